From an optimization exercise on the open Yosys and OpenROAD flow, aimed at small area; shortcuts taken in it are not production practice.
Only simulation tests tie the RTL to the original design; equivalence was not proved.
The runs stand in the order in which they began. Some may have run side by side, so a run need not build on the results above it, and the first need not be the original design.
Not every run is shown, and edits may drop behaviour that the tests do not exercise.
No activity file was given, so power comes from the tool's default toggle rates.

`design/flow/config.mk`:
```
export PLATFORM = sky130hd
export DESIGN_NAME = dp_dtm
export DESIGN_NICKNAME = dp_dtm
export VERILOG_FILES = /design/flow/design.v
export SDC_FILE = /design/flow/constraint.sdc
export NUM_CORES = 4
export LEC_CHECK = 0
export CAP_MARGIN = 20
export CORE_MARGIN = 2
export CORE_UTILIZATION = 40
export SLEW_MARGIN = 20
```
`design/flow/constraint.sdc`:
```
create_clock -name core_clock -period 10.0 [get_ports {tck}]
set_input_delay 2.0000 -clock core_clock [delete_from_list [all_inputs] [get_ports {tck}]]
set_output_delay 2.0000 -clock core_clock [all_outputs]
set_load 0.01 [all_outputs]
```
`design/flow/design.v`:
```
typedef enum logic [3 : 0]
{
    SEL_IDCODE  =   4'h0,
    SEL_DTMCS   =   4'h1,
    SEL_DMI     =   4'h2,
    SEL_BYPASS  =   4'h3,
    SEL_ANY     =   4'b????
} sel_dr_types;
typedef enum logic [4 : 0]
{
    BYPASS_0        =   5'h00,
    IDCODE          =   5'h01,
    DTMCS           =   5'h10,
    DMI             =   5'h11,
    RSV_BYPASS_0    =   5'h12,
    RSV_BYPASS_1    =   5'h13,
    RSV_BYPASS_2    =   5'h14,
    RSV_BYPASS_3    =   5'h15,
    RSV_BYPASS_4    =   5'h16,
    RSV_BYPASS_5    =   5'h17,
    BYPASS_1        =   5'h1f,
    ANY             =   5'b?????
} ir_types;
module dp_tap_controller
(
    input   logic   [0 : 0]     tms,         
    input   logic   [0 : 0]     tck,         
    input   logic   [0 : 0]     trst,        
    output  logic   [0 : 0]     iclk,        
    output  logic   [0 : 0]     iresetn,     
    output  logic   [0 : 0]     sel_tdo,     
    output  logic   [0 : 0]     mode,        
    output  logic   [0 : 0]     shift_dr,    
    output  logic   [0 : 0]     clk_dr,      
    output  logic   [0 : 0]     update_dr,   
    output  logic   [0 : 0]     shift_ir,    
    output  logic   [0 : 0]     clk_ir,      
    output  logic   [0 : 0]     update_ir    
);
    enum
    logic   [3 : 0]     { 
                            TEST_LOGIC_RESET_S, 
                            RUN_TEST_IDLE_S,
                            SELECT_DR_SCAN_S, 
                            CAPTURE_DR_S,
                            SHIFT_DR_S,
                            EXIT1_DR_S,
                            PAUSE_DR_S,
                            EXIT2_DR_S,
                            UPDATE_DR_S,
                            SELECT_IR_SCAN_S,
                            CAPTURE_IR_S,
                            SHIFT_IR_S,
                            EXIT1_IR_S,
                            PAUSE_IR_S,
                            EXIT2_IR_S,
                            UPDATE_IR_S
                        } state, next_state;
    assign iclk      = tck;
    assign iresetn   = trst;
    always_ff @(posedge tck, negedge trst) 
        if( !trst )
            state <= TEST_LOGIC_RESET_S;
        else
            state <= next_state;
    always_comb
    begin
        next_state = state;
        case( state )
            TEST_LOGIC_RESET_S  :   next_state = tms ? state              : RUN_TEST_IDLE_S;
            RUN_TEST_IDLE_S     :   next_state = tms ? SELECT_DR_SCAN_S   : state;
            SELECT_DR_SCAN_S    :   next_state = tms ? SELECT_IR_SCAN_S   : CAPTURE_DR_S;
            CAPTURE_DR_S        :   next_state = tms ? EXIT1_DR_S         : SHIFT_DR_S;
            SHIFT_DR_S          :   next_state = tms ? EXIT1_DR_S         : state;
            EXIT1_DR_S          :   next_state = tms ? UPDATE_DR_S        : PAUSE_DR_S;
            PAUSE_DR_S          :   next_state = tms ? EXIT2_DR_S         : state;
            EXIT2_DR_S          :   next_state = tms ? UPDATE_DR_S        : SHIFT_DR_S;
            UPDATE_DR_S         :   next_state = tms ? SELECT_DR_SCAN_S   : RUN_TEST_IDLE_S;
            SELECT_IR_SCAN_S    :   next_state = tms ? TEST_LOGIC_RESET_S : CAPTURE_IR_S;
            CAPTURE_IR_S        :   next_state = tms ? EXIT1_IR_S         : SHIFT_IR_S;
            SHIFT_IR_S          :   next_state = tms ? EXIT1_IR_S         : state;
            EXIT1_IR_S          :   next_state = tms ? UPDATE_IR_S        : PAUSE_IR_S;
            PAUSE_IR_S          :   next_state = tms ? EXIT2_IR_S         : state;
            EXIT2_IR_S          :   next_state = tms ? UPDATE_IR_S        : SHIFT_IR_S;
            UPDATE_IR_S         :   next_state = tms ? SELECT_DR_SCAN_S   : RUN_TEST_IDLE_S;
            default             : ;
        endcase         
    end
    always_ff @(posedge tck, negedge trst)
        if( !trst )
            mode <= '0;
        else if( state == TEST_LOGIC_RESET_S )
            mode <= tms ? '0 : '1;
    always_ff @(posedge tck, negedge trst)
        if( !trst )
            update_dr <= '0;
        else
        begin
            case( state )
                EXIT1_DR_S  :   update_dr <= tms ? '1 : update_dr;
                EXIT2_DR_S  :   update_dr <= tms ? '1 : update_dr;
                UPDATE_DR_S :   update_dr <= '0;
                default     : ;
            endcase
        end
    always_ff @(posedge tck, negedge trst)
        if( !trst )
            shift_dr <= '0;
        else
        begin
            case( state )
                CAPTURE_DR_S    :   shift_dr <= tms ? shift_dr : '1;
                SHIFT_DR_S      :   shift_dr <= tms ? '0 : '1;
                default         : ;
            endcase
        end
    always_ff @(posedge tck, negedge trst)
        if( !trst )
            clk_dr <= '0;
        else
        begin
            case( state )
                SELECT_DR_SCAN_S    :   clk_dr <= tms ? clk_dr : '1;
                CAPTURE_DR_S        :   clk_dr <= tms ? '0 : '1;
                SHIFT_DR_S          :   clk_dr <= tms ? '0 : '1;
                default             : ;
            endcase
        end
    always_ff @(posedge tck, negedge trst)
        if( !trst )
            update_ir   <= '0;
        else
        begin
            case( state )
                EXIT1_IR_S  :   update_ir <= tms ? '1 : update_ir;
                EXIT2_IR_S  :   update_ir <= tms ? '1 : update_ir;
                UPDATE_IR_S :   update_ir <= '0;
                default     : ;
            endcase
        end
    always_ff @(posedge tck, negedge trst)
        if( !trst )
            shift_ir <= '0;
        else
        begin
            case( state )
                CAPTURE_IR_S    :   shift_ir <= tms ? shift_ir : '1;
                SHIFT_IR_S      :   shift_ir <= tms ? '0 : '1;
                default         : ;
            endcase
        end
    always_ff @(posedge tck, negedge trst)
        if( !trst )
            clk_ir <= '0;
        else
        begin
            case( state )
                SELECT_IR_SCAN_S    :   clk_ir <= tms ? clk_ir : '0;
                CAPTURE_IR_S        :   clk_ir <= tms ? '0 : '1;
                SHIFT_IR_S          :   clk_ir <= tms ? '0 : '1;
                default             : ;
            endcase
        end
    always_ff @(posedge tck, negedge trst)
        if( !trst )
            sel_tdo <= '0;
        else
        begin
            case( state )
                SELECT_DR_SCAN_S    :   sel_tdo <= tms ? sel_tdo : '0;
                SELECT_IR_SCAN_S    :   sel_tdo <= tms ? sel_tdo : '1;
                default             : ;
            endcase
        end
endmodule
module dp_ir_dec
( 
    input   logic   [4 : 0]     pdi,   
    output  logic   [3 : 0]     bsr_sel      
);
    always_comb
    begin
        bsr_sel = SEL_IDCODE;
        casex( pdi )
            IDCODE          :   bsr_sel = SEL_IDCODE;
            DTMCS           :   bsr_sel = SEL_DTMCS;
            DMI             :   bsr_sel = SEL_DMI;
            BYPASS_0        :   bsr_sel = SEL_BYPASS;
            BYPASS_1        :   bsr_sel = SEL_BYPASS;
            RSV_BYPASS_0    :   bsr_sel = SEL_BYPASS;
            RSV_BYPASS_1    :   bsr_sel = SEL_BYPASS;
            RSV_BYPASS_2    :   bsr_sel = SEL_BYPASS;
            RSV_BYPASS_3    :   bsr_sel = SEL_BYPASS;
            RSV_BYPASS_4    :   bsr_sel = SEL_BYPASS;
            RSV_BYPASS_5    :   bsr_sel = SEL_BYPASS;
            ANY             :   bsr_sel = SEL_IDCODE;
        endcase
    end
endmodule
module dp_mux_dr
( 
    input   logic   [3 : 0][0 : 0]  sdi,             
    input   logic   [0 : 0]         shift_dr,        
    input   logic   [0 : 0]         clk_dr,          
    input   logic   [0 : 0]         update_dr,       
    output  logic   [0 : 0]         sdo,             
    output  logic   [3 : 0][0 : 0]  shift_dr_out,    
    output  logic   [3 : 0][0 : 0]  clk_dr_out,      
    output  logic   [3 : 0][0 : 0]  update_dr_out,   
    input   logic   [3 : 0]         bsr_sel          
);
    always_comb
    begin
        sdo             = 1'b0;
        clk_dr_out      = 4'h0;
        shift_dr_out    = 4'h0;
        update_dr_out   = 4'h0;
        casex( bsr_sel )
            SEL_IDCODE:
                begin 
                    sdo                             = sdi[SEL_IDCODE];
                    update_dr_out   [SEL_IDCODE]    = update_dr; 
                    clk_dr_out      [SEL_IDCODE]    = clk_dr; 
                    shift_dr_out    [SEL_IDCODE]    = shift_dr;
                end
            SEL_DTMCS:
                begin 
                    sdo                             = sdi[SEL_DTMCS];
                    update_dr_out   [SEL_DTMCS]     = update_dr; 
                    clk_dr_out      [SEL_DTMCS]     = clk_dr; 
                    shift_dr_out    [SEL_DTMCS]     = shift_dr;
                end
            SEL_DMI:
                begin 
                    sdo                             = sdi[SEL_DMI];
                    update_dr_out   [SEL_DMI]       = update_dr; 
                    clk_dr_out      [SEL_DMI]       = clk_dr; 
                    shift_dr_out    [SEL_DMI]       = shift_dr;
                end
            SEL_BYPASS:
                begin 
                    sdo                             = sdi[SEL_BYPASS];
                    update_dr_out   [SEL_BYPASS]    = update_dr; 
                    clk_dr_out      [SEL_BYPASS]    = clk_dr; 
                    shift_dr_out    [SEL_BYPASS]    = shift_dr;
                end
            SEL_ANY:
                begin 
                    sdo                             = sdi[SEL_IDCODE];
                    update_dr_out   [SEL_IDCODE]    = update_dr; 
                    clk_dr_out      [SEL_IDCODE]    = clk_dr; 
                    shift_dr_out    [SEL_IDCODE]    = shift_dr;
                end
            default:;
        endcase
    end
endmodule
module dp_one_bsc
#(
    parameter                   UPD_r = '0,
                                CAP_r = '0
)(
    input   logic   [0 : 0]     iclk,        
    input   logic   [0 : 0]     iresetn,     
    input   logic   [0 : 0]     pdi,         
    output  logic   [0 : 0]     pdo,         
    input   logic   [0 : 0]     sdi,         
    output  logic   [0 : 0]     sdo,         
    input   logic   [0 : 0]     mode,        
    input   logic   [0 : 0]     shift_dr,    
    input   logic   [0 : 0]     clk_dr,      
    input   logic   [0 : 0]     update_dr    
);
    logic   [0 : 0]     shift_dr_mux;    
    logic   [0 : 0]     CAP;             
    logic   [0 : 0]     UPD;             
    assign shift_dr_mux = shift_dr ? sdi : pdi;
    assign sdo   = CAP;
    assign pdo   = mode ? UPD : pdi;
    always_ff @(posedge iclk, negedge iresetn)
        if( !iresetn )
            CAP <= CAP_r;
        else
            CAP <= clk_dr ? shift_dr_mux : CAP;
    always_ff @(posedge iclk, negedge iresetn)
        if( !iresetn )
            UPD <= UPD_r;
        else
            UPD <= update_dr ? CAP : UPD;
endmodule
module dp_bsr 
#(
    parameter                       width = 8,
                                    UPD_r = 8'h55,
                                    CAP_r = 8'haa
)(
    input   logic   [0       : 0]   iclk,        
    input   logic   [0       : 0]   iresetn,     
    input   logic   [width-1 : 0]   pdi,         
    output  logic   [width-1 : 0]   pdo,         
    input   logic   [0       : 0]   sdi,         
    output  logic   [0       : 0]   sdo,         
    input   logic   [0       : 0]   mode,        
    input   logic   [0       : 0]   shift_dr,    
    input   logic   [0       : 0]   clk_dr,      
    input   logic   [0       : 0]   update_dr    
);
    logic   [width : 0]     i_con;   
    assign sdo      = i_con[width];
    assign i_con[0] = sdi;
    genvar bsc_n;    
    generate
        for( bsc_n = 0 ; bsc_n < width ; bsc_n = bsc_n + 1 )
        begin: generate_bsr
            dp_one_bsc
            #(
                .UPD_r      ( UPD_r [bsc_n]         ),
                .CAP_r      ( CAP_r [bsc_n]         )
            )
            dp_one_bsc_ 
            (
                .iclk       ( iclk                  ),   
                .iresetn    ( iresetn               ),   
                .pdi        ( pdi   [bsc_n        ] ),   
                .pdo        ( pdo   [bsc_n        ] ),   
                .sdi        ( i_con [width-bsc_n-1] ),   
                .sdo        ( i_con [width-bsc_n-0] ),   
                .mode       ( mode                  ),   
                .shift_dr   ( shift_dr              ),   
                .clk_dr     ( clk_dr                ),   
                .update_dr  ( update_dr             )    
            );
        end
    endgenerate
endmodule
module dp_br
( 
    input   logic   [0 : 0]     iclk,        
    input   logic   [0 : 0]     iresetn,     
    input   logic   [0 : 0]     sdi,         
    output  logic   [0 : 0]     sdo,         
    input   logic   [0 : 0]     clock_dr     
);
    always_ff @(posedge iclk, negedge iresetn)
        if( !iresetn )
            sdo <= '0;
        else
            sdo <= clock_dr ? sdi : sdo;
endmodule
module dp_one_irc
#(
    parameter                   UPD_r = '0,
                                CAP_r = '0
)(
    input   logic   [0 : 0]     iclk,        
    input   logic   [0 : 0]     iresetn,     
    input   logic   [0 : 0]     pdi,         
    output  logic   [0 : 0]     pdo,         
    input   logic   [0 : 0]     sdi,         
    output  logic   [0 : 0]     sdo,         
    input   logic   [0 : 0]     shift_ir,    
    input   logic   [0 : 0]     clk_ir,      
    input   logic   [0 : 0]     update_ir    
);
    logic   [0 : 0]     shift_ir_mux;    
    logic   [0 : 0]     CAP;             
    logic   [0 : 0]     UPD;             
    assign shift_ir_mux = shift_ir ? sdi : pdi;
    assign sdo   = CAP;
    assign pdo   = UPD;
    always_ff @(posedge iclk, negedge iresetn)
        if( !iresetn )
            CAP <= CAP_r;
        else
            CAP <= clk_ir ? shift_ir_mux : CAP;
    always_ff @(posedge iclk, negedge iresetn)
        if( !iresetn )
            UPD <= UPD_r;
        else
            UPD <= update_ir ? CAP : UPD;
endmodule
module dp_ir 
#(
    parameter                       width = 8,
                                    UPD_r = 8'h55,
                                    CAP_r = 8'haa
)(
    input   logic   [0       : 0]   iclk,        
    input   logic   [0       : 0]   iresetn,     
    input   logic   [width-1 : 0]   pdi,         
    output  logic   [width-1 : 0]   pdo,         
    input   logic   [0       : 0]   sdi,         
    output  logic   [0       : 0]   sdo,         
    input   logic   [0       : 0]   shift_ir,    
    input   logic   [0       : 0]   clk_ir,      
    input   logic   [0       : 0]   update_ir    
);
    logic   [width : 0]     i_con;       
    assign sdo      = i_con[width];
    assign i_con[0] = sdi;
    genvar irc_n;    
    generate
        for( irc_n = 0 ; irc_n < width ; irc_n = irc_n + 1 )
        begin : generate_irc
            dp_one_irc
            #(
                .UPD_r      ( UPD_r [irc_n]         ),
                .CAP_r      ( CAP_r [irc_n]         )
            )
            dp_one_irc_ 
            (
                .iclk       ( iclk                  ),   
                .iresetn    ( iresetn               ),   
                .pdi        ( pdi   [irc_n        ] ),   
                .pdo        ( pdo   [irc_n        ] ),   
                .sdi        ( i_con [width-irc_n-1] ),   
                .sdo        ( i_con [width-irc_n-0] ),   
                .shift_ir   ( shift_ir              ),   
                .clk_ir     ( clk_ir                ),   
                .update_ir  ( update_ir             )    
            );
        end
    endgenerate
endmodule
module dp_dtm 
( 
    input   logic   [0  : 0]    tdi,             
    input   logic   [0  : 0]    tms,             
    input   logic   [0  : 0]    tck,             
    input   logic   [0  : 0]    trst,            
    output  logic   [0  : 0]    tdo,             
    output  logic   [6  : 0]    dmi_address,     
    output  logic   [31 : 0]    dmi_wdata,       
    input   logic   [31 : 0]    dmi_rdata,       
    output  logic   [1  : 0]    dmi_op           
);
    localparam          IDCODE_V =  
                                    {
                                        4'b0001,                     
                                        16'b0000_0000_0000_0111,     
                                        11'b000_0000_0111,           
                                        1'b1                         
                                    };
    localparam          DTMCS_V = 
                                    {
                                        14'b00_0000_0000_0000,       
                                        1'b0,                        
                                        1'b0,                        
                                        1'b0,                        
                                        3'b001,                      
                                        2'b00,                       
                                        6'b00_0110,                  
                                        4'b0001                      
                                    };
    localparam          DMI_V   = 
                                    {
                                        7'b000_0000,                 
                                        32'h00_00_00_00,             
                                        2'b00                        
                                    };
    logic   [0  : 0]        iclk;            
    logic   [0  : 0]        iresetn;         
    logic   [0  : 0]        mode_tap;        
    logic   [0  : 0]        shift_tap;       
    logic   [0  : 0]        clk_tap;         
    logic   [0  : 0]        update_tap;      
    logic   [0  : 0]        sel_tdo;         
    logic   [3  : 0]        bsr_sel;         
    logic   [0  : 0]        sdo_ir;          
    logic   [4  : 0]        pdo_ir;          
    logic   [0  : 0]        sdo_dr;          
    logic   [3  : 0][0 : 0] sdo_bsr;         
    logic   [0  : 0]        mode_bsr;        
    logic   [3  : 0][0 : 0] shift_bsr;       
    logic   [3  : 0][0 : 0] clk_bsr;         
    logic   [3  : 0][0 : 0] update_bsr;      
    logic   [0  : 0]        shift_ir;        
    logic   [0  : 0]        clk_ir;          
    logic   [0  : 0]        update_ir;       
    logic   [40 : 0]        pdo_dmi;         
    logic   [40 : 0]        pdi_dmi;
    assign mode_bsr = mode_tap;
    assign tdo  = sel_tdo ? sdo_ir : sdo_dr;
    assign  dmi_address = pdo_dmi[40 : 34],
            dmi_wdata   = pdo_dmi[33 :  2],
            dmi_op      = pdo_dmi[1  :  0];
    assign  pdi_dmi     = { 7'b000_0000 , dmi_rdata , 2'b00 };
    dp_tap_controller
    dp_tap_controller_0
    (
        .tms            ( tms                           ),   
        .tck            ( tck                           ),   
        .trst           ( trst                          ),   
        .iclk           ( iclk                          ),   
        .iresetn        ( iresetn                       ),   
        .sel_tdo        ( sel_tdo                       ),   
        .mode           ( mode_tap                      ),   
        .shift_dr       ( shift_tap                     ),   
        .clk_dr         ( clk_tap                       ),   
        .update_dr      ( update_tap                    ),   
        .shift_ir       ( shift_ir                      ),   
        .clk_ir         ( clk_ir                        ),   
        .update_ir      ( update_ir                     )    
    );
    dp_mux_dr  
    dp_mux_dr_0
    ( 
        .sdi            ( sdo_bsr                       ),
        .shift_dr       ( shift_tap                     ),
        .clk_dr         ( clk_tap                       ),
        .update_dr      ( update_tap                    ),
        .sdo            ( sdo_dr                        ),
        .shift_dr_out   ( shift_bsr                     ),
        .clk_dr_out     ( clk_bsr                       ),
        .update_dr_out  ( update_bsr                    ),
        .bsr_sel        ( bsr_sel                       )
    );
    dp_ir_dec 
    dp_ir_dec_0 
    ( 
        .pdi            ( pdo_ir                        ),   
        .bsr_sel        ( bsr_sel                       )    
    );
    dp_bsr 
    #(
        .width          ( 32                            ),
        .UPD_r          ( DTMCS_V                       ),
        .CAP_r          ( DTMCS_V                       )
    ) 
    dp_bsr_dtmcs
    (
        .iclk           ( iclk                          ),   
        .iresetn        ( iresetn                       ),   
        .pdi            ( DTMCS_V                       ),   
        .pdo            (                               ),   
        .sdi            ( tdi                           ),   
        .sdo            ( sdo_bsr       [SEL_DTMCS]     ),   
        .mode           ( mode_bsr                      ),   
        .shift_dr       ( shift_bsr     [SEL_DTMCS]     ),   
        .clk_dr         ( clk_bsr       [SEL_DTMCS]     ),   
        .update_dr      ( update_bsr    [SEL_DTMCS]     )    
    );
    dp_bsr 
    #(
        .width          ( 41                            ),
        .UPD_r          ( DMI_V                         ),
        .CAP_r          ( DMI_V                         )
    ) 
    dp_bsr_dmi
    (
        .iclk           ( iclk                          ),   
        .iresetn        ( iresetn                       ),   
        .pdi            ( pdi_dmi                       ),   
        .pdo            ( pdo_dmi                       ),   
        .sdi            ( tdi                           ),   
        .sdo            ( sdo_bsr       [SEL_DMI]       ),   
        .mode           ( mode_bsr                      ),   
        .shift_dr       ( shift_bsr     [SEL_DMI]       ),   
        .clk_dr         ( clk_bsr       [SEL_DMI]       ),   
        .update_dr      ( update_bsr    [SEL_DMI]       )    
    );
    dp_bsr 
    #(
        .width          ( 32                            ),
        .UPD_r          ( IDCODE_V                      ),
        .CAP_r          ( IDCODE_V                      )
    ) 
    dp_bsr_idcode
    (
        .iclk           ( iclk                          ),   
        .iresetn        ( iresetn                       ),   
        .pdi            ( IDCODE_V                      ),   
        .pdo            (                               ),   
        .sdi            ( tdi                           ),   
        .sdo            ( sdo_bsr       [SEL_IDCODE]    ),   
        .mode           ( mode_bsr                      ),   
        .shift_dr       ( shift_bsr     [SEL_IDCODE]    ),   
        .clk_dr         ( clk_bsr       [SEL_IDCODE]    ),   
        .update_dr      ( update_bsr    [SEL_IDCODE]    )    
    );
    dp_br
    dp_br_0 
    ( 
        .iclk           ( iclk                          ),   
        .iresetn        ( iresetn                       ),   
        .sdi            ( tdi                           ),   
        .sdo            ( sdo_bsr       [SEL_BYPASS]    ),   
        .clock_dr       ( clk_bsr       [SEL_BYPASS]    )    
    );
    dp_ir 
    #(
        .width          ( 5                ),
        .UPD_r          ( 5'h01              ),
        .CAP_r          ( 5'h01              )
    ) 
    dp_ir_reg 
    (
        .iclk           ( iclk                          ),   
        .iresetn        ( iresetn                       ),   
        .pdi            ( '0                            ),   
        .pdo            ( pdo_ir                        ),   
        .sdi            ( tdi                           ),   
        .sdo            ( sdo_ir                        ),   
        .shift_ir       ( shift_ir                      ),   
        .clk_ir         ( clk_ir                        ),   
        .update_ir      ( update_ir                     )    
    );
endmodule
```
`design/flow/run.sh`:
```
#!/bin/bash
# synth_recipe.tcl (not shown) runs the flow's synth.tcl, then flattens the netlist and writes it again
# the make line also repeats each setting of config.mk as NAME=value (left out here)
make -C /OpenROAD-flow-scripts/flow DESIGN_CONFIG=/design/flow/config.mk WORK_HOME=/design/flow/orfs CLKGATE_MAP_FILE= SYNTH_SCRIPT=/design/flow/synth_recipe.tcl finish
```
==> reports/summary.txt, run 1 <==
Post-synthesis cell type count: 42
# hold bufs at CTS: 0
Antenna violations before repair: 0
Top post-synthesis cells by area: dfrtp_1 (49%), mux2_2 (11%), nand2_1 (8.3%)
Synth Flop Type: dfrtp_1
Final net count: 812
RSZ-0062 raised after global routing: false
Clock Latency Late Sink: 0.42 ns
Synth Instances: 771
Largest net degree at the start of global routing: 99
Total Routing Usage GR: 15.1%
Post-synth top area share: 49.2%
Post-place setup slack: 4.77 ns
Placed cells: 1021
Synth Register Bits: 169
Reg clk slew, reported paths: 0.06 ns
Placement Rows: 51
TNS Setup: 0 ns
Outcome: no timing/DRC/antenna violations
Pwr Density: 303 nW/um^2
Worst Min Path Start: dp_bsr_idcode.generate_bsr[12].dp_one_bsc_.CAP
Grt ovf: 0
Setup crit start: dmi_rdata[21]
Initial Util: 40.6%
Die Span X: 144 um
Period utilisation layout: 52.2%
Worst-path fanout max: 2
Mapped Nets: 807
WP data arrival: 3.22 ns
Syn. warnings: 10
Final worst slack: 4.78 ns
Max Cap Viol: 0
First-pass DRT Iterations: 6
Iteration-0 DRC Markers: 399
Critical path launch point type: input port
Commonest non-fill, non-tap cells in the layout: nand2_1 (175), dfrtp_1 (154), o21ai_0 (106)
Detailed Route WL: 14700 um
Post-synthesis sequential area ratio: 53.9%
R2R setup slack: 7.94 ns
Relative slew slack: 40.8%
Die Ht: 144 um
Non-filler cells, final: 1054
Via count: 5183
Critical Path Most Common Cell: clkdlybuf4s50_1
CTS H-tree lvls: 4
Setup violators final: 0
Max Slew Vio Count: 0
Reg2reg path depth: 4
Hold EP: dp_bsr_idcode.generate_bsr[12].dp_one_bsc_.CAP
Ant diodes: 0
Critical path cell sequence: clkdlybuf4s50_1, mux2_2, clkdlybuf4s50_1
Reg-to-reg critical path endpoint: dp_bsr_dmi.generate_bsr[27].dp_one_bsc_.UPD
Largest stage delay on the critical path: 0.48 ns
Filler cell count in the final layout: 1814
Worst EP required: 8.00 ns
Post-CTS Resized: 0
Fmax: 192 MHz
Layout cells sized above 1: 16.7%
Clock buffer depth: 2
First-pass GRT wire length: 25100 um
Min Tclk post-route: 5.22 ns
Slew @ Worst Pin: 0.888 ns
Class of the worst hold path: register to register
CTS buffer count: 17
Synth async-reset ratio: 100%
WHS: 0.471 ns
WL per Instance: 13.9 um
EDFF count, synth: 0
Root Buffer: clkbuf_16
Final GP Congestion: 0.739
Core area: 19400 sq um
CP max stage cell: clkdlybuf4s50_1
Mean Syn Cell Area: 10.2 sq um
CTS tree: built
Die area: 20800 sq um
Setup crit end kind: output port
Vias in the first global route: 5221
Synth-to-Final Area Change: 16.2%
Most common cell after layout, fill and taps aside: nand2_1
Drt drc: 0
Mapped cell area: 7880 sq um
Hold path depth: 2
Clock sink count: 169
Clk_skew: 0.00572 ns
Worst r2r src: dp_ir_reg.generate_irc[1].dp_one_irc_.UPD
Post CTS Setup Buffer Count: 0
DP HPWL: 9170 um
Pleak: 3.97 nW
Critical path type: input port to output port
Vias per inst: 4.92
Dominant cell type by area after synthesis: dfrtp_1
Port bufs: 77
Post-route ant nets: 0
I/O Pins: 78
Final hold vios: 0
Worst vdd ir: 0.000182 V
through the flow:
step	total power (W)	area [sq um]	util, %
detailed placement	0.00206	8470	43.7
finish	0.00277	9150	47.2
CTS	0.00281	9130	47.1
global placement	0.00203	8470	43.7
floorplan	0.00184	7880	-
global route	0.00297	9150	47.2
cell families after synthesis:
family / count (synthesis) / synth area share, %
simple gates: 236 / 13.1
flops: 169 / 53.9
compound gates: 145 / 9.98
mux: 111 / 15.4
buf+inv: 110 / 7.61
per-layer routing:
layer | global-route usage [%] | vias to the layer above | part of all wire, %
met5 | 0 | - | 0
li1 | - | 2567 | -
met3 | 3.91 | 14 | 2.8
met4 | 4.45 | 0 | 1.1
met1 | 20.0 | 2543 | 48
met2 | 24.4 | 59 | 48
flip-flops by register name (all words and copies together) (netlist names):
register / count
dp_bsr_dmi.generate_bsr.dp_one_bsc_.UPD: 41
dp_tap_controller_0.clk_dr: 1
dp_tap_controller_0.update_dr: 1
dp_ir_reg.generate_irc.dp_one_irc_.UPD: 5
dp_ir_reg.generate_irc.dp_one_irc_.CAP: 5
dp_tap_controller_0.state: 4
dp_tap_controller_0.mode: 1
dp_tap_controller_0.shift_dr: 1
dp_tap_controller_0.update_ir: 1
dp_bsr_idcode.generate_bsr.dp_one_bsc_.CAP: 32
dp_bsr_dmi.generate_bsr.dp_one_bsc_.CAP: 41
dp_tap_controller_0.clk_ir: 1
dp_br_0.sdo: 1
dp_bsr_dtmcs.generate_bsr.dp_one_bsc_.CAP: 32
dp_tap_controller_0.shift_ir: 1
dp_tap_controller_0.sel_tdo: 1
worst max-delay path, delay by kind of cell:
| kind | cells | cell delay [ns] |
|---|---|---|
| muxes | 1 | 0.29 |
| buffers and inverters | 2 | 0.92 |
Yosys cell counts (2+ instances only):
library cell and count:
a21oi_1 8, a31oi_1 6, and2_1 9, and4_1 2, buf_2 8, buf_4 45, clkbuf_1 43, clkinv_1 2
dfrtp_1 155, dfstp_2 14, inv_1 11, mux2_1 2, mux2_2 75, mux2i_1 33, nand2_1 175, nand2b_1 2
nand3_1 18, nand4_1 3, nor2_1 5, nor2b_1 14, nor4_1 2, o21ai_0 106, o21ai_1 7, o221ai_1 2
o22ai_1 4, o31ai_1 4
worst max-delay path by stage:
stage | to | cells past startpoint
after floorplan | dmi_wdata[6] | 2
after global placement | dmi_wdata[21] | 3
after detailed placement | dmi_wdata[21] | 3
after CTS | dmi_wdata[21] | 3
after global routing | dmi_wdata[10] | 3
final | dmi_wdata[21] | 3
layout make-up:
type | count | area, sq um | area share [%]
inverter | 13 | 48.8 | 0.533
multi-input combinational | 492 | 3030 | 33.1
clock inverter | 12 | 221 | 2.42
tap | 265 | 332 | 3.62
clock buffer | 20 | 437 | 4.77
sequential | 169 | 4250 | 46.5
timing repair buffer | 83 | 830 | 9.07
report_power, final:
part	total, W	internal (W)	switching [W]	leakage (nW)
logic	0.000895	0.000468	0.000427	1.58
registers	0.00115	0.000931	0.000214	2.06
clock network	0.000733	0.000469	0.000264	0.322
total	0.00277	0.00187	0.000905	3.97
==> run 2, diff against run 1 <==
==> design/flow/design.v (replaced) <==
module dp_dtm
(
    input   logic   [0  : 0]    tdi,
    input   logic   [0  : 0]    tms,
    input   logic   [0  : 0]    tck,
    input   logic   [0  : 0]    trst,
    output  logic   [0  : 0]    tdo,
    output  logic   [6  : 0]    dmi_address,
    output  logic   [31 : 0]    dmi_wdata,
    input   logic   [31 : 0]    dmi_rdata,
    output  logic   [1  : 0]    dmi_op
);
    localparam logic [3:0] TLR  = 4'hF, RTI  = 4'hC, SDS  = 4'h7, CDR  = 4'h6,
                           SHDR = 4'h2, E1DR = 4'h1, PDR  = 4'h3, E2DR = 4'h0,
                           UDR  = 4'h5, SIS  = 4'h4, CIR  = 4'hE, SHIR = 4'hA,
                           E1IR = 4'h9, PIR  = 4'hB, E2IR = 4'h8, UIR  = 4'hD;
    logic [3:0]  state, next_state;
    logic        mode;
    logic        shf;           
    logic [4:0]  ir;            
    logic [40:0] sr;            
    logic [40:0] upd;           
    always_comb
        case (state)
            TLR:     next_state = tms ? TLR  : RTI;
            RTI:     next_state = tms ? SDS  : RTI;
            SDS:     next_state = tms ? SIS  : CDR;
            CDR:     next_state = tms ? E1DR : SHDR;
            SHDR:    next_state = tms ? E1DR : SHDR;
            E1DR:    next_state = tms ? UDR  : PDR;
            PDR:     next_state = tms ? E2DR : PDR;
            E2DR:    next_state = tms ? UDR  : SHDR;
            UDR:     next_state = tms ? SDS  : RTI;
            SIS:     next_state = tms ? TLR  : CIR;
            CIR:     next_state = tms ? E1IR : SHIR;
            SHIR:    next_state = tms ? E1IR : SHIR;
            E1IR:    next_state = tms ? UIR  : PIR;
            PIR:     next_state = tms ? E2IR : PIR;
            E2IR:    next_state = tms ? UIR  : SHIR;
            default: next_state = tms ? SDS  : RTI;    
        endcase
    always_ff @(posedge tck, negedge trst)
        if (!trst) state <= TLR;
        else       state <= next_state;
    always_ff @(posedge tck, negedge trst)
        if (!trst)              mode <= 1'b0;
        else if (state == TLR)  mode <= !tms;
    wire capture = state[2] & state[1] & !state[0];
    wire is_ir   = state[3];
    wire update  = state[2] & !state[1] & state[0];
    always_ff @(posedge tck)
        shf <= !tms & state[1] & !state[0];
    wire sel_dtmcs = (ir == 5'h10);
    wire sel_dmi   = (ir == 5'h11);
    wire sel_byp   = (ir == 5'h00) | (ir[4:3] == 2'b10 & ir[2:1] != 2'b00) | (ir == 5'h1f);
    wire sel_id    = !sel_dtmcs & !sel_dmi & !sel_byp;
    logic [40:0] cap;
    always_comb begin
        cap         = '0;
        cap[40]     = is_ir ? ir[4] : (sel_byp & tdi);
        cap[39]     = is_ir & ir[3];
        cap[38]     = is_ir & ir[2];
        cap[37]     = is_ir ? ir[1] : sel_id;
        cap[36]     = is_ir & ir[0];
        cap[33:2]   = dmi_rdata & {32{sel_dmi}};
        cap[23]     = sel_dmi ? dmi_rdata[21] : sel_id;
        cap[22]     = sel_dmi ? dmi_rdata[20] : sel_id;
        cap[21]     = sel_dmi ? dmi_rdata[19] : 1'b1;
        cap[15]     = sel_dmi ? dmi_rdata[13] : sel_dtmcs;
        cap[14]     = sel_dmi ? dmi_rdata[12] : sel_dtmcs;
        cap[12]     = sel_dmi ? dmi_rdata[10] : sel_id;
        cap[11]     = sel_dmi ? dmi_rdata[9]  : sel_id;
        cap[10]     = sel_dmi ? dmi_rdata[8]  : sel_id;
        cap[9]      = sel_dmi ? dmi_rdata[7]  : 1'b1;
        cap[8:2]    = dmi_rdata[6:0];
    end
    always_ff @(posedge tck)
        if (capture)  sr <= cap;
        else if (shf) sr <= {tdi, sr[40:1]};
    always_ff @(posedge tck, negedge trst)
        if (!trst)                  ir <= 5'h01;
        else if (update & is_ir)    ir <= sr[40:36];
    always_ff @(posedge tck, negedge trst)
        if (!trst)                           upd <= '0;
        else if (update & !is_ir & sel_dmi)  upd <= sr;
    assign tdo = is_ir   ? sr[36] :
                 sel_dmi ? sr[0]  :
                 sel_byp ? sr[40] : sr[9];
    assign dmi_address = mode ? upd[40:34] : 7'd0;
    assign dmi_wdata   = mode ? upd[33:2]  : dmi_rdata;
    assign dmi_op      = mode ? upd[1:0]   : 2'd0;
endmodule
==> run 2 against run 1 <==
Routed wire length is 34% lower. Largest cell class unchanged. Highest routed layer unchanged. Critical endpoint unchanged. Via count decreased by 45%. Maximum frequency is 0.14% lower.
==> reports/summary.txt, run 2 <==
Outcome: no timing/DRC/antenna violations
Synth Instances: 326 (-58%)
Iteration-0 DRC Markers: 158 (-60%)
Ant diodes: 0 (unchanged)
Max Cap Viol: 0 (unchanged)
Fmax: 191 MHz (-0.14%)
Mapped cell area: 4440 sq um (-44%)
Layout cells sized above 1: 24.6% (+7.9 points)
Biggest regs: sr x41, upd x41, ir x5
Vias in the first global route: 2819 (-46%)
Pleak: 2.34 nW (-41%)
Setup violators final: 0 (unchanged)
Class of the worst hold path: register to register
Setup crit end kind: output port
Die Span X: 109 um (-24%)
Via count: 2826 (-45%)
Die area: 12000 sq um (-43%)
Top post-synthesis cells by area: dfrtp_1 (26%), edfxtp_1 (25%), mux2_4 (10%)
Drt drc: 0 (unchanged)
Port bufs: 77 (unchanged)
Critical path launch point type: input port
Pwr Density: 258 nW/um^2 (-15%)
First-pass GRT wire length: 15200 um (-39%)
Period utilisation layout: 52.2% (+0.073 points)
Final hold vios: 0 (unchanged)
Synth Flop Type: dfrtp_1
Root Buffer: clkbuf_8
Clock Latency Late Sink: 0.37 ns (-0.05 ns)
Mean Syn Cell Area: 13.6 sq um (+33%)
Post-synthesis cell type count: 40 (-4.8%)
Reg clk slew, reported paths: 0.10 ns (+0.04 ns)
Mapped Nets: 362 (-55%)
Commonest non-fill, non-tap cells in the layout: clkdlybuf4s50_1 (76), dfrtp_1 (46), mux2_2 (38)
CTS tree: built
Initial Util: 41.0% (+0.38 points)
Relative slew slack: 30.7% (-10 points)
Grt ovf: 0 (unchanged)
Worst-path fanout max: 2 (unchanged)
R2R setup slack: 7.49 ns (-0.45 ns)
CTS H-tree lvls: 3 (-1)
Final net count: 429 (-47%)
Min Tclk post-route: 5.22 ns (+0.00732 ns)
Worst EP required: 8.00 ns (about the same)
Total Power: 0.00142 W (-49%)
Detailed Route WL: 9730 um (-34%)
Vias per inst: 5.25 (+6.8%)
Post-synth top area share: 25.9% (-23 points)
Total Routing Usage GR: 16.8% (+1.8 points)
Final GP Congestion: 0.763 (+3.2%)
Final core occ: 50.6% (+3.4 points)
Post-route ant nets: 0 (unchanged)
Syn. warnings: 1 (-9)
RSZ-0062 raised after global routing: false
DP HPWL: 6160 um (-33%)
Post-synth top cells: dfrtp_1 (46), mux2_2 (38), edfxtp_1 (37)
I/O Pins: 78 (unchanged)
CTS buffer count: 9 (-8)
Synth Register Bits: 93 (-45%)
Placement Rows: 38 (-25%)
Post-synthesis sequential area ratio: 56.1% (+2.2 points)
WP data arrival: 3.22 ns (about the same)
Slew @ Worst Pin: 1.04 ns (+0.152 ns)
Post CTS Setup Buffer Count: 0 (unchanged)
Most common cell in the netlist: dfrtp_1
Post-CTS Resized: 0 (unchanged)
Synth async-reset ratio: 54.8% (-45 points)
Clock buffer depth: 2 (unchanged)
Max Slew Vio Count: 0 (unchanged)
WL per Instance: 18.1 um (+30%)
Largest net degree at the start of global routing: 52 (-47%)
Die Ht: 109 um (-24%)
Most common cell after layout, fill and taps aside: clkdlybuf4s50_1
Clock sink count: 93 (-45%)
EDFF count, synth: 37 (+37)
# hold bufs at CTS: 0 (unchanged)
Antenna violations before repair: 0 (unchanged)
Critical path type: input port to output port
Synth-to-Final Area Change: 23.4%
Worst vdd ir: 0.000118 V (-35%)
Dominant cell type by area after synthesis: dfrtp_1
Clk_skew: 0.0128 ns (+0.00711 ns)
TNS Setup: 0 ns (unchanged)
First-pass DRT Iterations: 4 (-2)
Core area: 10800 sq um (-44%)
## run 2: per-layer routing
layer | track usage, % | share of wire, % | vias up
met3 | 3.44 | 4.5 | 11
li1 | - | - | 1342
met4 | 4.07 | 0.97 | 0
met5 | 0 | 0 | -
met1 | 22.8 | 48 | 1406
met2 | 27.8 | 46 | 67
## run 2: where the power goes
group	total, W	leakage, nW	internal (W)	switching, W
Clock	0.000237	0.0886	0.0000943	0.000142
Sequential	0.000686	1.08	0.000562	0.000124
Combinational	0.000494	1.17	0.000274	0.000220
Total	0.00142	2.34	0.000931	0.000485
## run 2: stage by stage
| stage | cells | hold WS [ns] | instance area (sq um) | worst slack, ns |
|---|---|---|---|---|
| after floorplan | 326 | 0.459 | 4440 | 5.73 |
| after global placement | 521 | 0.466 | 5280 | 4.76 |
| after detailed placement | 522 | 0.477 | 5300 | 4.78 |
| after CTS | 538 | 0.494 | 5480 | 4.78 |
| after global routing | 538 | 0.516 | 5480 | 4.75 |
| final | 538 | 0.492 | 5480 | 4.78 |
## run 2: cell type report
cell class / count / area [sq um]
Sequential cell: 93 / 2490
Timing Repair Buffer: 82 / 816
Multi-Input combinational cell: 203 / 1800
Clock inverter: 7 / 57.6
Tap cell: 140 / 175
Clock buffer: 9 / 124
Fill cell: 981 / 5360
Inverter: 4 / 15.0
## run 2: worst max-delay path, cell delays in order
cell,delay (ns)
clkdlybuf4s50_1,0.45
mux2_2,0.30
clkdlybuf4s50_1,0.48
## run 2: final timing paths
kind | start | end | depth (start not counted)
max in group asynchronous | trst[0] | upd[10] | 2
min in group asynchronous | trst[0] | upd[29] | 2
min | sr[17] | upd[17] | 1
max | dmi_rdata[21] | dmi_wdata[21] | 3
max reg2reg | ir[3] | upd[19] | 5
min reg2reg | sr[17] | upd[17] | 1
## run 2: cell families (layout without fill, tap and decap cells)
| logic type | Yosys count | after routing | share of synthesized area (%) |
|---|---|---|---|
| DFF | 93 | 93 | 56.1 |
| AOI/OAI and AO/OA | 62 | 62 | 10.1 |
| buffers and inverters | 30 | 102 | 3.41 |
| and+or+nand+nor | 59 | 59 | 7.15 |
| muxes | 82 | 82 | 23.2 |
==> run 3, diff against run 2 <==
--- a/design/flow/design.v
+++ b/design/flow/design.v
@@ -80,13 +80,18 @@
     always_ff @(posedge tck, negedge trst)
         if (!trst)                  ir <= 5'h01;
         else if (update & is_ir)    ir <= sr[40:36];
+    logic valid;
+    wire  upd_en = update & !is_ir & sel_dmi;
     always_ff @(posedge tck, negedge trst)
-        if (!trst)                           upd <= '0;
-        else if (update & !is_ir & sel_dmi)  upd <= sr;
+        if (!trst)        valid <= 1'b0;
+        else if (upd_en)  valid <= 1'b1;
+    always_ff @(posedge tck)
+        if (upd_en) upd <= sr;
     assign tdo = is_ir   ? sr[36] :
                  sel_dmi ? sr[0]  :
                  sel_byp ? sr[40] : sr[9];
-    assign dmi_address = mode ? upd[40:34] : 7'd0;
-    assign dmi_wdata   = mode ? upd[33:2]  : dmi_rdata;
-    assign dmi_op      = mode ? upd[1:0]   : 2'd0;
+    wire show = mode & valid;
+    assign dmi_address = upd[40:34] & {7{show}};
+    assign dmi_wdata   = (upd[33:2] & {32{show}}) | (dmi_rdata & {32{!mode}});
+    assign dmi_op      = upd[1:0] & {2{show}};
 endmodule
==> run 3 against run 2 <==
Still clean on timing, DRC and antenna. Clock power increased by 5%. First-iteration DRC count is 20% lower. Design area is 5.4% lower. Worst hold slack got worse by 0.037 ns. Largest power group unchanged. Highest routed layer unchanged.
==> reports/summary.txt, run 3 <==
Final GP Congestion: 0.770 (+0.98%)
Filler cell count in the final layout: 930 (-5.2%)
Largest net degree at the start of global routing: 43 (-17%)
Clock Latency Late Sink: 0.36 ns (about the same)
Critical path cell sequence: clkdlybuf4s50_1, inv_1, o21ai_0, clkdlybuf4s50_1
Die Span X: 106 um (-3.4%)
Ant diodes: 0 (unchanged)
Mean Syn Cell Area: 11.7 sq um (-14%)
Most common cell after layout, fill and taps aside: edfxtp_1
CTS H-tree lvls: 3 (unchanged)
Commonest non-fill, non-tap cells in the layout: edfxtp_1 (78), clkdlybuf4s50_1 (77), nand2_1 (54)
First-pass GRT wire length: 14500 um (-4.7%)
Compound-Gate Fraction of Synth Area: 14.1% (+4.0 points)
Multiplexer share of the synthesized area: 2.33% (-21 points)
Pleak: 1.91 nW (-18%)
Post-Synth Simple-Gate Area: 11.5% (+4.3 points)
RSZ-0062 raised after global routing: false
CTS tree: built
Synth Area in XOR/XNOR: 0% (unchanged)
Total Routing Usage GR: 16.8% (-0.050 points)
Post-synthesis cell type count: 39 (-2.5%)
Min Tclk post-route: 5.35 ns (+0.128 ns)
Non-filler cells, final: 563 (+4.6%)
Period utilisation layout: 53.5% (+1.3 points)
Fmax: 187 MHz (-2.4%)
Iteration-0 DRC Markers: 127 (-20%)
Synth-to-Final Area Change: 25.3%
Vias in the first global route: 2722 (-3.4%)
Clk_skew: 0.0138 ns (+0.00102 ns)
EDFF count, synth: 78 (+110%)
Final hold vios: 0 (unchanged)
Largest family of logic cells by synthesized area: compound AO/OA/AOI/OAI gates
Core area: 10200 sq um (-6.0%)
Critical path launch point type: input port
Dominant cell type by area after synthesis: edfxtp_1
Die area: 11200 sq um (-6.6%)
Max Cap Viol: 0 (unchanged)
Clock sink count: 94 (+1.1%)
Root Buffer: clkbuf_8
CTS buffer count: 9 (unchanged)
Relative slew slack: 33.8% (+3.1 points)
Post-CTS Resized: 0 (unchanged)
Slew @ Worst Pin: 0.993 ns (-0.0470 ns)
Antenna violations before repair: 0 (unchanged)
Post-route ant nets: 0 (unchanged)
Setup violators final: 0 (unchanged)
WP data arrival: 3.35 ns (+0.13 ns)
Detailed Route WL: 8910 um (-8.4%)
Via count: 2873 (+1.7%)
Syn. warnings: 1 (unchanged)
Grt ovf: 0 (unchanged)
Reg clk slew, reported paths: 0.09 ns (about the same)
Area of the multi-input gates: 1170 sq um (-35%)
Placed cells: 547 (+4.8%)
# hold bufs at CTS: 0 (unchanged)
CP max stage cell: clkdlybuf4s50_1
Vias per inst: 5.10 (-2.9%)
Critical Path Most Common Cell: clkdlybuf4s50_1
Reg2reg path depth: 5 (unchanged)
Critical path type: input port to output port
Worst EP required: 8.00 ns (about the same)
Synth async-reset ratio: 11.7% (-43 points)
Final net count: 458 (+6.8%)
Post CTS Setup Buffer Count: 0 (unchanged)
Layout cells sized above 1: 8.67% (-16 points)
Initial Util: 40.6% (-0.35 points)
Top post-synthesis cells by area: edfxtp_1 (57%), o21ai_0 (5.4%), nand2_1 (4.9%)
Hold path depth: 0 (-1)
Outcome: no timing/DRC/antenna violations
Class of the worst hold path: register to register
Port bufs: 77 (unchanged)
Worst-path fanout max: 2 (unchanged)
I/O Pins: 78 (unchanged)
Adder-cell area share of the yosys netlist: 0% (unchanged)
Post-synthesis sequential area ratio: 65.8% (+9.7 points)
Clock buffer depth: 2 (unchanged)
First-pass DRT Iterations: 4 (unchanged)
Storage cell area: 2720 sq um (+9.2%)
Max Slew Vio Count: 0 (unchanged)
Mapped cell area: 4140 sq um (-6.8%)
Pwr Density: 248 nW/um^2 (-4.1%)
Post-synth top cells: edfxtp_1 (78), nand2_1 (54), o21ai_0 (45)
Post-synth top area share: 56.6% (+31 points)
TNS Setup: 0 ns (unchanged)
Synth Instances: 355 (+8.9%)
Synth Register Bits: 94 (+1.1%)
Most common cell in the netlist: edfxtp_1
Largest stage delay on the critical path: 0.58 ns (+0.10 ns)
Synth Flop Type: edfxtp_1
Drt drc: 0 (unchanged)
Mapped Nets: 391 (+8.0%)
WL per Instance: 15.8 um (-12%)
Biggest regs: sr x41, upd x41, ir x5
Die Ht: 106 um (-3.4%)
Placement Rows: 37 (-2.6%)
Worst vdd ir: 0.000185 V (+57%)
Setup crit end kind: output port
DP HPWL: 5750 um (-6.7%)
run 3: cell count changes in the layout (fill, tap and decap cells not counted), sizes merged, moves of 8 or more:
cell,change
and2,-8
and3,+9
dfrtp,-40
edfxtp,+41
inv,+29
mux2,-73
nand2,+39
o21ai,+39
run 3: cells by family (layout without fill, tap and decap cells):
group                  count (synthesis)  count (layout)
AO/OA/AOI/OAI                         94              94
buffers and inverters                 61             133
flip-flops                            94              94
multiplexers                           9               9
AND/OR/NAND/NOR                       97              97
run 3: power by group:
part / total, W / internal [W] / switching, W
Sequential: 0.000656 / 0.000565 / 0.0000900
Clock: 0.000248 / 0.000116 / 0.000132
Combinational: 0.000382 / 0.000175 / 0.000206
run 3: final timing paths:
kind	from	end	slack [ns]
min in group asynchronous	trst[0]	ir[3]	1.97
max in group asynchronous	trst[0]	state[3]	7.67
hold reg to reg	sr[30]	upd[30]	0.45
setup / recovery	dmi_rdata[0]	dmi_wdata[0]	4.65
setup reg to reg	state[0]	sr[2]	7.96
hold / removal	sr[30]	upd[30]	0.45
run 3: per-layer routing:
| layer | vias up | part of all wire (%) | GRT usage (%) |
|---|---|---|---|
| met5 | - | 0 | 0 |
| met4 | 0 | 1.3 | 5.55 |
| met3 | 10 | 6.1 | 3.59 |
| met2 | 89 | 46 | 25.6 |
| met1 | 1379 | 46 | 23.9 |
| li1 | 1395 | - | - |
run 3: area by class of cell:
| cell class | instances | area share (%) |
|---|---|---|
| sequential | 94 | 52.5 |
| timing repair buffer | 81 | 15.4 |
| tap | 136 | 3.28 |
| clock buffer | 10 | 2.46 |
| inverter | 36 | 2.61 |
| clock inverter | 6 | 1.21 |
| multi-input combinational | 200 | 22.5 |
run 3: stage by stage:
stage / utilization [%] / setup WS [ns] / total power [W] / area (sq um) / hold WS, ns
after floorplan: - / 4.62 / 0.000871 / 4140 / 0.426
after global placement: 49.1 / 4.60 / 0.00104 / 5000 / 0.431
after detailed placement: 49.1 / 4.60 / 0.00105 / 5000 / 0.435
after CTS: 50.9 / 4.60 / 0.00130 / 5190 / 0.451
after global routing: 50.9 / 4.56 / 0.00137 / 5190 / 0.460
final: 50.9 / 4.65 / 0.00129 / 5190 / 0.455
run 3: critical path: cells and delay by family:
family	cells	cell delay, ns
AO/OA/AOI/OAI	1	0.25
buffers and inverters	3	1.09
==> run 4, diff against run 3 <==
==> design/flow/design.v (replaced) <==
module dp_dtm
(
    input   logic   [0  : 0]    tdi,
    input   logic   [0  : 0]    tms,
    input   logic   [0  : 0]    tck,
    input   logic   [0  : 0]    trst,
    output  logic   [0  : 0]    tdo,
    output  logic   [6  : 0]    dmi_address,
    output  logic   [31 : 0]    dmi_wdata,
    input   logic   [31 : 0]    dmi_rdata,
    output  logic   [1  : 0]    dmi_op
);
    localparam logic [3:0] TLR  = 4'h0, RTI  = 4'h3, SDS  = 4'h8, CDR  = 4'h9,
                           SHDR = 4'hD, E1DR = 4'hE, PDR  = 4'hC, E2DR = 4'hF,
                           UDR  = 4'hA, SIS  = 4'hB, CIR  = 4'h1, SHIR = 4'h5,
                           E1IR = 4'h6, PIR  = 4'h4, E2IR = 4'h7, UIR  = 4'h2;
    logic [3:0]  state, next_state;
    logic        mode;
    logic        shf;           
    logic [4:0]  ir;            
    logic [40:0] sr;            
    logic [40:0] sr_d;
    logic [40:0] upd;           
    logic        valid;         
    always_comb
        case (state)
            TLR:     next_state = tms ? TLR  : RTI;
            RTI:     next_state = tms ? SDS  : RTI;
            SDS:     next_state = tms ? SIS  : CDR;
            CDR:     next_state = tms ? E1DR : SHDR;
            SHDR:    next_state = tms ? E1DR : SHDR;
            E1DR:    next_state = tms ? UDR  : PDR;
            PDR:     next_state = tms ? E2DR : PDR;
            E2DR:    next_state = tms ? UDR  : SHDR;
            UDR:     next_state = tms ? SDS  : RTI;
            SIS:     next_state = tms ? TLR  : CIR;
            CIR:     next_state = tms ? E1IR : SHIR;
            SHIR:    next_state = tms ? E1IR : SHIR;
            E1IR:    next_state = tms ? UIR  : PIR;
            PIR:     next_state = tms ? E2IR : PIR;
            E2IR:    next_state = tms ? UIR  : SHIR;
            default: next_state = tms ? SDS  : RTI;    
        endcase
    always_ff @(posedge tck, negedge trst)
        if (!trst) state <= TLR;
        else       state <= next_state;
    always_ff @(posedge tck, negedge trst)
        if (!trst)              mode <= 1'b0;
        else if (state == TLR)  mode <= !tms;
    wire capture = !state[2] & !state[1] & state[0];
    wire ncap    = !capture;
    wire is_ir   = !state[3];
    wire update  = !state[2] & state[1] & !state[0];
    always_ff @(posedge tck)
        shf <= !tms & !state[1] & state[0];
    wire sel_dtmcs = (ir == 5'h10);
    wire sel_dmi   = (ir == 5'h11);
    wire sel_byp   = (ir == 5'h00) | (ir[4:3] == 2'b10 & ir[2:1] != 2'b00) | (ir == 5'h1f);
    wire sel_id    = !sel_dtmcs & !sel_dmi & !sel_byp;
    wire cap_dmi   = capture & sel_dmi;
    wire cap_ndmi  = capture & !sel_dmi;
    wire cap_id    = capture & sel_id;
    wire cap_dtmcs = capture & sel_dtmcs;
    wire cap_ir    = capture & is_ir;
    assign sr_d[40] = capture ? (is_ir ? ir[4] : (sel_byp & tdi)) : tdi;
    dp_ao22  b39 (cap_ir, ir[3], ncap, sr[40], sr_d[39]);
    dp_ao22  b38 (cap_ir, ir[2], ncap, sr[39], sr_d[38]);
    assign sr_d[37] = capture ? (is_ir ? ir[1] : sel_id) : sr[38];
    dp_ao22  b36 (cap_ir, ir[0], ncap, sr[37], sr_d[36]);
    dp_and2  b35 (ncap, sr[36], sr_d[35]);
    dp_and2  b34 (ncap, sr[35], sr_d[34]);
    genvar j;
    generate
        for (j = 2; j <= 33; j = j + 1) begin : g_sr
            if (j == 23 || j == 22 || j == 12 || j == 11 || j == 10)
                dp_ao221 b (cap_dmi, dmi_rdata[j-2], ncap, sr[j+1], cap_id, sr_d[j]);
            else if (j == 21 || j == 9)
                dp_ao221 b (cap_dmi, dmi_rdata[j-2], ncap, sr[j+1], cap_ndmi, sr_d[j]);
            else if (j == 15 || j == 14)
                dp_ao221 b (cap_dmi, dmi_rdata[j-2], ncap, sr[j+1], cap_dtmcs, sr_d[j]);
            else if (j <= 8)
                dp_ao22  b (capture, dmi_rdata[j-2], ncap, sr[j+1], sr_d[j]);
            else
                dp_ao22  b (cap_dmi, dmi_rdata[j-2], ncap, sr[j+1], sr_d[j]);
        end
    endgenerate
    dp_and2  b1 (ncap, sr[2], sr_d[1]);
    dp_and2  b0 (ncap, sr[1], sr_d[0]);
    always_ff @(posedge tck)
        if (capture | shf) sr <= sr_d;
    always_ff @(posedge tck, negedge trst)
        if (!trst)                  ir <= 5'h01;
        else if (update & is_ir)    ir <= sr[40:36];
    wire upd_en = update & !is_ir & sel_dmi;
    always_ff @(posedge tck, negedge trst)
        if (!trst)        valid <= 1'b0;
        else if (upd_en)  valid <= 1'b1;
    always_ff @(posedge tck)
        if (upd_en) upd <= sr;
    assign tdo = is_ir   ? sr[36] :
                 sel_dmi ? sr[0]  :
                 sel_byp ? sr[40] : sr[9];
    wire show  = mode & valid;
    wire nmode = !mode;
    generate
        for (j = 0; j < 32; j = j + 1) begin : g_wdata
            dp_ao22 o (show, upd[j+2], nmode, dmi_rdata[j], dmi_wdata[j]);
        end
        for (j = 0; j < 7; j = j + 1) begin : g_addr
            dp_and2 o (show, upd[j+34], dmi_address[j]);
        end
        for (j = 0; j < 2; j = j + 1) begin : g_op
            dp_and2 o (show, upd[j], dmi_op[j]);
        end
    endgenerate
endmodule
module dp_ao22 (input logic a, b, c, d, output logic y);
    assign y = (a & b) | (c & d);
endmodule
module dp_ao221 (input logic a, b, c, d, e, output logic y);
    assign y = (a & b) | (c & d) | e;
endmodule
module dp_and2 (input logic a, b, output logic y);
    assign y = a & b;
endmodule
--- a/design/flow/config.mk
+++ b/design/flow/config.mk
@@ -9,3 +9,5 @@
 export CORE_MARGIN = 2
 export CORE_UTILIZATION = 40
 export SLEW_MARGIN = 20
+export SYNTH_HIERARCHICAL = 1
+export SYNTH_MINIMUM_KEEP_SIZE = 0
==> run 4 against run 3 <==
Largest power group unchanged. Cell count down 17%. Core utilization increased by 3.1 points. Still clean on timing, DRC and antenna. Sequential cell count unchanged. Via count down 11%. Total power is 3.3% higher. Setup slack improved by 0.11 ns. Non-clock buffer count is 1 higher. Count of clock-buffer cells in the layout down 1. Critical path depth down 1. Die area is 5.8% lower.
==> reports/summary.txt, run 4 <==
Synth Register Bits: 94 (unchanged)
Vias in the first global route: 2430 (-11%)
First-pass GRT wire length: 13200 um (-9.0%)
Outcome: no timing/DRC/antenna violations
Antenna violations before repair: 0 (unchanged)
Mapped cell area: 3890 sq um (-6.0%)
Reg clk slew, reported paths: 0.09 ns (about the same)
CTS tree: built
Clk_skew: 0.0127 ns (-0.00119 ns)
WL per Instance: 17.9 um (+13%)
Synth-to-Final Area Change: 29.5%
Grt ovf: 0 (unchanged)
Synth Flop Type: edfxtp_1
Critical path launch point type: input port
Initial Util: 41.7% (+1.1 points)
Class of the worst hold path: register to register
Worst Min Path Start: sr[1]
Post-synthesis cell type count: 35 (-10%)
Setup crit end kind: output port
Dominant cell type by area after synthesis: edfxtp_1
R2R setup slack: 7.72 ns (-0.24 ns)
Vias per inst: 5.45 (+6.9%)
Iteration-0 DRC Markers: 179 (+41%)
DP HPWL: 5190 um (-9.7%)
Reg2reg path depth: 4 (-1)
Via count: 2547 (-11%)
Root Buffer: clkbuf_8
Setup violators final: 0 (unchanged)
Synth Instances: 250 (-30%)
Worst r2r src: state[0]
Most common cell in the netlist: edfxtp_1
Final hold vios: 0 (unchanged)
Total Power: 0.00133 W (+3.3%)
Syn. warnings: 7 (+6)
Post-synth top area share: 63.3% (+6.7 points)
Synth async-reset ratio: 11.7% (unchanged)
# hold bufs at CTS: 0 (unchanged)
Worst-path fanout max: 2 (unchanged)
Total Routing Usage GR: 16.6% (-0.14 points)
Compound-Gate Fraction of Synth Area: 18.5% (+4.4 points)
CTS H-tree lvls: 3 (unchanged)
Clock Latency Late Sink: 0.35 ns (about the same)
Die Span X: 103 um (-2.9%)
RSZ-0062 raised after global routing: false
CTS buffer count: 9 (unchanged)
Worst vdd ir: 0.000131 V (-29%)
Max Slew Vio Count: 0 (unchanged)
Placement Rows: 35 (-5.4%)
First-pass DRT Iterations: 4 (unchanged)
Port bufs: 77 (unchanged)
Layout cells sized above 1: 9.47% (+0.80 points)
Mean Syn Cell Area: 15.6 sq um (+33%)
Largest net degree at the start of global routing: 46 (+7.0%)
WP data arrival: 3.24 ns (-0.11 ns)
Biggest regs: sr x41, upd x41, ir x5
Post-synthesis sequential area ratio: 70.9% (+5.1 points)
Reg-to-reg critical path endpoint: sr[10]
Clock sink count: 94 (unchanged)
Most common cell after layout, fill and taps aside: edfxtp_1
Worst EP required: 8.00 ns (about the same)
Post-CTS Resized: 0 (unchanged)
Core area: 9330 sq um (-8.4%)
Final GP Congestion: 0.763 (-0.88%)
Slew @ Worst Pin: 0.626 ns (-0.366 ns)
Final net count: 370 (-19%)
Hold EP: upd[1]
Mapped Nets: 286 (-27%)
Period utilisation layout: 52.4% (-1.1 points)
Multiplexer share of the synthesized area: 1.42% (-0.91 points)
Post-synth top cells: edfxtp_1 (82), a22o_1 (58), and2_1 (15)
Detailed Route WL: 8380 um (-6.0%)
Relative slew slack: 58.2% (+24 points)
Die Ht: 103 um (-2.9%)
Largest family of logic cells by synthesized area: compound AO/OA/AOI/OAI gates
Commonest non-fill, non-tap cells in the layout: edfxtp_1 (82), clkdlybuf4s50_1 (77), a22o_1 (58)
TNS Setup: 0 ns (unchanged)
I/O Pins: 78 (unchanged)
Critical path type: input port to output port
Fmax: 191 MHz (+2.1%)
Pwr Density: 264 nW/um^2 (+6.3%)
Synth Area in XOR/XNOR: 0% (unchanged)
Max Cap Viol: 0 (unchanged)
Post-route ant nets: 0 (unchanged)
Hold path depth: 0 (unchanged)
Adder-cell area share of the yosys netlist: 0% (unchanged)
Min Tclk post-route: 5.24 ns (-0.110 ns)
Pleak: 1.79 nW (-6.5%)
Top post-synthesis cells by area: edfxtp_1 (63%), a22o_1 (13%), dfrtp_1 (6.4%)
EDFF count, synth: 82 (+5.1%)
Die area: 10500 sq um (-5.8%)
Ant diodes: 0 (unchanged)
Clock buffer depth: 2 (unchanged)
Post-Synth Simple-Gate Area: 7.46% (-4.0 points)
Drt drc: 0 (unchanged)
Post CTS Setup Buffer Count: 0 (unchanged)
Final core occ: 54.0% (+3.1 points)
## run 4: cell types whose count changed in the layout (fill, tap and decap cells not counted), sizes merged, moves of 5 or more
cell and change:
nand2 -49, o21ai -40, a22o +38, inv -31, and2 +12, and3 -11, a221o +9, a21oi -5
## run 4: worst max path at each step
stage,start,to,slack (ns),cells after the start
final,dmi_rdata[13],dmi_wdata[13],4.76,3
after global routing,dmi_rdata[13],dmi_wdata[13],4.73,3
after CTS,dmi_rdata[13],dmi_wdata[13],4.73,3
after detailed placement,dmi_rdata[13],dmi_wdata[13],4.73,3
after global placement,dmi_rdata[13],dmi_wdata[13],4.76,3
after floorplan,ir[0],valid,4.61,4
## run 4: layout make-up
cell class / instances / area, sq um
clock inverter: 6 / 70.1
multi-input combinational: 142 / 1090
clock buffer: 9 / 124
timing repair buffer: 82 / 816
tap: 129 / 161
fill: 820 / 4290
inverter: 5 / 18.8
sequential: 94 / 2760
## run 4: cell families after synthesis
family,after synthesis
buf+inv,14
compound gates,88
mux,5
simple gates,49
flops,94
## run 4: per-stage QoR
stage / setup slack (ns) / cells / hold slack (ns) / area, sq um
2_1_floorplan: 4.61 / 250 / 0.417 / 3890
3_3_place_gp: 4.76 / 451 / 0.421 / 4820
3_5_place_dp: 4.73 / 451 / 0.428 / 4820
4_1_cts: 4.73 / 466 / 0.450 / 5010
5_1_grt: 4.73 / 467 / 0.474 / 5040
6_report: 4.76 / 467 / 0.447 / 5040
## run 4: layer usage
metal | up-vias | track usage, % | wire (um)
met3 | 8 | 3.93 | 510
met1 | 1260 | 25.6 | 4220
met5 | - | 0 | 0
met2 | 83 | 23.8 | 3570
li1 | 1196 | - | -
met4 | 0 | 4.31 | 80
## run 4: worst max-delay path: stages
cell	delay (ns)
clkdlybuf4s50_1	0.53
a22o_1	0.17
clkdlybuf4s50_1	0.54
## run 4: modules after synthesis, one instance, submodules excluded
module / cells / times used
dp_and2: 1 / 13
dp_ao22: 1 / 58
dp_ao221: 1 / 9
dp_dtm: 170 / 1
## run 4: where the power goes
part	total [W]	switching (W)	leakage, nW	internal, W
clock network	0.000251	0.000135	0.0936	0.000116
logic	0.000423	0.000205	0.801	0.000219
registers	0.000652	0.0000806	0.893	0.000572
==> run 5, diff against run 4 <==
--- a/design/flow/config.mk
+++ b/design/flow/config.mk
@@ -8,6 +8,7 @@
 export CAP_MARGIN = 20
 export CORE_MARGIN = 2
 export CORE_UTILIZATION = 40
+export CTS_BUF_LIST = sky130_fd_sc_hd__clkbuf_4 sky130_fd_sc_hd__clkbuf_8
 export SLEW_MARGIN = 20
 export SYNTH_HIERARCHICAL = 1
 export SYNTH_MINIMUM_KEEP_SIZE = 0
==> run 5 against run 4 <==
Register-to-register slack barely moved. Sequential power barely moved. Global-route usage unchanged. Routed wire length unchanged. Setup slack unchanged. Clock skew unchanged. Largest cell class unchanged. Still clean on timing, DRC and antenna.
==> reports/summary.txt, run 5 <==
Reg-to-reg critical path endpoint: sr[10]
Initial Util: 41.7% (unchanged)
Port bufs: 77 (unchanged)
Most common cell after layout, fill and taps aside: edfxtp_1
Vias in the first global route: 2430 (unchanged)
Filler cell count in the final layout: 820 (unchanged)
Post-synthesis sequential area ratio: 70.9% (unchanged)
Die Ht: 103 um (unchanged)
Clock buffer depth: 2 (unchanged)
Final worst slack: 4.76 ns (unchanged)
Core area: 9330 sq um (unchanged)
Post-synth top cells: edfxtp_1 (82), a22o_1 (58), and2_1 (15)
Largest stage delay on the critical path: 0.54 ns (about the same)
Commonest non-fill, non-tap cells in the layout: edfxtp_1 (82), clkdlybuf4s50_1 (77), a22o_1 (58)
WL per Instance: 17.9 um (unchanged)
Final core occ: 54.0% (unchanged)
R2R setup slack: 7.72 ns (about the same)
Hold path depth: 0 (unchanged)
Setup crit end kind: output port
Final net count: 370 (unchanged)
Via count: 2547 (unchanged)
Clock sink count: 94 (unchanged)
Post-synthesis cell type count: 35 (unchanged)
Ant diodes: 0 (unchanged)
Max Cap Viol: 0 (unchanged)
Mean Syn Cell Area: 15.6 sq um (unchanged)
Post-CTS Resized: 0 (unchanged)
Worst-path fanout max: 2 (unchanged)
Critical Path Most Common Cell: clkdlybuf4s50_1
CTS H-tree lvls: 3 (unchanged)
Synth async-reset ratio: 11.7% (unchanged)
Outcome: no timing/DRC/antenna violations
Die Span X: 103 um (unchanged)
CTS tree: built
Final GP Congestion: 0.763 (unchanged)
DP HPWL: 5190 um (unchanged)
Synth-to-Final Area Change: 29.5% (unchanged)
Mapped cell area: 3890 sq um (unchanged)
Dominant cell type by area after synthesis: edfxtp_1
Most common cell in the netlist: edfxtp_1
Min Tclk post-route: 5.24 ns (unchanged)
Placement Rows: 35 (unchanged)
Slew @ Worst Pin: 0.626 ns (unchanged)
Final hold vios: 0 (unchanged)
Pleak: 1.79 nW (unchanged)
Vias per inst: 5.45 (unchanged)
Synth Instances: 250 (unchanged)
CP max stage cell: clkdlybuf4s50_1
Hold EP: upd[1]
I/O Pins: 78 (unchanged)
Worst vdd ir: 0.000131 V (unchanged)
Setup violators final: 0 (unchanged)
Biggest regs: sr x41, upd x41, ir x5
Worst r2r src: state[0]
Max Slew Vio Count: 0 (unchanged)
Fmax: 191 MHz (unchanged)
Buf/Inv on CP: 2 (unchanged)
Class of the worst hold path: register to register
Synth Register Bits: 94 (unchanged)
Iteration-0 DRC Markers: 179 (unchanged)
Area of the multi-input gates: 1090 sq um (unchanged)
Period utilisation layout: 52.4% (unchanged)
Worst Min Path Start: sr[1]
Critical path type: input port to output port
Largest net degree at the start of global routing: 46 (unchanged)
Antenna violations before repair: 0 (unchanged)
WP data arrival: 3.24 ns (about the same)
Syn. warnings: 7 (unchanged)
Synth Flop Type: edfxtp_1
Mapped Nets: 286 (unchanged)
Top post-synthesis cells by area: edfxtp_1 (63%), a22o_1 (13%), dfrtp_1 (6.4%)
Critical path launch point type: input port
Clk_skew: 0.0127 ns (unchanged)
Clock Latency Late Sink: 0.35 ns (about the same)
First-pass DRT Iterations: 4 (unchanged)
RSZ-0062 raised after global routing: false
Drt drc: 0 (unchanged)
TNS Setup: 0 ns (unchanged)
Grt ovf: 0 (unchanged)
Die area: 10500 sq um (unchanged)
Post-route ant nets: 0 (unchanged)
# hold bufs at CTS: 0 (unchanged)
Post-synth top area share: 63.3% (unchanged)
Post CTS Setup Buffer Count: 0 (unchanged)
Reg2reg path depth: 4 (unchanged)
Post-place setup slack: 4.73 ns (unchanged)
Storage cell area: 2760 sq um (unchanged)
First-pass GRT wire length: 13200 um (unchanged)
Critical path cell sequence: clkdlybuf4s50_1, a22o_1, clkdlybuf4s50_1
Worst EP required: 8.00 ns (about the same)
Root Buffer: clkbuf_8
Layout cells sized above 1: 9.47% (unchanged)
EDFF count, synth: 82 (unchanged)
Pwr Density: 264 nW/um^2 (unchanged)
Detailed Route WL: 8380 um (unchanged)
Relative slew slack: 58.2% (unchanged)
Crit path max-delay family: buffers and inverters
CTS buffer count: 9 (unchanged)
Reg clk slew, reported paths: 0.09 ns (about the same)
Total Routing Usage GR: 16.6% (unchanged)
run 5: cell counts after synthesis:
Identical to the previous run, type by type.
run 5: power breakdown:
group	leakage, nW	switching [W]	total, W	internal [W]
logic	0.801	0.000205	0.000423	0.000219
clock network	0.0936	0.000135	0.000251	0.000116
registers	0.893	0.0000806	0.000652	0.000572
run 5: Yosys stat by module, one instance, submodules excluded:
module,flops+latches,area (sq um)
dp_and2,0,6.26
dp_ao22,0,8.76
dp_dtm,94,3210
dp_ao221,0,10.0
run 5: cell type report:
type | instances | share of cell area, %
Clock buffer | 9 | 2.46
Clock inverter | 6 | 1.39
Inverter | 5 | 0.373
Multi-Input combinational cell | 142 | 21.6
Sequential cell | 94 | 54.8
Tap cell | 129 | 3.20
Timing Repair Buffer | 82 | 16.2
run 5: worst max path at each step:
stage                  start             to  slack, ns  cells past startpoint
2_1_floorplan          ir[0]          valid       4.61                      4
3_3_place_gp   dmi_rdata[13]  dmi_wdata[13]       4.76                      3
3_5_place_dp   dmi_rdata[13]  dmi_wdata[13]       4.73                      3
4_1_cts        dmi_rdata[13]  dmi_wdata[13]       4.73                      3
5_1_grt        dmi_rdata[13]  dmi_wdata[13]       4.73                      3
6_report       dmi_rdata[13]  dmi_wdata[13]       4.76                      3
run 5: cells by family after synthesis:
kind of cell           after synthesis  share of synthesized area, %
AOI/OAI and AO/OA                   88                          18.5
buffers and inverters               14                          1.67
DFF                                 94                          70.9
muxes                                5                          1.42
and+or+nand+nor                     49                          7.46
run 5: per-stage QoR:
stage / hold WS (ns) / std cells / area (sq um) / total power (W)
CTS: 0.450 / 466 / 5010 / 0.00133
floorplan: 0.417 / 250 / 3890 / 0.000898
finish: 0.447 / 467 / 5040 / 0.00133
global placement: 0.421 / 451 / 4820 / 0.00107
global route: 0.474 / 467 / 5040 / 0.00141
detailed placement: 0.428 / 451 / 4820 / 0.00108
run 5: worst register-to-register path, cell delays in order, from the launching register on:
cell and delay (ns):
dfrtp_1 0.57, or3b_1 0.38, buf_4 0.30, nor2_4 0.58, a221o_1 0.30
run 5: layer usage:
| metal | part of all wire, % | GRT usage (%) |
|---|---|---|
| met5 | 0 | 0 |
| met4 | 0.95 | 4.31 |
| met3 | 6.1 | 3.93 |
| met2 | 43 | 23.8 |
| met1 | 50 | 25.6 |
==> run 6, diff against run 5 <==
==> design/flow/config.mk (replaced) <==
export PLATFORM = sky130hd
export DESIGN_NAME = dp_dtm
export DESIGN_NICKNAME = dp_dtm
export VERILOG_FILES = /design/flow/design.v
export SDC_FILE = /design/flow/constraint.sdc
export NUM_CORES = 4
export LEC_CHECK = 0
export CAP_MARGIN = 0
export CORE_MARGIN = 2
export CORE_UTILIZATION = 40
export SLEW_MARGIN = 0
export SYNTH_HIERARCHICAL = 1
export SYNTH_MINIMUM_KEEP_SIZE = 0
==> run 6 against run 5 <==
Register-to-register slack worse by 0.39 ns. Core utilization down 0.27 points. Routed wire length up 0.73%. Area after synthesis unchanged. Clock skew down 0.0037 ns. Combinational power down 2%. Clock power about the same. Critical path type unchanged. Largest cell class unchanged.
==> reports/summary.txt, run 6 <==
Outcome: no timing/DRC/antenna violations
Ant diodes: 0 (unchanged)
Critical Path Most Common Cell: clkdlybuf4s50_1
Largest stage delay on the critical path: 0.55 ns (about the same)
Critical path type: input port to output port
Max Cap Viol: 0 (unchanged)
Slew @ Worst Pin: 1.12 ns (+0.498 ns)
Synth Flop Type: edfxtp_1
Layout cells sized above 1: 9.20% (-0.27 points)
Post-synth top cells: edfxtp_1 (82), a22o_1 (58), and2_1 (15)
Post-route ant nets: 0 (unchanged)
R2R setup slack: 7.33 ns (-0.39 ns)
Buf/Inv on CP: 2 (unchanged)
RSZ-0062 raised after global routing: false
Crit path max-delay family: buffers and inverters
Placed cell areas: 4820 sq um (unchanged)
Most common cell after layout, fill and taps aside: edfxtp_1
# hold bufs at CTS: 0 (unchanged)
Commonest non-fill, non-tap cells in the layout: edfxtp_1 (82), clkdlybuf4s50_1 (77), a22o_1 (58)
CP max stage cell: clkdlybuf4s50_1
Antenna violations before repair: 0 (unchanged)
CTS buffer count: 9 (unchanged)
Critical Path Stages: 3 (unchanged)
Biggest regs: sr x41, upd x41, ir x5
Setup violators final: 0 (unchanged)
First-pass GRT wire length: 13200 um (unchanged)
Clock sink count: 94 (unchanged)
Post CTS Setup Buffer Count: 0 (unchanged)
Core area: 9330 sq um (unchanged)
Die Ht: 103 um (unchanged)
Worst EP required: 8.00 ns (about the same)
Grt ovf: 0 (unchanged)
Die Span X: 103 um (unchanged)
Clock Latency Late Sink: 0.35 ns (about the same)
Setup crit end kind: output port
Finished Cell Area: 5010 sq um (-0.50%)
Top post-synthesis cells by area: edfxtp_1 (63%), a22o_1 (13%), dfrtp_1 (6.4%)
Iteration-0 DRC Markers: 123 (-31%)
TNS Setup: 0 ns (unchanged)
Worst r2r src: state[0]
Vias in the first global route: 2430 (unchanged)
Synth async-reset ratio: 11.7% (unchanged)
Dominant cell type by area after synthesis: edfxtp_1
CTS tree: built
Via count: 2537 (-0.39%)
Synth-to-Final Area Change: 28.8%
Port bufs: 77 (unchanged)
Clock buffer depth: 2 (unchanged)
Mean Syn Cell Area: 15.6 sq um (unchanged)
Worst vdd ir: 0.000147 V (+13%)
First-pass DRT Iterations: 4 (unchanged)
Period utilisation layout: 52.5% (+0.080 points)
EDFF count, synth: 82 (unchanged)
I/O Pins: 78 (unchanged)
Pleak: 1.78 nW (-0.34%)
Vias per inst: 5.44 (-0.18%)
Largest net degree at the start of global routing: 46 (unchanged)
Setup crit start: dmi_rdata[13]
Relative slew slack: 25.0% (-33 points)
Placement Rows: 35 (unchanged)
Pwr Density: 263 nW/um^2 (about the same)
WP data arrival: 3.25 ns (about the same)
Worst Setup EP: dmi_wdata[13]
CTS H-tree lvls: 3 (unchanged)
DP HPWL: 5190 um (unchanged)
Syn. warnings: 7 (unchanged)
Fmax: 190 MHz (-0.15%)
Max Slew Vio Count: 0 (unchanged)
Post-synthesis cell type count: 35 (unchanged)
Class of the worst hold path: register to register
Post-CTS Resized: 0 (unchanged)
Post-synthesis sequential area ratio: 70.9% (unchanged)
Most common cell in the netlist: edfxtp_1
Reg clk slew, reported paths: 0.09 ns (about the same)
Reg2reg path depth: 4 (unchanged)
Synth Register Bits: 94 (unchanged)
Synth Instances: 250 (unchanged)
Clk_skew: 0.00896 ns (-0.00369 ns)
Critical path cell sequence: clkdlybuf4s50_1, a22o_1, clkdlybuf4s50_1
Initial Util: 41.7% (unchanged)
Mapped Nets: 286 (unchanged)
Final hold vios: 0 (unchanged)
Post-synth top area share: 63.3% (unchanged)
Total Routing Usage GR: 16.6% (unchanged)
Final net count: 369 (-0.27%)
Drt drc: 0 (unchanged)
Reg-to-reg critical path endpoint: sr[10]
Final GP Congestion: 0.763 (unchanged)
Critical path launch point type: input port
Min Tclk post-route: 5.25 ns (+0.00803 ns)
Mapped cell area: 3890 sq um (unchanged)
WL per Instance: 18.1 um (+0.94%)
Root Buffer: clkbuf_8
Worst-path fanout max: 2 (unchanged)
Detailed Route WL: 8440 um (+0.73%)
Die area: 10500 sq um (unchanged)
[run 6: cell counts after synthesis]
No cell type changed its count.
[run 6: layout make-up]
class / count / area, sq um
fillers: 824 / 4320
flip-flops and latches: 94 / 2760
multi-input cells: 142 / 1080
repair buffers: 81 / 801
well taps: 129 / 161
clock buffers: 9 / 124
clock inverters: 6 / 70.1
inverters: 5 / 18.8
[run 6: logic make-up (layout without fill, tap and decap cells)]
family | Yosys count | count (layout) | share of synthesized area (%)
flip-flops | 94 | 94 | 70.9
AND/OR/NAND/NOR | 49 | 49 | 7.46
AO/OA/AOI/OAI | 88 | 88 | 18.5
buffers and inverters | 14 | 101 | 1.67
multiplexers | 5 | 5 | 1.42
[run 6: worst min-delay path by stage]
stage | startpoint | to | slack [ns] | cells past startpoint
2_1_floorplan | sr[0] | upd[0] | 0.42 | 0
3_3_place_gp | sr[1] | upd[1] | 0.42 | 0
3_5_place_dp | sr[1] | upd[1] | 0.43 | 0
4_1_cts | sr[1] | upd[1] | 0.45 | 0
5_1_grt | sr[2] | upd[2] | 0.47 | 0
6_report | sr[1] | upd[1] | 0.45 | 0
[run 6: where the power goes]
part / switching [W] / internal (W) / total (W)
sequential: 0.0000807 / 0.000573 / 0.000654
combinational: 0.000204 / 0.000212 / 0.000416
clock: 0.000134 / 0.000116 / 0.000250
total: 0.000418 / 0.000902 / 0.00132
[run 6: modules after synthesis (local to each module, per instance)]
module    flip-flops and latches  cells inside  copies in the design
dp_dtm                        94           170                     1
dp_ao221                       0             1                     9
dp_ao22                        0             1                    58
dp_and2                        0             1                    13
[run 6: metal layers]
| layer | up-vias | track usage [%] | wire length (um) |
|---|---|---|---|
| met2 | 72 | 23.8 | 3730 |
| met5 | - | 0 | 0 |
| met3 | 4 | 3.93 | 450 |
| met1 | 1269 | 25.6 | 4220 |
| li1 | 1192 | - | - |
| met4 | 0 | 4.31 | 38 |
[run 6: per-stage QoR]
step / setup slack (ns) / util, % / power [W] / std cells / hold WS, ns
finish: 4.75 / 53.7 / 0.00132 / 466 / 0.448
global route: 4.72 / 53.7 / 0.00140 / 466 / 0.474
CTS: 4.73 / 53.7 / 0.00133 / 466 / 0.450
detailed placement: 4.73 / 51.6 / 0.00108 / 451 / 0.428
global placement: 4.76 / 51.6 / 0.00107 / 451 / 0.421
floorplan: 4.61 / - / 0.000898 / 250 / 0.417
==> run 7, diff against run 6 <==
==> design/flow/design.v (replaced) <==
module dp_ctrl
(
    input  logic [3:0] s,         
    input  logic       tms,
    input  logic       tdi,
    input  logic [4:0] ir,
    input  logic       mode,
    input  logic       valid,
    input  logic       shf,
    input  logic       sr0, sr9,
    input  logic [4:0] srt,       
    input  logic       sr38,
    output logic [3:0] ns,
    output logic       mode_d, valid_d, shf_d,
    output logic [4:0] ir_d,
    output logic       sr_en, upd_en,
    output logic       capture, ncap, cap_dmi, cap_ndmi, cap_id, cap_dtmcs, cap_ir,
    output logic       sr_d40, sr_d37,
    output logic       show, nmode, tdo
);
    wire _000_;
    wire _001_;
    wire _002_;
    wire _003_;
    wire _004_;
    wire _005_;
    wire _006_;
    wire _007_;
    wire _008_;
    wire _009_;
    wire _010_;
    wire _011_;
    wire _012_;
    wire _013_;
    wire _014_;
    wire _015_;
    wire _016_;
    wire _017_;
    wire _018_;
    wire _019_;
    wire _020_;
    wire _021_;
    wire _022_;
    wire _023_;
    wire _024_;
    wire _025_;
    wire _026_;
    wire _027_;
    wire _028_;
    wire _029_;
    wire _030_;
    wire _031_;
    wire _032_;
    wire _033_;
    wire _034_;
    wire _035_;
    wire _036_;
    wire _037_;
    wire _038_;
    wire _039_;
    wire _040_;
    wire _041_;
    wire _042_;
    wire _043_;
    wire _044_;
    wire _045_;
    wire _046_;
    wire _047_;
    dp_g_inv g0 (.A(tms), .Y(_013_));
    dp_g_inv g1 (.A(s[1]), .Y(_014_));
    dp_g_inv g2 (.A(s[3]), .Y(_015_));
    dp_g_inv g3 (.A(s[2]), .Y(_016_));
    dp_g_inv g4 (.A(ir[1]), .Y(_017_));
    dp_g_inv g5 (.A(ir[0]), .Y(_018_));
    dp_g_inv g6 (.A(srt[4]), .Y(_019_));
    dp_g_inv g7 (.A(ir[4]), .Y(_020_));
    dp_g_inv g8 (.A(mode), .Y(nmode));
    dp_g_nor2 g9 (.A(_014_), .B(s[2]), .Y(_021_));
    dp_g_inv g10 (.A(_021_), .Y(_022_));
    dp_g_nand2 g11 (.A(s[0]), .B(s[3]), .Y(_023_));
    dp_g_nor2 g12 (.A(s[1]), .B(s[0]), .Y(_024_));
    dp_g_nand2 g13 (.A(_014_), .B(s[0]), .Y(_025_));
    dp_g_nor2 g14 (.A(s[2]), .B(_025_), .Y(capture));
    dp_g_inv g15 (.A(capture), .Y(ncap));
    dp_g_nor2 g16 (.A(s[3]), .B(ncap), .Y(cap_ir));
    dp_g_and2 g17 (.A(_016_), .B(_024_), .X(_026_));
    dp_g_nand2 g18 (.A(_015_), .B(_026_), .Y(_027_));
    dp_g_nand2 g19 (.A(_021_), .B(_023_), .Y(_028_));
    dp_g_nor2 g20 (.A(_013_), .B(_028_), .Y(_029_));
    dp_g_o21ai g21 (.A1(_013_), .A2(s[3]), .B1(_026_), .Y(_030_));
    dp_g_a32oi g22 (.A1(_016_), .A2(_025_), .A3(_030_), .B1(_013_), .B2(_027_), .Y(_031_));
    dp_g_o21bai g23 (.A1(tms), .A2(_028_), .B1_N(_031_), .Y(ns[1]));
    dp_g_nand3 g24 (.A(s[1]), .B(s[2]), .C(_013_), .Y(_032_));
    dp_g_nand2 g25 (.A(s[2]), .B(_024_), .Y(_033_));
    dp_g_nand3b g26 (.A_N(_032_), .B(_015_), .C(s[0]), .Y(_034_));
    dp_g_nand3 g27 (.A(_025_), .B(_033_), .C(_032_), .Y(ns[2]));
    dp_g_nor2 g28 (.A(tms), .B(_025_), .Y(shf_d));
    dp_g_o21ai g29 (.A1(_013_), .A2(_033_), .B1(_030_), .Y(_035_));
    dp_g_a311oi g30 (.A1(s[0]), .A2(s[3]), .A3(_013_), .B1(shf_d), .C1(_035_), .Y(_036_));
    dp_g_a31oi g31 (.A1(_028_), .A2(_034_), .A3(_036_), .B1(_029_), .Y(ns[0]));
    dp_g_o22ai g32 (.A1(_013_), .A2(_028_), .B1(_015_), .B2(_021_), .Y(ns[3]));
    dp_g_nor2 g33 (.A(s[0]), .B(_022_), .Y(_037_));
    dp_g_nand2 g34 (.A(_015_), .B(_037_), .Y(_038_));
    dp_g_inv g35 (.A(_038_), .Y(_039_));
    dp_g_o22a g36 (.A1(ir[3]), .A2(_039_), .B1(srt[3]), .B2(_038_), .X(ir_d[3]));
    dp_g_o22a g37 (.A1(ir[2]), .A2(_039_), .B1(srt[2]), .B2(_038_), .X(ir_d[2]));
    dp_g_nand2 g38 (.A(srt[1]), .B(_039_), .Y(_040_));
    dp_g_o21ai g39 (.A1(_017_), .A2(_039_), .B1(_040_), .Y(ir_d[1]));
    dp_g_nand2 g40 (.A(srt[0]), .B(_039_), .Y(_041_));
    dp_g_o21ai g41 (.A1(_018_), .A2(_039_), .B1(_041_), .Y(ir_d[0]));
    dp_g_o22ai g42 (.A1(_019_), .A2(_038_), .B1(_020_), .B2(_039_), .Y(ir_d[4]));
    dp_g_nor2 g43 (.A(ir[2]), .B(ir[1]), .Y(_042_));
    dp_g_or3 g44 (.A(ir[3]), .B(ir[2]), .C(ir[1]), .X(_043_));
    dp_g_inv g45 (.A(_043_), .Y(_044_));
    dp_g_nor2 g46 (.A(_020_), .B(_043_), .Y(_045_));
    dp_g_nand2 g47 (.A(ir[0]), .B(_045_), .Y(_046_));
    dp_g_inv g48 (.A(_046_), .Y(_047_));
    dp_g_and3 g49 (.A(s[3]), .B(_037_), .C(_047_), .X(upd_en));
    dp_g_or2 g50 (.A(valid), .B(upd_en), .X(valid_d));
    dp_g_or2 g51 (.A(shf), .B(capture), .X(sr_en));
    dp_g_nand3 g52 (.A(ir[1]), .B(ir[0]), .C(ir[2]), .Y(_000_));
    dp_g_o21ai g53 (.A1(ir[3]), .A2(_042_), .B1(_000_), .Y(_001_));
    dp_g_a32oi g54 (.A1(_018_), .A2(_044_), .A3(_020_), .B1(ir[4]), .B2(_001_), .Y(_002_));
    dp_g_o21ai g55 (.A1(_020_), .A2(_043_), .B1(_002_), .Y(_003_));
    dp_g_nor2 g56 (.A(ncap), .B(_003_), .Y(cap_id));
    dp_g_o22ai g57 (.A1(s[3]), .A2(_017_), .B1(_015_), .B2(_003_), .Y(_004_));
    dp_g_a22o g58 (.A1(sr38), .A2(ncap), .B1(capture), .B2(_004_), .X(sr_d37));
    dp_g_nand2 g59 (.A(ir[4]), .B(cap_ir), .Y(_005_));
    dp_g_o21ai g60 (.A1(s[3]), .A2(ncap), .B1(tdi), .Y(_006_));
    dp_g_a32oi g61 (.A1(s[3]), .A2(capture), .A3(_002_), .B1(_005_), .B2(_006_), .Y(sr_d40));
    dp_g_and3 g62 (.A(_018_), .B(capture), .C(_045_), .X(cap_dtmcs));
    dp_g_nor2 g63 (.A(ncap), .B(_047_), .Y(cap_ndmi));
    dp_g_nor2 g64 (.A(ncap), .B(_046_), .Y(cap_dmi));
    dp_g_nand2 g65 (.A(mode), .B(_027_), .Y(_007_));
    dp_g_o21ai g66 (.A1(tms), .A2(_027_), .B1(_007_), .Y(mode_d));
    dp_g_and2 g67 (.A(valid), .B(mode), .X(show));
    dp_g_nand2 g68 (.A(_015_), .B(srt[0]), .Y(_008_));
    dp_g_nand2 g69 (.A(sr9), .B(_002_), .Y(_009_));
    dp_g_o21ai g70 (.A1(_019_), .A2(_002_), .B1(_009_), .Y(_010_));
    dp_g_nor2 g71 (.A(_047_), .B(_010_), .Y(_011_));
    dp_g_o21ai g72 (.A1(sr0), .A2(_046_), .B1(s[3]), .Y(_012_));
    dp_g_o21ai g73 (.A1(_011_), .A2(_012_), .B1(_008_), .Y(tdo));
endmodule
module dp_g_a22o (input logic A1, A2, B1, B2, output logic X);
    assign X = (B1&B2) | (A1&A2);
endmodule
module dp_g_a311oi (input logic A1, A2, A3, B1, C1, output logic Y);
    assign Y = (!A1&!B1&!C1) | (!A2&!B1&!C1) | (!A3&!B1&!C1);
endmodule
module dp_g_a31oi (input logic A1, A2, A3, B1, output logic Y);
    assign Y = (!A1&!B1) | (!A2&!B1) | (!A3&!B1);
endmodule
module dp_g_a32oi (input logic A1, A2, A3, B1, B2, output logic Y);
    assign Y = (!A1&!B1) | (!A1&!B2) | (!A2&!B1) | (!A3&!B1) | (!A2&!B2) | (!A3&!B2);
endmodule
module dp_g_and2 (input logic A, B, output logic X);
    assign X = (A&B);
endmodule
module dp_g_and3 (input logic A, B, C, output logic X);
    assign X = (A&B&C);
endmodule
module dp_g_inv (input logic A, output logic Y);
    assign Y = (!A);
endmodule
module dp_g_nand2 (input logic A, B, output logic Y);
    assign Y = (!A) | (!B);
endmodule
module dp_g_nand3 (input logic A, B, C, output logic Y);
    assign Y = (!A) | (!B) | (!C);
endmodule
module dp_g_nand3b (input logic A_N, B, C, output logic Y);
    assign Y = (A_N) | (!B) | (!C);
endmodule
module dp_g_nor2 (input logic A, B, output logic Y);
    assign Y = (!A&!B);
endmodule
module dp_g_o21ai (input logic A1, A2, B1, output logic Y);
    assign Y = (!A1&!A2) | (!B1);
endmodule
module dp_g_o21bai (input logic A1, A2, B1_N, output logic Y);
    assign Y = (!A1&!A2) | (B1_N);
endmodule
module dp_g_o22a (input logic A1, A2, B1, B2, output logic X);
    assign X = (A1&B1) | (A2&B1) | (A1&B2) | (A2&B2);
endmodule
module dp_g_o22ai (input logic A1, A2, B1, B2, output logic Y);
    assign Y = (!B1&!B2) | (!A1&!A2);
endmodule
module dp_g_or2 (input logic A, B, output logic X);
    assign X = (A) | (B);
endmodule
module dp_g_or3 (input logic A, B, C, output logic X);
    assign X = (A) | (B) | (C);
endmodule
module dp_dtm
(
    input   logic   [0  : 0]    tdi,
    input   logic   [0  : 0]    tms,
    input   logic   [0  : 0]    tck,
    input   logic   [0  : 0]    trst,
    output  logic   [0  : 0]    tdo,
    output  logic   [6  : 0]    dmi_address,
    output  logic   [31 : 0]    dmi_wdata,
    input   logic   [31 : 0]    dmi_rdata,
    output  logic   [1  : 0]    dmi_op
);
    logic [3:0]  state, next_state;   
    logic        mode, mode_d;
    logic        shf, shf_d;          
    logic [4:0]  ir, ir_d;            
    logic [40:0] sr;                  
    logic [40:0] sr_d;
    logic [40:0] upd;                 
    logic        valid, valid_d;      
    logic        sr_en, upd_en;
    logic        capture, ncap, cap_dmi, cap_ndmi, cap_id, cap_dtmcs, cap_ir;
    logic        show, nmode;
    dp_ctrl ctrl
    (
        .s          ( state         ),
        .tms        ( tms           ),
        .tdi        ( tdi           ),
        .ir         ( ir            ),
        .mode       ( mode          ),
        .valid      ( valid         ),
        .shf        ( shf           ),
        .sr0        ( sr[0]         ),
        .sr9        ( sr[9]         ),
        .srt        ( sr[40:36]     ),
        .sr38       ( sr[38]        ),
        .ns         ( next_state    ),
        .mode_d     ( mode_d        ),
        .valid_d    ( valid_d       ),
        .shf_d      ( shf_d         ),
        .ir_d       ( ir_d          ),
        .sr_en      ( sr_en         ),
        .upd_en     ( upd_en        ),
        .capture    ( capture       ),
        .ncap       ( ncap          ),
        .cap_dmi    ( cap_dmi       ),
        .cap_ndmi   ( cap_ndmi      ),
        .cap_id     ( cap_id        ),
        .cap_dtmcs  ( cap_dtmcs     ),
        .cap_ir     ( cap_ir        ),
        .sr_d40     ( sr_d[40]      ),
        .sr_d37     ( sr_d[37]      ),
        .show       ( show          ),
        .nmode      ( nmode         ),
        .tdo        ( tdo           )
    );
    always_ff @(posedge tck, negedge trst)
        if (!trst) begin
            state <= 4'h0;
            mode  <= 1'b0;
            valid <= 1'b0;
            ir    <= 5'h01;
        end else begin
            state <= next_state;
            mode  <= mode_d;
            valid <= valid_d;
            ir    <= ir_d;
        end
    always_ff @(posedge tck)
        shf <= shf_d;
    dp_ao22  b39 (cap_ir, ir[3], ncap, sr[40], sr_d[39]);
    dp_ao22  b38 (cap_ir, ir[2], ncap, sr[39], sr_d[38]);
    dp_ao22  b36 (cap_ir, ir[0], ncap, sr[37], sr_d[36]);
    dp_and2  b35 (ncap, sr[36], sr_d[35]);
    dp_and2  b34 (ncap, sr[35], sr_d[34]);
    genvar j;
    generate
        for (j = 2; j <= 33; j = j + 1) begin : g_sr
            if (j == 23 || j == 22 || j == 12 || j == 11 || j == 10)
                dp_ao221 b (cap_dmi, dmi_rdata[j-2], ncap, sr[j+1], cap_id, sr_d[j]);
            else if (j == 21 || j == 9)
                dp_ao221 b (cap_dmi, dmi_rdata[j-2], ncap, sr[j+1], cap_ndmi, sr_d[j]);
            else if (j == 15 || j == 14)
                dp_ao221 b (cap_dmi, dmi_rdata[j-2], ncap, sr[j+1], cap_dtmcs, sr_d[j]);
            else if (j <= 8)
                dp_ao22  b (capture, dmi_rdata[j-2], ncap, sr[j+1], sr_d[j]);
            else
                dp_ao22  b (cap_dmi, dmi_rdata[j-2], ncap, sr[j+1], sr_d[j]);
        end
    endgenerate
    dp_and2  b1 (ncap, sr[2], sr_d[1]);
    dp_and2  b0 (ncap, sr[1], sr_d[0]);
    always_ff @(posedge tck)
        if (sr_en) sr <= sr_d;
    always_ff @(posedge tck)
        if (upd_en) upd <= sr;
    generate
        for (j = 0; j < 32; j = j + 1) begin : g_wdata
            dp_ao22 o (show, upd[j+2], nmode, dmi_rdata[j], dmi_wdata[j]);
        end
        for (j = 0; j < 7; j = j + 1) begin : g_addr
            dp_and2 o (show, upd[j+34], dmi_address[j]);
        end
        for (j = 0; j < 2; j = j + 1) begin : g_op
            dp_and2 o (show, upd[j], dmi_op[j]);
        end
    endgenerate
endmodule
module dp_ao22 (input logic a, b, c, d, output logic y);
    assign y = (a & b) | (c & d);
endmodule
module dp_ao221 (input logic a, b, c, d, e, output logic y);
    assign y = (a & b) | (c & d) | e;
endmodule
module dp_and2 (input logic a, b, output logic y);
    assign y = a & b;
endmodule
==> run 7 against run 6 <==
Still clean on timing, DRC and antenna. Worst hold slack worse by 0.0039 ns. Sequential cell count unchanged. Routed wire length fell by 1.4%. Combinational power up 13%. Highest routed layer unchanged.
==> reports/summary.txt, run 7 <==
Commonest non-fill, non-tap cells in the layout: edfxtp_1 (82), clkdlybuf4s50_1 (77), a22o_1 (59)
First-pass DRT Iterations: 4 (unchanged)
Final hold vios: 0 (unchanged)
Class of the worst hold path: register to register
Reg clk slew, reported paths: 0.08 ns (about the same)
RSZ-0062 raised after global routing: false
Port bufs: 77 (unchanged)
Mapped Nets: 284 (-0.70%)
CTS H-tree lvls: 3 (unchanged)
Worst-path fanout max: 2 (unchanged)
Clock sink count: 94 (unchanged)
CTS buffer count: 9 (unchanged)
Critical path cell sequence: clkdlybuf4s50_1, a22o_1, clkdlybuf4s50_1
Synth-to-Final Area Change: 30.9%
Worst vdd ir: 0.000183 V (+24%)
Total Routing Usage GR: 16.7% (+0.11 points)
Ant diodes: 0 (unchanged)
Synth Register Bits: 94 (unchanged)
Post-synthesis cell type count: 22 (-37%)
Max Slew Vio Count: 0 (unchanged)
Setup violators final: 0 (unchanged)
Pwr Density: 289 nW/um^2 (+9.9%)
R2R setup slack: 7.50 ns (+0.17 ns)
Root Buffer: clkbuf_8
WL per Instance: 17.6 um (-2.6%)
Post CTS Setup Buffer Count: 0 (unchanged)
Critical path type: input port to output port
EDFF count, synth: 82 (unchanged)
WP data arrival: 3.20 ns (-0.05 ns)
Fmax: 192 MHz (+1.0%)
Outcome: no timing/DRC/antenna violations
# hold bufs at CTS: 0 (unchanged)
Post-synth top area share: 64.7% (+1.4 points)
Clk_skew: 0.0122 ns (+0.00323 ns)
Largest net degree at the start of global routing: 45 (-2.2%)
Final net count: 375 (+1.6%)
Synth Instances: 248 (-0.80%)
Post-CTS Resized: 0 (unchanged)
TNS Setup: 0 ns (unchanged)
Post-route ant nets: 0 (unchanged)
Setup crit end kind: output port
Worst Setup EP: dmi_wdata[11]
CTS tree: built
Critical Path Most Common Cell: clkdlybuf4s50_1
Post-synthesis sequential area ratio: 72.5% (+1.6 points)
Syn. warnings: 7 (unchanged)
Via count: 2576 (+1.5%)
Worst r2r src: ir[2]
Antenna violations before repair: 0 (unchanged)
Clock Latency Late Sink: 0.35 ns (about the same)
Filler cell count in the final layout: 787 (-4.5%)
Biggest regs: sr x41, upd x41, ir x5
Placement Rows: 35 (unchanged)
I/O Pins: 78 (unchanged)
Critical path launch point type: input port
Reg2reg path depth: 5 (+1)
Die area: 10300 sq um (-2.1%)
Mean Syn Cell Area: 15.3 sq um (-1.4%)
First-pass GRT wire length: 13100 um (-0.73%)
Worst EP required: 8.00 ns (about the same)
WHS: 0.444 ns (-0.00387 ns)
Min Tclk post-route: 5.20 ns (-0.0519 ns)
Synth async-reset ratio: 11.7% (unchanged)
Die Ht: 102 um (-1.1%)
Setup crit start: dmi_rdata[11]
Vias in the first global route: 2485 (+2.3%)
Max Cap Viol: 0 (unchanged)
Core area: 9240 sq um (-0.94%)
Grt ovf: 0 (unchanged)
CP max stage cell: clkdlybuf4s50_1
Top post-synthesis cells by area: edfxtp_1 (65%), a22o_1 (14%), dfrtp_1 (6.6%)
Drt drc: 0 (unchanged)
Synth Flop Type: edfxtp_1
Largest stage delay on the critical path: 0.54 ns (about the same)
Final GP Congestion: 0.820 (+7.3%)
Clock buffer depth: 2 (unchanged)
Die Span X: 102 um (-1.1%)
Layout cells sized above 1: 6.41% (-2.8 points)
Most common cell after layout, fill and taps aside: edfxtp_1
DP HPWL: 5120 um (-1.4%)
Dominant cell type by area after synthesis: edfxtp_1
Slew @ Worst Pin: 1.08 ns (-0.0408 ns)
Initial Util: 41.2% (-0.54 points)
Period utilisation layout: 52.0% (-0.52 points)
Mapped cell area: 3800 sq um (-2.2%)
Post-synth top cells: edfxtp_1 (82), a22o_1 (59), and2_1 (15)
Relative slew slack: 27.7% (+2.7 points)
Iteration-0 DRC Markers: 140 (+14%)
Pleak: 1.87 nW (+4.8%)
Reg-to-reg critical path endpoint: upd[14]
Most common cell in the netlist: edfxtp_1
Vias per inst: 5.46 (+0.25%)
Detailed Route WL: 8330 um (-1.4%)
run 7: cell count changes in the layout (fill, tap and decap cells not counted), moves of 3 or more:
cell | previous run | this run
nand2_1 | 5 | 13
inv_1 | 3 | 14
a32oi_1 | 0 | 3
a31oi_1 | 4 | 1
a21oi_1 | 4 | 0
nor3_1 | 4 | 0
o21ai_1 | 0 | 11
nor2_1 | 7 | 12
o21ai_0 | 7 | 0
nand2b_1 | 3 | 0
mux2_2 | 4 | 0
run 7: worst min path at each step:
stage | startpoint | endpoint | slack, ns | cells after the start
finish | sr[35] | upd[35] | 0.44 | 0
detailed placement | sr[35] | upd[35] | 0.43 | 0
global placement | sr[2] | upd[2] | 0.42 | 0
floorplan | sr[1] | upd[1] | 0.42 | 0
global route | sr[1] | upd[1] | 0.46 | 0
CTS | sr[35] | upd[35] | 0.45 | 0
run 7: power breakdown:
part | total [W] | switching [W] | internal [W]
logic | 0.000468 | 0.000244 | 0.000224
clock network | 0.000276 | 0.000134 | 0.000143
registers | 0.000697 | 0.0000730 | 0.000624
run 7: cell families (layout without fill, tap and decap cells):
group	Yosys count	after routing	share of synthesized area, %
flip-flops	94	94	72.5
AO/OA/AOI/OAI	90	90	19.6
AND/OR/NAND/NOR	50	50	6.45
buffers and inverters	14	109	1.38
run 7: metal layers:
metal	vias up	GRT usage, %	part of all wire (%)
met5	-	0	0
met4	0	3.43	0.82
met3	6	5.24	5.4
met2	73	25.5	46
met1	1305	23.8	47
li1	1192	-	-
run 7: layout make-up:
cell class	instances	area [sq um]	area share [%]
repair buffers	80	793	15.9
flip-flops and latches	94	2760	55.4
multi-input cells	140	996	20.0
well taps	129	161	3.24
clock inverters	6	93.8	1.88
clock buffers	9	124	2.49
inverters	14	52.6	1.06
run 7: Yosys stat by module, one instance, submodules excluded, a selection:
| module | flip-flops and latches | cell area (sq um) | cells |
|---|---|---|---|
| dp_g_o21ai | 0 | 5.00 | 1 |
| dp_g_nor2 | 0 | 3.75 | 1 |
| dp_and2 | 0 | 6.26 | 1 |
| dp_g_or3 | 0 | 6.26 | 1 |
| dp_g_and2 | 0 | 6.26 | 1 |
| dp_g_nand3 | 0 | 5.00 | 1 |
| dp_g_or2 | 0 | 6.26 | 1 |
| dp_g_nand3b | 0 | 7.51 | 1 |
run 7: worst max-delay path: cells and delay by family:
kind            cells  cell delay (ns)
compound gates      1             0.16
buf+inv             2             1.05
run 7: stage by stage:
| step | std cells | total power (W) | utilization, % | worst slack [ns] | area, sq um |
|---|---|---|---|---|---|
| 3_3_place_gp | 457 | 0.00117 | 51.5 | 4.78 | 4760 |
| 2_1_floorplan | 248 | 0.000966 | - | 5.80 | 3800 |
| 3_5_place_dp | 457 | 0.00117 | 51.5 | 4.79 | 4760 |
| 4_1_cts | 472 | 0.00146 | 53.9 | 4.79 | 4980 |
| 6_report | 472 | 0.00144 | 53.9 | 4.80 | 4980 |
| 5_1_grt | 472 | 0.00153 | 53.9 | 4.76 | 4980 |
==> run 8, diff against run 7 <==
--- a/design/flow/config.mk
+++ b/design/flow/config.mk
@@ -7,7 +7,7 @@
 export LEC_CHECK = 0
 export CAP_MARGIN = 0
 export CORE_MARGIN = 2
-export CORE_UTILIZATION = 40
+export CORE_UTILIZATION = 55
 export SLEW_MARGIN = 0
 export SYNTH_HIERARCHICAL = 1
 export SYNTH_MINIMUM_KEEP_SIZE = 0
==> run 8 against run 7 <==
Still clean. Clock power rose by 13%. Setup slack got worse by 0.028 ns. Area after synthesis did not move. Register-to-register slack got worse by 0.34 ns. Via count barely moved. Non-clock buffer count fell by 1. Combinational power barely moved. Sequential power rose by 1%. First-iteration DRC count rose by 74%.
==> reports/summary.txt, run 8 <==
Post-synthesis cell type count: 22 (unchanged)
Clk_skew: 0.0128 ns (+0.000614 ns)
Pwr Density: 299 nW/um^2 (+3.4%)
Outcome: no timing/DRC/antenna violations
Iteration-0 DRC Markers: 244 (+74%)
Port bufs: 77 (unchanged)
RSZ-0062 raised after global routing: false
R2R setup slack: 7.16 ns (-0.34 ns)
Post-CTS Resized: 0 (unchanged)
Setup crit end kind: output port
Synth Flop Type: edfxtp_1
Worst-path fanout max: 2 (unchanged)
Most common cell after layout, fill and taps aside: edfxtp_1
Clock buffer depth: 2 (unchanged)
Grt ovf: 0 (unchanged)
Commonest non-fill, non-tap cells in the layout: edfxtp_1 (82), clkdlybuf4s50_1 (77), a22o_1 (59)
Mapped cell area: 3800 sq um (unchanged)
Most common cell in the netlist: edfxtp_1
Worst r2r src: state[0]
CTS tree: built
Critical Path Stages: 3 (unchanged)
Period utilisation layout: 52.3% (+0.28 points)
Worst Min Path Start: sr[35]
Detailed Route WL: 8360 um (+0.47%)
Vias per inst: 6.11 (+12%)
Final GP Congestion: 0.830 (+1.3%)
Placement Rows: 30 (-14%)
Critical Path Most Common Cell: clkdlybuf4s50_1
Mapped Nets: 284 (unchanged)
First-pass GRT wire length: 12700 um (-2.6%)
Pleak: 1.87 nW (+0.34%)
Largest stage delay on the critical path: 0.57 ns (+0.03 ns)
Post-route ant nets: 0 (unchanged)
Final hold vios: 0 (unchanged)
Buf/Inv on CP: 2 (unchanged)
Synth async-reset ratio: 11.7% (unchanged)
Vias in the first global route: 2508 (+0.93%)
Top post-synthesis cells by area: edfxtp_1 (65%), a22o_1 (14%), dfrtp_1 (6.6%)
Core area: 6760 sq um (-27%)
Post-synth top cells: edfxtp_1 (82), a22o_1 (59), and2_1 (15)
EDFF count, synth: 82 (unchanged)
Synth Register Bits: 94 (unchanged)
# hold bufs at CTS: 0 (unchanged)
Die Span X: 87.2 um (-14%)
WP data arrival: 3.23 ns (+0.03 ns)
Synth Instances: 248 (unchanged)
Syn. warnings: 7 (unchanged)
Antenna violations before repair: 0 (unchanged)
I/O Pins: 78 (unchanged)
Layout cells sized above 1: 5.56% (-0.86 points)
TNS Setup: 0 ns (unchanged)
Clock sink count: 94 (unchanged)
Reg-to-reg critical path endpoint: sr[10]
Post-synthesis sequential area ratio: 72.5% (unchanged)
Max Slew Vio Count: 0 (unchanged)
DP HPWL: 5260 um (+2.7%)
Post-synth top area share: 64.7% (unchanged)
Class of the worst hold path: register to register
Critical path cell sequence: clkdlybuf4s50_1, a22o_1, clkdlybuf4s50_1
Die area: 7600 sq um (-26%)
Drt drc: 0 (unchanged)
Dominant cell type by area after synthesis: edfxtp_1
Setup violators final: 0 (unchanged)
Post CTS Setup Buffer Count: 0 (unchanged)
Via count: 2577 (+0.039%)
CTS H-tree lvls: 3 (unchanged)
Storage cell area: 2760 sq um (unchanged)
Placed cells: 407 (-11%)
Root Buffer: clkbuf_8
Largest net degree at the start of global routing: 45 (unchanged)
Synth-to-Final Area Change: 30.0%
Fmax: 191 MHz (-0.54%)
Worst vdd ir: 0.000248 V (+36%)
Die Ht: 87.2 um (-14%)
Max Cap Viol: 0 (unchanged)
Reg2reg path depth: 5 (unchanged)
Mean Syn Cell Area: 15.3 sq um (unchanged)
Slew @ Worst Pin: 1.10 ns (+0.0172 ns)
Crit path max-delay family: buffers and inverters
Hold path depth: 0 (unchanged)
Relative slew slack: 26.5% (-1.1 points)
Initial Util: 56.3% (+15 points)
Final net count: 374 (-0.27%)
Critical path launch point type: input port
First-pass DRT Iterations: 5 (+1)
Ant diodes: 0 (unchanged)
Hold EP: upd[35]
Min Tclk post-route: 5.23 ns (+0.0285 ns)
Non-filler cells, final: 422 (-11%)
CTS buffer count: 9 (unchanged)
Area of the multi-input gates: 996 sq um (unchanged)
Biggest regs: sr x41, upd x41, ir x5
Total Routing Usage GR: 22.9% (+6.1 points)
Clock Latency Late Sink: 0.34 ns (about the same)
CP max stage cell: clkdlybuf4s50_1
Worst EP required: 8.00 ns (about the same)
Critical path type: input port to output port
WL per Instance: 19.8 um (+12%)
Reg clk slew, reported paths: 0.09 ns (about the same)
Filler cell count in the final layout: 463 (-41%)
## run 8: cell counts after synthesis
No cell type changed its count.
## run 8: through the flow
step / hold WS, ns / worst slack [ns] / utilization [%] / total power [W] / cell area (sq um)
after global routing: 0.466 / 4.75 / 73.2 / 0.00155 / 4940
after detailed placement: 0.431 / 4.80 / 69.5 / 0.00117 / 4690
final: 0.451 / 4.77 / 73.2 / 0.00148 / 4940
after floorplan: 0.417 / 5.80 / - / 0.000966 / 3800
after global placement: 0.420 / 4.81 / 69.5 / 0.00116 / 4690
after CTS: 0.449 / 4.77 / 73.2 / 0.00149 / 4940
## run 8: logic make-up after synthesis
group	synth area share, %
buffers and inverters	1.38
AOI/OAI and AO/OA	19.6
DFF	72.5
and+or+nand+nor	6.45
## run 8: power by group
part | total (W) | leakage (nW) | switching [W] | internal [W]
Combinational | 0.000465 | 0.850 | 0.000243 | 0.000222
Clock | 0.000311 | 0.124 | 0.000120 | 0.000190
Sequential | 0.000704 | 0.899 | 0.0000790 | 0.000625
Total | 0.00148 | 1.87 | 0.000442 | 0.00104
## run 8: metal layers
layer	track usage, %	wire length (um)
met5	0	0
met4	11.0	116
met3	4.08	535
met2	35.3	4190
met1	31.8	3520
## run 8: Yosys stat by module, one instance, submodules excluded, excerpt
| module | copies in the design | flops+latches | area, sq um | cells |
|---|---|---|---|---|
| dp_ao221 | 9 | 0 | 10.0 | 1 |
| dp_and2 | 13 | 0 | 6.26 | 1 |
| dp_g_inv | 14 | 0 | 3.75 | 1 |
| dp_g_nand3 | 3 | 0 | 5.00 | 1 |
| dp_g_nand2 | 13 | 0 | 3.75 | 1 |
| dp_g_or2 | 2 | 0 | 6.26 | 1 |
## run 8: final cells by class
class | count | share of cell area (%)
Sequential cell | 94 | 55.8
Multi-Input combinational cell | 140 | 20.1
Clock inverter | 4 | 2.43
Inverter | 14 | 1.06
Tap cell | 80 | 2.02
Timing Repair Buffer | 79 | 15.9
Clock buffer | 11 | 2.66
## run 8: how the worst max path moves through the flow
stage / start / endpoint / slack [ns]
finish: dmi_rdata[19] / dmi_wdata[19] / 4.77
global route: dmi_rdata[27] / dmi_wdata[27] / 4.75
CTS: dmi_rdata[19] / dmi_wdata[19] / 4.77
detailed placement: dmi_rdata[19] / dmi_wdata[19] / 4.80
global placement: dmi_rdata[7] / dmi_wdata[7] / 4.81
floorplan: dmi_rdata[0] / dmi_wdata[0] / 5.80
==> run 9, diff against run 8 <==
--- a/design/flow/config.mk
+++ b/design/flow/config.mk
@@ -7,7 +7,8 @@
 export LEC_CHECK = 0
 export CAP_MARGIN = 0
 export CORE_MARGIN = 2
-export CORE_UTILIZATION = 55
+export CORE_UTILIZATION = 40
+export PLACE_DENSITY = 0.75
 export SLEW_MARGIN = 0
 export SYNTH_HIERARCHICAL = 1
 export SYNTH_MINIMUM_KEEP_SIZE = 0
==> run 9 against run 8 <==
Sequential share of layout area about the same. Count of clock-buffer cells in the layout decreased by 2. Via count decreased by 0.58%. Critical endpoint is now dmi_wdata[11]. Sequential cell count unchanged. Total power decreased by 4.9%. Sequential power decreased by 0.6%. Still clean.
==> reports/summary.txt, run 9 <==
Outcome: no timing/DRC/antenna violations
Clk_skew: 0.00842 ns (-0.00438 ns)
Clock Latency Late Sink: 0.35 ns (about the same)
Clock buffer depth: 2 (unchanged)
Final worst slack: 4.80 ns (+0.0264 ns)
Detailed Route WL: 8460 um (+1.1%)
Antenna violations before repair: 0 (unchanged)
Period utilisation layout: 52.0% (-0.26 points)
Worst vdd ir: 0.000223 V (-10%)
R2R setup slack: 7.21 ns (+0.05 ns)
Storage cell area: 2760 sq um (unchanged)
Initial Util: 41.2% (-15 points)
Synth async-reset ratio: 11.7% (unchanged)
Post-synthesis cell type count: 22 (unchanged)
First-pass GRT wire length: 13600 um (+6.8%)
WL per Instance: 18.0 um (-9.4%)
Relative slew slack: 26.8% (+0.28 points)
Synth Instances: 248 (unchanged)
Post-synth top area share: 64.7% (unchanged)
Worst-path fanout max: 2 (unchanged)
Reg clk slew, reported paths: 0.09 ns (about the same)
Critical path launch point type: input port
Min Tclk post-route: 5.20 ns (-0.0264 ns)
Class of the worst hold path: register to register
Layout cells sized above 1: 5.56% (unchanged)
Max Slew Vio Count: 0 (unchanged)
Synth Register Bits: 94 (unchanged)
Vias per inst: 5.44 (-11%)
Vias in the first global route: 2567 (+2.4%)
CTS tree: built
Fmax: 192 MHz (+0.51%)
First-pass DRT Iterations: 5 (unchanged)
Met2 wire len: 4070 um (-2.8%)
Total Routing Usage GR: 17.3% (-5.5 points)
Critical path type: input port to output port
Biggest regs: sr x41, upd x41, ir x5
Post-synthesis sequential area ratio: 72.5% (unchanged)
Syn. warnings: 7 (unchanged)
Final net count: 374 (unchanged)
TNS Setup: 0 ns (unchanged)
Pleak: 1.84 nW (-1.8%)
Post-synth top cells: edfxtp_1 (82), a22o_1 (59), and2_1 (15)
Slew @ Worst Pin: 1.10 ns (-0.00417 ns)
DP HPWL: 5270 um (+0.26%)
Post-place setup slack: 4.78 ns (-0.0160 ns)
CTS H-tree lvls: 3 (unchanged)
Highest routed layer: met4
Placement Rows: 35 (+17%)
Synth Flop Type: edfxtp_1
Area of the multi-input gates: 996 sq um (unchanged)
Pwr Density: 285 nW/um^2 (-4.8%)
Die Ht: 102 um (+16%)
Metal-1 WL: 3700 um (+5.0%)
Die area: 10300 sq um (+36%)
Worst EP required: 8.00 ns (about the same)
I/O Pins: 78 (unchanged)
Grt ovf: 0 (unchanged)
Iteration-0 DRC Markers: 132 (-46%)
EDFF count, synth: 82 (unchanged)
Most common cell after layout, fill and taps aside: edfxtp_1
Mean Syn Cell Area: 15.3 sq um (unchanged)
RSZ-0062 raised after global routing: false
Root Buffer: clkbuf_8
Max Cap Viol: 0 (unchanged)
Port bufs: 77 (unchanged)
Filler cell count in the final layout: 795 (+72%)
Post CTS Setup Buffer Count: 0 (unchanged)
WP data arrival: 3.20 ns (-0.03 ns)
Drt drc: 0 (unchanged)
Dominant cell type by area after synthesis: edfxtp_1
Top post-synthesis cells by area: edfxtp_1 (65%), a22o_1 (14%), dfrtp_1 (6.6%)
Post-CTS Resized: 0 (unchanged)
Largest net degree at the start of global routing: 45 (unchanged)
CTS buffer count: 9 (unchanged)
Via count: 2562 (-0.58%)
Ant diodes: 0 (unchanged)
Commonest non-fill, non-tap cells in the layout: edfxtp_1 (82), clkdlybuf4s50_1 (77), a22o_1 (59)
Core area: 9240 sq um (+37%)
Mapped cell area: 3800 sq um (unchanged)
Clock sink count: 94 (unchanged)
Final hold vios: 0 (unchanged)
# hold bufs at CTS: 0 (unchanged)
Mapped Nets: 284 (unchanged)
Setup crit end kind: output port
Final GP Congestion: 0.867 (+4.4%)
Setup violators final: 0 (unchanged)
Synth-to-Final Area Change: 29.9% (about the same)
Die Span X: 102 um (+16%)
Most common cell in the netlist: edfxtp_1
Metal3 WL: 583 um (+9.0%)
Post-route ant nets: 0 (unchanged)
## run 9: logic make-up after synthesis
family                 share of synthesized area (%)
buffers and inverters                           1.38
flip-flops                                      72.5
AO/OA/AOI/OAI                                   19.6
AND/OR/NAND/NOR                                 6.45
## run 9: path summary, 6_finish.rpt
path,endpoint,startpoint,depth (start not counted)
max,dmi_wdata[11],dmi_rdata[11],3
max reg2reg,sr[11],state[0],5
min reg2reg,upd[35],sr[35],0
max in group asynchronous,ir[0],trst[0],1
min in group asynchronous,state[2],trst[0],1
min,upd[35],sr[35],0
## run 9: per-stage QoR
step,hold WS [ns],instance area (sq um),instances,total power (W),util [%]
3_5_place_dp,0.429,4750,456,0.00117,51.5
5_1_grt,0.460,4940,471,0.00150,53.5
6_report,0.445,4940,471,0.00141,53.5
4_1_cts,0.444,4940,471,0.00142,53.5
3_3_place_gp,0.425,4750,456,0.00115,51.5
2_1_floorplan,0.417,3800,248,0.000966,-
## run 9: Yosys stat by module (local to each module, per instance), a selection
module	flip-flops and latches	copies in the design
dp_dtm	94	1
dp_g_a32oi	0	3
dp_g_o22a	0	2
dp_g_o21bai	0	1
dp_and2	0	13
dp_g_o22ai	0	3
dp_g_nand3	0	3
dp_g_o21ai	0	11
## run 9: layer usage
layer  vias up  global-route usage (%)
li1       1191                       -
met2       102                    27.0
met1      1261                    24.5
met5         -                       0
met3         8                    3.31
met4         0                    5.82
## run 9: layout make-up
cell class	instances	area share (%)
clock inverter	6	1.27
timing repair buffer	79	15.9
clock buffer	9	2.51
tap	129	3.27
sequential	94	55.8
multi-input combinational	140	20.2
inverter	14	1.06
## run 9: report_power, final
group,internal (W),leakage [nW],switching [W]
sequential,0.000624,0.899,0.0000760
clock,0.000114,0.0908,0.000127
combinational,0.000222,0.850,0.000244
total,0.000960,1.84,0.000447
## run 9: worst max-delay path: stages
cell             delay [ns]
clkdlybuf4s50_1        0.51
a22o_1                 0.15
clkdlybuf4s50_1        0.55
==> run 10, diff against run 9 <==
--- a/design/flow/design.v
+++ b/design/flow/design.v
@@ -63,90 +63,81 @@
     wire _042_;
     wire _043_;
     wire _044_;
-    wire _045_;
-    wire _046_;
-    wire _047_;
-    dp_g_inv g0 (.A(tms), .Y(_013_));
-    dp_g_inv g1 (.A(s[1]), .Y(_014_));
-    dp_g_inv g2 (.A(s[3]), .Y(_015_));
-    dp_g_inv g3 (.A(s[2]), .Y(_016_));
-    dp_g_inv g4 (.A(ir[1]), .Y(_017_));
-    dp_g_inv g5 (.A(ir[0]), .Y(_018_));
-    dp_g_inv g6 (.A(srt[4]), .Y(_019_));
-    dp_g_inv g7 (.A(ir[4]), .Y(_020_));
+    dp_g_inv g0 (.A(s[0]), .Y(_008_));
+    dp_g_inv g1 (.A(s[1]), .Y(_009_));
+    dp_g_inv g2 (.A(s[3]), .Y(_010_));
+    dp_g_inv g3 (.A(s[2]), .Y(_011_));
+    dp_g_inv g4 (.A(tms), .Y(_012_));
+    dp_g_inv g5 (.A(ir[1]), .Y(_013_));
+    dp_g_inv g6 (.A(ir[0]), .Y(_014_));
+    dp_g_inv g7 (.A(ir[4]), .Y(_015_));
     dp_g_inv g8 (.A(mode), .Y(nmode));
-    dp_g_nor2 g9 (.A(_014_), .B(s[2]), .Y(_021_));
-    dp_g_inv g10 (.A(_021_), .Y(_022_));
-    dp_g_nand2 g11 (.A(s[0]), .B(s[3]), .Y(_023_));
-    dp_g_nor2 g12 (.A(s[1]), .B(s[0]), .Y(_024_));
-    dp_g_nand2 g13 (.A(_014_), .B(s[0]), .Y(_025_));
-    dp_g_nor2 g14 (.A(s[2]), .B(_025_), .Y(capture));
-    dp_g_inv g15 (.A(capture), .Y(ncap));
-    dp_g_nor2 g16 (.A(s[3]), .B(ncap), .Y(cap_ir));
-    dp_g_and2 g17 (.A(_016_), .B(_024_), .X(_026_));
-    dp_g_nand2 g18 (.A(_015_), .B(_026_), .Y(_027_));
-    dp_g_nand2 g19 (.A(_021_), .B(_023_), .Y(_028_));
-    dp_g_nor2 g20 (.A(_013_), .B(_028_), .Y(_029_));
-    dp_g_o21ai g21 (.A1(_013_), .A2(s[3]), .B1(_026_), .Y(_030_));
-    dp_g_a32oi g22 (.A1(_016_), .A2(_025_), .A3(_030_), .B1(_013_), .B2(_027_), .Y(_031_));
-    dp_g_o21bai g23 (.A1(tms), .A2(_028_), .B1_N(_031_), .Y(ns[1]));
-    dp_g_nand3 g24 (.A(s[1]), .B(s[2]), .C(_013_), .Y(_032_));
-    dp_g_nand2 g25 (.A(s[2]), .B(_024_), .Y(_033_));
-    dp_g_nand3b g26 (.A_N(_032_), .B(_015_), .C(s[0]), .Y(_034_));
-    dp_g_nand3 g27 (.A(_025_), .B(_033_), .C(_032_), .Y(ns[2]));
-    dp_g_nor2 g28 (.A(tms), .B(_025_), .Y(shf_d));
-    dp_g_o21ai g29 (.A1(_013_), .A2(_033_), .B1(_030_), .Y(_035_));
-    dp_g_a311oi g30 (.A1(s[0]), .A2(s[3]), .A3(_013_), .B1(shf_d), .C1(_035_), .Y(_036_));
-    dp_g_a31oi g31 (.A1(_028_), .A2(_034_), .A3(_036_), .B1(_029_), .Y(ns[0]));
-    dp_g_o22ai g32 (.A1(_013_), .A2(_028_), .B1(_015_), .B2(_021_), .Y(ns[3]));
-    dp_g_nor2 g33 (.A(s[0]), .B(_022_), .Y(_037_));
-    dp_g_nand2 g34 (.A(_015_), .B(_037_), .Y(_038_));
-    dp_g_inv g35 (.A(_038_), .Y(_039_));
-    dp_g_o22a g36 (.A1(ir[3]), .A2(_039_), .B1(srt[3]), .B2(_038_), .X(ir_d[3]));
-    dp_g_o22a g37 (.A1(ir[2]), .A2(_039_), .B1(srt[2]), .B2(_038_), .X(ir_d[2]));
-    dp_g_nand2 g38 (.A(srt[1]), .B(_039_), .Y(_040_));
-    dp_g_o21ai g39 (.A1(_017_), .A2(_039_), .B1(_040_), .Y(ir_d[1]));
-    dp_g_nand2 g40 (.A(srt[0]), .B(_039_), .Y(_041_));
-    dp_g_o21ai g41 (.A1(_018_), .A2(_039_), .B1(_041_), .Y(ir_d[0]));
-    dp_g_o22ai g42 (.A1(_019_), .A2(_038_), .B1(_020_), .B2(_039_), .Y(ir_d[4]));
-    dp_g_nor2 g43 (.A(ir[2]), .B(ir[1]), .Y(_042_));
-    dp_g_or3 g44 (.A(ir[3]), .B(ir[2]), .C(ir[1]), .X(_043_));
-    dp_g_inv g45 (.A(_043_), .Y(_044_));
-    dp_g_nor2 g46 (.A(_020_), .B(_043_), .Y(_045_));
-    dp_g_nand2 g47 (.A(ir[0]), .B(_045_), .Y(_046_));
-    dp_g_inv g48 (.A(_046_), .Y(_047_));
-    dp_g_and3 g49 (.A(s[3]), .B(_037_), .C(_047_), .X(upd_en));
-    dp_g_or2 g50 (.A(valid), .B(upd_en), .X(valid_d));
-    dp_g_or2 g51 (.A(shf), .B(capture), .X(sr_en));
-    dp_g_nand3 g52 (.A(ir[1]), .B(ir[0]), .C(ir[2]), .Y(_000_));
-    dp_g_o21ai g53 (.A1(ir[3]), .A2(_042_), .B1(_000_), .Y(_001_));
-    dp_g_a32oi g54 (.A1(_018_), .A2(_044_), .A3(_020_), .B1(ir[4]), .B2(_001_), .Y(_002_));
-    dp_g_o21ai g55 (.A1(_020_), .A2(_043_), .B1(_002_), .Y(_003_));
-    dp_g_nor2 g56 (.A(ncap), .B(_003_), .Y(cap_id));
-    dp_g_o22ai g57 (.A1(s[3]), .A2(_017_), .B1(_015_), .B2(_003_), .Y(_004_));
-    dp_g_a22o g58 (.A1(sr38), .A2(ncap), .B1(capture), .B2(_004_), .X(sr_d37));
-    dp_g_nand2 g59 (.A(ir[4]), .B(cap_ir), .Y(_005_));
-    dp_g_o21ai g60 (.A1(s[3]), .A2(ncap), .B1(tdi), .Y(_006_));
-    dp_g_a32oi g61 (.A1(s[3]), .A2(capture), .A3(_002_), .B1(_005_), .B2(_006_), .Y(sr_d40));
-    dp_g_and3 g62 (.A(_018_), .B(capture), .C(_045_), .X(cap_dtmcs));
-    dp_g_nor2 g63 (.A(ncap), .B(_047_), .Y(cap_ndmi));
-    dp_g_nor2 g64 (.A(ncap), .B(_046_), .Y(cap_dmi));
-    dp_g_nand2 g65 (.A(mode), .B(_027_), .Y(_007_));
-    dp_g_o21ai g66 (.A1(tms), .A2(_027_), .B1(_007_), .Y(mode_d));
-    dp_g_and2 g67 (.A(valid), .B(mode), .X(show));
-    dp_g_nand2 g68 (.A(_015_), .B(srt[0]), .Y(_008_));
-    dp_g_nand2 g69 (.A(sr9), .B(_002_), .Y(_009_));
-    dp_g_o21ai g70 (.A1(_019_), .A2(_002_), .B1(_009_), .Y(_010_));
-    dp_g_nor2 g71 (.A(_047_), .B(_010_), .Y(_011_));
-    dp_g_o21ai g72 (.A1(sr0), .A2(_046_), .B1(s[3]), .Y(_012_));
-    dp_g_o21ai g73 (.A1(_011_), .A2(_012_), .B1(_008_), .Y(tdo));
+    dp_g_nor2 g9 (.A(s[0]), .B(_011_), .Y(_016_));
+    dp_g_nand2 g10 (.A(_008_), .B(_009_), .Y(_017_));
+    dp_g_nand2 g11 (.A(s[3]), .B(_011_), .Y(_018_));
+    dp_g_nor2 g12 (.A(_017_), .B(_018_), .Y(cap_ir));
+    dp_g_nand3 g13 (.A(_008_), .B(_009_), .C(_010_), .Y(_019_));
+    dp_g_nor2 g14 (.A(s[2]), .B(_019_), .Y(_020_));
+    dp_g_o21ai g15 (.A1(_009_), .A2(_010_), .B1(_016_), .Y(_021_));
+    dp_g_nor2 g16 (.A(_012_), .B(_021_), .Y(_022_));
+    dp_g_nand2 g17 (.A(_012_), .B(_020_), .Y(_023_));
+    dp_g_nor2 g18 (.A(_012_), .B(_016_), .Y(_024_));
+    dp_g_nand2 g19 (.A(_019_), .B(_024_), .Y(_025_));
+    dp_g_a31oi g20 (.A1(_021_), .A2(_023_), .A3(_025_), .B1(_022_), .Y(ns[2]));
+    dp_g_o22ai g21 (.A1(_012_), .A2(_021_), .B1(_009_), .B2(_016_), .Y(ns[1]));
+    dp_g_nor2 g22 (.A(_011_), .B(_012_), .Y(_026_));
+    dp_g_o21ai g23 (.A1(_008_), .A2(_026_), .B1(_018_), .Y(ns[0]));
+    dp_g_a31oi g24 (.A1(_010_), .A2(_011_), .A3(_017_), .B1(_012_), .Y(_027_));
+    dp_g_a31oi g25 (.A1(s[0]), .A2(_010_), .A3(_012_), .B1(_027_), .Y(ns[3]));
+    dp_g_nor2 g26 (.A(_011_), .B(_019_), .Y(_028_));
+    dp_g_inv g27 (.A(_028_), .Y(_029_));
+    dp_g_o22a g28 (.A1(ir[3]), .A2(_028_), .B1(srt[3]), .B2(_029_), .X(ir_d[3]));
+    dp_g_o22a g29 (.A1(ir[2]), .A2(_028_), .B1(srt[2]), .B2(_029_), .X(ir_d[2]));
+    dp_g_nand2 g30 (.A(srt[1]), .B(_028_), .Y(_030_));
+    dp_g_o21ai g31 (.A1(_013_), .A2(_028_), .B1(_030_), .Y(ir_d[1]));
+    dp_g_nand2 g32 (.A(srt[0]), .B(_028_), .Y(_031_));
+    dp_g_o21ai g33 (.A1(_014_), .A2(_028_), .B1(_031_), .Y(ir_d[0]));
+    dp_g_nor2 g34 (.A(s[0]), .B(_018_), .Y(capture));
+    dp_g_inv g35 (.A(capture), .Y(ncap));
+    dp_g_or2 g36 (.A(shf), .B(capture), .X(sr_en));
+    dp_g_o21ai g37 (.A1(s[1]), .A2(_018_), .B1(_029_), .Y(_032_));
+    dp_g_inv g38 (.A(_032_), .Y(_033_));
+    dp_g_nor2 g39 (.A(ir[3]), .B(ir[2]), .Y(_034_));
+    dp_g_nand3 g40 (.A(_013_), .B(_014_), .C(_034_), .Y(_035_));
+    dp_g_nand4 g41 (.A(_013_), .B(ir[0]), .C(_034_), .D(ir[4]), .Y(_036_));
+    dp_g_inv g42 (.A(_036_), .Y(_037_));
+    dp_g_o21ai g43 (.A1(_015_), .A2(_035_), .B1(_036_), .Y(_038_));
+    dp_g_nand3 g44 (.A(ir[1]), .B(ir[0]), .C(ir[2]), .Y(_039_));
+    dp_g_o21bai g45 (.A1(ir[2]), .A2(ir[1]), .B1_N(ir[3]), .Y(_040_));
+    dp_g_a32oi g46 (.A1(ir[4]), .A2(_040_), .A3(_039_), .B1(_015_), .B2(_035_), .Y(_041_));
+    dp_g_inv g47 (.A(_041_), .Y(_042_));
+    dp_g_or2 g48 (.A(_038_), .B(_041_), .X(_043_));
+    dp_g_o22ai g49 (.A1(_032_), .A2(_043_), .B1(_013_), .B2(_033_), .Y(_044_));
+    dp_g_o22a g50 (.A1(ncap), .A2(_044_), .B1(sr38), .B2(capture), .X(sr_d37));
+    dp_g_nor2 g51 (.A(tdi), .B(cap_ir), .Y(_000_));
+    dp_g_nand2 g52 (.A(_033_), .B(_041_), .Y(_001_));
+    dp_g_nand2 g53 (.A(ir[4]), .B(_032_), .Y(_002_));
+    dp_g_a31oi g54 (.A1(capture), .A2(_001_), .A3(_002_), .B1(_000_), .Y(sr_d40));
+    dp_g_and3 g55 (.A(_014_), .B(capture), .C(_038_), .X(cap_dtmcs));
+    dp_g_nor2 g56 (.A(ncap), .B(_043_), .Y(cap_id));
+    dp_g_nor2 g57 (.A(ncap), .B(_037_), .Y(cap_ndmi));
+    dp_g_nor2 g58 (.A(ncap), .B(_036_), .Y(cap_dmi));
+    dp_g_o21ai g59 (.A1(nmode), .A2(_020_), .B1(_023_), .Y(mode_d));
+    dp_g_nor2 g60 (.A(tms), .B(_018_), .Y(shf_d));
+    dp_g_o22ai g61 (.A1(sr9), .A2(_041_), .B1(srt[4]), .B2(_042_), .Y(_003_));
+    dp_g_nand2 g62 (.A(sr0), .B(_037_), .Y(_004_));
+    dp_g_o21ai g63 (.A1(_037_), .A2(_003_), .B1(_004_), .Y(_005_));
+    dp_g_a22o g64 (.A1(srt[0]), .A2(_032_), .B1(_033_), .B2(_005_), .X(tdo));
+    dp_g_nand2 g65 (.A(srt[4]), .B(_028_), .Y(_006_));
+    dp_g_o21ai g66 (.A1(_015_), .A2(_028_), .B1(_006_), .Y(ir_d[4]));
+    dp_g_nand3 g67 (.A(s[1]), .B(_010_), .C(_016_), .Y(_007_));
+    dp_g_nor2 g68 (.A(_036_), .B(_007_), .Y(upd_en));
+    dp_g_or2 g69 (.A(valid), .B(upd_en), .X(valid_d));
+    dp_g_and2 g70 (.A(mode), .B(valid), .X(show));
 endmodule
 module dp_g_a22o (input logic A1, A2, B1, B2, output logic X);
     assign X = (B1&B2) | (A1&A2);
 endmodule
-module dp_g_a311oi (input logic A1, A2, A3, B1, C1, output logic Y);
-    assign Y = (!A1&!B1&!C1) | (!A2&!B1&!C1) | (!A3&!B1&!C1);
-endmodule
 module dp_g_a31oi (input logic A1, A2, A3, B1, output logic Y);
     assign Y = (!A1&!B1) | (!A2&!B1) | (!A3&!B1);
 endmodule
@@ -168,8 +159,8 @@
 module dp_g_nand3 (input logic A, B, C, output logic Y);
     assign Y = (!A) | (!B) | (!C);
 endmodule
-module dp_g_nand3b (input logic A_N, B, C, output logic Y);
-    assign Y = (A_N) | (!B) | (!C);
+module dp_g_nand4 (input logic A, B, C, D, output logic Y);
+    assign Y = (!A) | (!B) | (!C) | (!D);
 endmodule
 module dp_g_nor2 (input logic A, B, output logic Y);
     assign Y = (!A&!B);
@@ -189,9 +180,6 @@
 module dp_g_or2 (input logic A, B, output logic X);
     assign X = (A) | (B);
 endmodule
-module dp_g_or3 (input logic A, B, C, output logic X);
-    assign X = (A) | (B) | (C);
-endmodule
 module dp_dtm
 (
     input   logic   [0  : 0]    tdi,
==> run 10 against run 9 <==
Still clean on timing, DRC and antenna. Total power shrank 5.8%. Global-route usage decreased by 0.72 points. Clock skew is 0.0054 ns higher. Die area shrank 0.54%. Count of clock-buffer cells in the layout is the same. Clock power up 18%. Non-clock buffer count increased by 1. Worst hold slack gained 0.0049 ns. Critical endpoint is now dmi_wdata[7]. Largest cell class unchanged. Largest power group unchanged. Highest routed layer unchanged.
==> reports/summary.txt, run 10 <==
Outcome: no timing/DRC/antenna violations
Critical path launch point type: input port
Post-route ant nets: 0 (unchanged)
Clk_skew: 0.0138 ns (+0.00540 ns)
Pleak: 1.83 nW (-0.28%)
Finished Cell Area: 4950 sq um (+0.23%)
Critical Path Most Common Cell: clkdlybuf4s50_1
Worst EP required: 8.00 ns (about the same)
Port bufs: 77 (unchanged)
Max Cap Viol: 0 (unchanged)
# hold bufs at CTS: 0 (unchanged)
Largest net degree at the start of global routing: 43 (-4.4%)
Post-CTS Resized: 0 (unchanged)
Die Ht: 101 um (-0.27%)
Final net count: 372 (-0.53%)
Detailed Route WL: 8360 um (-1.1%)
Slew @ Worst Pin: 1.09 ns (-0.00719 ns)
Relative slew slack: 27.3% (+0.48 points)
Top post-synthesis cells by area: edfxtp_1 (65%), a22o_1 (14%), dfrtp_1 (6.6%)
Synth Register Bits: 94 (unchanged)
DP HPWL: 5330 um (+1.2%)
CTS buffer count: 9 (unchanged)
Placement Rows: 35 (unchanged)
RSZ-0062 raised after global routing: false
Worst vdd ir: 0.0000942 V (-58%)
Iteration-0 DRC Markers: 195 (+48%)
Clock sink count: 94 (unchanged)
Mapped Nets: 281 (-1.1%)
Mean Syn Cell Area: 15.4 sq um (+0.66%)
Post-synth top area share: 65.1% (+0.36 points)
CTS H-tree lvls: 3 (unchanged)
Pwr Density: 268 nW/um^2 (-6.0%)
Setup crit end kind: output port
R2R setup slack: 7.09 ns (-0.12 ns)
Post CTS Setup Buffer Count: 0 (unchanged)
Final GP Congestion: 0.845 (-2.5%)
Fmax: 192 MHz (-0.13%)
Synth Instances: 245 (-1.2%)
Reg clk slew, reported paths: 0.10 ns (about the same)
Setup crit start: dmi_rdata[7]
Vias per inst: 5.62 (+3.3%)
WP data arrival: 3.21 ns (about the same)
I/O Pins: 78 (unchanged)
Worst Setup EP: dmi_wdata[7]
Synth Flop Type: edfxtp_1
Clock Latency Late Sink: 0.36 ns (about the same)
Grt ovf: 0 (unchanged)
Vias in the first global route: 2575 (+0.31%)
Ant diodes: 0 (unchanged)
Placed cell areas: 4720 sq um (-0.63%)
CP max stage cell: clkdlybuf4s50_1
Synth async-reset ratio: 11.7% (unchanged)
First-pass GRT wire length: 12900 um (-5.5%)
Die area: 10200 sq um (-0.54%)
Reg2reg path depth: 6 (+1)
Root Buffer: clkbuf_8
Most common cell after layout, fill and taps aside: edfxtp_1
WL per Instance: 18.5 um (+3.0%)
Total Routing Usage GR: 16.6% (-0.72 points)
Via count: 2539 (-0.90%)
Post-synth top cells: edfxtp_1 (82), a22o_1 (59), nor2_1 (15)
Initial Util: 41.1% (about the same)
Synth-to-Final Area Change: 30.9%
Period utilisation layout: 52.1% (+0.065 points)
First-pass DRT Iterations: 4 (-1)
Drt drc: 0 (unchanged)
Final hold vios: 0 (unchanged)
TNS Setup: 0 ns (unchanged)
Max Slew Vio Count: 0 (unchanged)
Largest stage delay on the critical path: 0.54 ns (about the same)
Dominant cell type by area after synthesis: edfxtp_1
Syn. warnings: 7 (unchanged)
Worst r2r src: state[2]
Critical path type: input port to output port
Biggest regs: sr x41, upd x41, ir x5
Class of the worst hold path: register to register
Layout cells sized above 1: 6.74% (+1.2 points)
Die Span X: 101 um (-0.27%)
EDFF count, synth: 82 (unchanged)
Post-synthesis cell type count: 20 (-9.1%)
Reg-to-reg critical path endpoint: sr[11]
Clock buffer depth: 2 (unchanged)
Antenna violations before repair: 0 (unchanged)
Setup violators final: 0 (unchanged)
Commonest non-fill, non-tap cells in the layout: edfxtp_1 (82), clkdlybuf4s50_1 (77), a22o_1 (59)
CTS tree: built
Most common cell in the netlist: edfxtp_1
Post-synthesis sequential area ratio: 72.9% (+0.41 points)
Worst-path fanout max: 2 (unchanged)
Mapped cell area: 3780 sq um (-0.56%)
Min Tclk post-route: 5.21 ns (+0.00654 ns)
Core area: 9200 sq um (-0.47%)
Critical path cell sequence: clkdlybuf4s50_1, a22o_1, clkdlybuf4s50_1
[run 10: worst min-delay path by stage]
stage | from | to | slack (ns) | cells after the start
2_1_floorplan | sr[1] | upd[1] | 0.42 | 0
3_3_place_gp | sr[35] | upd[35] | 0.42 | 0
3_5_place_dp | sr[35] | upd[35] | 0.43 | 0
4_1_cts | sr[35] | upd[35] | 0.45 | 0
5_1_grt | sr[35] | upd[35] | 0.46 | 0
6_report | sr[35] | upd[35] | 0.45 | 0
[run 10: power breakdown]
group	internal [W]	switching (W)	leakage, nW	total (W)
registers	0.000577	0.0000531	0.894	0.000630
clock network	0.000144	0.000139	0.108	0.000284
logic	0.000199	0.000213	0.833	0.000412
[run 10: area by class of cell]
type	count	area, sq um
clock inverter	7	104
tap	111	139
clock buffer	9	124
sequential	94	2760
fill	773	4240
timing repair buffer	80	793
inverter	14	52.6
multi-input combinational	137	981
[run 10: per-layer routing]
layer,vias to the layer above,global-route usage [%],routed length [um]
met5,-,0,0
met4,0,7.38,148
met3,12,3.59,408
met2,73,25.5,3810
met1,1275,22.8,3990
li1,1179,-,-
[run 10: per-stage QoR]
step	setup WS (ns)	utilization, %	power [W]	instances	hold slack [ns]
3_3_place_gp	4.79	51.4	0.00104	436	0.425
2_1_floorplan	5.80	-	0.000864	245	0.417
4_1_cts	4.78	53.9	0.00133	452	0.451
5_1_grt	4.73	53.9	0.00139	452	0.458
3_5_place_dp	4.79	51.4	0.00105	436	0.428
6_report	4.79	53.9	0.00133	452	0.450
[run 10: per-module statistics from Yosys (local to each module, per instance), a selection]
module	cell area, sq um	times used
dp_g_a32oi	8.76	1
dp_ao22	8.76	58
dp_g_a22o	8.76	1
dp_g_nand4	6.26	1
dp_g_o22ai	6.26	3
dp_g_a31oi	6.26	4
dp_and2	6.26	13
dp_g_nand3	5.00	4
[run 10: critical path: cells and delay by family]
| family | cells | cell delay (ns) |
|---|---|---|
| buffers and inverters | 2 | 1.05 |
| AO/OA/AOI/OAI | 1 | 0.16 |
[run 10: logic make-up (layout without fill, tap and decap cells)]
logic type / after synthesis / after routing / synth area share [%]
flops: 94 / 94 / 72.9
buf+inv: 14 / 110 / 1.39
simple gates: 48 / 48 / 6.15
compound gates: 89 / 89 / 19.5
==> run 11, diff against run 10 <==
--- a/design/flow/config.mk
+++ b/design/flow/config.mk
@@ -8,7 +8,7 @@
 export CAP_MARGIN = 0
 export CORE_MARGIN = 2
 export CORE_UTILIZATION = 40
-export PLACE_DENSITY = 0.75
+export PLACE_DENSITY = 0.5
 export SLEW_MARGIN = 0
 export SYNTH_HIERARCHICAL = 1
 export SYNTH_MINIMUM_KEEP_SIZE = 0
==> run 11 against run 10 <==
Sequential cell count did not move. Setup slack got worse by 0.061 ns. Total power fell by 4.8%. Critical path type unchanged. Largest cell class unchanged. Largest power group unchanged.
==> reports/summary.txt, run 11 <==
Reg clk slew, reported paths: 0.09 ns (about the same)
First-pass GRT wire length: 13400 um (+4.5%)
Mean Syn Cell Area: 15.4 sq um (unchanged)
Dominant cell type by area after synthesis: edfxtp_1
Critical path launch point type: input port
EDFF count, synth: 82 (unchanged)
DP HPWL: 5180 um (-2.8%)
Mapped cell area: 3780 sq um (unchanged)
Drt drc: 0 (unchanged)
Initial Util: 41.1% (unchanged)
Post CTS Setup Buffer Count: 0 (unchanged)
Port bufs: 77 (unchanged)
Min Tclk post-route: 5.27 ns (+0.0612 ns)
Core area: 9200 sq um (unchanged)
Setup violators final: 0 (unchanged)
Pleak: 1.82 nW (-0.95%)
Detailed Route WL: 8630 um (+3.3%)
Synth-to-Final Area Change: 29.4%
Final GP Congestion: 0.801 (-5.2%)
WP data arrival: 3.27 ns (+0.06 ns)
R2R setup slack: 7.09 ns (about the same)
Max Cap Viol: 0 (unchanged)
Commonest non-fill, non-tap cells in the layout: edfxtp_1 (82), clkdlybuf4s50_1 (77), a22o_1 (59)
Final hold vios: 0 (unchanged)
Largest net degree at the start of global routing: 43 (unchanged)
Worst EP required: 8.00 ns (about the same)
Final net count: 373 (+0.27%)
Post-synth top area share: 65.1% (unchanged)
First-pass DRT Iterations: 6 (+2)
Post-CTS Resized: 0 (unchanged)
Clock buffer depth: 2 (unchanged)
I/O Pins: 78 (unchanged)
Antenna violations before repair: 0 (unchanged)
Hold path depth: 0 (unchanged)
Non-filler cells, final: 453 (+0.22%)
Hold EP: upd[27]
Post-route ant nets: 0 (unchanged)
Relative slew slack: 23.8% (-3.5 points)
Post-synth top cells: edfxtp_1 (82), a22o_1 (59), nor2_1 (15)
Clock sink count: 94 (unchanged)
Biggest regs: sr x41, upd x41, ir x5
Mapped Nets: 281 (unchanged)
Layout cells sized above 1: 6.73% (-0.020 points)
Max Slew Vio Count: 0 (unchanged)
Placed cells: 437 (+0.23%)
# hold bufs at CTS: 0 (unchanged)
Synth Register Bits: 94 (unchanged)
Syn. warnings: 7 (unchanged)
Top post-synthesis cells by area: edfxtp_1 (65%), a22o_1 (14%), dfrtp_1 (6.6%)
CTS H-tree lvls: 3 (unchanged)
CTS buffer count: 9 (unchanged)
TNS Setup: 0 ns (unchanged)
Die Ht: 101 um (unchanged)
Total Routing Usage GR: 17.1% (+0.54 points)
Grt ovf: 0 (unchanged)
WL per Instance: 19.1 um (+3.0%)
Die Span X: 101 um (unchanged)
RSZ-0062 raised after global routing: false
Die area: 10200 sq um (unchanged)
Synth Flop Type: edfxtp_1
Slew @ Worst Pin: 1.14 ns (+0.0518 ns)
Placement Rows: 35 (unchanged)
Worst-path fanout max: 2 (unchanged)
Reg2reg path depth: 6 (unchanged)
Synth async-reset ratio: 11.7% (unchanged)
Synth Instances: 245 (unchanged)
Post-synthesis cell type count: 20 (unchanged)
Fmax: 190 MHz (-1.2%)
Clk_skew: 0.0141 ns (+0.000232 ns)
Ant diodes: 0 (unchanged)
Iteration-0 DRC Markers: 125 (-36%)
Worst vdd ir: 0.000224 V (+140%)
Clock Latency Late Sink: 0.34 ns (-0.02 ns)
Post-synthesis sequential area ratio: 72.9% (unchanged)
Vias in the first global route: 2512 (-2.4%)
Reg-to-reg critical path endpoint: sr[21]
Most common cell in the netlist: edfxtp_1
Vias per inst: 5.64 (+0.37%)
Most common cell after layout, fill and taps aside: edfxtp_1
Pwr Density: 258 nW/um^2 (-3.7%)
Root Buffer: clkbuf_8
Via count: 2554 (+0.59%)
Setup crit end kind: output port
Critical path type: input port to output port
Worst Min Path Start: sr[27]
CTS tree: built
Worst r2r src: state[2]
Outcome: no timing/DRC/antenna violations
Period utilisation layout: 52.7% (+0.61 points)
Class of the worst hold path: register to register
-- run 11: cell types whose count changed in the layout (fill, tap and decap cells not counted), sizes merged --
cell	previous run	this run
inv	17	15
clkbuf	9	10
clkinv	0	4
buf	3	4
bufinv	2	0
clkinvlp	2	1
-- run 11: per-stage QoR --
stage | hold slack (ns) | total power (W) | utilization [%] | setup slack [ns] | cell area [sq um]
2_1_floorplan | 0.417 | 0.000864 | - | 5.80 | 3780
3_3_place_gp | 0.436 | 0.00106 | 51.5 | 4.77 | 4730
3_5_place_dp | 0.437 | 0.00105 | 51.5 | 4.76 | 4730
4_1_cts | 0.459 | 0.00128 | 53.2 | 4.75 | 4900
5_1_grt | 0.471 | 0.00134 | 53.2 | 4.71 | 4900
6_report | 0.456 | 0.00126 | 53.2 | 4.73 | 4900
-- run 11: logic make-up (layout without fill, tap and decap cells) --
logic type             after synthesis  after routing  share of synthesized area, %
AOI/OAI and AO/OA                   89             89                          19.5
buffers and inverters               14            111                          1.39
DFF                                 94             94                          72.9
and+or+nand+nor                     48             48                          6.15
-- run 11: worst max-delay path by stage --
stage,endpoint,slack (ns),startpoint
global placement,dmi_wdata[27],4.77,dmi_rdata[27]
CTS,dmi_wdata[27],4.75,dmi_rdata[27]
global route,dmi_wdata[27],4.71,dmi_rdata[27]
detailed placement,dmi_wdata[27],4.76,dmi_rdata[27]
finish,dmi_wdata[27],4.73,dmi_rdata[27]
floorplan,dmi_wdata[0],5.80,dmi_rdata[0]
-- run 11: per-module statistics from Yosys (local to each module, per instance), excerpt --
| module | cells | flip-flops and latches |
|---|---|---|
| dp_dtm | 94 | 94 |
| dp_g_o22a | 1 | 0 |
| dp_g_nand3 | 1 | 0 |
| dp_g_inv | 1 | 0 |
| dp_g_a22o | 1 | 0 |
| dp_g_and2 | 1 | 0 |
| dp_g_nand4 | 1 | 0 |
| dp_g_a32oi | 1 | 0 |
| dp_g_nor2 | 1 | 0 |
| dp_g_o22ai | 1 | 0 |
| dp_g_o21ai | 1 | 0 |
-- run 11: routing by layer --
| layer | part of all wire [%] | GRT usage [%] | vias up |
|---|---|---|---|
| met4 | 1.1 | 5.51 | 0 |
| li1 | - | - | 1185 |
| met2 | 46 | 25.6 | 80 |
| met5 | 0 | 0 | - |
| met1 | 49 | 25.7 | 1282 |
| met3 | 4.6 | 2.97 | 7 |
-- run 11: cell type report --
cell class	count	area, sq um
timing repair buffer	81	801
fill	812	4300
sequential	94	2760
clock buffer	10	128
inverter	14	52.6
tap	111	139
multi-input combinational	137	981
clock inverter	6	36.3
-- run 11: critical path, stage by stage --
cell and delay (ns):
clkdlybuf4s50_1 0.55, a22o_1 0.18, clkdlybuf4s50_1 0.54
-- run 11: power breakdown --
group | internal [W] | switching [W] | leakage, nW
Clock | 0.0000898 | 0.000129 | 0.0862
Combinational | 0.000201 | 0.000211 | 0.837
Sequential | 0.000577 | 0.0000539 | 0.894
Total | 0.000867 | 0.000394 | 1.82
==> run 12, diff against run 11 <==
--- a/design/flow/config.mk
+++ b/design/flow/config.mk
@@ -8,7 +8,7 @@
 export CAP_MARGIN = 0
 export CORE_MARGIN = 2
 export CORE_UTILIZATION = 40
-export PLACE_DENSITY = 0.5
+export PLACE_DENSITY = 0.9
 export SLEW_MARGIN = 0
 export SYNTH_HIERARCHICAL = 1
 export SYNTH_MINIMUM_KEEP_SIZE = 0
==> run 12 against run 11 <==
Clock skew fell by 0.00096 ns. Design area rose by 1.3%. Non-clock buffer count fell by 2. Total power rose by 6.4%. Die area did not move. Routed wire length fell by 2.3%. Sequential cell count did not move. Cell count fell by 0.44%. Sequential power barely moved. Synthesized cell count did not move. Maximum frequency rose by 0.23%. Clock power rose by 37%.
==> reports/summary.txt, run 12 <==
Drt drc: 0 (unchanged)
Synth Area in XOR/XNOR: 0% (unchanged)
EDFF count, synth: 82 (unchanged)
Post-synth top cells: edfxtp_1 (82), a22o_1 (59), nor2_1 (15)
RSZ-0062 raised after global routing: false
Clock Latency Late Sink: 0.36 ns (+0.02 ns)
Most common cell in the netlist: edfxtp_1
Final GP Congestion: 0.857 (+7.0%)
Post-synthesis sequential area ratio: 72.9% (unchanged)
Filler cell count in the final layout: 775 (-4.6%)
Post-route ant nets: 0 (unchanged)
Antenna violations before repair: 0 (unchanged)
CTS buffer count: 9 (unchanged)
Mapped Nets: 281 (unchanged)
Top post-synthesis cells by area: edfxtp_1 (65%), a22o_1 (14%), dfrtp_1 (6.6%)
M1 GR Usage: 22.6% (-3.0 points)
Die Ht: 101 um (unchanged)
Post CTS Setup Buffer Count: 0 (unchanged)
Adder-cell area share of the yosys netlist: 0% (unchanged)
Syn. warnings: 7 (unchanged)
First-pass GRT wire length: 13300 um (-0.72%)
WL per Instance: 18.7 um (-1.9%)
CTS H-tree lvls: 3 (unchanged)
Worst-path fanout max: 2 (unchanged)
Post-synth top area share: 65.1% (unchanged)
Slew @ Worst Pin: 1.21 ns (+0.0639 ns)
Die area: 10200 sq um (unchanged)
Largest family of logic cells by synthesized area: compound AO/OA/AOI/OAI gates
Largest net degree at the start of global routing: 43 (unchanged)
Met3 Usage GRT: 3.59% (+0.62 points)
Max Cap Viol: 0 (unchanged)
Worst vdd ir: 0.000210 V (-6.4%)
Dominant cell type by area after synthesis: edfxtp_1
Clk pwr share: 22.3% (+5.0 points)
Period utilisation layout: 52.6% (-0.12 points)
Routing usage on met2: 28.7% (+3.2 points)
Reg clk slew, reported paths: 0.09 ns (about the same)
Ant diodes: 0 (unchanged)
Post-Synth Simple-Gate Area: 6.15% (unchanged)
First-pass DRT Iterations: 4 (-2)
Core area: 9200 sq um (unchanged)
Multiplexer share of the synthesized area: 0% (unchanged)
Clk_skew: 0.0131 ns (-0.000958 ns)
Total Power: 0.00134 W (+6.4%)
Class of the worst hold path: register to register
Combinational power share: 30.5% (-2.2 points)
Sw Pwr: 0.000400 W (+1.5%)
Finished Cell Area: 4960 sq um (+1.3%)
Worst Min Path Start: sr[35]
Critical path type: input port to output port
Synth Instances: 245 (unchanged)
Layout cells sized above 1: 6.47% (-0.25 points)
Grt ovf: 0 (unchanged)
Placed cell areas: 4720 sq um (-0.32%)
Worst r2r src: state[2]
Setup crit end kind: output port
Post-CTS Resized: 0 (unchanged)
CTS tree: built
R2R setup slack: 7.22 ns (+0.13 ns)
Max Slew Vio Count: 0 (unchanged)
DP HPWL: 5460 um (+5.3%)
Via count: 2587 (+1.3%)
Commonest non-fill, non-tap cells in the layout: edfxtp_1 (82), clkdlybuf4s50_1 (77), a22o_1 (59)
Synth Register Bits: 94 (unchanged)
Final net count: 371 (-0.54%)
Register share of total power: 47.1% (-2.9 points)
Reg2reg path depth: 6 (unchanged)
Iteration-0 DRC Markers: 108 (-14%)
Initial Util: 41.1% (unchanged)
Biggest regs: sr x41, upd x41, ir x5
Most common cell after layout, fill and taps aside: edfxtp_1
Vias in the first global route: 2539 (+1.1%)
Mapped cell area: 3780 sq um (unchanged)
Root Buffer: clkbuf_8
Die Span X: 101 um (unchanged)
Critical path launch point type: input port
Outcome: no timing/DRC/antenna violations
WP data arrival: 3.26 ns (about the same)
TNS Setup: 0 ns (unchanged)
Worst EP required: 8.00 ns (about the same)
Total Routing Usage GR: 17.2% (+0.035 points)
Pleak: 1.84 nW (+1.3%)
Sw Share: 29.8% (-1.4 points)
Reg-to-reg critical path endpoint: sr[11]
Detailed Route WL: 8430 um (-2.3%)
Synth async-reset ratio: 11.7% (unchanged)
Vias per inst: 5.74 (+1.7%)
Clock buffer depth: 2 (unchanged)
Placement Rows: 35 (unchanged)
Min Tclk post-route: 5.26 ns (-0.0121 ns)
Synth-to-Final Area Change: 31.2%
Relative slew slack: 19.5% (-4.4 points)
Synth Flop Type: edfxtp_1
Cell internal pwr: 0.000943 W (+8.7%)
# hold bufs at CTS: 0 (unchanged)
Hold path depth: 0 (unchanged)
Pwr Density: 271 nW/um^2 (+5.0%)
Setup violators final: 0 (unchanged)
WHS: 0.452 ns (-0.00391 ns)
Storage cell area: 2760 sq um (unchanged)
Port bufs: 77 (unchanged)
Clock sink count: 94 (unchanged)
Final hold vios: 0 (unchanged)
Post-synthesis cell type count: 20 (unchanged)
I/O Pins: 78 (unchanged)
Compound-Gate Fraction of Synth Area: 19.5% (unchanged)
Fmax: 190 MHz (+0.23%)
GRT busiest layer: met2
Mean Syn Cell Area: 15.4 sq um (unchanged)
Area of the multi-input gates: 981 sq um (unchanged)
Hold EP: upd[35]
[run 12: per-layer routing]
| layer | share of wire (%) | vias up |
|---|---|---|
| met5 | 0 | - |
| met4 | 1.3 | 0 |
| met3 | 5.7 | 14 |
| met2 | 50 | 101 |
| met1 | 43 | 1296 |
| li1 | - | 1176 |
[run 12: layout make-up]
type	instances	area share (%)
Sequential cell	94	55.6
Multi-Input combinational cell	137	19.8
Timing Repair Buffer	79	15.8
Tap cell	111	2.80
Clock buffer	9	2.50
Clock inverter	7	2.42
Inverter	14	1.06
[run 12: modules after synthesis (local to each module, per instance), excerpt]
module | flops+latches | cells inside | area, sq um | times used
dp_g_a31oi | 0 | 1 | 6.26 | 4
dp_g_o21ai | 0 | 1 | 5.00 | 9
dp_g_nand4 | 0 | 1 | 6.26 | 1
dp_g_and2 | 0 | 1 | 6.26 | 1
dp_and2 | 0 | 1 | 6.26 | 13
dp_g_nand3 | 0 | 1 | 5.00 | 4
[run 12: kinds of logic after synthesis]
group	after synthesis
compound gates	89
simple gates	48
flops	94
buf+inv	14
[run 12: power by group through the flow]
stage / logic, W / registers [W] / clock network, W
after floorplan: 0.000246 / 0.000619 / 0
after global placement: 0.000397 / 0.000633 / 0
after detailed placement: 0.000412 / 0.000641 / 0
after CTS: 0.000416 / 0.000633 / 0.000308
after global routing: 0.000450 / 0.000646 / 0.000323
final: 0.000410 / 0.000633 / 0.000300
[run 12: worst max path at each step]
stage                   from       endpoint  depth (start not counted)
5_1_grt        dmi_rdata[11]  dmi_wdata[11]                          3
3_5_place_dp   dmi_rdata[11]  dmi_wdata[11]                          3
4_1_cts        dmi_rdata[11]  dmi_wdata[11]                          3
2_1_floorplan   dmi_rdata[0]   dmi_wdata[0]                          1
3_3_place_gp   dmi_rdata[11]  dmi_wdata[11]                          3
6_report       dmi_rdata[11]  dmi_wdata[11]                          3
[run 12: through the flow]
step	worst slack, ns	util, %	cells
global route	4.73	53.9	451
floorplan	5.80	-	245
global placement	4.78	51.3	435
CTS	4.74	53.9	451
detailed placement	4.75	51.3	435
finish	4.74	53.9	451
[run 12: worst max-delay path, stage by stage]
cell	delay, ns
clkdlybuf4s50_1	0.54
a22o_1	0.16
clkdlybuf4s50_1	0.56
==> run 13, diff against run 12 <==
--- a/design/flow/config.mk
+++ b/design/flow/config.mk
@@ -8,7 +8,7 @@
 export CAP_MARGIN = 0
 export CORE_MARGIN = 2
 export CORE_UTILIZATION = 40
-export PLACE_DENSITY = 0.9
+export PLACE_DENSITY = 0.4
 export SLEW_MARGIN = 0
 export SYNTH_HIERARCHICAL = 1
 export SYNTH_MINIMUM_KEEP_SIZE = 0
==> run 13 against run 12 <==
Still clean on timing, DRC and antenna. Via count is 3.6% lower. Core utilization down 0.26 points. Synthesized cell count did not move. Die area unchanged. Total power shrank 2.9%. Sequential cell count stayed put. Clock power shrank 11%. Sequential share of layout area up 0.27 points. Critical path depth unchanged. Critical endpoint is now dmi_wdata[8]. Largest power group unchanged.
==> reports/summary.txt, run 13 <==
Routing usage on met2: 26.2% (-2.5 points)
Period utilisation layout: 52.2% (-0.40 points)
TNS Setup: 0 ns (unchanged)
Initial Util: 41.1% (unchanged)
Pleak: 1.83 nW (-0.46%)
First-pass GRT wire length: 13200 um (-1.4%)
Hold EP: upd[15]
Dominant cell type by area after synthesis: edfxtp_1
WL per Instance: 18.3 um (-1.9%)
WP data arrival: 3.22 ns (-0.04 ns)
CTS buffer count: 9 (unchanged)
Clock Latency Late Sink: 0.36 ns (about the same)
M1 GR Usage: 23.3% (+0.68 points)
Iteration-0 DRC Markers: 132 (+22%)
Setup crit start: dmi_rdata[8]
Max Slew Vio Count: 0 (unchanged)
Drt drc: 0 (unchanged)
# hold bufs at CTS: 0 (unchanged)
Final net count: 372 (+0.27%)
Die area: 10200 sq um (unchanged)
Grt ovf: 0 (unchanged)
Most common cell after layout, fill and taps aside: edfxtp_1
DP HPWL: 5130 um (-6.1%)
Worst vdd ir: 0.000189 V (-9.9%)
Reg2reg path depth: 6 (unchanged)
Layout cells sized above 1: 6.74% (+0.27 points)
Via count: 2495 (-3.6%)
Worst Min Path Start: sr[15]
Outcome: no timing/DRC/antenna violations
Post-synthesis sequential area ratio: 72.9% (unchanged)
Fmax: 192 MHz (+0.77%)
Clk_skew: 0.0157 ns (+0.00263 ns)
Hold path depth: 0 (unchanged)
Slew @ Worst Pin: 1.13 ns (-0.0798 ns)
Setup violators final: 0 (unchanged)
Final hold vios: 0 (unchanged)
RSZ-0062 raised after global routing: false
Port bufs: 77 (unchanged)
Mean Syn Cell Area: 15.4 sq um (unchanged)
Pwr Density: 264 nW/um^2 (-2.4%)
Vias per inst: 5.52 (-3.8%)
Mapped cell area: 3780 sq um (unchanged)
Die Span X: 101 um (unchanged)
Detailed Route WL: 8290 um (-1.7%)
Worst r2r src: state[2]
Worst-path fanout max: 2 (unchanged)
Clock sink count: 94 (unchanged)
Setup crit end kind: output port
Post-synthesis cell type count: 20 (unchanged)
CTS tree: built
Core area: 9200 sq um (unchanged)
Max Cap Viol: 0 (unchanged)
Met3 Usage GRT: 3.45% (-0.14 points)
Relative slew slack: 24.9% (+5.4 points)
Final GP Congestion: 0.797 (-7.0%)
Ant diodes: 0 (unchanged)
Largest net degree at the start of global routing: 43 (unchanged)
Post-synth top area share: 65.1% (unchanged)
First-pass DRT Iterations: 5 (+1)
Placement Rows: 35 (unchanged)
Root Buffer: clkbuf_8
Mapped Nets: 281 (unchanged)
Synth async-reset ratio: 11.7% (unchanged)
Total Power: 0.00130 W (-2.9%)
Synth-to-Final Area Change: 30.5%
Reg clk slew, reported paths: 0.10 ns (about the same)
Synth Register Bits: 94 (unchanged)
EDFF count, synth: 82 (unchanged)
Synth Flop Type: edfxtp_1
Critical path type: input port to output port
Post-synth top cells: edfxtp_1 (82), a22o_1 (59), nor2_1 (15)
Antenna violations before repair: 0 (unchanged)
Most common cell in the netlist: edfxtp_1
Synth Instances: 245 (unchanged)
Critical path launch point type: input port
I/O Pins: 78 (unchanged)
Post-route ant nets: 0 (unchanged)
Commonest non-fill, non-tap cells in the layout: edfxtp_1 (82), clkdlybuf4s50_1 (77), a22o_1 (59)
CTS H-tree lvls: 3 (unchanged)
R2R setup slack: 7.08 ns (-0.14 ns)
Total Routing Usage GR: 16.7% (-0.42 points)
Clock buffer depth: 2 (unchanged)
Vias in the first global route: 2528 (-0.43%)
Worst EP required: 8.00 ns (about the same)
Reg-to-reg critical path endpoint: sr[11]
Post-CTS Resized: 0 (unchanged)
Min Tclk post-route: 5.22 ns (-0.0403 ns)
Biggest regs: sr x41, upd x41, ir x5
GRT busiest layer: met2
Post CTS Setup Buffer Count: 0 (unchanged)
Syn. warnings: 7 (unchanged)
Die Ht: 101 um (unchanged)
Top post-synthesis cells by area: edfxtp_1 (65%), a22o_1 (14%), dfrtp_1 (6.6%)
Class of the worst hold path: register to register
[run 13: worst max-delay path: stages]
cell             delay [ns]
clkdlybuf4s50_1        0.51
a22o_1                 0.15
clkdlybuf4s50_1        0.55
[run 13: report_power, final]
part           switching, W  internal [W]  total, W
Clock              0.000140      0.000127  0.000267
Combinational      0.000210      0.000199  0.000409
Sequential        0.0000527      0.000577  0.000629
[run 13: how the worst max path moves through the flow]
stage / depth (start not counted) / end / slack [ns]
after global placement: 3 / dmi_wdata[9] / 4.78
after floorplan: 1 / dmi_wdata[0] / 5.80
after CTS: 3 / dmi_wdata[9] / 4.78
after detailed placement: 3 / dmi_wdata[9] / 4.78
final: 3 / dmi_wdata[8] / 4.78
after global routing: 3 / dmi_wdata[7] / 4.75
[run 13: Yosys stat by module (local to each module, per instance), excerpt]
module      flip-flops and latches  cell area (sq um)
dp_g_a32oi                       0               8.76
dp_g_nor2                        0               3.75
dp_g_or2                         0               6.26
dp_ao221                         0               10.0
dp_dtm                          94               2760
dp_g_a31oi                       0               6.26
dp_g_nand4                       0               6.26
dp_g_and2                        0               6.26
dp_g_inv                         0               3.75
dp_g_and3                        0               6.26
dp_g_nand3                       0               5.00
dp_g_o22ai                       0               6.26
dp_ao22                          0               8.76
[run 13: final cells by class]
cell class / instances / area, sq um
inverters: 14 / 52.6
clock buffers: 10 / 138
fillers: 801 / 4260
flip-flops and latches: 94 / 2760
multi-input cells: 137 / 981
well taps: 111 / 139
clock inverters: 6 / 75.1
repair buffers: 80 / 793
[run 13: cells by family (layout without fill, tap and decap cells)]
group / after synthesis / count (layout) / synth area share (%)
simple gates: 48 / 48 / 6.15
compound gates: 89 / 89 / 19.5
flops: 94 / 94 / 72.9
buf+inv: 14 / 110 / 1.39
[run 13: metrics by stage]
step	hold WS [ns]	instances	setup slack, ns	utilization, %	cell area (sq um)
floorplan	0.417	245	5.80	-	3780
global placement	0.431	436	4.78	51.4	4720
detailed placement	0.429	436	4.78	51.4	4720
CTS	0.453	452	4.78	53.7	4940
global route	0.467	452	4.75	53.7	4940
finish	0.453	452	4.78	53.7	4940
[run 13: per-layer routing]
| metal | routed length [um] | vias up |
|---|---|---|
| met2 | 3870 | 78 |
| li1 | - | 1182 |
| met3 | 482 | 8 |
| met4 | 110 | 0 |
| met5 | 0 | - |
| met1 | 3820 | 1227 |
==> run 14, diff against run 13 <==
--- a/design/flow/config.mk
+++ b/design/flow/config.mk
@@ -8,7 +8,7 @@
 export CAP_MARGIN = 0
 export CORE_MARGIN = 2
 export CORE_UTILIZATION = 40
-export PLACE_DENSITY = 0.4
+export PLACE_DENSITY = 0.6
 export SLEW_MARGIN = 0
 export SYNTH_HIERARCHICAL = 1
 export SYNTH_MINIMUM_KEEP_SIZE = 0
==> run 14 against run 13 <==
Still clean. Sequential power about the same. Global-route usage about the same. Sequential cell count unchanged. Setup slack improved by 0.012 ns. Area after synthesis unchanged. Non-clock buffer count unchanged. Cell count unchanged. Register-to-register slack improved by 0.07 ns. Design area unchanged. Sequential share of layout area unchanged. Count of clock-buffer cells in the layout unchanged.
==> reports/summary.txt, run 14 <==
Synth-to-Final Area Change: 30.5% (unchanged)
Placed cell areas: 4720 sq um (unchanged)
Post-synthesis sequential area ratio: 72.9% (unchanged)
Final net count: 372 (unchanged)
R2R setup slack: 7.15 ns (+0.07 ns)
Period utilisation layout: 52.0% (-0.12 points)
Root Buffer: clkbuf_8
Synth Register Bits: 94 (unchanged)
Critical path launch point type: input port
Die area: 10200 sq um (unchanged)
Critical path type: input port to output port
Max Slew Vio Count: 0 (unchanged)
First-pass DRT Iterations: 4 (-1)
Layout cells sized above 1: 6.74% (unchanged)
Worst EP required: 8.00 ns (about the same)
DP HPWL: 5080 um (-0.97%)
Synth Flop Type: edfxtp_1
Total Routing Usage GR: 16.7% (-0.037 points)
Die Ht: 101 um (unchanged)
CTS buffer count: 9 (unchanged)
Clk_skew: 0.0168 ns (+0.00105 ns)
I/O Pins: 78 (unchanged)
Post-synth top area share: 65.1% (unchanged)
Die Span X: 101 um (unchanged)
Setup crit end kind: output port
Hold path depth: 0 (unchanged)
Post-synth top cells: edfxtp_1 (82), a22o_1 (59), nor2_1 (15)
Clock buffer depth: 2 (unchanged)
CTS tree: built
Worst r2r src: state[2]
Total Power: 0.00131 W (+0.11%)
Vias per inst: 5.61 (+1.6%)
TNS Setup: 0 ns (unchanged)
Class of the worst hold path: register to register
RSZ-0062 raised after global routing: false
Top post-synthesis cells by area: edfxtp_1 (65%), a22o_1 (14%), dfrtp_1 (6.6%)
Pwr Density: 264 nW/um^2 (+0.11%)
CTS H-tree lvls: 3 (unchanged)
Placement Rows: 35 (unchanged)
Pleak: 1.83 nW (unchanged)
Final GP Congestion: 0.861 (+8.0%)
Ant diodes: 0 (unchanged)
Post-synthesis cell type count: 20 (unchanged)
Most common cell after layout, fill and taps aside: edfxtp_1
Worst vdd ir: 0.000209 V (+10%)
Relative slew slack: 27.9% (+3.0 points)
Synth async-reset ratio: 11.7% (unchanged)
Mapped cell area: 3780 sq um (unchanged)
Grt ovf: 0 (unchanged)
Worst-path fanout max: 2 (unchanged)
Commonest non-fill, non-tap cells in the layout: edfxtp_1 (82), clkdlybuf4s50_1 (77), a22o_1 (59)
Via count: 2536 (+1.6%)
Sw Pwr: 0.000403 W (+0.33%)
Post-route ant nets: 0 (unchanged)
Reg clk slew, reported paths: 0.10 ns (about the same)
Synth Instances: 245 (unchanged)
Mapped Nets: 281 (unchanged)
EDFF count, synth: 82 (unchanged)
Sw Share: 30.9% (+0.067 points)
Clock Latency Late Sink: 0.36 ns (about the same)
First-pass GRT wire length: 13200 um (about the same)
Post CTS Setup Buffer Count: 0 (unchanged)
Port bufs: 77 (unchanged)
Final hold vios: 0 (unchanged)
WP data arrival: 3.20 ns (-0.02 ns)
Non-filler cells, final: 452 (unchanged)
Iteration-0 DRC Markers: 139 (+5.3%)
# hold bufs at CTS: 0 (unchanged)
Detailed Route WL: 8160 um (-1.5%)
Slew @ Worst Pin: 1.08 ns (-0.0443 ns)
Outcome: no timing/DRC/antenna violations
Reg-to-reg critical path endpoint: sr[10]
Post-CTS Resized: 0 (unchanged)
Max Cap Viol: 0 (unchanged)
Biggest regs: sr x41, upd x41, ir x5
Reg2reg path depth: 6 (unchanged)
Mean Syn Cell Area: 15.4 sq um (unchanged)
Syn. warnings: 7 (unchanged)
Clock sink count: 94 (unchanged)
Fmax: 192 MHz (+0.22%)
Setup violators final: 0 (unchanged)
Cell internal pwr: 0.000902 W (about the same)
Combinational power share: 31.4% (about the same)
Largest net degree at the start of global routing: 43 (unchanged)
Hold EP: upd[2]
Finished Cell Area: 4940 sq um (unchanged)
Core area: 9200 sq um (unchanged)
WL per Instance: 18.1 um (-1.5%)
Antenna violations before repair: 0 (unchanged)
Dominant cell type by area after synthesis: edfxtp_1
Min Tclk post-route: 5.20 ns (-0.0116 ns)
Initial Util: 41.1% (unchanged)
Drt drc: 0 (unchanged)
Vias in the first global route: 2546 (+0.71%)
Worst Min Path Start: sr[2]
Clk pwr share: 20.4% (about the same)
Most common cell in the netlist: edfxtp_1
Register share of total power: 48.2% (about the same)
Placed cells: 436 (unchanged)
run 14: cell counts after synthesis:
No cell type changed its count.
run 14: worst max-delay path: stages:
cell and delay (ns):
clkdlybuf4s50_1 0.53, a22o_1 0.14, clkdlybuf4s50_1 0.53
run 14: layout make-up:
class	instances	area [sq um]
flip-flops and latches	94	2760
clock inverters	6	75.1
fillers	786	4260
inverters	14	52.6
repair buffers	80	793
multi-input cells	137	981
well taps	111	139
clock buffers	10	138
run 14: logic make-up after synthesis:
kind of cell	count (synthesis)	share of synthesized area (%)
AND/OR/NAND/NOR	48	6.15
AO/OA/AOI/OAI	89	19.5
flip-flops	94	72.9
buffers and inverters	14	1.39
run 14: worst max path at each step:
stage | from | to | cells after the start
2_1_floorplan | dmi_rdata[0] | dmi_wdata[0] | 1
3_3_place_gp | dmi_rdata[11] | dmi_wdata[11] | 3
3_5_place_dp | dmi_rdata[11] | dmi_wdata[11] | 3
4_1_cts | dmi_rdata[11] | dmi_wdata[11] | 3
5_1_grt | dmi_rdata[26] | dmi_wdata[26] | 3
6_report | dmi_rdata[26] | dmi_wdata[26] | 3
run 14: per-stage QoR:
stage / worst slack (ns) / hold WS, ns / util, %
5_1_grt: 4.76 / 0.470 / 53.7
2_1_floorplan: 5.80 / 0.417 / -
6_report: 4.80 / 0.458 / 53.7
3_3_place_gp: 4.79 / 0.427 / 51.4
3_5_place_dp: 4.79 / 0.428 / 51.4
4_1_cts: 4.79 / 0.455 / 53.7
run 14: metal layers:
metal	share of wire, %	GRT usage (%)	vias to the layer above
met5	0	0	-
met4	1.2	6.24	0
met3	5.8	3.04	9
met2	46	26.1	87
met1	47	23.5	1263
li1	-	-	1177
run 14: power groups by stage:
stage	combinational [W]	clock, W	sequential, W
after floorplan	0.000246	0	0.000619
after detailed placement	0.000409	0	0.000639
after global routing	0.000452	0.000288	0.000641
after global placement	0.000412	0	0.000635
after CTS	0.000415	0.000274	0.000630
final	0.000411	0.000266	0.000629
run 14: modules after synthesis, one instance, submodules excluded, a selection:
module      flops+latches  cells  area [sq um]  times used
dp_dtm                 94     94          2760           1
dp_ao22                 0      1          8.76          58
dp_g_o22a               0      1          8.76           3
dp_g_a32oi              0      1          8.76           1
dp_g_a22o               0      1          8.76           1
dp_g_or2                0      1          6.26           3
dp_g_o22ai              0      1          6.26           3
dp_g_a31oi              0      1          6.26           4
dp_g_nand3              0      1          5.00           4
dp_g_nor2               0      1          3.75          15
dp_g_inv                0      1          3.75          14
==> run 15, diff against run 14 <==
--- a/design/flow/config.mk
+++ b/design/flow/config.mk
@@ -8,7 +8,8 @@
 export CAP_MARGIN = 0
 export CORE_MARGIN = 2
 export CORE_UTILIZATION = 40
-export PLACE_DENSITY = 0.6
+export GPL_TIMING_DRIVEN = 0
+export PLACE_DENSITY = 0.5
 export SLEW_MARGIN = 0
 export SYNTH_HIERARCHICAL = 1
 export SYNTH_MINIMUM_KEEP_SIZE = 0
==> run 15 against run 14 <==
Maximum frequency decreased by 0.57%. Cell count fell by 0.22%. Count of clock-buffer cells in the layout stayed put. Critical endpoint is now dmi_wdata[8]. Global-route usage up 0.51 points. Worst hold slack worse by 0.014 ns. Sequential cell count unchanged. Total power down 0.79%. Sequential share of layout area down 0.085 points. Highest routed layer unchanged. Design area up 0.15%. First-iteration DRC count rose by 7.2%. Via count decreased by 1.0%. Synthesized cell count unchanged.
==> reports/summary.txt, run 15 <==
First-pass GRT wire length: 13300 um (+1.2%)
Clock Latency Late Sink: 0.36 ns (about the same)
Post-CTS Resized: 0 (unchanged)
Filler cell count in the final layout: 794 (+1.0%)
First-pass DRT Iterations: 5 (+1)
DP HPWL: 5270 um (+3.8%)
Synth Instances: 245 (unchanged)
Class of the worst hold path: register to register
Highest routed layer: met4
Final net count: 372 (unchanged)
CTS H-tree lvls: 3 (unchanged)
Vias in the first global route: 2487 (-2.3%)
Finished Cell Area: 4940 sq um (+0.15%)
Largest net degree at the start of global routing: 44 (+2.3%)
Synth-to-Final Area Change: 30.7%
Post-synth top area share: 65.1% (unchanged)
Total Routing Usage GR: 17.2% (+0.51 points)
Outcome: no timing/DRC/antenna violations
Iteration-0 DRC Markers: 149 (+7.2%)
Area of the multi-input gates: 982 sq um (+0.13%)
Synth Flop Type: edfxtp_1
Mapped cell area: 3780 sq um (unchanged)
Period utilisation layout: 52.3% (+0.30 points)
Die Span X: 101 um (unchanged)
Total Power: 0.00130 W (-0.79%)
Core area: 9200 sq um (unchanged)
Mean Syn Cell Area: 15.4 sq um (unchanged)
Max Cap Viol: 0 (unchanged)
Max Slew Vio Count: 0 (unchanged)
WP data arrival: 3.23 ns (+0.03 ns)
Metal3 WL: 562 um (+18%)
Setup crit end kind: output port
Pleak: 1.82 nW (-0.40%)
Critical path launch point type: input port
Min Tclk post-route: 5.23 ns (+0.0298 ns)
Dominant cell type by area after synthesis: edfxtp_1
CTS buffer count: 9 (unchanged)
Critical path type: input port to output port
TNS Setup: 0 ns (unchanged)
Post-synthesis sequential area ratio: 72.9% (unchanged)
Clock buffer depth: 2 (unchanged)
EDFF count, synth: 82 (unchanged)
Storage cell area: 2760 sq um (unchanged)
Met2 wire len: 3810 um (+1.5%)
Port bufs: 77 (unchanged)
RSZ-0062 raised after global routing: false
Final GP Congestion: 0.789 (-8.4%)
Worst-path fanout max: 2 (unchanged)
# hold bufs at CTS: 0 (unchanged)
Initial Util: 41.1% (unchanged)
Pwr Density: 262 nW/um^2 (-0.94%)
Die Ht: 101 um (unchanged)
Top post-synthesis cells by area: edfxtp_1 (65%), a22o_1 (14%), dfrtp_1 (6.6%)
Metal-1 WL: 4120 um (+7.6%)
Clk_skew: 0.0118 ns (-0.00492 ns)
Reg clk slew, reported paths: 0.09 ns (about the same)
Fmax: 191 MHz (-0.57%)
Root Buffer: clkbuf_8
Post-synth top cells: edfxtp_1 (82), a22o_1 (59), nor2_1 (15)
WL per Instance: 19.1 um (+5.9%)
Synth Register Bits: 94 (unchanged)
Synth async-reset ratio: 11.7% (unchanged)
Post-route ant nets: 0 (unchanged)
CTS tree: built
Slew @ Worst Pin: 1.23 ns (+0.145 ns)
Ant diodes: 0 (unchanged)
Post CTS Setup Buffer Count: 0 (unchanged)
Most common cell after layout, fill and taps aside: edfxtp_1
Syn. warnings: 7 (unchanged)
Clock sink count: 94 (unchanged)
Placed cell areas: 4760 sq um (+0.71%)
Relative slew slack: 18.2% (-9.7 points)
I/O Pins: 78 (unchanged)
Final hold vios: 0 (unchanged)
Worst vdd ir: 0.000144 V (-31%)
Drt drc: 0 (unchanged)
Antenna violations before repair: 0 (unchanged)
Grt ovf: 0 (unchanged)
Die area: 10200 sq um (unchanged)
Via count: 2510 (-1.0%)
Worst EP required: 8.00 ns (about the same)
Detailed Route WL: 8630 um (+5.7%)
Mapped Nets: 281 (unchanged)
Post-synthesis cell type count: 20 (unchanged)
Layout cells sized above 1: 6.76% (+0.020 points)
Placement Rows: 35 (unchanged)
Setup violators final: 0 (unchanged)
Commonest non-fill, non-tap cells in the layout: edfxtp_1 (82), clkdlybuf4s50_1 (77), a22o_1 (59)
Vias per inst: 5.57 (-0.81%)
Most common cell in the netlist: edfxtp_1
Biggest regs: sr x41, upd x41, ir x5
[run 15: logic make-up after synthesis]
group	count (synthesis)	synth area share, %
DFF	94	72.9
AOI/OAI and AO/OA	89	19.5
and+or+nand+nor	48	6.15
buffers and inverters	14	1.39
[run 15: worst paths after layout]
path | startpoint | endpoint | slack [ns] | cells after the start
max in group asynchronous | trst[0] | mode | 7.63 | 1
min in group asynchronous | trst[0] | state[2] | 1.99 | 1
min | sr[35] | upd[35] | 0.44 | 0
min reg2reg | sr[35] | upd[35] | 0.44 | 0
max | dmi_rdata[8] | dmi_wdata[8] | 4.77 | 3
max reg2reg | state[2] | sr[10] | 6.76 | 7
[run 15: report_power, final]
group,switching [W],internal [W],leakage (nW)
clock network,0.000132,0.000115,0.0888
logic,0.000216,0.000205,0.842
registers,0.0000525,0.000575,0.894
total,0.000401,0.000895,1.82
[run 15: through the flow]
stage,util (%),worst slack (ns),instances,hold slack (ns)
floorplan,-,5.80,245,0.417
global placement,51.0,4.75,433,0.427
detailed placement,51.7,4.76,436,0.425
CTS,53.8,4.76,451,0.447
global route,53.8,4.75,451,0.465
finish,53.8,4.77,451,0.444
[run 15: cell type report]
type / count / area share (%)
Clock inverter: 5 / 1.19
Tap cell: 111 / 2.81
Timing Repair Buffer: 80 / 16.7
Clock buffer: 10 / 2.58
Inverter: 14 / 1.06
Sequential cell: 94 / 55.8
Multi-Input combinational cell: 137 / 19.9
[run 15: worst max-delay path, stage by stage]
cell and delay [ns]:
clkdlybuf4s50_1 0.51, a22o_1 0.17, clkdlybuf4s50_1 0.55
[run 15: per-module statistics from Yosys (local to each module, per instance), a selection]
module	cells	times used	flip-flops and latches
dp_g_o21ai	1	9	0
dp_g_o21bai	1	1	0
dp_ao221	1	9	0
dp_g_o22ai	1	3	0
dp_g_or2	1	3	0
dp_g_nor2	1	15	0
dp_g_a32oi	1	1	0
dp_g_a22o	1	1	0
dp_g_o22a	1	3	0
dp_dtm	94	1	94
dp_g_and2	1	1	0
dp_g_and3	1	1	0
dp_g_nand3	1	4	0
dp_g_inv	1	14	0
[run 15: metal layers]
| metal | track usage (%) | vias up |
|---|---|---|
| met3 | 4.21 | 11 |
| li1 | - | 1182 |
| met4 | 5.82 | 0 |
| met2 | 25.2 | 88 |
| met1 | 25.3 | 1229 |
| met5 | 0 | - |
==> run 16, diff against run 15 <==
--- a/design/flow/config.mk
+++ b/design/flow/config.mk
@@ -7,8 +7,7 @@
 export LEC_CHECK = 0
 export CAP_MARGIN = 0
 export CORE_MARGIN = 2
-export CORE_UTILIZATION = 40
-export GPL_TIMING_DRIVEN = 0
+export CORE_UTILIZATION = 35
 export PLACE_DENSITY = 0.5
 export SLEW_MARGIN = 0
 export SYNTH_HIERARCHICAL = 1
==> run 16 against run 15 <==
Critical path type unchanged. Largest power group unchanged. Synthesized cell count unchanged. Still clean. Largest cell class unchanged. Design area decreased by 0.15%. Cell count increased by 6.0%. Sequential power about the same. Global-route usage decreased by 1.3 points. First-iteration DRC count decreased by 21%. Setup slack improved by 0.025 ns.
==> reports/summary.txt, run 16 <==
Synth Instances: 245 (unchanged)
Synth Area in XOR/XNOR: 0% (unchanged)
Min Tclk post-route: 5.21 ns (-0.0251 ns)
Largest net degree at the start of global routing: 43 (-2.3%)
Synth-to-Final Area Change: 30.5%
Post-route ant nets: 0 (unchanged)
Worst Min Path Start: sr[35]
Hold path depth: 0 (unchanged)
TNS Setup: 0 ns (unchanged)
Core area: 10400 sq um (+13%)
Top post-synthesis cells by area: edfxtp_1 (65%), a22o_1 (14%), dfrtp_1 (6.6%)
Clock Latency Late Sink: 0.36 ns (about the same)
Setup crit end kind: output port
First-pass DRT Iterations: 4 (-1)
DP HPWL: 5320 um (+0.83%)
Placement Rows: 37 (+5.7%)
Post-synthesis sequential area ratio: 72.9% (unchanged)
Reg clk slew, reported paths: 0.10 ns (about the same)
Mapped cell area: 3780 sq um (unchanged)
Relative slew slack: 24.1% (+5.9 points)
Final net count: 373 (+0.27%)
Final hold vios: 0 (unchanged)
First-pass GRT wire length: 13900 um (+4.7%)
Multiplexer share of the synthesized area: 0% (unchanged)
WL per Instance: 18.4 um (-3.8%)
Grt ovf: 0 (unchanged)
Area of the multi-input gates: 981 sq um (-0.13%)
EDFF count, synth: 82 (unchanged)
Compound-Gate Fraction of Synth Area: 19.5% (unchanged)
Commonest non-fill, non-tap cells in the layout: edfxtp_1 (82), clkdlybuf4s50_1 (77), a22o_1 (59)
Reg-to-reg critical path endpoint: sr[11]
Total Routing Usage GR: 15.9% (-1.3 points)
Critical path type: input port to output port
Most common cell after layout, fill and taps aside: edfxtp_1
Post CTS Setup Buffer Count: 0 (unchanged)
Pleak: 1.81 nW (-0.60%)
Critical path launch point type: input port
I/O Pins: 78 (unchanged)
Vias in the first global route: 2577 (+3.6%)
Post-synth top area share: 65.1% (unchanged)
Antenna violations before repair: 0 (unchanged)
CTS buffer count: 9 (unchanged)
Mean Syn Cell Area: 15.4 sq um (unchanged)
Adder-cell area share of the yosys netlist: 0% (unchanged)
Max Slew Vio Count: 0 (unchanged)
Largest family of logic cells by synthesized area: compound AO/OA/AOI/OAI gates
Vias per inst: 5.26 (-5.5%)
Period utilisation layout: 52.1% (-0.25 points)
Root Buffer: clkbuf_8
Slew @ Worst Pin: 1.14 ns (-0.0877 ns)
Fmax: 192 MHz (+0.48%)
Clock sink count: 94 (unchanged)
Outcome: no timing/DRC/antenna violations
Synth async-reset ratio: 11.7% (unchanged)
Die area: 11700 sq um (+14%)
Biggest regs: sr x41, upd x41, ir x5
Iteration-0 DRC Markers: 117 (-21%)
Via count: 2513 (+0.12%)
Filler cell count in the final layout: 948 (+19%)
Post-synthesis cell type count: 20 (unchanged)
Drt drc: 0 (unchanged)
Die Ht: 108 um (+6.6%)
CTS tree: built
R2R setup slack: 7.15 ns (+0.39 ns)
RSZ-0062 raised after global routing: false
Syn. warnings: 7 (unchanged)
Port bufs: 77 (unchanged)
Final GP Congestion: 0.769 (-2.5%)
Synth Register Bits: 94 (unchanged)
Pwr Density: 258 nW/um^2 (-1.6%)
Post-synth top cells: edfxtp_1 (82), a22o_1 (59), nor2_1 (15)
Worst-path fanout max: 2 (unchanged)
Worst EP required: 8.00 ns (about the same)
# hold bufs at CTS: 0 (unchanged)
Class of the worst hold path: register to register
Dominant cell type by area after synthesis: edfxtp_1
Die Span X: 108 um (+6.6%)
Synth Flop Type: edfxtp_1
Layout cells sized above 1: 6.73% (-0.040 points)
Worst r2r src: state[2]
Storage cell area: 2760 sq um (unchanged)
Max Cap Viol: 0 (unchanged)
Worst vdd ir: 0.000178 V (+23%)
Post-Synth Simple-Gate Area: 6.15% (unchanged)
CTS H-tree lvls: 3 (unchanged)
Most common cell in the netlist: edfxtp_1
Initial Util: 36.3% (-4.8 points)
Ant diodes: 0 (unchanged)
Hold EP: upd[35]
Setup violators final: 0 (unchanged)
Clock buffer depth: 2 (unchanged)
Reg2reg path depth: 6 (-1)
Mapped Nets: 281 (unchanged)
Detailed Route WL: 8790 um (+1.9%)
WP data arrival: 3.21 ns (-0.02 ns)
Total Power: 0.00127 W (-1.7%)
Clk_skew: 0.0129 ns (+0.00103 ns)
Post-CTS Resized: 0 (unchanged)
[run 16: cell counts after synthesis]
No cell type changed its count.
[run 16: layer usage]
metal | up-vias | share of wire [%] | global-route usage (%)
li1 | 1187 | - | -
met1 | 1241 | 49 | 23.3
met2 | 75 | 44 | 23.1
met3 | 10 | 6.1 | 4.22
met4 | 0 | 1.1 | 4.95
met5 | - | 0 | 0
[run 16: worst max-delay path: stages]
cell	delay, ns
clkdlybuf4s50_1	0.50
a22o_1	0.17
clkdlybuf4s50_1	0.54
[run 16: how the worst max path moves through the flow]
stage	depth (start not counted)	start	slack, ns	to
2_1_floorplan	1	dmi_rdata[0]	5.80	dmi_wdata[0]
3_3_place_gp	3	dmi_rdata[21]	4.80	dmi_wdata[21]
3_5_place_dp	3	dmi_rdata[21]	4.79	dmi_wdata[21]
4_1_cts	3	dmi_rdata[21]	4.79	dmi_wdata[21]
5_1_grt	3	dmi_rdata[12]	4.77	dmi_wdata[12]
6_report	3	dmi_rdata[21]	4.79	dmi_wdata[21]
[run 16: stage by stage]
step,setup WS (ns),hold WS (ns),util (%),instance area [sq um],cells
4_1_cts,4.79,0.452,47.4,4940,478
3_3_place_gp,4.80,0.423,45.7,4760,462
2_1_floorplan,5.80,0.417,-,3780,245
6_report,4.79,0.454,47.4,4940,478
5_1_grt,4.77,0.468,47.4,4940,478
3_5_place_dp,4.79,0.428,45.7,4760,462
[run 16: logic make-up after synthesis]
group	after synthesis
and+or+nand+nor	48
AOI/OAI and AO/OA	89
buffers and inverters	14
DFF	94
[run 16: cell type report]
class	instances	area share, %
flip-flops and latches	94	55.9
multi-input cells	137	19.9
repair buffers	81	16.2
well taps	136	3.45
clock buffers	10	2.58
inverters	14	1.06
clock inverters	6	0.938
[run 16: where the power goes]
group,switching (W),total [W],internal (W)
Clock,0.000136,0.000228,0.0000918
Combinational,0.000214,0.000414,0.000201
Sequential,0.0000535,0.000630,0.000577
[run 16: modules after synthesis (local to each module, per instance), a selection]
module / flops+latches / copies in the design
dp_g_o22a: 0 / 3
dp_g_a22o: 0 / 1
dp_g_o22ai: 0 / 3
dp_and2: 0 / 13
dp_g_and2: 0 / 1
dp_g_inv: 0 / 14
dp_g_nand2: 0 / 10
==> run 17, diff against run 16 <==
--- a/design/flow/config.mk
+++ b/design/flow/config.mk
@@ -7,8 +7,8 @@
 export LEC_CHECK = 0
 export CAP_MARGIN = 0
 export CORE_MARGIN = 2
-export CORE_UTILIZATION = 35
-export PLACE_DENSITY = 0.5
+export CORE_UTILIZATION = 40
+export PLACE_DENSITY = 0.45
 export SLEW_MARGIN = 0
 export SYNTH_HIERARCHICAL = 1
 export SYNTH_MINIMUM_KEEP_SIZE = 0
==> run 17 against run 16 <==
Setup slack lost 0.028 ns. First-iteration DRC count grew 34%. Count of clock-buffer cells in the layout grew 1. Design area shrank 0.28%. Highest routed layer unchanged. Sequential share of layout area grew 0.16 points.
==> reports/summary.txt, run 17 <==
WP data arrival: 3.24 ns (+0.03 ns)
Slew @ Worst Pin: 1.06 ns (-0.0780 ns)
Synth-to-Final Area Change: 30.2%
Synth Register Bits: 94 (unchanged)
Filler cell count in the final layout: 835 (-12%)
Fmax: 191 MHz (-0.53%)
Post-place setup slack: 4.76 ns (-0.0253 ns)
Port bufs: 77 (unchanged)
Synth Flop Type: edfxtp_1
Mapped Nets: 281 (unchanged)
Dominant cell type by area after synthesis: edfxtp_1
Final worst slack: 4.76 ns (-0.0275 ns)
Worst r2r src: state[2]
Most common cell after layout, fill and taps aside: edfxtp_1
Iteration-0 DRC Markers: 157 (+34%)
Worst EP required: 8.00 ns (about the same)
Final GP Congestion: 0.811 (+5.4%)
Max Slew Vio Count: 0 (unchanged)
Synth Instances: 245 (unchanged)
Post CTS Setup Buffer Count: 0 (unchanged)
Post-synth top area share: 65.1% (unchanged)
CTS tree: built
Synth async-reset ratio: 11.7% (unchanged)
Die Ht: 101 um (-6.2%)
Placed cell areas: 4740 sq um (-0.50%)
RSZ-0062 raised after global routing: false
Via count: 2518 (+0.20%)
Worst vdd ir: 0.000180 V (+1.1%)
Mapped cell area: 3780 sq um (unchanged)
Max Cap Viol: 0 (unchanged)
Placement Rows: 35 (-5.4%)
Clock sink count: 94 (unchanged)
Root Buffer: clkbuf_8
Initial Util: 41.1% (+4.8 points)
Critical path type: input port to output port
Reg clk slew, reported paths: 0.10 ns (about the same)
Post-synthesis cell type count: 20 (unchanged)
Clock buffer depth: 2 (unchanged)
Class of the worst hold path: register to register
GRT busiest layer: met2
EDFF count, synth: 82 (unchanged)
Non-filler cells, final: 454 (-5.0%)
Detailed Route WL: 8680 um (-1.3%)
M1 GR Usage: 25.0% (+1.7 points)
Syn. warnings: 7 (unchanged)
First-pass DRT Iterations: 4 (unchanged)
Largest net degree at the start of global routing: 42 (-2.3%)
Post-CTS Resized: 0 (unchanged)
Critical path launch point type: input port
Post-synth top cells: edfxtp_1 (82), a22o_1 (59), nor2_1 (15)
Post-synthesis sequential area ratio: 72.9% (unchanged)
Routing usage on met2: 26.8% (+3.7 points)
Vias per inst: 5.55 (+5.5%)
Setup crit end kind: output port
Post-route ant nets: 0 (unchanged)
Ant diodes: 0 (unchanged)
Worst Min Path Start: sr[18]
Placed cells: 438 (-5.2%)
Die area: 10200 sq um (-12%)
Vias in the first global route: 2489 (-3.4%)
Drt drc: 0 (unchanged)
Mean Syn Cell Area: 15.4 sq um (unchanged)
Top post-synthesis cells by area: edfxtp_1 (65%), a22o_1 (14%), dfrtp_1 (6.6%)
Worst-path fanout max: 2 (unchanged)
Final hold vios: 0 (unchanged)
Finished Cell Area: 4920 sq um (-0.28%)
Pwr Density: 260 nW/um^2 (+1.0%)
# hold bufs at CTS: 0 (unchanged)
WL per Instance: 19.1 um (+3.9%)
Core area: 9200 sq um (-12%)
Relative slew slack: 29.3% (+5.3 points)
Layout cells sized above 1: 7.00% (+0.27 points)
Min Tclk post-route: 5.24 ns (+0.0275 ns)
First-pass GRT wire length: 13400 um (-3.6%)
Clk_skew: 0.0138 ns (+0.000908 ns)
CTS H-tree lvls: 3 (unchanged)
Clock Latency Late Sink: 0.36 ns (about the same)
I/O Pins: 78 (unchanged)
Die Span X: 101 um (-6.2%)
CTS buffer count: 9 (unchanged)
Pleak: 1.83 nW (+0.72%)
DP HPWL: 5270 um (-0.89%)
Final net count: 374 (+0.27%)
Most common cell in the netlist: edfxtp_1
Period utilisation layout: 52.4% (+0.28 points)
Commonest non-fill, non-tap cells in the layout: edfxtp_1 (82), clkdlybuf4s50_1 (77), a22o_1 (59)
Met3 Usage GRT: 3.24% (-0.98 points)
TNS Setup: 0 ns (unchanged)
Biggest regs: sr x41, upd x41, ir x5
Grt ovf: 0 (unchanged)
Setup crit start: dmi_rdata[8]
Total Routing Usage GR: 17.5% (+1.6 points)
Antenna violations before repair: 0 (unchanged)
Setup violators final: 0 (unchanged)
Outcome: no timing/DRC/antenna violations
-- run 17: cell counts after synthesis --
Identical to the previous run, type by type.
-- run 17: kinds of logic after synthesis --
kind of cell,share of synthesized area [%]
DFF,72.9
and+or+nand+nor,6.15
buffers and inverters,1.39
AOI/OAI and AO/OA,19.5
-- run 17: where the power goes --
| part | switching, W | total, W | internal [W] |
|---|---|---|---|
| registers | 0.0000517 | 0.000628 | 0.000577 |
| logic | 0.000215 | 0.000416 | 0.000201 |
| clock network | 0.000138 | 0.000238 | 0.000100 |
-- run 17: through the flow --
stage               power (W)  hold slack [ns]  utilization [%]
floorplan            0.000864            0.417                -
global placement      0.00105            0.432             51.5
detailed placement    0.00105            0.432             51.5
CTS                   0.00129            0.445             53.5
global route          0.00135            0.452             53.5
finish                0.00128            0.443             53.5
-- run 17: per-module statistics from Yosys, one instance, submodules excluded, excerpt --
| module | area [sq um] | times used | flip-flops and latches | cells |
|---|---|---|---|---|
| dp_g_a22o | 8.76 | 1 | 0 | 1 |
| dp_ao221 | 10.0 | 9 | 0 | 1 |
| dp_g_and3 | 6.26 | 1 | 0 | 1 |
| dp_g_o22ai | 6.26 | 3 | 0 | 1 |
| dp_g_nand2 | 3.75 | 10 | 0 | 1 |
| dp_g_a31oi | 6.26 | 4 | 0 | 1 |
| dp_and2 | 6.26 | 13 | 0 | 1 |
| dp_g_inv | 3.75 | 14 | 0 | 1 |
| dp_dtm | 2760 | 1 | 94 | 94 |
| dp_g_o22a | 8.76 | 3 | 0 | 1 |
| dp_g_nand3 | 5.00 | 4 | 0 | 1 |
| dp_g_o21bai | 7.51 | 1 | 0 | 1 |
| dp_g_a32oi | 8.76 | 1 | 0 | 1 |
| dp_g_nor2 | 3.75 | 15 | 0 | 1 |
| dp_g_nand4 | 6.26 | 1 | 0 | 1 |
-- run 17: worst paths after layout --
| kind | to | depth (start not counted) | slack [ns] |
|---|---|---|---|
| setup / recovery | dmi_wdata[8] | 3 | 4.76 |
| hold / removal | upd[18] | 0 | 0.44 |
| setup reg to reg | sr[12] | 8 | 6.91 |
| hold reg to reg | upd[18] | 0 | 0.44 |
| max in group asynchronous | ir[0] | 1 | 7.65 |
| min in group asynchronous | state[0] | 1 | 1.98 |
-- run 17: per-layer routing --
layer,up-vias,wire (um)
li1,1185,-
met1,1241,4100
met2,82,4050
met3,10,407
met4,0,119
met5,-,0
-- run 17: worst max-delay path, stage by stage --
cell	delay [ns]
clkdlybuf4s50_1	0.52
a22o_1	0.18
clkdlybuf4s50_1	0.54
-- run 17: layout make-up --
class                           count  area (sq um)  share of cell area, %
Clock buffer                       11           141                   2.87
Clock inverter                      5          42.5                  0.864
Inverter                           14          52.6                   1.07
Multi-Input combinational cell    137           981                   19.9
Sequential cell                    94          2760                   56.0
Tap cell                          111           139                   2.82
Timing Repair Buffer               82           808                   16.4
==> run 18, diff against run 17 <==
--- a/design/flow/config.mk
+++ b/design/flow/config.mk
@@ -8,7 +8,7 @@
 export CAP_MARGIN = 0
 export CORE_MARGIN = 2
 export CORE_UTILIZATION = 40
-export PLACE_DENSITY = 0.45
+export PLACE_DENSITY = 0.55
 export SLEW_MARGIN = 0
 export SYNTH_HIERARCHICAL = 1
 export SYNTH_MINIMUM_KEEP_SIZE = 0
==> run 18 against run 17 <==
Maximum frequency increased by 0.93%. Die area stayed put. Area after synthesis unchanged. Cell count down 0.22%. Via count rose by 0.56%. Combinational power barely moved. Sequential cell count is the same. Largest power group unchanged. Routed wire length fell by 0.41%. Worst hold slack better by 0.012 ns. Design area about the same. Count of clock-buffer cells in the layout shrank 1.
==> reports/summary.txt, run 18 <==
Clock buffer depth: 2 (unchanged)
Post-synthesis sequential area ratio: 72.9% (unchanged)
Final hold vios: 0 (unchanged)
Crit path max-delay family: buffers and inverters
Via count: 2532 (+0.56%)
Port bufs: 77 (unchanged)
R2R setup slack: 7.31 ns (+0.40 ns)
Largest stage delay on the critical path: 0.53 ns (about the same)
Max Cap Viol: 0 (unchanged)
Outcome: no timing/DRC/antenna violations
Post CTS Setup Buffer Count: 0 (unchanged)
Placed cell areas: 4740 sq um (unchanged)
Worst EP required: 8.00 ns (about the same)
Final GP Congestion: 0.783 (-3.4%)
Detailed Route WL: 8640 um (-0.41%)
Worst Setup EP: dmi_wdata[29]
Synth-to-Final Area Change: 30.3% (about the same)
Buf/Inv on CP: 2 (unchanged)
DP HPWL: 5200 um (-1.3%)
Die Span X: 101 um (unchanged)
Synth Instances: 245 (unchanged)
First-pass GRT wire length: 13400 um (-0.16%)
Clock sink count: 94 (unchanged)
Reg2reg path depth: 4 (-4)
Critical Path Most Common Cell: clkdlybuf4s50_1
CTS buffer count: 9 (unchanged)
Final net count: 374 (unchanged)
Ant diodes: 0 (unchanged)
Critical path launch point type: input port
Non-filler cells, final: 453 (-0.22%)
Die area: 10200 sq um (unchanged)
Initial Util: 41.1% (unchanged)
Synth Register Bits: 94 (unchanged)
Vias in the first global route: 2547 (+2.3%)
Worst-path fanout max: 2 (unchanged)
Critical Path Stages: 3 (unchanged)
Grt ovf: 0 (unchanged)
CTS H-tree lvls: 3 (unchanged)
Clock Latency Late Sink: 0.36 ns (about the same)
Total Power: 0.00129 W (+0.79%)
I/O Pins: 78 (unchanged)
Dominant cell type by area after synthesis: edfxtp_1
Class of the worst hold path: register to register
Pleak: 1.83 nW (+0.12%)
Biggest regs: sr x41, upd x41, ir x5
Reg-to-reg critical path endpoint: sr[17]
Vias per inst: 5.59 (+0.78%)
Critical path cell sequence: clkdlybuf4s50_1, a22o_1, clkdlybuf4s50_1
First-pass DRT Iterations: 4 (unchanged)
Setup crit end kind: output port
Slew @ Worst Pin: 1.04 ns (-0.0217 ns)
Fmax: 193 MHz (+0.93%)
Post-synth top area share: 65.1% (unchanged)
Iteration-0 DRC Markers: 158 (+0.64%)
Critical path type: input port to output port
Root Buffer: clkbuf_8
EDFF count, synth: 82 (unchanged)
# hold bufs at CTS: 0 (unchanged)
Commonest non-fill, non-tap cells in the layout: edfxtp_1 (82), clkdlybuf4s50_1 (77), a22o_1 (59)
Total Routing Usage GR: 17.3% (-0.26 points)
Relative slew slack: 30.8% (+1.4 points)
Placement Rows: 35 (unchanged)
Setup violators final: 0 (unchanged)
Syn. warnings: 7 (unchanged)
Post-CTS Resized: 0 (unchanged)
CP max stage cell: clkdlybuf4s50_1
Die Ht: 101 um (unchanged)
Mapped cell area: 3780 sq um (unchanged)
Layout cells sized above 1: 6.73% (-0.27 points)
Max Slew Vio Count: 0 (unchanged)
Post-synthesis cell type count: 20 (unchanged)
Hold path depth: 0 (unchanged)
Core area: 9200 sq um (unchanged)
Synth async-reset ratio: 11.7% (unchanged)
Period utilisation layout: 51.9% (-0.48 points)
Mean Syn Cell Area: 15.4 sq um (unchanged)
Most common cell after layout, fill and taps aside: edfxtp_1
RSZ-0062 raised after global routing: false
Post-synth top cells: edfxtp_1 (82), a22o_1 (59), nor2_1 (15)
Antenna violations before repair: 0 (unchanged)
Largest net degree at the start of global routing: 43 (+2.4%)
Most common cell in the netlist: edfxtp_1
WP data arrival: 3.19 ns (-0.05 ns)
WL per Instance: 19.1 um (-0.20%)
Placed cells: 438 (unchanged)
CTS tree: built
Mapped Nets: 281 (unchanged)
Post-route ant nets: 0 (unchanged)
TNS Setup: 0 ns (unchanged)
Clk_skew: 0.0111 ns (-0.00264 ns)
Top post-synthesis cells by area: edfxtp_1 (65%), a22o_1 (14%), dfrtp_1 (6.6%)
Worst r2r src: state[2]
Finished Cell Area: 4930 sq um (about the same)
Pwr Density: 262 nW/um^2 (+0.71%)
Synth Flop Type: edfxtp_1
Drt drc: 0 (unchanged)
Filler cell count in the final layout: 811 (-2.9%)
Reg clk slew, reported paths: 0.09 ns (about the same)
Setup crit start: dmi_rdata[29]
Min Tclk post-route: 5.19 ns (-0.0482 ns)
Worst vdd ir: 0.000174 V (-3.2%)
-- run 18: cell counts after synthesis --
No cell type changed its count.
-- run 18: logic make-up after synthesis --
family | count (synthesis) | synth area share (%)
DFF | 94 | 72.9
and+or+nand+nor | 48 | 6.15
AOI/OAI and AO/OA | 89 | 19.5
buffers and inverters | 14 | 1.39
-- run 18: layout make-up --
| class | instances | area (sq um) | area share, % |
|---|---|---|---|
| flip-flops and latches | 94 | 2760 | 56.0 |
| multi-input cells | 137 | 981 | 19.9 |
| repair buffers | 82 | 808 | 16.4 |
| well taps | 111 | 139 | 2.82 |
| clock buffers | 10 | 128 | 2.59 |
| clock inverters | 5 | 60.1 | 1.22 |
| inverters | 14 | 52.6 | 1.07 |
-- run 18: worst min path at each step --
stage | start | endpoint | slack [ns]
floorplan | sr[1] | upd[1] | 0.42
CTS | sr[35] | upd[35] | 0.45
finish | sr[35] | upd[35] | 0.45
global route | sr[34] | upd[34] | 0.47
global placement | sr[35] | upd[35] | 0.43
detailed placement | sr[35] | upd[35] | 0.43
-- run 18: where the power goes --
part / internal [W] / switching [W]
Clock: 0.000115 / 0.000132
Sequential: 0.000577 / 0.0000532
Combinational: 0.000201 / 0.000215
-- run 18: layer usage --
layer  track usage (%)  part of all wire [%]  wire (um)  up-vias
li1                  -                     -          -     1185
met5                 0                     0          0        -
met3              2.76                   5.5        476       10
met1              26.1                    48       4190     1248
met4              6.24                   1.3        112        0
met2              25.4                    45       3860       89
-- run 18: metrics by stage --
step,utilization (%),setup slack [ns],hold slack [ns]
after floorplan,-,5.80,0.417
after global placement,51.5,4.77,0.427
after detailed placement,51.5,4.80,0.430
after CTS,53.6,4.80,0.453
after global routing,53.6,4.77,0.469
final,53.6,4.81,0.455
-- run 18: per-module statistics from Yosys, one instance, submodules excluded, excerpt --
| module | flip-flops and latches | cells | copies in the design | area, sq um |
|---|---|---|---|---|
| dp_and2 | 0 | 1 | 13 | 6.26 |
| dp_dtm | 94 | 94 | 1 | 2760 |
| dp_g_o22ai | 0 | 1 | 3 | 6.26 |
| dp_g_inv | 0 | 1 | 14 | 3.75 |
| dp_ao221 | 0 | 1 | 9 | 10.0 |
| dp_g_or2 | 0 | 1 | 3 | 6.26 |
| dp_g_a22o | 0 | 1 | 1 | 8.76 |
| dp_g_nand3 | 0 | 1 | 4 | 5.00 |
| dp_g_a31oi | 0 | 1 | 4 | 6.26 |
| dp_g_and3 | 0 | 1 | 1 | 6.26 |
| dp_ao22 | 0 | 1 | 58 | 8.76 |
